What follows belongs to an exercise in optimizing a design on an open flow for small area, a short achievable clock period and few clock cycles; a production flow would make more cautious choices.
Function was checked by simulation only, so behaviour that the tests miss may differ from the original.
The runs stand in the order in which they began. Some may have run side by side, so a run need not build on the results above it, and the first need not be the original design.
The series may have gaps, and a smaller design here may also do less where the tests do not look.
No activity file was given, so power comes from the tool's default toggle rates.

[flow/run.sh]
#!/bin/bash
# synth_recipe.tcl (not shown) runs the flow's synth.tcl, then flattens the netlist and writes it again
# the make line also repeats each setting of config.mk as NAME=value (left out here)
make -C /OpenROAD-flow-scripts/flow DESIGN_CONFIG=/design/flow/config.mk WORK_HOME=/design/flow/orfs CLKGATE_MAP_FILE= SYNTH_SCRIPT=/design/flow/synth_recipe.tcl finish
[flow/config.mk]
export PLATFORM = sky130hd
export DESIGN_NAME = lc4_core
export DESIGN_NICKNAME = lc4_core
export VERILOG_FILES = /design/flow/design.v
export SDC_FILE = /design/flow/constraint.sdc
export NUM_CORES = 4
export LEC_CHECK = 0
export CAP_MARGIN = 20
export CORE_MARGIN = 2
export CORE_UTILIZATION = 40
export SLEW_MARGIN = 20
[flow/constraint.sdc]
create_clock -name core_clock -period 60.0 [get_ports {clk}]
set_input_delay 12.0000 -clock core_clock [delete_from_list [all_inputs] [get_ports {clk}]]
set_output_delay 12.0000 -clock core_clock [all_outputs]
set_load 0.01 [all_outputs]
[flow/design.v]
`timescale 1ns / 1ps
`default_nettype none
module Nbit_reg #(parameter n=1, r=0)
   (input  wire [n-1:0] in,
    output wire [n-1:0] out,
    input  wire         clk,
    input  wire         we,
    input  wire         gwe,
    input  wire         rst
    );
   reg [n-1:0] state;
   assign out = state;
   always @(posedge clk) 
     begin 
       if (gwe & rst) 
         state <= r;
       else if (gwe & we) 
         state <= in; 
     end
endmodule
module gp1(input wire a, b,
           output wire g, p);
   assign g = a & b;
   assign p = a | b;
endmodule
module gp4(input wire [3:0] gin, pin,
           input wire cin,
           output wire gout, pout,
           output wire [2:0] cout);
  assign pout = (&  pin [3:0]);
  assign gout = (gin[0] & pin[1] & pin[2] & pin[3]) |(gin[1] & pin[2] & pin[3])| (gin[2] & pin[3]) | gin[3];
  assign cout[0] = (gin[0] | pin[0] & cin); 
  assign cout[1] = (gin[1] | pin[1] & cout[0]);
  assign cout[2] = (gin[2] | pin[2] & cout[1]);
endmodule
module cla16
  (input wire [15:0]  a, b,
   input wire         cin,
   output wire [15:0] sum);
  wire [15:0] gin, pin;
  genvar i;
  for(i = 0; i < 16; i=i+1) begin
    gp1 g(.a(a[i]), .b(b[i]), .g(gin[i]), .p(pin[i]));
  end
  wire [15:0] cout;
  wire g30_1, p30_1;
  gpn #(4) gf1(.gin(gin[3:0]), .pin(pin[3:0]), .cin(cin), .gout(g30_1), .pout(p30_1), .cout(cout[2:0]));
  assign cout[3] = (cin & p30_1) | g30_1;
  wire g30_2, p30_2;
  gp4 gf2(.gin(gin[7:4]), .pin(pin[7:4]), .cin(cout[3]), .gout(g30_2), .pout(p30_2), .cout(cout[6:4]));
  assign cout[7] = (cout[3] & p30_2) | g30_2;
  wire g30_3, p30_3;
  gp4 gf3(.gin(gin[11:8]), .pin(pin[11:8]), .cin(cout[7]), .gout(g30_3), .pout(p30_3), .cout(cout[10:8]));
  assign cout[11] = (cout[7] & p30_3) | g30_3;
  wire g30_4, p30_4;
  gp4 gf4(.gin(gin[15:12]), .pin(pin[15:12]), .cin(cout[11]), .gout(g30_4), .pout(p30_4), .cout(cout[14:12]));
  assign cout[15] = (cout[11] & p30_4) | g30_4;
  assign sum[0] = a[0] ^ b[0] ^ cin;
  for(i = 1; i < 16; i = i + 1) begin
    assign sum[i] = a[i] ^ b[i] ^ cout[i - 1];
  end
endmodule
module gpn
  #(parameter N = 4)
  (input wire [N-1:0] gin, pin,
   input wire  cin,
   output wire gout, pout,
   output wire [N-2:0] cout);
  assign pout = (&  pin [N - 1:0]);
  wire [N-2: 0] temp;
  genvar i;
  for (i = 0; i < N-1; i = i + 1) begin
    assign temp[i] = gin[i] & (& pin[N-1:i+1]);
  end
  assign gout = (| temp [N-2:0]) | gin[N-1];
  assign cout[0] = (gin[0] | pin[0] & cin); 
  for(i = 0; i < N - 2; i = i + 1) begin
    assign cout[i + 1] = (gin[i + 1] | pin[i + 1] & cout[i]);
  end
endmodule
`timescale 1ns / 1ps
`default_nettype none
module lc4_divider(input  wire [15:0] i_dividend,
                   input  wire [15:0] i_divisor,
                   output wire [15:0] o_remainder,
                   output wire [15:0] o_quotient);
      wire [15:0] temp_rem [16:0];
      wire [15:0] temp_quot [16:0];
      wire [15:0] temp_div [16:0];
      assign temp_rem[0] = 16'b0;
      assign temp_quot[0] = 16'b0;
      assign temp_div[0] = i_dividend;
      genvar i;
      for (i = 0; i < 16; i = i + 1) begin
            lc4_divider_one_iter div_one_iter(.i_dividend(temp_div[i]),
                              .i_divisor(i_divisor),
                              .i_remainder(temp_rem[i]),
                              .i_quotient(temp_quot[i]),
                              .o_dividend(temp_div[i + 1]),
                              .o_remainder(temp_rem[i + 1]),
                              .o_quotient(temp_quot[i + 1]));
      end
      wire divisor_zero_check = (i_divisor == 16'b0);
      assign o_quotient = divisor_zero_check ? 16'b0 : temp_quot[16];
      assign o_remainder = divisor_zero_check ? 16'b0 : temp_rem[16];
endmodule  
module lc4_divider_one_iter(input  wire [15:0] i_dividend,
                            input  wire [15:0] i_divisor,
                            input  wire [15:0] i_remainder,
                            input  wire [15:0] i_quotient,
                            output wire [15:0] o_dividend,
                            output wire [15:0] o_remainder,
                            output wire [15:0] o_quotient);
       wire zerocheck = 0 == i_divisor;
      assign o_dividend = i_dividend << 1;
      wire [15:0] div_shift_t, a_comp_t, prequot, preremainder, tempquot, remshift;
      assign remshift = i_remainder << 1;
      assign div_shift_t = (i_dividend >> 15) & 1'b1;
      assign a_comp_t =  div_shift_t | remshift;
      wire select_t = a_comp_t < i_divisor;
      assign preremainder = (select_t ? a_comp_t : (a_comp_t - i_divisor));
      assign o_remainder = zerocheck ? 16'b0 : preremainder;
      assign tempquot = i_quotient << 1;
      assign prequot = (select_t ? tempquot : tempquot | 1'b1);
      assign o_quotient = zerocheck ? 16'b0 : prequot;
endmodule
`timescale 1ns / 1ps
`default_nettype none
module cla_input_rs (  
      input wire [15:0] insn,
      input wire [15:0] pc,
      input wire [15:0] r1,
      output wire [15:0] rs
);
      assign rs = (insn[15:12] == 4'd1) | (insn[15:12] == 4'd6) | (insn[15:12] == 4'd7) ? r1 : pc;
endmodule
module cla_input_rt (  
      input wire [15:0] insn,
      input wire [15:0] r2,
      input wire [15:0] imm11,
      input wire [15:0] imm5,
      input wire [15:0] uimm7,
      input wire [15:0] imm9,
      input wire [15:0] imm6,
      output wire [15:0] rt
);
      wire [15:0] mux1, mux2;
      assign mux1 = (insn[5:4] == 2'b00) ? r2 : ((insn[5:4] == 2'b01) ? ~r2 : imm5);
      assign mux2 = imm9;
      assign rt = (insn[15:12] == 4'b1100) ? imm11 : 
                  ((insn[15:12] == 4'b0001) ? mux1 : 
                   (insn[15:12] == 4'b0010) ? uimm7 :
                   (insn[15:12] == 4'b0000) ? mux2 :
                   (insn[15:12] == 4'b0110 | insn[15:12] == 4'b0111) ? imm6:
                   16'b0
                  );
endmodule
module cla_input_ci (
      input wire [15:0] insn,
      output wire cin
);
      wire mux_top = (insn[5:3] == 3'b010) ? ((insn[15:12] == 4'b0001) ? 1 : 0) : 0;
      wire mux_bot = (insn[15:12] == 4'b0000 | insn[15:12] == 4'b0100 | insn[15:12] == 4'b1100 | insn[15:12] == 4'b1111) ? 1 : 0;
      assign cin = mux_top | mux_bot;
endmodule
module comparators (
      input wire [15:0] insn,
      input wire [15:0] r1,
      input wire [15:0] r2,
      input wire [15:0] imm7,
      input wire [15:0] uimm7,
      output wire [15:0] comp_out
);
      wire [15:0] mux_rs = (insn[8:7] == 2'b00 | insn[8:7] == 2'b10) ? $signed(r1) : r1; 
      wire [15:0] mux_rt = (insn[8:7] == 2'b00) ? $signed(r2) : 
                        (insn[8:7] == 2'b01) ? r2 :
                        (insn[8:7] == 2'b10) ? imm7 :
                        uimm7;
      wire signed [15:0] signed_comp_out = ($signed(mux_rs) > $signed(mux_rt)) ? 16'b1 : ($signed(mux_rs) == $signed(mux_rt)) ? 16'b0 : 16'hFFFF;
      wire [15:0] unsigned_comp_out = (mux_rs > mux_rt) ? 16'b1 : (mux_rs == mux_rt) ? 16'b0 : 16'hFFFF;
      assign comp_out = (insn[8:7] == 2'b00 | insn[8:7] == 2'b10) ? signed_comp_out : unsigned_comp_out;
endmodule
module lc4_alu(input  wire [15:0] i_insn,
               input wire [15:0]  i_pc,
               input wire [15:0]  i_r1data,
               input wire [15:0]  i_r2data,
               output wire [15:0] o_result);
      wire [15:0] imm5, imm6, imm7, imm9, imm11, uimm4, uimm7, uimm8;
      assign uimm4 = {12'b0, i_insn[3:0]};
      assign uimm7 = {9'b0, i_insn[6:0]};
      assign uimm8 = {8'b0, i_insn[7:0]};
      assign imm5 = {{12{i_insn[4]}}, i_insn[3:0]};
      assign imm6 = {{11{i_insn[5]}}, i_insn[4:0]};
      assign imm7 = {{10{i_insn[6]}}, i_insn[5:0]};
      assign imm9 = {{8{i_insn[8]}}, i_insn[7:0]};
      assign imm11 = {{6{i_insn[10]}}, i_insn[9:0]};
      wire cla_cin;
      wire [15:0] cla_rt, cla_rs;
      cla_input_ci get_cin(.insn(i_insn), .cin(cla_cin));
      cla_input_rs get_rs(.insn(i_insn), .pc(i_pc), .r1(i_r1data), .rs(cla_rs));
      cla_input_rt get_rt(.insn(i_insn), .r2(i_r2data), .imm11(imm11), .imm5(imm5), .uimm7(uimm7), .imm9(imm9), .imm6(imm6), .rt(cla_rt));
      wire [15:0] cla_output;
      cla16 get_cla_out(.a(cla_rs), .b(cla_rt), .cin(cla_cin), .sum(cla_output));
      wire [15:0] mult_out = i_r1data * i_r2data;
      wire [15:0] div_out, mod_out;
      lc4_divider div(.i_dividend(i_r1data), .i_divisor(i_r2data), .o_remainder(mod_out), .o_quotient(div_out));
      wire [15:0] math_mux = (i_insn[5:3] == 3'b011) ? div_out : (i_insn[5:3] == 3'b001) ? mult_out : cla_output;
      wire [15:0] comp_result;
      comparators get_comp(.insn(i_insn), .r1(i_r1data), .r2(i_r2data), .imm7(imm7), .uimm7(uimm7), .comp_out(comp_result));
      wire signed [15:0] sra_temp = $signed(i_r1data) >>> uimm4;
      wire [15:0] shift_result = (i_insn[5:4] == 2'b00) ? (i_r1data << uimm4) : 
                              (i_insn[5:4] == 2'b01) ? sra_temp : 
                              (i_insn[5:4] == 2'b10) ? (i_r1data >> uimm4) : 
                              mod_out;
      wire [15:0] hiconst = (i_r1data & 8'hFF) | (uimm8 << 8);
      wire [15:0] trap = 16'h8000 | uimm8;
      wire [15:0] basic_log = (i_insn[5:3] == 3'b000) ? i_r1data & i_r2data :
                              (i_insn[5:3] == 3'b001) ? ~i_r1data :
                              (i_insn[5:3] == 3'b010) ? i_r1data | i_r2data :
                              (i_insn[5:3] == 3'b011) ? i_r1data ^ i_r2data :
                              i_r1data & imm5;
      wire [15:0] jsr_out =  (i_insn[11] == 1) ? ((i_pc & 16'h8000) | (i_insn[10:0] << 4)) : i_r1data;
      wire [15:0] jmp_out = (i_insn[11] == 1) ? cla_output : i_r1data;
      assign o_result =  (i_insn[15:12] == 4'b0100) ? jsr_out : 
                        (i_insn[15:12] == 4'b0101) ? basic_log : 
                        (i_insn[15:12] == 4'b1101) ? hiconst : 
                        (i_insn[15:12] == 4'b1111) ? trap :  
                        (i_insn[15:12] == 4'b1001) ? imm9 : 
                        (i_insn[15:12] == 4'b1010) ? shift_result : 
                        (i_insn[15:12] == 4'b0010) ? comp_result : 
                        (i_insn[15:12] == 4'b0001) ? math_mux : 
                        (i_insn[15:12] == 4'b1100) ? jmp_out : 
                        (i_insn[15:12] == 4'b0000) ? cla_output : 
                        (i_insn[15:12] == 4'b0110) ? cla_output : 
                        (i_insn[15:12] == 4'b0111) ? cla_output :
                        (i_insn[15:12] == 4'b1000) ? i_r1data : 
                        16'b0;
endmodule
`timescale 1ns / 1ps
`default_nettype none
module lc4_decoder(input  wire [15:0] insn,                
                   output wire [ 2:0] r1sel,               
                   output wire        r1re,                
                   output wire [ 2:0] r2sel,               
                   output wire        r2re,                
                   output wire [ 2:0] wsel,                
                   output wire        regfile_we,          
                   output wire        nzp_we,              
                   output wire        select_pc_plus_one,  
                   output wire        is_load,             
                   output wire        is_store,            
                   output wire        is_branch,           
                   output wire        is_control_insn      
                   );
   wire [3:0] opcode = insn[15:12];
   assign     is_branch = (opcode == 4'b0000 & insn != 0);
   wire       is_arith = (opcode == 4'b0001);
   wire       is_add = (is_arith & (insn[5:3] == 3'b000));
   wire       is_mul = (is_arith & (insn[5:3] == 3'b001));
   wire       is_sub = (is_arith & (insn[5:3] == 3'b010));
   wire       is_div = (is_arith & (insn[5:3] == 3'b011));
   wire       is_addi = (is_arith & insn[5]);
   wire       is_compare = (opcode == 4'b0010);
   wire       is_cmp = (is_compare & (insn[8:7] == 2'b00));
   wire       is_cmpu = (is_compare & (insn[8:7] == 2'b01));
   wire       is_cmpi = (is_compare & (insn[8:7] == 2'b10));
   wire       is_cmpiu = (is_compare & (insn[8:7] == 2'b11));
   wire       is_jsr = (insn[15:11] == 5'b01001);
   wire       is_jsrr = (insn[15:11] == 5'b01000);
   wire       is_logic = (opcode == 4'b0101);
   wire       is_and = (is_logic & (insn[5:3] == 3'b000));
   wire       is_not = (is_logic & (insn[5:3] == 3'b001));
   wire       is_or = (is_logic & (insn[5:3] == 3'b010));
   wire       is_xor = (is_logic & (insn[5:3] == 3'b011));
   wire       is_andi = (is_logic & insn[5]);
   wire       is_ldr = (opcode == 4'b0110);
   wire       is_str = (opcode == 4'b0111);
   wire       is_rti = (opcode == 4'b1000);
   wire       is_const = (opcode == 4'b1001);
   wire       is_shift = (opcode == 4'b1010);
   wire       is_sll = (is_shift & (insn[5:4] == 2'b00));
   wire       is_sra = (is_shift & (insn[5:4] == 2'b01));
   wire       is_srl = (is_shift & (insn[5:4] == 2'b10));
   wire       is_mod = (is_shift & (insn[5:4] == 2'b11));
   wire       is_jmpr = (insn[15:11] == 5'b11000);
   wire       is_jmp = (insn[15:11] == 5'b11001);
   wire       is_hiconst = (opcode == 4'b1101);
   wire       is_trap = (opcode == 4'b1111);
   assign r1sel = (is_compare | is_hiconst) ? insn[11:9] :   
                  (is_rti) ? 3'd7 : insn[8:6];
   assign r1re = is_arith | 
                 is_compare | 
                 is_jsrr | 
                 is_logic | 
                 is_ldr | 
                 is_str | 
                 is_rti | 
                 is_shift | 
                 is_jmpr |
                 is_hiconst
                 ;
   assign r2sel = (is_str) ? insn[11:9] : insn[2:0];  
   assign r2re = is_add | is_mul |  is_sub | is_div |
                 is_cmp | is_cmpu |
                 is_and | is_or | is_xor |
                 is_str |
                 is_mod;
   assign wsel = (is_jsr | is_jsrr | is_trap) ? 3'd7 : insn[11:9];   
   assign regfile_we = is_arith | is_jsr | is_jsrr | is_logic | is_ldr | is_const | is_shift | is_hiconst | is_trap;
   assign nzp_we = regfile_we | is_compare;
   assign select_pc_plus_one = is_trap | is_jsrr | is_jsr;
   assign is_load = is_ldr;
   assign is_store = is_str;
   assign is_control_insn =  is_jsr | is_jsrr | is_rti | is_jmpr | is_jmp | is_trap;
endmodule
`timescale 1ns / 1ps
`default_nettype none
module lc4_regfile #(parameter n = 16)
   (input  wire         clk,
    input  wire         gwe,
    input  wire         rst,
    input  wire [  2:0] i_rs,       
    output wire [n-1:0] o_rs_data,  
    input  wire [  2:0] i_rt,       
    output wire [n-1:0] o_rt_data,  
    input  wire [  2:0] i_rd,       
    input  wire [n-1:0] i_wdata,    
    input  wire         i_rd_we     
    );
    wire [8:0] registers_write_q;
    wire [16:0] o_data_temp [8:0];
    genvar i;
    for (i = 0; i < 8; i=i+1) begin
        assign registers_write_q[i] = (i_rd == i) & i_rd_we;
        Nbit_reg #(16, 0) thing_register(.in(i_wdata), .out(o_data_temp[i]), .clk(clk), .we(registers_write_q[i]), .gwe(gwe), .rst(rst));
    end
    assign o_rs_data = i_rs == 0 ? o_data_temp[0] :
                       i_rs == 1 ? o_data_temp[1] :
                       i_rs == 2 ? o_data_temp[2] :
                       i_rs == 3 ? o_data_temp[3] :
                       i_rs == 4 ? o_data_temp[4] :
                       i_rs == 5 ? o_data_temp[5] :
                       i_rs == 6 ? o_data_temp[6] :
                       o_data_temp[7];
    assign o_rt_data = i_rt == 0 ? o_data_temp[0] :
                       i_rt == 1 ? o_data_temp[1] :
                       i_rt == 2 ? o_data_temp[2] :
                       i_rt == 3 ? o_data_temp[3] :
                       i_rt == 4 ? o_data_temp[4] :
                       i_rt == 5 ? o_data_temp[5] :
                       i_rt == 6 ? o_data_temp[6] :
                       o_data_temp[7];
endmodule
`timescale 1ns / 1ps
`default_nettype none
module lc4_processor
   (input  wire        clk,                 
    input  wire        rst,                 
    input  wire        gwe,                 
    output wire [15:0] o_cur_pc,            
    input  wire [15:0] i_cur_insn,          
    output wire [15:0] o_dmem_addr,         
    input  wire [15:0] i_cur_dmem_data,     
    output wire        o_dmem_we,           
    output wire [15:0] o_dmem_towrite,      
    output wire [1:0]  test_stall,          
    output wire [15:0] test_cur_pc,         
    output wire [15:0] test_cur_insn,       
    output wire        test_regfile_we,     
    output wire [2:0]  test_regfile_wsel,   
    output wire [15:0] test_regfile_data,   
    output wire        test_nzp_we,         
    output wire [2:0]  test_nzp_new_bits,   
    output wire        test_dmem_we,        
    output wire [15:0] test_dmem_addr,      
    output wire [15:0] test_dmem_data,      
    input  wire [7:0]  switch_data,         
    output wire [7:0]  led_data             
    );
   assign led_data = switch_data;
   assign test_stall = 2'b0; 
   wire [15:0]   pc;       
   wire [15:0]   next_pc;  
   Nbit_reg #(16, 16'h8200) pc_reg (.in(next_pc), .out(pc), .clk(clk), .we(1'b1), .gwe(gwe), .rst(rst));
   wire [2:0] r1sel,r2sel, wsel;
   wire r1re, r2re, regfile_we, nzp_we, select_pc_plus_one, is_load, is_store, is_branch, is_control_insn;
   lc4_decoder decodermain(.insn(i_cur_insn),  .r1sel(r1sel), .r1re(r1re), .r2sel(r2sel), .r2re(r2re), .wsel(wsel), .regfile_we(regfile_we), .nzp_we(nzp_we), .select_pc_plus_one(select_pc_plus_one), .is_load(is_load), .is_store(is_store), .is_branch(is_branch), .is_control_insn(is_control_insn));
   wire [15:0] o_rs_data, o_rt_data;
   lc4_regfile #(16) theregisterfile(.clk(clk), .gwe(gwe), .rst(rst),
    .i_rs(r1sel),       
    .o_rs_data(o_rs_data),  
    .i_rt(r2sel),       
    .o_rt_data(o_rt_data),  
    .i_rd(wsel),       
    .i_wdata(i_wdata),    
    .i_rd_we(regfile_we)     
    );
   wire [15:0] alu_result;
   lc4_alu alu_main(.i_insn(i_cur_insn), .i_pc(pc), .i_r1data(o_rs_data), .i_r2data(o_rt_data),
               .o_result(alu_result));
   wire [15:0] alu_datamem_output;
   assign o_dmem_addr = (is_load == 1 | is_store == 1) ? alu_result : 16'b0;
   assign o_dmem_towrite = is_store == 1 ? o_rt_data : 16'b0;
   assign o_dmem_we = is_store;
   assign alu_datamem_output = is_load ? i_cur_dmem_data : alu_result;
   wire [15:0] pc_plus_1;
   cla16 cla_one(.a(pc), .b(0), .cin(1), .sum(pc_plus_1));
   wire [2:0] nzp_new_bits = ($signed(i_wdata) == 0) ? 3'b010 : 
                        ($signed(i_wdata) > 0) ? 3'b001 :
                        3'b100;
   wire [2:0] nzp_old_bits;
   Nbit_reg #(3, 0) nzp_reg (.in(nzp_new_bits), .out(nzp_old_bits), .clk(clk), .we(nzp_we), .gwe(gwe), .rst(rst));
   wire nzp_correct = i_cur_insn[11] == 1 & nzp_old_bits == 3'b100 | i_cur_insn[10] == 1 & nzp_old_bits == 3'b010 | i_cur_insn[9] == 1 & nzp_old_bits == 3'b001;
   assign next_pc = (is_control_insn == 1) | (is_branch == 1 & nzp_correct) ?
      alu_datamem_output : pc_plus_1;
   wire  [15:0] i_wdata = select_pc_plus_one == 1 ? pc_plus_1 : alu_datamem_output;
   assign test_cur_pc = pc;
   assign test_cur_insn = i_cur_insn;
   assign test_regfile_wsel = wsel;
   assign test_regfile_data = i_wdata;
   assign test_nzp_we = nzp_we;
   assign test_dmem_we = is_store;
   assign test_nzp_new_bits = nzp_new_bits;
   assign test_dmem_addr = o_dmem_addr;
   assign test_regfile_we = regfile_we;
   assign test_dmem_data = is_store == 1 ? o_dmem_towrite :
                           is_load == 1 ? i_cur_dmem_data:
                           0;
   assign o_cur_pc = pc;
endmodule
`timescale 1ns / 1ps
`default_nettype none
module lc4_core
   (input  wire        clk,
    input  wire        rst,
    output wire [15:0] o_cur_pc,
    input  wire [15:0] i_cur_insn,
    output wire [15:0] o_dmem_addr,
    input  wire [15:0] i_cur_dmem_data,
    output wire        o_dmem_we,
    output wire [15:0] o_dmem_towrite,
    output wire [1:0]  test_stall,
    output wire [15:0] test_cur_pc,
    output wire [15:0] test_cur_insn,
    output wire        test_regfile_we,
    output wire [2:0]  test_regfile_wsel,
    output wire [15:0] test_regfile_data,
    output wire        test_nzp_we,
    output wire [2:0]  test_nzp_new_bits,
    output wire        test_dmem_we,
    output wire [15:0] test_dmem_addr,
    output wire [15:0] test_dmem_data
    );
   wire [7:0] led_unused;
   lc4_processor proc (.clk(clk), .rst(rst), .gwe(1'b1),
                       .o_cur_pc(o_cur_pc), .i_cur_insn(i_cur_insn),
                       .o_dmem_addr(o_dmem_addr), .i_cur_dmem_data(i_cur_dmem_data),
                       .o_dmem_we(o_dmem_we), .o_dmem_towrite(o_dmem_towrite),
                       .test_stall(test_stall), .test_cur_pc(test_cur_pc),
                       .test_cur_insn(test_cur_insn), .test_regfile_we(test_regfile_we),
                       .test_regfile_wsel(test_regfile_wsel), .test_regfile_data(test_regfile_data),
                       .test_nzp_we(test_nzp_we), .test_nzp_new_bits(test_nzp_new_bits),
                       .test_dmem_we(test_dmem_we), .test_dmem_addr(test_dmem_addr),
                       .test_dmem_data(test_dmem_data),
                       .switch_data(8'd0), .led_data(led_unused));
endmodule
==> results.sh, run 1 <==
export IMPL_h_tree_depth=4
export IMPL_cp_common_cell="buf_4"
export IMPL_crit_slowest_cell="or4_4"
export IMPL_antenna_found_initial=11
export IMPL_insertion_delay_ps=460
export IMPL_drive_above_1_share_pct=26.3
export IMPL_finalClockSkew_ps=17.7
export IMPL_chipWidth_um=300
export IMPL_fill_cells=8473
export IMPL_crit_path_start="i_cur_insn[13]"
export IMPL_cts_inserted_buffers=17
export IMPL_stdcell_area_sq_mm=0.0477
export IMPL_synth_largest_area_cell="ha_1"
export IMPL_maxCapViolCount=0
export IMPL_initial_core_util_pct=40.4
export IMPL_cpPeakStageDelay_ps=540
export IMPL_finalWeightedCongestion=1.05
export IMPL_port_buffers=171
export IMPL_post_route_drc_count=0
export IMPL_cts_tree="built"
export IMPL_slew_viol_final=0
export IMPL_synth_edf_count=0
export IMPL_dp_hpwl_um=143000
export IMPL_cts_root_buf="clkbuf_16"
export IMPL_critPathKind="in -> out"
export IMPL_vias=45200
export IMPL_r2r_slack_ps=25380
export IMPL_syn_avg_cell_area_sq_um=6.93
export IMPL_synth_flop_cell="dfxtp_1"
export IMPL_slew_headroom_pct=16.0
export IMPL_drt_wl_total_um=188000
export IMPL_register_area_sq_mm=0.00294
export IMPL_crit_arrival_ps=46690
export IMPL_hold_path_class="reg -> reg"
export IMPL_outcome="complete, no violations"
export IMPL_finalCriticalPeriod_ps=58690
export IMPL_overflow=0
export IMPL_core_sq_mm=0.0868
export IMPL_yosysWarnings=7
export IMPL_grt_max_degree=137
export IMPL_via_per_inst=6.19
export IMPL_rows=108
export IMPL_synth_area_leaders="ha_1 (14%), dfxtp_1 (8.4%), nor2_1 (6.8%)"
export IMPL_finalHoldViolCount=0
export IMPL_grtUsageTotal_pct=40.3
export IMPL_yosysSeqAreaShare_pct=8.40
export IMPL_postRouteAntennaNets=0
export IMPL_grt_pass1_wl_um=276000
export IMPL_cp_required_ps=48000
export IMPL_grt_pass1_vias=42900
export IMPL_critPathCaptureType="output port"
export IMPL_post_dp_cell_area_sq_mm=0.0455
export IMPL_syn_instance_count=5053
export IMPL_drtIter0Drc=5497
export IMPL_r2r_end="proc.nzp_reg.state[1]$_SDFFE_PP0P_"
export IMPL_period_share_pct=97.8
export IMPL_yosysUniqueCellTypes=123
export IMPL_drtPass1Iterations=7
export IMPL_setup_viol=0
export IMPL_wl_per_cell_um=25.8
export IMPL_clockBufferDepth=2
export IMPL_async_flop_share_pct=0
export IMPL_cts_sinks=147
export IMPL_cts_clk_slew_worst_paths_ps=70
export IMPL_worst_slew_pin_slew_ps=1260
export IMPL_io_pins=174
export IMPL_nNetsFinal=6659
export IMPL_die_area_sq_mm=0.0900
export IMPL_synth_seq_cells=147
export IMPL_syn_area_sq_mm=0.0350
export IMPL_multi_input_area_sq_mm=0.0303
export IMPL_crit_fanout=8
export IMPL_hold_depth=2
export IMPL_cp_start_kind="primary input"
export IMPL_synth_top_area_share_pct=13.9
export IMPL_reg2regPathDepth=185
export IMPL_die_y_um=300
export IMPL_syn_to_final_growth_pct=36.1
export IMPL_fmax_ghz=0.0170
## worst max-delay path, delay by kind of cell
| kind | cells | cell delay, ps |
|---|---|---|
| mux | 4 | 710 |
| xor+xnor | 1 | 90 |
| compound gates | 84 | 16490 |
| buf+inv | 33 | 4830 |
| fa+ha+maj | 17 | 4690 |
| simple gates | 50 | 7770 |
## metrics by stage
| step | utilization [%] | hold slack (ps) | TNS, ps | setup WS [ps] | std cells |
|---|---|---|---|---|---|
| finish | 55.0 | 476 | 0 | 1310 | 7302 |
| CTS | 53.4 | 473 | 0 | 21.2 | 7233 |
| floorplan | - | 442 | 0 | 23.8 | 5061 |
| detailed placement | 52.4 | 463 | -49600 | -1900 | 7185 |
| global route | 55.0 | 491 | -2410 | -323 | 7298 |
| global placement | 52.4 | 464 | -12220 | -968 | 7185 |
## sequential cells by signal, indices dropped and copies added, names as in the netlist
name and flops:
proc.theregisterfile.genblk1.thing_register.state 128, proc.pc_reg.state 16, proc.nzp_reg.state 3
## synth_stat cells (60+ instances only)
cell type	number
o211ai_1	60
nor2_1	631
inv_1	281
a211oi_1	139
a21oi_1	444
nand2_1	546
fa_1	107
and2_1	69
ha_1	389
dfxtp_1	147
clkbuf_1	215
xnor2_1	126
nor3_1	121
o21ai_0	359
a31oi_1	64
o21a_1	81
buf_4	76
a21o_1	86
mux2i_1	61
nand3_1	92
## per-layer routing
metal  wire length [um]  share of wire (%)  track usage (%)  vias to the layer above
li1                   -                  -                -                    20400
met1              75900                 40             52.3                    21500
met2              78500                 42             60.7                     2667
met3              20800                 11             9.72                      713
met4              13100                7.0             23.0                        8
met5                 48              0.025                0                        -
## worst max-delay path by stage
stage	end	slack, ps	cells past startpoint
6_report	test_nzp_new_bits[0]	1310	189
5_1_grt	test_nzp_new_bits[0]	-320	192
4_1_cts	test_nzp_new_bits[1]	20	188
3_5_place_dp	test_nzp_new_bits[1]	-1900	187
3_3_place_gp	test_nzp_new_bits[1]	-970	184
2_1_floorplan	test_nzp_new_bits[1]	20	191
## layout by cell type (no fill, tap or decap), types with 34 or more instances in the layout
| master | netlist | routed |
|---|---|---|
| o21ai_1 | 12 | 63 |
| nand2_1 | 546 | 539 |
| a21oi_2 | 3 | 34 |
| xnor2_1 | 126 | 125 |
| ha_1 | 389 | 381 |
| a211oi_1 | 139 | 117 |
| a21oi_1 | 444 | 412 |
| o21a_1 | 81 | 77 |
| a31oi_1 | 64 | 57 |
| nand2b_1 | 48 | 47 |
| nor2_1 | 631 | 619 |
| inv_1 | 281 | 281 |
| clkdlybuf4s50_1 | 0 | 152 |
| mux2i_1 | 61 | 55 |
| o21ai_0 | 359 | 281 |
| xor2_1 | 52 | 52 |
| buf_4 | 76 | 1221 |
| dfxtp_1 | 147 | 147 |
| nor3_1 | 121 | 110 |
| fa_1 | 107 | 104 |
| a21o_1 | 86 | 86 |
| nand3_1 | 92 | 91 |
| and2_1 | 69 | 67 |
| o22ai_1 | 47 | 44 |
| o211ai_1 | 60 | 60 |
## area by class of cell
class	instances	share of cell area (%)
tap	1155	3.03
timing repair buffer	1423	23.7
clock inverter	14	0.252
inverter	299	2.35
multi-input combinational	4241	63.5
sequential	147	6.17
antenna	5	0.0262
clock buffer	18	0.921
## what timing repair did
action	4_1_cts	5_1_grt
pin swaps	14	108
hold buffers	0	0
resized for setup	67	265
setup buffers	16	64
cloned	0	1
endpoints found under the setup margin	47	47
## kinds of logic after synthesis
logic type	Yosys count	share of synthesized area [%]
AOI/OAI and AO/OA	1722	32.5
xor gates and xnor gates	184	4.83
adders and majority gates	496	20.0
buffers and inverters	673	8.45
DFF	147	8.40
muxes	99	3.41
other	1	0.0107
and+or+nand+nor	1731	22.4
Testbench counts, summed over its fixed seeds: cycles 48,000.
Power of run 1 is left out: the tool's default activity adds up to more than one toggle a clock period on the data nets, which glitch-free logic cannot reach.
==> run 2, diff against run 1 <==
==> flow/design.v (replaced) <==
`timescale 1ns / 1ps
`default_nettype none
module lc4_divider
   (input  wire        clk,
    input  wire        rst,
    input  wire        i_go,         
    input  wire [15:0] i_dividend,
    input  wire [15:0] i_divisor,
    output wire        o_done,       
    output wire [15:0] o_quotient,
    output wire [15:0] o_remainder);
   reg        busy;
   reg [1:0]  k;
   reg [15:0] rr;
   reg [11:0] qq;
   wire [15:0] a = i_dividend;
   wire [15:0] b = i_divisor;
   wire bz = (b == 16'd0);
   wire c1 = ({4'd0,  a[15:4]}  < b);
   wire c2 = ({8'd0,  a[15:8]}  < b);
   wire c3 = ({12'd0, a[15:12]} < b);
   wire [1:0]  j  = (c1 | bz) ? 2'd0 : c2 ? 2'd1 : c3 ? 2'd2 : 2'd3;
   wire [15:0] r0 = c1 ? {4'd0, a[15:4]} : c2 ? {8'd0, a[15:8]} :
                    c3 ? {12'd0, a[15:12]} : 16'd0;
   wire [1:0]  kk  = busy ? k : j;
   wire [15:0] rin = busy ? rr : r0;
   wire [11:0] qin = busy ? qq : 12'd0;
   wire [3:0]  bits = (kk == 2'd0) ? a[3:0] : (kk == 2'd1) ? a[7:4] :
                      (kk == 2'd2) ? a[11:8] : a[15:12];
   wire [15:0] rs0, rs1, rs2, rs3;
   wire [3:0]  qc;
   lc4_div_row row3 (.i_r(rin), .i_bit(bits[3]), .i_b(b), .o_q(qc[3]), .o_r(rs3));
   lc4_div_row row2 (.i_r(rs3), .i_bit(bits[2]), .i_b(b), .o_q(qc[2]), .o_r(rs2));
   lc4_div_row row1 (.i_r(rs2), .i_bit(bits[1]), .i_b(b), .o_q(qc[1]), .o_r(rs1));
   lc4_div_row row0 (.i_r(rs1), .i_bit(bits[0]), .i_b(b), .o_q(qc[0]), .o_r(rs0));
   assign o_done      = (kk == 2'd0);
   assign o_quotient  = bz ? 16'd0 : {qin, qc};
   assign o_remainder = bz ? 16'd0 : rs0;
   always @(posedge clk) begin
      if (rst)
        busy <= 1'b0;
      else if (i_go)
        busy <= (kk != 2'd0);
      if (i_go) begin
         k  <= kk - 2'd1;
         rr <= rs0;
         qq <= {qin[7:0], qc};
      end
   end
endmodule
module lc4_div_row
   (input  wire [15:0] i_r,
    input  wire        i_bit,
    input  wire [15:0] i_b,
    output wire        o_q,
    output wire [15:0] o_r);
   wire [16:0] t = {i_r, i_bit};
   wire [17:0] d = {1'b0, t} - {2'b0, i_b};
   assign o_q = ~d[17];
   assign o_r = o_q ? d[15:0] : t[15:0];
endmodule
`timescale 1ns / 1ps
`default_nettype none
module lc4_regfile
   (input  wire        clk,
    input  wire        rst,
    input  wire [2:0]  i_rs,
    output wire [15:0] o_rs_data,
    input  wire [2:0]  i_rt,
    output wire [15:0] o_rt_data,
    input  wire [2:0]  i_rd,
    input  wire [15:0] i_wdata,
    input  wire        i_rd_we);
   reg [15:0] r [0:7];
   wire [15:0] wd = rst ? 16'd0 : i_wdata;
   genvar i;
   for (i = 0; i < 8; i = i + 1) begin : g_reg
      always @(posedge clk)
        if (rst | (i_rd_we & (i_rd == i))) r[i] <= wd;
   end
   assign o_rs_data = r[i_rs];
   assign o_rt_data = r[i_rt];
endmodule
`timescale 1ns / 1ps
`default_nettype none
module lc4_core
   (input  wire        clk,
    input  wire        rst,
    output wire [15:0] o_cur_pc,
    input  wire [15:0] i_cur_insn,
    output wire [15:0] o_dmem_addr,
    input  wire [15:0] i_cur_dmem_data,
    output wire        o_dmem_we,
    output wire [15:0] o_dmem_towrite,
    output wire [1:0]  test_stall,
    output wire [15:0] test_cur_pc,
    output wire [15:0] test_cur_insn,
    output wire        test_regfile_we,
    output wire [2:0]  test_regfile_wsel,
    output wire [15:0] test_regfile_data,
    output wire        test_nzp_we,
    output wire [2:0]  test_nzp_new_bits,
    output wire        test_dmem_we,
    output wire [15:0] test_dmem_addr,
    output wire [15:0] test_dmem_data
    );
   reg [15:0] pc;
   reg [2:0]  nzp;
   reg        x_valid;
   reg [15:0] x_insn, x_pc, x_a, x_b;
   reg        w_valid, w_rf_we, w_nzp_we, w_dmem_we;
   reg [15:0] w_pc, w_insn, w_val, w_addr;
   reg [2:0]  w_wsel, w_nzp;
   wire        x_stall;
   wire        x_rf_we, x_nzp_we;
   wire [2:0]  x_wsel, x_nzp;
   wire [15:0] x_res;
   wire [15:0] f_insn = i_cur_insn;
   wire [3:0]  f_op   = f_insn[15:12];
   wire [2:0]  f_asel = (f_op == 4'b0010 || f_op == 4'b1101) ? f_insn[11:9] :
                        (f_op == 4'b1000) ? 3'd7 : f_insn[8:6];
   wire [2:0]  f_bsel = (f_op == 4'b0111) ? f_insn[11:9] : f_insn[2:0];
   wire [15:0] rf_a, rf_b;
   wire        x_wr = x_valid & x_rf_we;
   lc4_regfile rf (.clk(clk), .rst(rst),
                   .i_rs(f_asel), .o_rs_data(rf_a),
                   .i_rt(f_bsel), .o_rt_data(rf_b),
                   .i_rd(x_wsel), .i_wdata(x_res), .i_rd_we(x_wr & ~x_stall));
   wire [15:0] f_a = (x_wr && x_wsel == f_asel) ? x_res : rf_a;
   wire [15:0] f_b = (x_wr && x_wsel == f_bsel) ? x_res : rf_b;
   wire [2:0]  f_nzp = (x_valid & x_nzp_we) ? x_nzp : nzp;
   wire [15:0] pc1 = pc + 16'd1;
   wire        f_is_br = (f_op == 4'b0000);
   wire [15:0] f_off = f_is_br ? {{7{f_insn[8]}}, f_insn[8:0]} : {{5{f_insn[10]}}, f_insn[10:0]};
   wire [15:0] f_tgt = pc1 + f_off;
   wire        f_taken = |(f_insn[11:9] & f_nzp);
   reg [15:0] f_npc;
   always @* begin
      case (f_op)
        4'b0000: f_npc = f_taken ? f_tgt : pc1;                         
        4'b0100: f_npc = f_insn[11] ? {pc[15], f_insn[10:0], 4'b0000}   
                                    : f_a;                              
        4'b1000: f_npc = f_a;                                           
        4'b1100: f_npc = f_insn[11] ? f_tgt : f_a;                      
        4'b1111: f_npc = {8'h80, f_insn[7:0]};                          
        default: f_npc = pc1;
      endcase
   end
   always @(posedge clk) begin
      if (rst) begin
         pc      <= 16'h8200;
         x_valid <= 1'b0;
      end else if (!x_stall) begin
         pc      <= f_npc;
         x_valid <= 1'b1;
      end
      if (!x_stall) begin
         x_insn <= f_insn;
         x_pc   <= pc;
         x_a    <= f_a;
         x_b    <= f_b;
      end
   end
   assign o_cur_pc = pc;
   wire [3:0] x_op = x_insn[15:12];
   wire x_arith = (x_op == 4'b0001);
   wire x_cmp   = (x_op == 4'b0010);
   wire x_jsr   = (x_op == 4'b0100);
   wire x_logic = (x_op == 4'b0101);
   wire x_ldr   = (x_op == 4'b0110);
   wire x_str   = (x_op == 4'b0111);
   wire x_const = (x_op == 4'b1001);
   wire x_shift = (x_op == 4'b1010);
   wire x_hic   = (x_op == 4'b1101);
   wire x_trap  = (x_op == 4'b1111);
   wire x_ari_r = x_arith & ~x_insn[5];
   wire x_mul   = x_ari_r & (x_insn[4:3] == 2'b01);
   wire x_sub   = x_ari_r & (x_insn[4:3] == 2'b10);
   wire x_div   = x_ari_r & (x_insn[4:3] == 2'b11);
   wire x_mod   = x_shift & (x_insn[5:4] == 2'b11);
   wire x_addr  = x_ldr | x_str;
   assign x_rf_we  = x_arith | x_jsr | x_logic | x_ldr | x_const | x_shift | x_hic | x_trap;
   assign x_nzp_we = x_rf_we | x_cmp;
   assign x_wsel   = (x_jsr | x_trap) ? 3'd7 : x_insn[11:9];
   wire [15:0] sx5 = {{11{x_insn[4]}}, x_insn[4:0]};
   wire [15:0] sx6 = {{10{x_insn[5]}}, x_insn[5:0]};
   wire [15:0] sx7 = {{9{x_insn[6]}}, x_insn[6:0]};
   wire [15:0] ux7 = {9'd0, x_insn[6:0]};
   wire [15:0] op2 = x_addr ? sx6 :
                     x_arith ? (x_insn[5] ? sx5 : x_b) :
                     (x_insn[8:7] == 2'b10) ? sx7 :
                     (x_insn[8:7] == 2'b11) ? ux7 : x_b;
   wire        x_neg = x_sub | x_cmp;
   wire        x_sgn = x_cmp & ~x_insn[7];
   wire [16:0] sum = {x_sgn & x_a[15], x_a} + ({x_sgn & op2[15], op2} ^ {17{x_neg}}) + {16'd0, x_neg};
   wire        c_lt = sum[16];
   wire        c_eq = (x_a == op2);
   wire [15:0] prod = x_a * x_b;
   wire        d_done;
   wire [15:0] quo, rem;
   lc4_divider div (.clk(clk), .rst(rst), .i_go(x_valid & (x_div | x_mod)),
                    .i_dividend(x_a), .i_divisor(x_b),
                    .o_done(d_done), .o_quotient(quo), .o_remainder(rem));
   assign x_stall = x_valid & (x_div | x_mod) & ~d_done;
   reg [15:0] lg;
   always @* begin
      if (x_insn[5]) lg = x_a & sx5;
      else case (x_insn[4:3])
             2'b00: lg = x_a & x_b;
             2'b01: lg = ~x_a;
             2'b10: lg = x_a | x_b;
             default: lg = x_a ^ x_b;
           endcase
   end
   wire [3:0]  sh  = x_insn[3:0];
   wire [15:0] sll = x_a << sh;
   wire [15:0] srl = x_a >> sh;
   wire [15:0] sra = $signed(x_a) >>> sh;
   wire [15:0] shr = (x_insn[5:4] == 2'b00) ? sll : (x_insn[5:4] == 2'b01) ? sra :
                     (x_insn[5:4] == 2'b10) ? srl : rem;
   wire [15:0] x_pc1 = x_pc + 16'd1;
   reg [15:0] res;
   always @* begin
      case (x_op)
        4'b0001: res = x_mul ? prod : x_div ? quo : sum[15:0];
        4'b0101: res = lg;
        4'b0110: res = i_cur_dmem_data;
        4'b1001: res = {{7{x_insn[8]}}, x_insn[8:0]};
        4'b1010: res = shr;
        4'b1101: res = {x_insn[7:0], x_a[7:0]};
        default: res = x_pc1;                         
      endcase
   end
   assign x_res = res;
   assign x_nzp = x_cmp ? {c_lt, c_eq, ~c_lt & ~c_eq}
                        : {res[15], res == 16'd0, ~res[15] & (res != 16'd0)};
   always @(posedge clk) begin
      if (rst)
        nzp <= 3'b000;
      else if (x_valid & x_nzp_we & ~x_stall)
        nzp <= x_nzp;
   end
   assign o_dmem_addr    = sum[15:0];
   assign o_dmem_we      = x_valid & x_str;
   assign o_dmem_towrite = x_b;
   always @(posedge clk) begin
      if (rst)
        w_valid <= 1'b0;
      else
        w_valid <= x_valid & ~x_stall;
      w_pc      <= x_pc;
      w_insn    <= x_insn;
      w_rf_we   <= x_rf_we;
      w_wsel    <= x_wsel;
      w_nzp_we  <= x_nzp_we;
      w_nzp     <= x_nzp;
      w_dmem_we <= x_str;
      w_addr    <= sum[15:0];
      w_val     <= x_str ? x_b : res;
   end
   assign test_stall        = {1'b0, ~w_valid};
   assign test_cur_pc       = w_pc;
   assign test_cur_insn     = w_insn;
   assign test_regfile_we   = w_rf_we;
   assign test_regfile_wsel = w_wsel;
   assign test_regfile_data = w_val;
   assign test_nzp_we       = w_nzp_we;
   assign test_nzp_new_bits = w_nzp;
   assign test_dmem_we      = w_dmem_we;
   assign test_dmem_addr    = w_addr;
   assign test_dmem_data    = w_val;
endmodule
==> run 2 against run 1 <==
Core utilization is 8.9 points lower. Worst hold slack worse by 47 ps. Sequential share of layout area is 20 points higher. Critical path depth is 132 lower. Maximum frequency grew to 3.2 times the previous value. Clock skew is 12 ps higher. Register-to-register slack better by 16000 ps.
==> results.sh, run 2 <==
export IMPL_core_sq_mm=0.0715
export IMPL_cpPeakStageDelay_ps=760
export IMPL_synth_most_common_cell="nand2_1"
export IMPL_hold_path_startpoint="x_pc[9]$_DFFE_PN_"
export IMPL_grtUsageTotal_pct=30.5
export IMPL_syn_area_sq_mm=0.0289
export IMPL_hold_path_class="reg -> reg"
export IMPL_chipWidth_um=273
export IMPL_synth_flop_cell="edfxtp_1"
export IMPL_dpl_cell_count=4387
export IMPL_critPathKind="reg -> reg"
export IMPL_crit_arrival_ps=18840
export IMPL_slew_viol_final=0
export IMPL_cts_inserted_buffers=39
export IMPL_nNetsFinal=3808
export IMPL_final_cell_mix="nand2_1 (371), nor2_1 (313), a21oi_1 (279)"
export IMPL_drtPass1Iterations=6
export IMPL_synth_area_leaders="edfxtp_1 (23%), ha_1 (9.1%), dfxtp_1 (6.6%)"
export IMPL_initial_core_util_pct=40.4
export IMPL_wl_per_cell_um=26.1
export IMPL_drt_wl_total_um=117000
export IMPL_drive_above_1_share_pct=7.70
export IMPL_final_common_cell="nand2_1"
export IMPL_cts_sinks=317
export IMPL_cp_start_kind="flip-flop"
export IMPL_io_pins=174
export IMPL_die_area_sq_mm=0.0744
export IMPL_drtIter0Drc=3169
export IMPL_largest_reg_flops=128
export IMPL_syn_avg_cell_area_sq_um=8.56
export IMPL_syn_to_final_growth_pct=13.9
export IMPL_rsz0062_at_grt="false"
export IMPL_critPathCaptureType="flip-flop"
export IMPL_die_y_um=273
export IMPL_cts_clk_slew_worst_paths_ps=60
export IMPL_h_tree_depth=2
export IMPL_cp_common_cell="ha_1"
export IMPL_period_share_pct=30.7
export IMPL_regMostFlops="rf.r"
export IMPL_r2r_start="x_b[2]$_DFFE_PN_"
export IMPL_finalClockSkew_ps=30.0
export IMPL_cp_num_buf_inv=4
export IMPL_clockBufferDepth=3
export IMPL_critPathTopFamily="compound AO/OA/AOI/OAI gates"
export IMPL_insertion_delay_ps=590
export IMPL_min_to="w_pc[9]$_DFF_P_"
export IMPL_r2r_end="pc[0]$_SDFFE_PP0N_"
export IMPL_finalNonFillerCells=4458
export IMPL_port_buffers=172
export IMPL_yosysUniqueCellTypes=110
export IMPL_outcome="complete, no violations"
export IMPL_n_antenna_cell=0
export IMPL_finalCriticalPeriod_ps=18410
export IMPL_crit_fanout=17
export IMPL_reg2regPathDepth=57
export IMPL_postCtsHoldBufs=0
export IMPL_grt_pass1_vias=26100
export IMPL_cts_post_setup_buffers_inserted=0
export IMPL_cts_root_buf="clkbuf_16"
export IMPL_postRouteAntennaNets=0
export IMPL_r2r_slack_ps=41590
export IMPL_cp_required_ps=60430
export IMPL_setup_viol=0
export IMPL_slew_headroom_pct=28.3
export IMPL_dp_hpwl_um=85500
export IMPL_yosysSeqAreaShare_pct=29.6
export IMPL_synth_top_area_share_pct=23.1
export IMPL_pre_cts_ws_ps=42030
export IMPL_grt_pass1_wl_um=171000
export IMPL_finalWeightedCongestion=1.04
export IMPL_vias=27400
export IMPL_synth_largest_area_cell="edfxtp_1"
export IMPL_finalHoldViolCount=0
export IMPL_grt_max_degree=66
export IMPL_post_route_drc_count=0
export IMPL_async_flop_share_pct=0
export IMPL_maxCapViolCount=0
export IMPL_rows=98
export IMPL_hold_depth=0
export IMPL_cts_resized=0
export IMPL_cts_tree="built"
export IMPL_overflow=0
export IMPL_synth_commonest_cells="nand2_1 (371), nor2_1 (313), a21oi_1 (280), inv_1 (233), o21ai_0 (227)"
export IMPL_tns_ps=0
export IMPL_via_per_inst=6.15
export IMPL_yosysWarnings=4
export IMPL_worst_slew_pin_slew_ps=1070
export IMPL_syn_instance_count=3378
export IMPL_synth_seq_cells=317
export IMPL_fmax_ghz=0.0543
export IMPL_setup_ws_ps=41590
export IMPL_synth_edf_count=222
export IMPL_crit_slowest_cell="clkinv_1"
export IMPL_antenna_found_initial=3
run 2: layout make-up:
cell class,count,area [sq um]
tap,950,1190
timing repair buffer,253,2330
fill,6921,38600
clock buffer,54,1090
multi-input combinational,2620,18600
clock inverter,17,174
sequential,317,8570
inverter,247,930
run 2: kinds of logic (layout without fill, tap and decap cells):
logic type	Yosys count	after routing	synth area share [%]
other cells	1	1	0.0130
mux	132	132	5.32
fa+ha+maj	296	296	15.0
simple gates	1018	1018	16.0
compound gates	1007	1007	22.8
flops	317	317	29.6
buf+inv	441	571	6.15
xor+xnor	166	166	5.03
run 2: per-layer routing:
metal / share of wire, % / wire length, um / track usage (%) / vias to the layer above
met2: 45 / 52300 / 48.5 / 1488
met5: 0.0094 / 11 / 0 / -
met4: 6.3 / 7360 / 16.8 / 2
met1: 40 / 46200 / 40.0 / 13200
met3: 9.1 / 10700 / 4.53 / 324
li1: - / - / - / 12400
run 2: worst reg2reg max path: cells and delay by family (launching register included):
kind                     cells  cell delay (ps)
AO/OA/AOI/OAI               31             9240
adder cells (fa/ha/maj)      6             2110
buffers and inverters        4             1450
flip-flops                   1              640
multiplexers                 3             1220
AND/OR/NAND/NOR             13             3580
run 2: metrics by stage:
step	instance area [sq um]	hold slack, ps	utilization, %
finish	32900	429	46.1
CTS	32900	429	46.1
global placement	31700	398	44.3
detailed placement	31700	410	44.3
floorplan	28900	346	-
global route	32900	446	46.1
run 2: worst max-delay path by stage:
stage	from	to	slack [ps]	cells past startpoint
global route	x_b[2]$_DFFE_PN_	pc[0]$_SDFFE_PP0N_	40370	60
global placement	x_b[2]$_DFFE_PN_	pc[9]$_SDFFE_PP1N_	42400	57
CTS	x_b[2]$_DFFE_PN_	pc[0]$_SDFFE_PP0N_	41900	57
floorplan	x_insn[2]$_DFFE_PN_	o_dmem_addr[14]	43940	15
finish	x_b[2]$_DFFE_PN_	pc[0]$_SDFFE_PP0N_	41590	57
detailed placement	x_b[2]$_DFFE_PN_	pc[0]$_SDFFE_PP0N_	42030	57
Testbench counts for the RTL of run 2, summed over its fixed seeds: cycles 48,366.
Power of run 2 is not shown: the default activity estimate is doubtful for this run.
==> run 3, diff against run 2 <==
==> flow/design.v (replaced) <==
`timescale 1ns / 1ps
`default_nettype none
module lc4_divider
   (input  wire        clk,
    input  wire        rst,
    input  wire        i_go,         
    input  wire [15:0] i_dividend,   
    input  wire [15:0] i_divisor,
    output wire        o_done,       
    output wire [15:0] o_shifted,    
    output wire [15:0] o_quotient,
    output wire [15:0] o_remainder);
   reg        busy;
   reg [2:0]  k;
   reg [15:0] rr;
   wire [15:0] a = i_dividend;
   wire [15:0] b = i_divisor;
   wire bz   = (b == 16'd0);
   wire fast = ~busy & ({2'd0, a[15:2]} < b);
   wire [15:0] rin  = fast ? {2'd0, a[15:2]} : busy ? rr : 16'd0;
   wire [1:0]  bits = fast ? a[1:0] : a[15:14];
   wire [15:0] rs1, rs0;
   wire [1:0]  qc;
   lc4_div_row row1 (.i_r(rin), .i_bit(bits[1]), .i_b(b), .o_q(qc[1]), .o_r(rs1));
   lc4_div_row row0 (.i_r(rs1), .i_bit(bits[0]), .i_b(b), .o_q(qc[0]), .o_r(rs0));
   assign o_done      = bz | fast | (busy & (k == 3'd0));
   assign o_shifted   = {a[13:0], qc};
   assign o_quotient  = bz ? 16'd0 : {busy ? a[13:0] : 14'd0, qc};
   assign o_remainder = bz ? 16'd0 : rs0;
   always @(posedge clk) begin
      if (rst)
        busy <= 1'b0;
      else if (i_go)
        busy <= ~o_done;
      k  <= busy ? k - 3'd1 : 3'd6;
      rr <= rs0;
   end
endmodule
module lc4_div_row
   (input  wire [15:0] i_r,
    input  wire        i_bit,
    input  wire [15:0] i_b,
    output wire        o_q,
    output wire [15:0] o_r);
   wire [16:0] t = {i_r, i_bit};
   wire [17:0] d = {1'b0, t} - {2'b0, i_b};
   assign o_q = ~d[17];
   assign o_r = o_q ? d[15:0] : t[15:0];
endmodule
`timescale 1ns / 1ps
`default_nettype none
module lc4_mul16
   (input  wire [15:0] i_a,
    input  wire [15:0] i_b,
    output wire [15:0] o_p);
   wire pp0_0 = i_a[0] & i_b[0];
   wire pp0_1 = i_a[0] & i_b[1];
   wire pp0_2 = i_a[0] & i_b[2];
   wire pp0_3 = i_a[0] & i_b[3];
   wire pp0_4 = i_a[0] & i_b[4];
   wire pp0_5 = i_a[0] & i_b[5];
   wire pp0_6 = i_a[0] & i_b[6];
   wire pp0_7 = i_a[0] & i_b[7];
   wire pp0_8 = i_a[0] & i_b[8];
   wire pp0_9 = i_a[0] & i_b[9];
   wire pp0_10 = i_a[0] & i_b[10];
   wire pp0_11 = i_a[0] & i_b[11];
   wire pp0_12 = i_a[0] & i_b[12];
   wire pp0_13 = i_a[0] & i_b[13];
   wire pp0_14 = i_a[0] & i_b[14];
   wire pp0_15 = i_a[0] & i_b[15];
   wire pp1_0 = i_a[1] & i_b[0];
   wire pp1_1 = i_a[1] & i_b[1];
   wire pp1_2 = i_a[1] & i_b[2];
   wire pp1_3 = i_a[1] & i_b[3];
   wire pp1_4 = i_a[1] & i_b[4];
   wire pp1_5 = i_a[1] & i_b[5];
   wire pp1_6 = i_a[1] & i_b[6];
   wire pp1_7 = i_a[1] & i_b[7];
   wire pp1_8 = i_a[1] & i_b[8];
   wire pp1_9 = i_a[1] & i_b[9];
   wire pp1_10 = i_a[1] & i_b[10];
   wire pp1_11 = i_a[1] & i_b[11];
   wire pp1_12 = i_a[1] & i_b[12];
   wire pp1_13 = i_a[1] & i_b[13];
   wire pp1_14 = i_a[1] & i_b[14];
   wire pp2_0 = i_a[2] & i_b[0];
   wire pp2_1 = i_a[2] & i_b[1];
   wire pp2_2 = i_a[2] & i_b[2];
   wire pp2_3 = i_a[2] & i_b[3];
   wire pp2_4 = i_a[2] & i_b[4];
   wire pp2_5 = i_a[2] & i_b[5];
   wire pp2_6 = i_a[2] & i_b[6];
   wire pp2_7 = i_a[2] & i_b[7];
   wire pp2_8 = i_a[2] & i_b[8];
   wire pp2_9 = i_a[2] & i_b[9];
   wire pp2_10 = i_a[2] & i_b[10];
   wire pp2_11 = i_a[2] & i_b[11];
   wire pp2_12 = i_a[2] & i_b[12];
   wire pp2_13 = i_a[2] & i_b[13];
   wire pp3_0 = i_a[3] & i_b[0];
   wire pp3_1 = i_a[3] & i_b[1];
   wire pp3_2 = i_a[3] & i_b[2];
   wire pp3_3 = i_a[3] & i_b[3];
   wire pp3_4 = i_a[3] & i_b[4];
   wire pp3_5 = i_a[3] & i_b[5];
   wire pp3_6 = i_a[3] & i_b[6];
   wire pp3_7 = i_a[3] & i_b[7];
   wire pp3_8 = i_a[3] & i_b[8];
   wire pp3_9 = i_a[3] & i_b[9];
   wire pp3_10 = i_a[3] & i_b[10];
   wire pp3_11 = i_a[3] & i_b[11];
   wire pp3_12 = i_a[3] & i_b[12];
   wire pp4_0 = i_a[4] & i_b[0];
   wire pp4_1 = i_a[4] & i_b[1];
   wire pp4_2 = i_a[4] & i_b[2];
   wire pp4_3 = i_a[4] & i_b[3];
   wire pp4_4 = i_a[4] & i_b[4];
   wire pp4_5 = i_a[4] & i_b[5];
   wire pp4_6 = i_a[4] & i_b[6];
   wire pp4_7 = i_a[4] & i_b[7];
   wire pp4_8 = i_a[4] & i_b[8];
   wire pp4_9 = i_a[4] & i_b[9];
   wire pp4_10 = i_a[4] & i_b[10];
   wire pp4_11 = i_a[4] & i_b[11];
   wire pp5_0 = i_a[5] & i_b[0];
   wire pp5_1 = i_a[5] & i_b[1];
   wire pp5_2 = i_a[5] & i_b[2];
   wire pp5_3 = i_a[5] & i_b[3];
   wire pp5_4 = i_a[5] & i_b[4];
   wire pp5_5 = i_a[5] & i_b[5];
   wire pp5_6 = i_a[5] & i_b[6];
   wire pp5_7 = i_a[5] & i_b[7];
   wire pp5_8 = i_a[5] & i_b[8];
   wire pp5_9 = i_a[5] & i_b[9];
   wire pp5_10 = i_a[5] & i_b[10];
   wire pp6_0 = i_a[6] & i_b[0];
   wire pp6_1 = i_a[6] & i_b[1];
   wire pp6_2 = i_a[6] & i_b[2];
   wire pp6_3 = i_a[6] & i_b[3];
   wire pp6_4 = i_a[6] & i_b[4];
   wire pp6_5 = i_a[6] & i_b[5];
   wire pp6_6 = i_a[6] & i_b[6];
   wire pp6_7 = i_a[6] & i_b[7];
   wire pp6_8 = i_a[6] & i_b[8];
   wire pp6_9 = i_a[6] & i_b[9];
   wire pp7_0 = i_a[7] & i_b[0];
   wire pp7_1 = i_a[7] & i_b[1];
   wire pp7_2 = i_a[7] & i_b[2];
   wire pp7_3 = i_a[7] & i_b[3];
   wire pp7_4 = i_a[7] & i_b[4];
   wire pp7_5 = i_a[7] & i_b[5];
   wire pp7_6 = i_a[7] & i_b[6];
   wire pp7_7 = i_a[7] & i_b[7];
   wire pp7_8 = i_a[7] & i_b[8];
   wire pp8_0 = i_a[8] & i_b[0];
   wire pp8_1 = i_a[8] & i_b[1];
   wire pp8_2 = i_a[8] & i_b[2];
   wire pp8_3 = i_a[8] & i_b[3];
   wire pp8_4 = i_a[8] & i_b[4];
   wire pp8_5 = i_a[8] & i_b[5];
   wire pp8_6 = i_a[8] & i_b[6];
   wire pp8_7 = i_a[8] & i_b[7];
   wire pp9_0 = i_a[9] & i_b[0];
   wire pp9_1 = i_a[9] & i_b[1];
   wire pp9_2 = i_a[9] & i_b[2];
   wire pp9_3 = i_a[9] & i_b[3];
   wire pp9_4 = i_a[9] & i_b[4];
   wire pp9_5 = i_a[9] & i_b[5];
   wire pp9_6 = i_a[9] & i_b[6];
   wire pp10_0 = i_a[10] & i_b[0];
   wire pp10_1 = i_a[10] & i_b[1];
   wire pp10_2 = i_a[10] & i_b[2];
   wire pp10_3 = i_a[10] & i_b[3];
   wire pp10_4 = i_a[10] & i_b[4];
   wire pp10_5 = i_a[10] & i_b[5];
   wire pp11_0 = i_a[11] & i_b[0];
   wire pp11_1 = i_a[11] & i_b[1];
   wire pp11_2 = i_a[11] & i_b[2];
   wire pp11_3 = i_a[11] & i_b[3];
   wire pp11_4 = i_a[11] & i_b[4];
   wire pp12_0 = i_a[12] & i_b[0];
   wire pp12_1 = i_a[12] & i_b[1];
   wire pp12_2 = i_a[12] & i_b[2];
   wire pp12_3 = i_a[12] & i_b[3];
   wire pp13_0 = i_a[13] & i_b[0];
   wire pp13_1 = i_a[13] & i_b[1];
   wire pp13_2 = i_a[13] & i_b[2];
   wire pp14_0 = i_a[14] & i_b[0];
   wire pp14_1 = i_a[14] & i_b[1];
   wire pp15_0 = i_a[15] & i_b[0];
   wire s0, c0;
   lc4_fa fa0 (.a(pp0_2), .b(pp1_1), .c(pp2_0), .s(s0), .co(c0));
   wire s1, c1;
   lc4_fa fa1 (.a(pp0_3), .b(pp1_2), .c(pp2_1), .s(s1), .co(c1));
   wire s2, c2;
   lc4_fa fa2 (.a(pp0_4), .b(pp1_3), .c(pp2_2), .s(s2), .co(c2));
   wire s3 = pp3_1 ^ pp4_0;
   wire c3 = pp3_1 & pp4_0;
   wire s4, c4;
   lc4_fa fa4 (.a(pp0_5), .b(pp1_4), .c(pp2_3), .s(s4), .co(c4));
   wire s5, c5;
   lc4_fa fa5 (.a(pp3_2), .b(pp4_1), .c(pp5_0), .s(s5), .co(c5));
   wire s6, c6;
   lc4_fa fa6 (.a(pp0_6), .b(pp1_5), .c(pp2_4), .s(s6), .co(c6));
   wire s7, c7;
   lc4_fa fa7 (.a(pp3_3), .b(pp4_2), .c(pp5_1), .s(s7), .co(c7));
   wire s8, c8;
   lc4_fa fa8 (.a(pp0_7), .b(pp1_6), .c(pp2_5), .s(s8), .co(c8));
   wire s9, c9;
   lc4_fa fa9 (.a(pp3_4), .b(pp4_3), .c(pp5_2), .s(s9), .co(c9));
   wire s10 = pp6_1 ^ pp7_0;
   wire c10 = pp6_1 & pp7_0;
   wire s11, c11;
   lc4_fa fa11 (.a(pp0_8), .b(pp1_7), .c(pp2_6), .s(s11), .co(c11));
   wire s12, c12;
   lc4_fa fa12 (.a(pp3_5), .b(pp4_4), .c(pp5_3), .s(s12), .co(c12));
   wire s13, c13;
   lc4_fa fa13 (.a(pp6_2), .b(pp7_1), .c(pp8_0), .s(s13), .co(c13));
   wire s14, c14;
   lc4_fa fa14 (.a(pp0_9), .b(pp1_8), .c(pp2_7), .s(s14), .co(c14));
   wire s15, c15;
   lc4_fa fa15 (.a(pp3_6), .b(pp4_5), .c(pp5_4), .s(s15), .co(c15));
   wire s16, c16;
   lc4_fa fa16 (.a(pp6_3), .b(pp7_2), .c(pp8_1), .s(s16), .co(c16));
   wire s17, c17;
   lc4_fa fa17 (.a(pp0_10), .b(pp1_9), .c(pp2_8), .s(s17), .co(c17));
   wire s18, c18;
   lc4_fa fa18 (.a(pp3_7), .b(pp4_6), .c(pp5_5), .s(s18), .co(c18));
   wire s19, c19;
   lc4_fa fa19 (.a(pp6_4), .b(pp7_3), .c(pp8_2), .s(s19), .co(c19));
   wire s20 = pp9_1 ^ pp10_0;
   wire c20 = pp9_1 & pp10_0;
   wire s21, c21;
   lc4_fa fa21 (.a(pp0_11), .b(pp1_10), .c(pp2_9), .s(s21), .co(c21));
   wire s22, c22;
   lc4_fa fa22 (.a(pp3_8), .b(pp4_7), .c(pp5_6), .s(s22), .co(c22));
   wire s23, c23;
   lc4_fa fa23 (.a(pp6_5), .b(pp7_4), .c(pp8_3), .s(s23), .co(c23));
   wire s24, c24;
   lc4_fa fa24 (.a(pp9_2), .b(pp10_1), .c(pp11_0), .s(s24), .co(c24));
   wire s25, c25;
   lc4_fa fa25 (.a(pp0_12), .b(pp1_11), .c(pp2_10), .s(s25), .co(c25));
   wire s26, c26;
   lc4_fa fa26 (.a(pp3_9), .b(pp4_8), .c(pp5_7), .s(s26), .co(c26));
   wire s27, c27;
   lc4_fa fa27 (.a(pp6_6), .b(pp7_5), .c(pp8_4), .s(s27), .co(c27));
   wire s28, c28;
   lc4_fa fa28 (.a(pp9_3), .b(pp10_2), .c(pp11_1), .s(s28), .co(c28));
   wire s29, c29;
   lc4_fa fa29 (.a(pp0_13), .b(pp1_12), .c(pp2_11), .s(s29), .co(c29));
   wire s30, c30;
   lc4_fa fa30 (.a(pp3_10), .b(pp4_9), .c(pp5_8), .s(s30), .co(c30));
   wire s31, c31;
   lc4_fa fa31 (.a(pp6_7), .b(pp7_6), .c(pp8_5), .s(s31), .co(c31));
   wire s32, c32;
   lc4_fa fa32 (.a(pp9_4), .b(pp10_3), .c(pp11_2), .s(s32), .co(c32));
   wire s33 = pp12_1 ^ pp13_0;
   wire c33 = pp12_1 & pp13_0;
   wire s34, c34;
   lc4_fa fa34 (.a(pp0_14), .b(pp1_13), .c(pp2_12), .s(s34), .co(c34));
   wire s35, c35;
   lc4_fa fa35 (.a(pp3_11), .b(pp4_10), .c(pp5_9), .s(s35), .co(c35));
   wire s36, c36;
   lc4_fa fa36 (.a(pp6_8), .b(pp7_7), .c(pp8_6), .s(s36), .co(c36));
   wire s37, c37;
   lc4_fa fa37 (.a(pp9_5), .b(pp10_4), .c(pp11_3), .s(s37), .co(c37));
   wire s38, c38;
   lc4_fa fa38 (.a(pp12_2), .b(pp13_1), .c(pp14_0), .s(s38), .co(c38));
   wire s39, c39;
   lc4_fa fa39 (.a(pp0_15), .b(pp1_14), .c(pp2_13), .s(s39), .co(c39));
   wire s40, c40;
   lc4_fa fa40 (.a(pp3_12), .b(pp4_11), .c(pp5_10), .s(s40), .co(c40));
   wire s41, c41;
   lc4_fa fa41 (.a(pp6_9), .b(pp7_8), .c(pp8_7), .s(s41), .co(c41));
   wire s42, c42;
   lc4_fa fa42 (.a(pp9_6), .b(pp10_5), .c(pp11_4), .s(s42), .co(c42));
   wire s43, c43;
   lc4_fa fa43 (.a(pp12_3), .b(pp13_2), .c(pp14_1), .s(s43), .co(c43));
   wire s44, c44;
   lc4_fa fa44 (.a(c0), .b(s1), .c(pp3_0), .s(s44), .co(c44));
   wire s45, c45;
   lc4_fa fa45 (.a(c1), .b(s2), .c(s3), .s(s45), .co(c45));
   wire s46, c46;
   lc4_fa fa46 (.a(c2), .b(c3), .c(s4), .s(s46), .co(c46));
   wire s47, c47;
   lc4_fa fa47 (.a(c4), .b(c5), .c(s6), .s(s47), .co(c47));
   wire s48 = s7 ^ pp6_0;
   wire c48 = s7 & pp6_0;
   wire s49, c49;
   lc4_fa fa49 (.a(c6), .b(c7), .c(s8), .s(s49), .co(c49));
   wire s50 = s9 ^ s10;
   wire c50 = s9 & s10;
   wire s51, c51;
   lc4_fa fa51 (.a(c8), .b(c9), .c(c10), .s(s51), .co(c51));
   wire s52, c52;
   lc4_fa fa52 (.a(s11), .b(s12), .c(s13), .s(s52), .co(c52));
   wire s53, c53;
   lc4_fa fa53 (.a(c11), .b(c12), .c(c13), .s(s53), .co(c53));
   wire s54, c54;
   lc4_fa fa54 (.a(s14), .b(s15), .c(s16), .s(s54), .co(c54));
   wire s55, c55;
   lc4_fa fa55 (.a(c14), .b(c15), .c(c16), .s(s55), .co(c55));
   wire s56, c56;
   lc4_fa fa56 (.a(s17), .b(s18), .c(s19), .s(s56), .co(c56));
   wire s57, c57;
   lc4_fa fa57 (.a(c17), .b(c18), .c(c19), .s(s57), .co(c57));
   wire s58, c58;
   lc4_fa fa58 (.a(c20), .b(s21), .c(s22), .s(s58), .co(c58));
   wire s59 = s23 ^ s24;
   wire c59 = s23 & s24;
   wire s60, c60;
   lc4_fa fa60 (.a(c21), .b(c22), .c(c23), .s(s60), .co(c60));
   wire s61, c61;
   lc4_fa fa61 (.a(c24), .b(s25), .c(s26), .s(s61), .co(c61));
   wire s62, c62;
   lc4_fa fa62 (.a(s27), .b(s28), .c(pp12_0), .s(s62), .co(c62));
   wire s63, c63;
   lc4_fa fa63 (.a(c25), .b(c26), .c(c27), .s(s63), .co(c63));
   wire s64, c64;
   lc4_fa fa64 (.a(c28), .b(s29), .c(s30), .s(s64), .co(c64));
   wire s65, c65;
   lc4_fa fa65 (.a(s31), .b(s32), .c(s33), .s(s65), .co(c65));
   wire s66, c66;
   lc4_fa fa66 (.a(c29), .b(c30), .c(c31), .s(s66), .co(c66));
   wire s67, c67;
   lc4_fa fa67 (.a(c32), .b(c33), .c(s34), .s(s67), .co(c67));
   wire s68, c68;
   lc4_fa fa68 (.a(s35), .b(s36), .c(s37), .s(s68), .co(c68));
   wire s69, c69;
   lc4_fa fa69 (.a(c34), .b(c35), .c(c36), .s(s69), .co(c69));
   wire s70, c70;
   lc4_fa fa70 (.a(c37), .b(c38), .c(s39), .s(s70), .co(c70));
   wire s71, c71;
   lc4_fa fa71 (.a(s40), .b(s41), .c(s42), .s(s71), .co(c71));
   wire s72 = s43 ^ pp15_0;
   wire c72 = s43 & pp15_0;
   wire s73, c73;
   lc4_fa fa73 (.a(c45), .b(s46), .c(s5), .s(s73), .co(c73));
   wire s74, c74;
   lc4_fa fa74 (.a(c46), .b(s47), .c(s48), .s(s74), .co(c74));
   wire s75, c75;
   lc4_fa fa75 (.a(c47), .b(c48), .c(s49), .s(s75), .co(c75));
   wire s76, c76;
   lc4_fa fa76 (.a(c49), .b(c50), .c(s51), .s(s76), .co(c76));
   wire s77, c77;
   lc4_fa fa77 (.a(c51), .b(c52), .c(s53), .s(s77), .co(c77));
   wire s78 = s54 ^ pp9_0;
   wire c78 = s54 & pp9_0;
   wire s79, c79;
   lc4_fa fa79 (.a(c53), .b(c54), .c(s55), .s(s79), .co(c79));
   wire s80 = s56 ^ s20;
   wire c80 = s56 & s20;
   wire s81, c81;
   lc4_fa fa81 (.a(c55), .b(c56), .c(s57), .s(s81), .co(c81));
   wire s82 = s58 ^ s59;
   wire c82 = s58 & s59;
   wire s83, c83;
   lc4_fa fa83 (.a(c57), .b(c58), .c(c59), .s(s83), .co(c83));
   wire s84, c84;
   lc4_fa fa84 (.a(s60), .b(s61), .c(s62), .s(s84), .co(c84));
   wire s85, c85;
   lc4_fa fa85 (.a(c60), .b(c61), .c(c62), .s(s85), .co(c85));
   wire s86, c86;
   lc4_fa fa86 (.a(s63), .b(s64), .c(s65), .s(s86), .co(c86));
   wire s87, c87;
   lc4_fa fa87 (.a(c63), .b(c64), .c(c65), .s(s87), .co(c87));
   wire s88, c88;
   lc4_fa fa88 (.a(s66), .b(s67), .c(s68), .s(s88), .co(c88));
   wire s89, c89;
   lc4_fa fa89 (.a(c66), .b(c67), .c(c68), .s(s89), .co(c89));
   wire s90, c90;
   lc4_fa fa90 (.a(s69), .b(s70), .c(s71), .s(s90), .co(c90));
   wire s91, c91;
   lc4_fa fa91 (.a(c74), .b(s75), .c(s50), .s(s91), .co(c91));
   wire s92, c92;
   lc4_fa fa92 (.a(c75), .b(s76), .c(s52), .s(s92), .co(c92));
   wire s93, c93;
   lc4_fa fa93 (.a(c76), .b(s77), .c(s78), .s(s93), .co(c93));
   wire s94, c94;
   lc4_fa fa94 (.a(c77), .b(c78), .c(s79), .s(s94), .co(c94));
   wire s95, c95;
   lc4_fa fa95 (.a(c79), .b(c80), .c(s81), .s(s95), .co(c95));
   wire s96, c96;
   lc4_fa fa96 (.a(c81), .b(c82), .c(s83), .s(s96), .co(c96));
   wire s97, c97;
   lc4_fa fa97 (.a(c83), .b(c84), .c(s85), .s(s97), .co(c97));
   wire s98, c98;
   lc4_fa fa98 (.a(c85), .b(c86), .c(s87), .s(s98), .co(c98));
   wire s99 = s88 ^ s38;
   wire c99 = s88 & s38;
   wire s100, c100;
   lc4_fa fa100 (.a(c87), .b(c88), .c(s89), .s(s100), .co(c100));
   wire s101 = s90 ^ s72;
   wire c101 = s90 & s72;
   wire s102, c102;
   lc4_fa fa102 (.a(c93), .b(s94), .c(s80), .s(s102), .co(c102));
   wire s103, c103;
   lc4_fa fa103 (.a(c94), .b(s95), .c(s82), .s(s103), .co(c103));
   wire s104, c104;
   lc4_fa fa104 (.a(c95), .b(s96), .c(s84), .s(s104), .co(c104));
   wire s105, c105;
   lc4_fa fa105 (.a(c96), .b(s97), .c(s86), .s(s105), .co(c105));
   wire s106, c106;
   lc4_fa fa106 (.a(c97), .b(s98), .c(s99), .s(s106), .co(c106));
   wire s107, c107;
   lc4_fa fa107 (.a(c98), .b(c99), .c(s100), .s(s107), .co(c107));
   wire s108, c108;
   lc4_fa fa108 (.a(c106), .b(s107), .c(s101), .s(s108), .co(c108));
   wire [15:0] xx = {s108, c105, c104, c103, c102, s102, c92, c91, s91, c73, s73, c44, s44, s0, pp0_1, pp0_0};
   wire [15:0] yy = {1'b0, s106, s105, s104, s103, 1'b0, s93, s92, 1'b0, s74, 1'b0, s45, 1'b0, 1'b0, pp1_0, 1'b0};
   assign o_p = xx + yy;
endmodule
module lc4_fa(input wire a, b, c, output wire s, co);
   assign s  = a ^ b ^ c;
   assign co = (a & b) | (a & c) | (b & c);
endmodule
`timescale 1ns / 1ps
`default_nettype none
module lc4_regfile
   (input  wire        clk,
    input  wire        rst,
    input  wire [2:0]  i_rs,
    output wire [15:0] o_rs_data,
    input  wire [2:0]  i_rt,
    output wire [15:0] o_rt_data,
    input  wire [2:0]  i_rd,
    input  wire [15:0] i_wdata,
    input  wire        i_rd_we);
   reg [15:0] r [0:7];
   wire [15:0] wd = rst ? 16'd0 : i_wdata;
   genvar i;
   for (i = 0; i < 8; i = i + 1) begin : g_reg
      always @(posedge clk)
        if (rst | (i_rd_we & (i_rd == i))) r[i] <= wd;
   end
   assign o_rs_data = r[i_rs];
   assign o_rt_data = r[i_rt];
endmodule
`timescale 1ns / 1ps
`default_nettype none
module lc4_core
   (input  wire        clk,
    input  wire        rst,
    output wire [15:0] o_cur_pc,
    input  wire [15:0] i_cur_insn,
    output wire [15:0] o_dmem_addr,
    input  wire [15:0] i_cur_dmem_data,
    output wire        o_dmem_we,
    output wire [15:0] o_dmem_towrite,
    output wire [1:0]  test_stall,
    output wire [15:0] test_cur_pc,
    output wire [15:0] test_cur_insn,
    output wire        test_regfile_we,
    output wire [2:0]  test_regfile_wsel,
    output wire [15:0] test_regfile_data,
    output wire        test_nzp_we,
    output wire [2:0]  test_nzp_new_bits,
    output wire        test_dmem_we,
    output wire [15:0] test_dmem_addr,
    output wire [15:0] test_dmem_data
    );
   reg [15:0] pc;
   reg [2:0]  nzp;
   reg        x_valid;
   reg [15:0] x_insn, x_pc, x_a, x_b;
   reg        w_valid, w_rf_we, w_nzp_we, w_dmem_we;
   reg [15:0] w_pc, w_insn, w_val, w_addr;
   reg [2:0]  w_wsel, w_nzp;
   wire        x_stall;
   wire        x_rf_we, x_nzp_we, x_ldr;
   wire [2:0]  x_wsel, x_nzp_alu, ld_nzp;
   wire [15:0] x_res;
   wire [15:0] f_insn = i_cur_insn;
   wire [3:0]  f_op   = f_insn[15:12];
   wire [2:0]  f_asel = (f_op == 4'b0010 || f_op == 4'b1101) ? f_insn[11:9] :
                        (f_op == 4'b1000) ? 3'd7 : f_insn[8:6];
   wire [2:0]  f_bsel = (f_op == 4'b0111) ? f_insn[11:9] : f_insn[2:0];
   wire [15:0] rf_a, rf_b;
   wire        x_wr = x_valid & x_rf_we;
   lc4_regfile rf (.clk(clk), .rst(rst),
                   .i_rs(f_asel), .o_rs_data(rf_a),
                   .i_rt(f_bsel), .o_rt_data(rf_b),
                   .i_rd(x_wsel), .i_wdata(x_res), .i_rd_we(x_wr & ~x_stall));
   wire [15:0] f_a = (x_wr && x_wsel == f_asel) ? x_res : rf_a;
   wire [15:0] f_b = (x_wr && x_wsel == f_bsel) ? x_res : rf_b;
   wire [2:0]  f_nzp = ~(x_valid & x_nzp_we) ? nzp : x_ldr ? ld_nzp : x_nzp_alu;
   wire        f_taken = |(f_insn[11:9] & f_nzp);
   wire [15:0] pc1 = pc + 16'd1;
   wire [9:0]  t9_lo = {1'b0, pc1[8:0]} + {1'b0, f_insn[8:0]};
   wire [6:0]  t9_hi = (t9_lo[9] & ~f_insn[8]) ? pc1[15:9] + 7'd1 :
                       (~t9_lo[9] & f_insn[8]) ? pc1[15:9] - 7'd1 : pc1[15:9];
   wire [15:0] t9 = {t9_hi, t9_lo[8:0]};
   wire [11:0] t11_lo = {1'b0, pc1[10:0]} + {1'b0, f_insn[10:0]};
   wire [4:0]  t11_hi = (t11_lo[11] & ~f_insn[10]) ? pc1[15:11] + 5'd1 :
                        (~t11_lo[11] & f_insn[10]) ? pc1[15:11] - 5'd1 : pc1[15:11];
   wire [15:0] t11 = {t11_hi, t11_lo[10:0]};
   wire f_br    = (f_op == 4'b0000);
   wire f_jmp   = (f_insn[15:11] == 5'b11001);
   wire f_jsr   = (f_insn[15:11] == 5'b01001);
   wire f_trap  = (f_op == 4'b1111);
   wire f_ind   = (f_insn[15:11] == 5'b11000) | (f_insn[15:11] == 5'b01000) |
                  (f_op == 4'b1000);                         
   wire f_seq   = ~(f_br | f_jmp | f_jsr | f_trap | f_ind);
   wire [15:0] f_npc =
      ({16{f_br & f_taken}}  & t9) |
      ({16{f_br & ~f_taken}} & pc1) |
      ({16{f_seq}}           & pc1) |
      ({16{f_jmp}}           & t11) |
      ({16{f_jsr}}           & {pc[15], f_insn[10:0], 4'b0000}) |
      ({16{f_trap}}          & {8'h80, f_insn[7:0]}) |
      ({16{f_ind}}           & f_a);
   wire [15:0] d_shifted;
   always @(posedge clk) begin
      if (rst) begin
         pc      <= 16'h8200;
         x_valid <= 1'b0;
      end else if (!x_stall) begin
         pc      <= f_npc;
         x_valid <= 1'b1;
      end
      if (!x_stall) begin
         x_insn <= f_insn;
         x_pc   <= pc;
         x_b    <= f_b;
      end
      x_a <= x_stall ? d_shifted : f_a;
   end
   assign o_cur_pc = pc;
   wire [3:0] x_op = x_insn[15:12];
   wire x_arith = (x_op == 4'b0001);
   wire x_cmp   = (x_op == 4'b0010);
   wire x_jsrx  = (x_op == 4'b0100);
   wire x_logic = (x_op == 4'b0101);
   wire x_str   = (x_op == 4'b0111);
   wire x_const = (x_op == 4'b1001);
   wire x_shift = (x_op == 4'b1010);
   wire x_hic   = (x_op == 4'b1101);
   wire x_trap  = (x_op == 4'b1111);
   assign x_ldr = (x_op == 4'b0110);
   wire x_ari_r = x_arith & ~x_insn[5];
   wire x_mul   = x_ari_r & (x_insn[4:3] == 2'b01);
   wire x_sub   = x_ari_r & (x_insn[4:3] == 2'b10);
   wire x_div   = x_ari_r & (x_insn[4:3] == 2'b11);
   wire x_mod   = x_shift & (x_insn[5:4] == 2'b11);
   wire x_shr   = x_shift & (x_insn[5] ^ x_insn[4]);    
   wire x_sh    = x_shift & ~(x_insn[5] & x_insn[4]);   
   assign x_rf_we  = x_arith | x_jsrx | x_logic | x_ldr | x_const | x_shift | x_hic | x_trap;
   assign x_nzp_we = x_rf_we | x_cmp;
   assign x_wsel   = (x_jsrx | x_trap) ? 3'd7 : x_insn[11:9];
   wire [15:0] addr = x_a + {{10{x_insn[5]}}, x_insn[5:0]};
   wire [15:0] sx5 = {{11{x_insn[4]}}, x_insn[4:0]};
   wire [15:0] op2 = x_arith ? (x_insn[5] ? sx5 : x_b) :
                     (x_insn[8:7] == 2'b10) ? {{9{x_insn[6]}}, x_insn[6:0]} :
                     (x_insn[8:7] == 2'b11) ? {9'd0, x_insn[6:0]} : x_b;
   wire        x_neg = x_sub | x_cmp;
   wire        x_sgn = x_cmp & ~x_insn[7];
   wire [16:0] sum = {x_sgn & x_a[15], x_a} + ({x_sgn & op2[15], op2} ^ {17{x_neg}}) + {16'd0, x_neg};
   wire        c_lt = sum[16];
   wire        c_eq = (x_a == op2);
   wire [15:0] x_a_rev, onehot;
   genvar i;
   for (i = 0; i < 16; i = i + 1) begin : g_rev
      assign x_a_rev[i] = x_a[15-i];
      assign onehot[i]  = (x_insn[3:0] == i);
   end
   wire [15:0] m_a = x_shr ? x_a_rev : x_a;
   wire [15:0] m_b = x_sh ? onehot : x_b;
   wire [15:0] prod, prod_rev;
   lc4_mul16 mul (.i_a(m_a), .i_b(m_b), .o_p(prod));
   for (i = 0; i < 16; i = i + 1) begin : g_prev
      assign prod_rev[i] = prod[15-i];
   end
   wire [15:0] sra_fill = {16{x_a[15] & ~x_insn[5] & x_insn[4]}} & ~(16'hFFFF >> x_insn[3:0]);
   wire        d_done;
   wire [15:0] quo, rem;
   lc4_divider div (.clk(clk), .rst(rst), .i_go(x_valid & (x_div | x_mod)),
                    .i_dividend(x_a), .i_divisor(x_b),
                    .o_done(d_done), .o_shifted(d_shifted),
                    .o_quotient(quo), .o_remainder(rem));
   assign x_stall = x_valid & (x_div | x_mod) & ~d_done;
   reg [15:0] lg;
   always @* begin
      if (x_insn[5]) lg = x_a & sx5;
      else case (x_insn[4:3])
             2'b00: lg = x_a & x_b;
             2'b01: lg = ~x_a;
             2'b10: lg = x_a | x_b;
             default: lg = x_a ^ x_b;
           endcase
   end
   wire [15:0] x_pc1 = x_pc + 16'd1;
   reg [15:0] res;
   always @* begin
      case (x_op)
        4'b0001: res = x_mul ? prod : x_div ? quo : sum[15:0];
        4'b0101: res = lg;
        4'b0110: res = i_cur_dmem_data;
        4'b1001: res = {{7{x_insn[8]}}, x_insn[8:0]};
        4'b1010: res = x_mod ? rem : x_shr ? (prod_rev | sra_fill) : prod;
        4'b1101: res = {x_insn[7:0], x_a[7:0]};
        default: res = x_pc1;                         
      endcase
   end
   assign x_res = res;
   wire [2:0] res_nzp = {res[15], res == 16'd0, ~res[15] & (res != 16'd0)};
   assign x_nzp_alu = x_cmp ? {c_lt, c_eq, ~c_lt & ~c_eq} : res_nzp;
   wire   ld_zero = (i_cur_dmem_data == 16'd0);
   assign ld_nzp  = {i_cur_dmem_data[15], ld_zero, ~i_cur_dmem_data[15] & ~ld_zero};
   always @(posedge clk) begin
      if (rst)
        nzp <= 3'b000;
      else if (x_valid & x_nzp_we & ~x_stall)
        nzp <= x_nzp_alu;
   end
   assign o_dmem_addr    = addr;
   assign o_dmem_we      = x_valid & x_str;
   assign o_dmem_towrite = x_b;
   always @(posedge clk) begin
      if (rst)
        w_valid <= 1'b0;
      else
        w_valid <= x_valid & ~x_stall;
      w_pc      <= x_pc;
      w_insn    <= x_insn;
      w_rf_we   <= x_rf_we;
      w_wsel    <= x_wsel;
      w_nzp_we  <= x_nzp_we;
      w_nzp     <= x_nzp_alu;
      w_dmem_we <= x_str;
      w_addr    <= addr;
      w_val     <= x_str ? x_b : res;
   end
   assign test_stall        = {1'b0, ~w_valid};
   assign test_cur_pc       = w_pc;
   assign test_cur_insn     = w_insn;
   assign test_regfile_we   = w_rf_we;
   assign test_regfile_wsel = w_wsel;
   assign test_regfile_data = w_val;
   assign test_nzp_we       = w_nzp_we;
   assign test_nzp_new_bits = w_nzp;
   assign test_dmem_we      = w_dmem_we;
   assign test_dmem_addr    = w_addr;
   assign test_dmem_data    = w_val;
endmodule
==> run 3 against run 2 <==
Worst hold slack lost 15 ps. Via count decreased by 13%. Non-clock buffer count rose by 6. Global-route usage grew 2.3 points. Wire length shrank 7.3%. Flip-flop and latch count decreased by 11. Core utilization up 1.1 points. Critical path depth down 39. First-iteration DRC count decreased by 23%. Maximum frequency increased by 8.3%. Die area decreased by 13%. Clock skew fell by 9.2 ps. Critical path type is now reg -> out. Highest routed layer unchanged.
==> results.sh, run 3 <==
export IMPL_crit_arrival_ps=4990
export IMPL_period_share_pct=28.3
export IMPL_syn_area_sq_mm=0.0251
export IMPL_cts_sinks=306
export IMPL_synth_area_leaders="edfxtp_1 (21%), dfxtp_1 (10%), ha_1 (7.4%)"
export IMPL_syn_instance_count=2862
export IMPL_antenna_found_initial=2
export IMPL_yosysUniqueCellTypes=90
export IMPL_synth_flop_cell="edfxtp_1"
export IMPL_yosysWarnings=4
export IMPL_worstSetupPathDepth=18
export IMPL_finalClockSkew_ps=20.8
export IMPL_drt_wl_total_um=108000
export IMPL_io_pins=174
export IMPL_critPathTopFamily="compound AO/OA/AOI/OAI gates"
export IMPL_critPathCaptureType="output port"
export IMPL_hold_path_class="reg -> reg"
export IMPL_cts_resized=0
export IMPL_insertion_delay_ps=570
export IMPL_core_sq_mm=0.0619
export IMPL_synth_seq_cells=306
export IMPL_grt_max_degree=69
export IMPL_outcome="complete, no violations"
export IMPL_nNetsFinal=3255
export IMPL_synth_edf_count=176
export IMPL_reg2regPathDepth=31
export IMPL_drtIter0Drc=2437
export IMPL_synth_most_common_cell="nor2_1"
export IMPL_h_tree_depth=2
export IMPL_slew_viol_final=0
export IMPL_cts_root_buf="clkbuf_16"
export IMPL_crit_fanout=13
export IMPL_clockBufferDepth=3
export IMPL_slew_headroom_pct=24.8
export IMPL_path_cells="ha_1 > a21o_1 > a21oi_1 > o21ai_0 > a21oi_1 > o21ai_0 > a21oi_1 > o21bai_1 > a21oi_1 > o21bai_1 > a21oi_1 > nor2b_1 > o21a_1 > o21ai_0 > nand2b_1 > a21oi_1 > xor2_1 > clkdlybuf4s50_1"
export IMPL_postCtsHoldBufs=0
export IMPL_cp_num_buf_inv=1
export IMPL_r2r_end="pc[13]$_SDFFE_PP0N_"
export IMPL_cts_clk_slew_worst_paths_ps=60
export IMPL_fmax_ghz=0.0589
export IMPL_finalWeightedCongestion=1.01
export IMPL_cts_tree="built"
export IMPL_async_flop_share_pct=0
export IMPL_synth_largest_area_cell="edfxtp_1"
export IMPL_cts_post_setup_buffers_inserted=0
export IMPL_cp_required_ps=48000
export IMPL_r2r_slack_ps=48130
export IMPL_rows=91
export IMPL_cpPeakStageDelay_ps=880
export IMPL_cp_start_kind="flip-flop"
export IMPL_critPathKind="reg -> out"
export IMPL_syn_avg_cell_area_sq_um=8.79
export IMPL_via_per_inst=6.23
export IMPL_largest_reg_flops=128
export IMPL_post_route_drc_count=0
export IMPL_port_buffers=172
export IMPL_r2r_start="x_insn[5]$_DFFE_PN_"
export IMPL_worst_slew_pin_slew_ps=1100
export IMPL_finalHoldViolCount=0
export IMPL_final_cell_mix="nor2_1 (304), nand2_1 (264), a21oi_1 (220)"
export IMPL_final_common_cell="nor2_1"
export IMPL_syn_to_final_growth_pct=16.1
export IMPL_yosysSeqAreaShare_pct=31.4
export IMPL_rsz0062_at_grt="false"
export IMPL_grt_pass1_wl_um=157000
export IMPL_crit_path_start="x_a[1]$_DFF_P_"
export IMPL_finalCriticalPeriod_ps=16990
export IMPL_crit_slowest_cell="dfxtp_1"
export IMPL_grtUsageTotal_pct=32.9
export IMPL_drtPass1Iterations=5
export IMPL_chipWidth_um=255
export IMPL_vias=24000
export IMPL_overflow=0
export IMPL_maxCapViolCount=0
export IMPL_cp_common_cell="a21oi_1"
export IMPL_endpoint="o_dmem_addr[15]"
export IMPL_die_y_um=255
export IMPL_regMostFlops="rf.r"
export IMPL_postRouteAntennaNets=0
export IMPL_wl_per_cell_um=28.1
export IMPL_initial_core_util_pct=40.6
export IMPL_die_area_sq_mm=0.0649
export IMPL_dp_hpwl_um=80300
export IMPL_drive_above_1_share_pct=8.10
export IMPL_tns_ps=0
export IMPL_cts_inserted_buffers=37
export IMPL_grt_pass1_vias=23400
export IMPL_setup_viol=0
export IMPL_synth_top_area_share_pct=21.0
export IMPL_synth_commonest_cells="nor2_1 (304), nand2_1 (264), a21oi_1 (220), inv_1 (212), edfxtp_1 (176)"
run 3: layout make-up:
type / count / area [sq um]
Fill cell: 5995 / 32700
Multi-Input combinational cell: 2165 / 15800
Tap cell: 837 / 1050
Sequential cell: 306 / 7890
Inverter: 215 / 808
Timing Repair Buffer: 259 / 2370
Antenna cell: 1 / 2.50
Clock inverter: 21 / 287
Clock buffer: 47 / 1000
run 3: cell families (layout without fill, tap and decap cells):
| logic type | Yosys count | count (layout) | synth area share (%) |
|---|---|---|---|
| compound gates | 778 | 778 | 20.0 |
| flops | 306 | 306 | 31.4 |
| buf+inv | 391 | 542 | 6.22 |
| other cells | 1 | 2 | 0.0149 |
| xor+xnor | 149 | 149 | 5.46 |
| fa+ha+maj | 240 | 240 | 14.5 |
| mux | 108 | 108 | 5.94 |
| simple gates | 889 | 889 | 16.4 |
run 3: worst register-to-register path, delay by kind of cell, from the launching register on:
family / cells / cell delay (ps)
compound gates: 8 / 2990
fa+ha+maj: 7 / 3350
buf+inv: 5 / 730
flops: 1 / 890
mux: 1 / 200
simple gates: 10 / 3540
run 3: through the flow:
| step | utilization, % | area, sq um | setup WS (ps) | hold WS, ps | cells |
|---|---|---|---|---|---|
| 5_1_grt | 47.1 | 29200 | 42780 | 426 | 3850 |
| 3_5_place_dp | 45.0 | 27900 | 43250 | 401 | 3782 |
| 2_1_floorplan | - | 25100 | 44830 | 349 | 2862 |
| 3_3_place_gp | 45.0 | 27900 | 43360 | 405 | 3781 |
| 6_report | 47.1 | 29200 | 43010 | 414 | 3851 |
| 4_1_cts | 47.1 | 29200 | 43010 | 415 | 3850 |
run 3: layer usage:
layer  GRT usage, %  part of all wire (%)
met4           19.6                   6.6
met2           51.8                    45
met1           41.5                    39
met3           6.86                   9.5
met5              0                 0.010
run 3: how the worst min path moves through the flow:
| stage | start | end | cells after the start |
|---|---|---|---|
| 6_report | x_pc[15]$_DFFE_PN_ | w_pc[15]$_DFF_P_ | 0 |
| 2_1_floorplan | x_insn[15]$_DFFE_PN_ | w_insn[15]$_DFF_P_ | 0 |
| 5_1_grt | x_pc[15]$_DFFE_PN_ | w_pc[15]$_DFF_P_ | 0 |
| 3_5_place_dp | x_pc[15]$_DFFE_PN_ | w_pc[15]$_DFF_P_ | 0 |
| 4_1_cts | x_pc[15]$_DFFE_PN_ | w_pc[15]$_DFF_P_ | 0 |
| 3_3_place_gp | div.k[0]$_SDFF_PN0_ | div.k[0]$_SDFF_PN0_ | 1 |
Testbench counts for the RTL of run 3, summed over its fixed seeds: cycles 49,549.
Power of run 3 is not shown: the default activity estimate is doubtful for this run.
==> run 4, diff against run 3 <==
--- a/flow/design.v
+++ b/flow/design.v
@@ -1,11 +1,165 @@
 `timescale 1ns / 1ps
 `default_nettype none
+module lc4_add16(input wire [15:0] a, input wire [15:0] b, input wire ci, output wire [15:0] s, output wire co);
+   wire [15:0] p = a ^ b;
+   wire [15:0] g0 = a & b;
+   wire gc0 = g0[0] | (p[0] & ci);
+   wire G0 = g0[1] | (p[1] & gc0);
+   wire P0 = p[1] & p[0];
+   wire G1 = g0[3] | (p[3] & g0[2]);
+   wire P1 = p[3] & p[2];
+   wire G2 = g0[5] | (p[5] & g0[4]);
+   wire P2 = p[5] & p[4];
+   wire G3 = g0[7] | (p[7] & g0[6]);
+   wire P3 = p[7] & p[6];
+   wire G4 = g0[9] | (p[9] & g0[8]);
+   wire P4 = p[9] & p[8];
+   wire G5 = g0[11] | (p[11] & g0[10]);
+   wire P5 = p[11] & p[10];
+   wire G6 = g0[13] | (p[13] & g0[12]);
+   wire P6 = p[13] & p[12];
+   wire G7 = g0[15] | (p[15] & g0[14]);
+   wire P7 = p[15] & p[14];
+   wire G8 = G1 | (P1 & G0);
+   wire P8 = P1 & P0;
+   wire G9 = G3 | (P3 & G2);
+   wire P9 = P3 & P2;
+   wire G10 = G5 | (P5 & G4);
+   wire P10 = P5 & P4;
+   wire G11 = G7 | (P7 & G6);
+   wire P11 = P7 & P6;
+   wire G12 = G9 | (P9 & G8);
+   wire P12 = P9 & P8;
+   wire G13 = G11 | (P11 & G10);
+   wire P13 = P11 & P10;
+   wire G14 = G13 | (P13 & G12);
+   wire P14 = P13 & P12;
+   wire G15 = G10 | (P10 & G12);
+   wire P15 = P10 & P12;
+   wire G16 = G2 | (P2 & G8);
+   wire P16 = P2 & P8;
+   wire G17 = G4 | (P4 & G12);
+   wire P17 = P4 & P12;
+   wire G18 = G6 | (P6 & G15);
+   wire P18 = P6 & P15;
+   wire G19 = g0[2] | (p[2] & G0);
+   wire P19 = p[2] & P0;
+   wire G20 = g0[4] | (p[4] & G8);
+   wire P20 = p[4] & P8;
+   wire G21 = g0[6] | (p[6] & G16);
+   wire P21 = p[6] & P16;
+   wire G22 = g0[8] | (p[8] & G12);
+   wire P22 = p[8] & P12;
+   wire G23 = g0[10] | (p[10] & G17);
+   wire P23 = p[10] & P17;
+   wire G24 = g0[12] | (p[12] & G15);
+   wire P24 = p[12] & P15;
+   wire G25 = g0[14] | (p[14] & G18);
+   wire P25 = p[14] & P18;
+   assign s[0] = p[0] ^ ci;
+   assign s[1] = p[1] ^ gc0;
+   assign s[2] = p[2] ^ G0;
+   assign s[3] = p[3] ^ G19;
+   assign s[4] = p[4] ^ G8;
+   assign s[5] = p[5] ^ G20;
+   assign s[6] = p[6] ^ G16;
+   assign s[7] = p[7] ^ G21;
+   assign s[8] = p[8] ^ G12;
+   assign s[9] = p[9] ^ G22;
+   assign s[10] = p[10] ^ G17;
+   assign s[11] = p[11] ^ G23;
+   assign s[12] = p[12] ^ G15;
+   assign s[13] = p[13] ^ G24;
+   assign s[14] = p[14] ^ G18;
+   assign s[15] = p[15] ^ G25;
+   assign co = G14;
+endmodule
+module lc4_add17(input wire [16:0] a, input wire [16:0] b, input wire ci, output wire [16:0] s, output wire co);
+   wire [16:0] p = a ^ b;
+   wire [16:0] g0 = a & b;
+   wire gc0 = g0[0] | (p[0] & ci);
+   wire G0 = g0[1] | (p[1] & gc0);
+   wire P0 = p[1] & p[0];
+   wire G1 = g0[3] | (p[3] & g0[2]);
+   wire P1 = p[3] & p[2];
+   wire G2 = g0[5] | (p[5] & g0[4]);
+   wire P2 = p[5] & p[4];
+   wire G3 = g0[7] | (p[7] & g0[6]);
+   wire P3 = p[7] & p[6];
+   wire G4 = g0[9] | (p[9] & g0[8]);
+   wire P4 = p[9] & p[8];
+   wire G5 = g0[11] | (p[11] & g0[10]);
+   wire P5 = p[11] & p[10];
+   wire G6 = g0[13] | (p[13] & g0[12]);
+   wire P6 = p[13] & p[12];
+   wire G7 = g0[15] | (p[15] & g0[14]);
+   wire P7 = p[15] & p[14];
+   wire G8 = G1 | (P1 & G0);
+   wire P8 = P1 & P0;
+   wire G9 = G3 | (P3 & G2);
+   wire P9 = P3 & P2;
+   wire G10 = G5 | (P5 & G4);
+   wire P10 = P5 & P4;
+   wire G11 = G7 | (P7 & G6);
+   wire P11 = P7 & P6;
+   wire G12 = G9 | (P9 & G8);
+   wire P12 = P9 & P8;
+   wire G13 = G11 | (P11 & G10);
+   wire P13 = P11 & P10;
+   wire G14 = G13 | (P13 & G12);
+   wire P14 = P13 & P12;
+   wire G15 = G10 | (P10 & G12);
+   wire P15 = P10 & P12;
+   wire G16 = G2 | (P2 & G8);
+   wire P16 = P2 & P8;
+   wire G17 = G4 | (P4 & G12);
+   wire P17 = P4 & P12;
+   wire G18 = G6 | (P6 & G15);
+   wire P18 = P6 & P15;
+   wire G19 = g0[2] | (p[2] & G0);
+   wire P19 = p[2] & P0;
+   wire G20 = g0[4] | (p[4] & G8);
+   wire P20 = p[4] & P8;
+   wire G21 = g0[6] | (p[6] & G16);
+   wire P21 = p[6] & P16;
+   wire G22 = g0[8] | (p[8] & G12);
+   wire P22 = p[8] & P12;
+   wire G23 = g0[10] | (p[10] & G17);
+   wire P23 = p[10] & P17;
+   wire G24 = g0[12] | (p[12] & G15);
+   wire P24 = p[12] & P15;
+   wire G25 = g0[14] | (p[14] & G18);
+   wire P25 = p[14] & P18;
+   wire G26 = g0[16] | (p[16] & G14);
+   wire P26 = p[16] & P14;
+   assign s[0] = p[0] ^ ci;
+   assign s[1] = p[1] ^ gc0;
+   assign s[2] = p[2] ^ G0;
+   assign s[3] = p[3] ^ G19;
+   assign s[4] = p[4] ^ G8;
+   assign s[5] = p[5] ^ G20;
+   assign s[6] = p[6] ^ G16;
+   assign s[7] = p[7] ^ G21;
+   assign s[8] = p[8] ^ G12;
+   assign s[9] = p[9] ^ G22;
+   assign s[10] = p[10] ^ G17;
+   assign s[11] = p[11] ^ G23;
+   assign s[12] = p[12] ^ G15;
+   assign s[13] = p[13] ^ G24;
+   assign s[14] = p[14] ^ G18;
+   assign s[15] = p[15] ^ G25;
+   assign s[16] = p[16] ^ G14;
+   assign co = G26;
+endmodule
+`timescale 1ns / 1ps
+`default_nettype none
 module lc4_divider
    (input  wire        clk,
     input  wire        rst,
     input  wire        i_go,         
     input  wire [15:0] i_dividend,   
     input  wire [15:0] i_divisor,
+    input  wire        i_div0,       
     output wire        o_done,       
     output wire [15:0] o_shifted,    
     output wire [15:0] o_quotient,
@@ -15,18 +169,20 @@
    reg [15:0] rr;
    wire [15:0] a = i_dividend;
    wire [15:0] b = i_divisor;
-   wire bz   = (b == 16'd0);
-   wire fast = ~busy & ({2'd0, a[15:2]} < b);
+   wire [16:0] cmp_s;
+   wire        cmp_c;
+   lc4_add17 cmp (.a({3'd0, a[15:2]}), .b(~{1'b0, b}), .ci(1'b1), .s(cmp_s), .co(cmp_c));
+   wire fast = ~busy & ~cmp_c;
    wire [15:0] rin  = fast ? {2'd0, a[15:2]} : busy ? rr : 16'd0;
    wire [1:0]  bits = fast ? a[1:0] : a[15:14];
    wire [15:0] rs1, rs0;
    wire [1:0]  qc;
    lc4_div_row row1 (.i_r(rin), .i_bit(bits[1]), .i_b(b), .o_q(qc[1]), .o_r(rs1));
    lc4_div_row row0 (.i_r(rs1), .i_bit(bits[0]), .i_b(b), .o_q(qc[0]), .o_r(rs0));
-   assign o_done      = bz | fast | (busy & (k == 3'd0));
+   assign o_done      = i_div0 | fast | (busy & (k == 3'd0));
    assign o_shifted   = {a[13:0], qc};
-   assign o_quotient  = bz ? 16'd0 : {busy ? a[13:0] : 14'd0, qc};
-   assign o_remainder = bz ? 16'd0 : rs0;
+   assign o_quotient  = {busy ? a[13:0] : 14'd0, qc};
+   assign o_remainder = rs0;
    always @(posedge clk) begin
       if (rst)
         busy <= 1'b0;
@@ -43,8 +199,8 @@
     output wire        o_q,
     output wire [15:0] o_r);
    wire [16:0] t = {i_r, i_bit};
-   wire [17:0] d = {1'b0, t} - {2'b0, i_b};
-   assign o_q = ~d[17];
+   wire [16:0] d;
+   lc4_add17 sub (.a(t), .b(~{1'b0, i_b}), .ci(1'b1), .s(d), .co(o_q));
    assign o_r = o_q ? d[15:0] : t[15:0];
 endmodule
 `timescale 1ns / 1ps
@@ -409,7 +565,8 @@
    lc4_fa fa108 (.a(c106), .b(s107), .c(s101), .s(s108), .co(c108));
    wire [15:0] xx = {s108, c105, c104, c103, c102, s102, c92, c91, s91, c73, s73, c44, s44, s0, pp0_1, pp0_0};
    wire [15:0] yy = {1'b0, s106, s105, s104, s103, 1'b0, s93, s92, 1'b0, s74, 1'b0, s45, 1'b0, 1'b0, pp1_0, 1'b0};
-   assign o_p = xx + yy;
+   wire        co_unused;
+   lc4_add16 fin (.a(xx), .b(yy), .ci(1'b0), .s(o_p), .co(co_unused));
 endmodule
 module lc4_fa(input wire a, b, c, output wire s, co);
    assign s  = a ^ b ^ c;
@@ -463,39 +620,44 @@
    reg [15:0] pc;
    reg [2:0]  nzp;
    reg        x_valid;
-   reg [15:0] x_insn, x_pc, x_a, x_b;
-   reg        w_valid, w_rf_we, w_nzp_we, w_dmem_we;
+   reg [15:0] x_insn, x_pc, x_a;
+   reg [2:0]  x_bsel;
+   reg        w_valid;
    reg [15:0] w_pc, w_insn, w_val, w_addr;
-   reg [2:0]  w_wsel, w_nzp;
+   reg [2:0]  w_nzp;
    wire        x_stall;
    wire        x_rf_we, x_nzp_we, x_ldr;
    wire [2:0]  x_wsel, x_nzp_alu, ld_nzp;
-   wire [15:0] x_res;
+   wire [15:0] x_res, x_b;
    wire [15:0] f_insn = i_cur_insn;
    wire [3:0]  f_op   = f_insn[15:12];
    wire [2:0]  f_asel = (f_op == 4'b0010 || f_op == 4'b1101) ? f_insn[11:9] :
                         (f_op == 4'b1000) ? 3'd7 : f_insn[8:6];
    wire [2:0]  f_bsel = (f_op == 4'b0111) ? f_insn[11:9] : f_insn[2:0];
-   wire [15:0] rf_a, rf_b;
+   wire [15:0] rf_a;
    wire        x_wr = x_valid & x_rf_we;
    lc4_regfile rf (.clk(clk), .rst(rst),
                    .i_rs(f_asel), .o_rs_data(rf_a),
-                   .i_rt(f_bsel), .o_rt_data(rf_b),
+                   .i_rt(x_bsel), .o_rt_data(x_b),
                    .i_rd(x_wsel), .i_wdata(x_res), .i_rd_we(x_wr & ~x_stall));
    wire [15:0] f_a = (x_wr && x_wsel == f_asel) ? x_res : rf_a;
-   wire [15:0] f_b = (x_wr && x_wsel == f_bsel) ? x_res : rf_b;
    wire [2:0]  f_nzp = ~(x_valid & x_nzp_we) ? nzp : x_ldr ? ld_nzp : x_nzp_alu;
    wire        f_taken = |(f_insn[11:9] & f_nzp);
-   wire [15:0] pc1 = pc + 16'd1;
-   wire [9:0]  t9_lo = {1'b0, pc1[8:0]} + {1'b0, f_insn[8:0]};
-   wire [6:0]  t9_hi = (t9_lo[9] & ~f_insn[8]) ? pc1[15:9] + 7'd1 :
-                       (~t9_lo[9] & f_insn[8]) ? pc1[15:9] - 7'd1 : pc1[15:9];
-   wire [15:0] t9 = {t9_hi, t9_lo[8:0]};
-   wire [11:0] t11_lo = {1'b0, pc1[10:0]} + {1'b0, f_insn[10:0]};
-   wire [4:0]  t11_hi = (t11_lo[11] & ~f_insn[10]) ? pc1[15:11] + 5'd1 :
-                        (~t11_lo[11] & f_insn[10]) ? pc1[15:11] - 5'd1 : pc1[15:11];
-   wire [15:0] t11 = {t11_hi, t11_lo[10:0]};
-   wire f_br    = (f_op == 4'b0000);
+   wire [15:0] pc1;
+   wire [16:0] pc_c;
+   assign pc_c[0] = 1'b1;
+   genvar i;
+   for (i = 0; i < 16; i = i + 1) begin : g_pc1
+      assign pc1[i]    = pc[i] ^ pc_c[i];
+      assign pc_c[i+1] = pc[i] & pc_c[i];
+   end
+   wire        f_br   = (f_op == 4'b0000);
+   wire        f_sign = f_br ? f_insn[8] : f_insn[10];
+   wire [10:0] f_off  = {f_br ? {2{f_insn[8]}} : f_insn[10:9], f_insn[8:0]};
+   wire [11:0] t_lo   = {1'b0, pc1[10:0]} + {1'b0, f_off};
+   wire [4:0]  t_hi   = (t_lo[11] & ~f_sign) ? pc1[15:11] + 5'd1 :
+                        (~t_lo[11] & f_sign) ? pc1[15:11] - 5'd1 : pc1[15:11];
+   wire [15:0] f_tgt  = {t_hi, t_lo[10:0]};
    wire f_jmp   = (f_insn[15:11] == 5'b11001);
    wire f_jsr   = (f_insn[15:11] == 5'b01001);
    wire f_trap  = (f_op == 4'b1111);
@@ -503,13 +665,11 @@
                   (f_op == 4'b1000);                         
    wire f_seq   = ~(f_br | f_jmp | f_jsr | f_trap | f_ind);
    wire [15:0] f_npc =
-      ({16{f_br & f_taken}}  & t9) |
-      ({16{f_br & ~f_taken}} & pc1) |
-      ({16{f_seq}}           & pc1) |
-      ({16{f_jmp}}           & t11) |
-      ({16{f_jsr}}           & {pc[15], f_insn[10:0], 4'b0000}) |
-      ({16{f_trap}}          & {8'h80, f_insn[7:0]}) |
-      ({16{f_ind}}           & f_a);
+      ({16{(f_br & f_taken) | f_jmp}} & f_tgt) |
+      ({16{(f_br & ~f_taken) | f_seq}} & pc1) |
+      ({16{f_jsr}}  & {pc[15], f_insn[10:0], 4'b0000}) |
+      ({16{f_trap}} & {8'h80, f_insn[7:0]}) |
+      ({16{f_ind}}  & f_a);
    wire [15:0] d_shifted;
    always @(posedge clk) begin
       if (rst) begin
@@ -522,7 +682,7 @@
       if (!x_stall) begin
          x_insn <= f_insn;
          x_pc   <= pc;
-         x_b    <= f_b;
+         x_bsel <= f_bsel;
       end
       x_a <= x_stall ? d_shifted : f_a;
    end
@@ -544,7 +704,7 @@
    wire x_div   = x_ari_r & (x_insn[4:3] == 2'b11);
    wire x_mod   = x_shift & (x_insn[5:4] == 2'b11);
    wire x_shr   = x_shift & (x_insn[5] ^ x_insn[4]);    
-   wire x_sh    = x_shift & ~(x_insn[5] & x_insn[4]);   
+   wire x_sll   = x_shift & (x_insn[5:4] == 2'b00);
    assign x_rf_we  = x_arith | x_jsrx | x_logic | x_ldr | x_const | x_shift | x_hic | x_trap;
    assign x_nzp_we = x_rf_we | x_cmp;
    assign x_wsel   = (x_jsrx | x_trap) ? 3'd7 : x_insn[11:9];
@@ -555,27 +715,31 @@
                      (x_insn[8:7] == 2'b11) ? {9'd0, x_insn[6:0]} : x_b;
    wire        x_neg = x_sub | x_cmp;
    wire        x_sgn = x_cmp & ~x_insn[7];
-   wire [16:0] sum = {x_sgn & x_a[15], x_a} + ({x_sgn & op2[15], op2} ^ {17{x_neg}}) + {16'd0, x_neg};
+   wire [16:0] sum;
+   wire        sum_co;
+   lc4_add17 alu_add (.a({x_sgn & x_a[15], x_a}),
+                      .b({x_sgn & op2[15], op2} ^ {17{x_neg}}),
+                      .ci(x_neg), .s(sum), .co(sum_co));
    wire        c_lt = sum[16];
-   wire        c_eq = (x_a == op2);
+   wire        c_eq = (sum[15:0] == 16'd0);
    wire [15:0] x_a_rev, onehot;
-   genvar i;
    for (i = 0; i < 16; i = i + 1) begin : g_rev
       assign x_a_rev[i] = x_a[15-i];
       assign onehot[i]  = (x_insn[3:0] == i);
    end
    wire [15:0] m_a = x_shr ? x_a_rev : x_a;
-   wire [15:0] m_b = x_sh ? onehot : x_b;
+   wire [15:0] m_b = x_shift ? onehot : x_b;
    wire [15:0] prod, prod_rev;
    lc4_mul16 mul (.i_a(m_a), .i_b(m_b), .o_p(prod));
    for (i = 0; i < 16; i = i + 1) begin : g_prev
       assign prod_rev[i] = prod[15-i];
    end
-   wire [15:0] sra_fill = {16{x_a[15] & ~x_insn[5] & x_insn[4]}} & ~(16'hFFFF >> x_insn[3:0]);
+   wire [15:0] sra_fill = {16{x_a[15] & ~x_insn[5]}} & ~(16'hFFFF >> x_insn[3:0]);
+   wire        div0 = (x_b == 16'd0);
    wire        d_done;
    wire [15:0] quo, rem;
    lc4_divider div (.clk(clk), .rst(rst), .i_go(x_valid & (x_div | x_mod)),
-                    .i_dividend(x_a), .i_divisor(x_b),
+                    .i_dividend(x_a), .i_divisor(x_b), .i_div0(div0),
                     .o_done(d_done), .o_shifted(d_shifted),
                     .o_quotient(quo), .o_remainder(rem));
    assign x_stall = x_valid & (x_div | x_mod) & ~d_done;
@@ -589,19 +753,29 @@
              default: lg = x_a ^ x_b;
            endcase
    end
-   wire [15:0] x_pc1 = x_pc + 16'd1;
-   reg [15:0] res;
-   always @* begin
-      case (x_op)
-        4'b0001: res = x_mul ? prod : x_div ? quo : sum[15:0];
-        4'b0101: res = lg;
-        4'b0110: res = i_cur_dmem_data;
-        4'b1001: res = {{7{x_insn[8]}}, x_insn[8:0]};
-        4'b1010: res = x_mod ? rem : x_shr ? (prod_rev | sra_fill) : prod;
-        4'b1101: res = {x_insn[7:0], x_a[7:0]};
-        default: res = x_pc1;                         
-      endcase
+   wire [15:0] x_pc1;
+   wire [16:0] xpc_c;
+   assign xpc_c[0] = 1'b1;
+   for (i = 0; i < 16; i = i + 1) begin : g_xpc1
+      assign x_pc1[i]    = x_pc[i] ^ xpc_c[i];
+      assign xpc_c[i+1]  = x_pc[i] & xpc_c[i];
    end
+   wire s_sum  = x_arith & ~x_mul & ~x_div;
+   wire s_prod = (x_arith & x_mul) | x_sll;
+   wire s_rsh  = x_shr;
+   wire s_quo  = x_div & ~div0;
+   wire s_rem  = x_mod & ~div0;
+   wire [15:0] res =
+      ({16{s_sum}}   & sum[15:0]) |
+      ({16{s_prod}}  & prod) |
+      ({16{s_rsh}}   & (prod_rev | sra_fill)) |
+      ({16{s_quo}}   & quo) |
+      ({16{s_rem}}   & rem) |
+      ({16{x_logic}} & lg) |
+      ({16{x_ldr}}   & i_cur_dmem_data) |
+      ({16{x_const}} & {{7{x_insn[8]}}, x_insn[8:0]}) |
+      ({16{x_hic}}   & {x_insn[7:0], x_a[7:0]}) |
+      ({16{x_jsrx | x_trap}} & x_pc1);
    assign x_res = res;
    wire [2:0] res_nzp = {res[15], res == 16'd0, ~res[15] & (res != 16'd0)};
    assign x_nzp_alu = x_cmp ? {c_lt, c_eq, ~c_lt & ~c_eq} : res_nzp;
@@ -621,25 +795,26 @@
         w_valid <= 1'b0;
       else
         w_valid <= x_valid & ~x_stall;
-      w_pc      <= x_pc;
-      w_insn    <= x_insn;
-      w_rf_we   <= x_rf_we;
-      w_wsel    <= x_wsel;
-      w_nzp_we  <= x_nzp_we;
-      w_nzp     <= x_nzp_alu;
-      w_dmem_we <= x_str;
-      w_addr    <= addr;
-      w_val     <= x_str ? x_b : res;
+      w_pc   <= x_pc;
+      w_insn <= x_insn;
+      w_nzp  <= x_nzp_alu;
+      w_addr <= addr;
+      w_val  <= x_str ? x_b : res;
    end
+   wire [3:0] w_op = w_insn[15:12];
+   wire w_jsrx = (w_op == 4'b0100) | (w_op == 4'b1111);
+   wire w_rf   = (w_op == 4'b0001) | (w_op == 4'b0100) | (w_op == 4'b0101) |
+                 (w_op == 4'b0110) | (w_op == 4'b1001) | (w_op == 4'b1010) |
+                 (w_op == 4'b1101) | (w_op == 4'b1111);
    assign test_stall        = {1'b0, ~w_valid};
    assign test_cur_pc       = w_pc;
    assign test_cur_insn     = w_insn;
-   assign test_regfile_we   = w_rf_we;
-   assign test_regfile_wsel = w_wsel;
+   assign test_regfile_we   = w_rf;
+   assign test_regfile_wsel = w_jsrx ? 3'd7 : w_insn[11:9];
    assign test_regfile_data = w_val;
-   assign test_nzp_we       = w_nzp_we;
+   assign test_nzp_we       = w_rf | (w_op == 4'b0010);
    assign test_nzp_new_bits = w_nzp;
-   assign test_dmem_we      = w_dmem_we;
+   assign test_dmem_we      = (w_op == 4'b0111);
    assign test_dmem_addr    = w_addr;
    assign test_dmem_data    = w_val;
 endmodule
==> run 4 against run 3 <==
Still clean on timing, DRC and antenna. Core utilization hardly changed. Flip-flop and latch count down 19. Register-to-register slack got worse by 1300 ps. Synthesized area is 7.2% lower. Maximum frequency barely moved. Largest cell class unchanged. Wire length fell by 14%. Die area is 7.1% lower.
==> results.sh, run 4 <==
export IMPL_outcome="complete, no violations"
export IMPL_finalClockSkew_ps=23.1
export IMPL_syn_area_sq_mm=0.0233
export IMPL_grt_max_degree=65
export IMPL_setup_viol=0
export IMPL_crit_fanout=19
export IMPL_drive_above_1_share_pct=8.65
export IMPL_syn_avg_cell_area_sq_um=9.18
export IMPL_critPathKind="reg -> out"
export IMPL_final_common_cell="nand2_1"
export IMPL_synth_most_common_cell="nand2_1"
export IMPL_cts_root_buf="clkbuf_16"
export IMPL_port_buffers=172
export IMPL_use_met1_pct=38.9
export IMPL_busiest_layer="met2"
export IMPL_crit_slowest_cell="edfxtp_1"
export IMPL_grt_pass1_vias=21100
export IMPL_tns_ps=0
export IMPL_syn_instance_count=2543
export IMPL_post_route_drc_count=0
export IMPL_dp_hpwl_um=69200
export IMPL_path_cells="ha_1 > a21o_1 > a21oi_1 > o21ai_0 > a21oi_1 > o21bai_1 > a21oi_1 > nor2b_1 > o21a_1 > o21ai_0 > nand2b_1 > a21oi_1 > nor2b_1 > o21a_1 > o21ai_0 > nand2b_1 > a21oi_1 > xor2_1 > clkdlybuf4s50_1"
export IMPL_synth_flop_cell="edfxtp_1"
export IMPL_synth_top_area_share_pct=21.0
export IMPL_setup_ws_ps=43000
export IMPL_yosysWarnings=4
export IMPL_syn_to_final_growth_pct=16.5
export IMPL_finalCriticalPeriod_ps=17000
export IMPL_wl_per_cell_um=26.9
export IMPL_n_antenna_cell=0
export IMPL_chipWidth_um=246
export IMPL_core_sq_mm=0.0577
export IMPL_async_flop_share_pct=0
export IMPL_critPathCaptureType="output port"
export IMPL_worst_slew_pin_slew_ps=1210
export IMPL_cts_resized=0
export IMPL_synth_largest_area_cell="edfxtp_1"
export IMPL_drtIter0Drc=2501
export IMPL_slew_headroom_pct=19.4
export IMPL_cts_post_setup_buffers_inserted=0
export IMPL_grt_pass1_wl_um=137000
export IMPL_synth_seq_cells=287
export IMPL_cp_common_cell="a21oi_1"
export IMPL_cts_clk_slew_worst_paths_ps=60
export IMPL_insertion_delay_ps=570
export IMPL_fmax_ghz=0.0588
export IMPL_postCtsHoldBufs=0
export IMPL_via_per_inst=6.12
export IMPL_drtPass1Iterations=9
export IMPL_yosysSeqAreaShare_pct=31.6
export IMPL_maxCapViolCount=0
export IMPL_grtUsageTotal_pct=30.5
export IMPL_slew_viol_final=0
export IMPL_drt_wl_total_um=93400
export IMPL_die_area_sq_mm=0.0603
export IMPL_grtUsageMet2_pct=48.5
export IMPL_cp_start_kind="flip-flop"
export IMPL_rows=88
export IMPL_die_y_um=246
export IMPL_postRouteAntennaNets=0
export IMPL_finalHoldViolCount=0
export IMPL_pre_cts_ws_ps=43600
export IMPL_gr_usage_met3_pct=5.53
export IMPL_yosysUniqueCellTypes=102
export IMPL_cpPeakStageDelay_ps=780
export IMPL_cts_tree="built"
export IMPL_finalWeightedCongestion=1.03
export IMPL_initial_core_util_pct=40.5
export IMPL_cp_required_ps=48000
export IMPL_synth_edf_count=163
export IMPL_leakage_nw=11.5
export IMPL_cts_sinks=287
export IMPL_crit_arrival_ps=5000
export IMPL_h_tree_depth=2
export IMPL_cts_inserted_buffers=35
export IMPL_nNetsFinal=2999
export IMPL_period_share_pct=28.3
export IMPL_antenna_found_initial=2
export IMPL_ir_drop_mv=0.112
export IMPL_hold_path_class="reg -> reg"
export IMPL_clockBufferDepth=3
export IMPL_rsz0062_at_grt="false"
export IMPL_regMostFlops="rf.r"
export IMPL_synth_area_leaders="edfxtp_1 (21%), dfxtp_1 (11%), fa_1 (9.8%)"
export IMPL_overflow=0
export IMPL_reg2regPathDepth=40
export IMPL_vias=21200
export IMPL_pwr_density_cell_mw_per_mm2=58.6
export IMPL_largest_reg_flops=128
export IMPL_final_cell_mix="nand2_1 (237), nor2_1 (235), inv_1 (211)"
export IMPL_io_pins=174
export IMPL_hold_depth=0
export IMPL_synth_commonest_cells="nand2_1 (237), nor2_1 (235), inv_1 (212), a21oi_1 (178), ha_1 (171)"
## run 4: cell count changes in the layout (fill, tap and decap cells not counted), sizes merged, moves of 18 or more
cell,delta
o21ai,-37
fa,+26
nor4,-20
ha,+22
xor2,-20
mux2i,+22
xnor2,-26
nor2,-68
mux4,-22
nand2,-26
a21oi,-40
and3,-18
## run 4: final timing paths
kind | to | slack [ps] | from
max | o_dmem_addr[15] | 43000 | x_insn[1]$_DFFE_PN_
min reg2reg | w_pc[5]$_DFF_P_ | 380 | x_pc[5]$_DFFE_PN_
min | w_pc[5]$_DFF_P_ | 380 | x_pc[5]$_DFFE_PN_
max reg2reg | pc[14]$_SDFFE_PP0N_ | 46840 | x_bsel[0]$_DFFE_PN_
## run 4: area by class of cell
class                      instances  area (sq um)
timing repair buffer             254          2340
clock inverter                    18           254
fill                            5565         30500
multi-input combinational       1890         14500
inverter                         212           796
sequential                       287          7380
tap                              765           957
clock buffer                      44           982
## run 4: power by group
group | internal, W | switching [W]
Combinational | 0.000407 | 0.000673
Sequential | 0.000257 | 0.0000231
Clock | 0.000142 | 0.0000906
## run 4: cells by family (layout without fill, tap and decap cells)
kind of cell    Yosys count  in the layout  synth area share [%]
xor+xnor                 99             99                  3.78
buf+inv                 366            528                  6.58
other cells               1              1                0.0161
flops                   287            287                  31.6
mux                     103            103                  4.97
compound gates          678            678                  19.8
fa+ha+maj               285            285                  18.9
simple gates            724            724                  14.3
## run 4: through the flow
stage | area [sq um] | cells | utilization, % | hold slack [ps] | power, W
floorplan | 23300 | 2543 | - | 346 | 0.000928
detailed placement | 25900 | 3407 | 45.0 | 368 | 0.00133
global placement | 25900 | 3407 | 45.0 | 369 | 0.00132
global route | 27200 | 3470 | 47.1 | 395 | 0.00168
CTS | 27200 | 3469 | 47.1 | 381 | 0.00157
finish | 27200 | 3470 | 47.1 | 381 | 0.00159
## run 4: critical path, delay by kind of cell (launching register included)
kind	cells	cell delay, ps
xor+xnor	1	240
buf+inv	1	580
fa+ha+maj	1	350
flops	1	780
simple gates	4	300
compound gates	12	2200
## run 4: metal layers
metal,part of all wire (%),wire [um]
met5,0,0
met4,6.4,5960
met3,9.2,8610
met2,45,42300
met1,39,36600
Testbench counts for the RTL of run 4, summed over its fixed seeds: cycles 49,549.
==> run 5, diff against run 4 <==
--- a/flow/config.mk
+++ b/flow/config.mk
@@ -8,4 +8,6 @@
 export CAP_MARGIN = 20
 export CORE_MARGIN = 2
 export CORE_UTILIZATION = 40
+export CTS_CLUSTER_DIAMETER = 100
+export CTS_CLUSTER_SIZE = 20
 export SLEW_MARGIN = 20
==> run 5 against run 4 <==
Still clean. Synthesized area is the same. Clock skew grew 1.7 ps. Worst setup slack lost 66 ps. Flip-flop and latch count is the same. Combinational power is essentially flat. Sequential power is essentially flat. Clock-buffer cell count shrank 14. Sequential share of layout area grew 0.59 points. Power shrank 5.1%. Critical path type unchanged.
==> results.sh, run 5 <==
export IMPL_finalNonFillerCells=3446
export IMPL_synth_area_leaders="edfxtp_1 (21%), dfxtp_1 (11%), fa_1 (9.8%)"
export IMPL_drtIter0Drc=2312
export IMPL_largest_reg_flops=128
export IMPL_die_area_sq_mm=0.0603
export IMPL_cts_root_buf="clkbuf_16"
export IMPL_r2r_start="x_bsel[0]$_DFFE_PN_"
export IMPL_rsz0062_at_grt="false"
export IMPL_grt_max_degree=65
export IMPL_overflow=0
export IMPL_grtUsageTotal_pct=30.3
export IMPL_drtPass1Iterations=9
export IMPL_grt_pass1_vias=21100
export IMPL_hold_path_startpoint="x_pc[5]$_DFFE_PN_"
export IMPL_intPower_w=0.000732
export IMPL_syn_area_sq_mm=0.0233
export IMPL_synth_largest_area_cell="edfxtp_1"
export IMPL_period_share_pct=28.4
export IMPL_wl_per_cell_um=27.1
export IMPL_cts_clk_slew_worst_paths_ps=80
export IMPL_grt_pass1_wl_um=137000
export IMPL_synth_most_common_cell="nand2_1"
export IMPL_slew_viol_final=0
export IMPL_ir_drop_mv=0.113
export IMPL_final_cell_mix="nand2_1 (237), nor2_1 (235), inv_1 (211)"
export IMPL_tns_ps=0
export IMPL_crit_arrival_ps=5060
export IMPL_io_pins=174
export IMPL_yosysSeqAreaShare_pct=31.6
export IMPL_syn_instance_count=2543
export IMPL_syn_avg_cell_area_sq_um=9.18
export IMPL_async_flop_share_pct=0
export IMPL_dp_hpwl_um=69200
export IMPL_drive_above_1_share_pct=7.68
export IMPL_maxCapViolCount=0
export IMPL_crit_fanout=19
export IMPL_finalCriticalPeriod_ps=17060
export IMPL_dpl_cell_count=3407
export IMPL_critPathCaptureType="output port"
export IMPL_cts_post_setup_buffers_inserted=0
export IMPL_nNetsFinal=2985
export IMPL_finalWeightedCongestion=1.03
export IMPL_min_to="w_pc[5]$_DFF_P_"
export IMPL_final_common_cell="nand2_1"
export IMPL_power_frac_seq_pct=18.5
export IMPL_chipWidth_um=246
export IMPL_switching_share_pct=51.6
export IMPL_critPathKind="reg -> out"
export IMPL_synth_commonest_cells="nand2_1 (237), nor2_1 (235), inv_1 (212), a21oi_1 (178), ha_1 (171)"
export IMPL_regMostFlops="rf.r"
export IMPL_slew_headroom_pct=22.6
export IMPL_die_y_um=246
export IMPL_n_antenna_cell=0
export IMPL_yosysUniqueCellTypes=102
export IMPL_fmax_ghz=0.0586
export IMPL_holdWs_ps=385
export IMPL_insertion_delay_ps=590
export IMPL_synth_top_area_share_pct=21.0
export IMPL_clock_power_share_pct=9.9
export IMPL_drt_wl_total_um=93300
export IMPL_synth_edf_count=163
export IMPL_clockBufferDepth=3
export IMPL_switching_power_w=0.000781
export IMPL_combPwrFrac_pct=71.6
export IMPL_finalPower_w=0.00151
export IMPL_postCtsHoldBufs=0
export IMPL_yosysWarnings=4
export IMPL_worst_slew_pin_slew_ps=1160
export IMPL_syn_to_final_growth_pct=14.0
export IMPL_cts_tree="built"
export IMPL_antenna_found_initial=2
export IMPL_outcome="complete, no violations"
export IMPL_cts_inserted_buffers=21
export IMPL_core_sq_mm=0.0577
export IMPL_hold_depth=0
export IMPL_synth_flop_cell="edfxtp_1"
export IMPL_cp_start_kind="flip-flop"
export IMPL_hold_path_class="reg -> reg"
export IMPL_synth_seq_cells=287
export IMPL_vias=21300
export IMPL_r2r_end="pc[14]$_SDFFE_PP0N_"
export IMPL_via_per_inst=6.17
export IMPL_finalHoldViolCount=0
export IMPL_reg2regPathDepth=40
export IMPL_cts_sinks=287
export IMPL_port_buffers=172
export IMPL_initial_core_util_pct=40.5
export IMPL_cts_resized=0
export IMPL_leakage_nw=11.2
export IMPL_h_tree_depth=1
export IMPL_rows=88
export IMPL_r2r_slack_ps=46800
export IMPL_post_route_drc_count=0
export IMPL_cp_required_ps=48000
export IMPL_pwr_density_cell_mw_per_mm2=56.9
export IMPL_postRouteAntennaNets=0
export IMPL_finalClockSkew_ps=24.8
export IMPL_setup_viol=0
==> run 5: cell counts after synthesis <==
Identical to the previous run, type by type.
==> run 5: cell families after synthesis <==
| logic type | count (synthesis) | share of synthesized area [%] |
|---|---|---|
| AOI/OAI and AO/OA | 678 | 19.8 |
| xor gates and xnor gates | 99 | 3.78 |
| adders and majority gates | 285 | 18.9 |
| buffers and inverters | 366 | 6.58 |
| DFF | 287 | 31.6 |
| muxes | 103 | 4.97 |
| other | 1 | 0.0161 |
| and+or+nand+nor | 724 | 14.3 |
==> run 5: how the worst max path moves through the flow <==
| stage | to | from |
|---|---|---|
| 6_report | o_dmem_addr[15] | x_insn[1]$_DFFE_PN_ |
| 3_5_place_dp | o_dmem_addr[15] | x_insn[1]$_DFFE_PN_ |
| 4_1_cts | o_dmem_addr[15] | x_insn[1]$_DFFE_PN_ |
| 2_1_floorplan | o_dmem_addr[14] | x_insn[1]$_DFFE_PN_ |
| 5_1_grt | o_dmem_addr[15] | x_insn[1]$_DFFE_PN_ |
| 3_3_place_gp | o_dmem_addr[15] | x_insn[1]$_DFFE_PN_ |
==> run 5: final cells by class <==
cell class | count | area [sq um]
Tap cell | 765 | 957
Fill cell | 5647 | 31100
Inverter | 212 | 796
Clock buffer | 30 | 559
Clock inverter | 8 | 93.8
Timing Repair Buffer | 254 | 2340
Multi-Input combinational cell | 1890 | 14500
Sequential cell | 287 | 7380
==> run 5: layer usage <==
metal / GRT usage [%] / vias up / part of all wire (%)
li1: - / 9299 / -
met1: 38.9 / 10500 / 39
met2: 48.6 / 1176 / 45
met3: 5.39 / 312 / 8.8
met4: 16.3 / 0 / 6.5
met5: 0 / - / 0
==> run 5: metrics by stage <==
stage,instance area [sq um],util (%),setup slack (ps)
after global placement,25900,45.0,43710
after global routing,26600,46.1,42490
final,26600,46.1,42940
after CTS,26600,46.1,42950
after floorplan,23300,-,44700
after detailed placement,25900,45.0,43600
==> run 5: power groups by stage <==
stage / registers (W) / logic [W] / clock network, W
6_report: 0.000280 / 0.00108 / 0.000150
3_3_place_gp: 0.000283 / 0.00103 / 0
2_1_floorplan: 0.000286 / 0.000642 / 0
5_1_grt: 0.000284 / 0.00116 / 0.000158
3_5_place_dp: 0.000284 / 0.00104 / 0
4_1_cts: 0.000280 / 0.00105 / 0.000152
==> run 5: worst max-delay path, cell delays in order (launching register included) <==
cell and delay (ps):
edfxtp_1 810, ha_1 360, a21o_1 170, a21oi_1 260
o21ai_0 110, a21oi_1 250, o21bai_1 100, a21oi_1 230
nor2b_1 80, o21a_1 180, o21ai_0 150, nand2b_1 70
a21oi_1 220, nor2b_1 70, o21a_1 180, o21ai_0 150
nand2b_1 80, a21oi_1 190, xor2_1 250, clkdlybuf4s50_1 580
==> run 6, diff against run 5 <==
--- a/flow/design.v
+++ b/flow/design.v
@@ -151,6 +151,143 @@
    assign s[16] = p[16] ^ G14;
    assign co = G26;
 endmodule
+module lc4_add16f(input wire [15:0] a, input wire [15:0] b, input wire ci, output wire [15:0] s, output wire co);
+   wire [15:0] p = a ^ b;
+   wire [15:0] g0 = a & b;
+   wire gc0 = g0[0] | (p[0] & ci);
+   wire G0 = g0[1] | (p[1] & gc0);
+   wire P0 = p[1] & p[0];
+   wire G1 = g0[3] | (p[3] & g0[2]);
+   wire P1 = p[3] & p[2];
+   wire G2 = g0[5] | (p[5] & g0[4]);
+   wire P2 = p[5] & p[4];
+   wire G3 = g0[7] | (p[7] & g0[6]);
+   wire P3 = p[7] & p[6];
+   wire G4 = g0[9] | (p[9] & g0[8]);
+   wire P4 = p[9] & p[8];
+   wire G5 = g0[11] | (p[11] & g0[10]);
+   wire P5 = p[11] & p[10];
+   wire G6 = g0[13] | (p[13] & g0[12]);
+   wire P6 = p[13] & p[12];
+   wire G7 = g0[15] | (p[15] & g0[14]);
+   wire P7 = p[15] & p[14];
+   wire G8 = g0[2] | (p[2] & G0);
+   wire P8 = p[2] & P0;
+   wire G9 = G1 | (P1 & G0);
+   wire P9 = P1 & P0;
+   wire G10 = g0[6] | (p[6] & G2);
+   wire P10 = p[6] & P2;
+   wire G11 = G3 | (P3 & G2);
+   wire P11 = P3 & P2;
+   wire G12 = g0[10] | (p[10] & G4);
+   wire P12 = p[10] & P4;
+   wire G13 = G5 | (P5 & G4);
+   wire P13 = P5 & P4;
+   wire G14 = g0[14] | (p[14] & G6);
+   wire P14 = p[14] & P6;
+   wire G15 = G7 | (P7 & G6);
+   wire P15 = P7 & P6;
+   wire G16 = g0[4] | (p[4] & G9);
+   wire P16 = p[4] & P9;
+   wire G17 = G2 | (P2 & G9);
+   wire P17 = P2 & P9;
+   wire G18 = G10 | (P10 & G9);
+   wire P18 = P10 & P9;
+   wire G19 = G11 | (P11 & G9);
+   wire P19 = P11 & P9;
+   wire G20 = g0[12] | (p[12] & G13);
+   wire P20 = p[12] & P13;
+   wire G21 = G6 | (P6 & G13);
+   wire P21 = P6 & P13;
+   wire G22 = G14 | (P14 & G13);
+   wire P22 = P14 & P13;
+   wire G23 = G15 | (P15 & G13);
+   wire P23 = P15 & P13;
+   wire G24 = g0[8] | (p[8] & G19);
+   wire P24 = p[8] & P19;
+   wire G25 = G4 | (P4 & G19);
+   wire P25 = P4 & P19;
+   wire G26 = G12 | (P12 & G19);
+   wire P26 = P12 & P19;
+   wire G27 = G13 | (P13 & G19);
+   wire P27 = P13 & P19;
+   wire G28 = G20 | (P20 & G19);
+   wire P28 = P20 & P19;
+   wire G29 = G21 | (P21 & G19);
+   wire P29 = P21 & P19;
+   wire G30 = G22 | (P22 & G19);
+   wire P30 = P22 & P19;
+   wire G31 = G23 | (P23 & G19);
+   wire P31 = P23 & P19;
+   assign s[0] = p[0] ^ ci;
+   assign s[1] = p[1] ^ gc0;
+   assign s[2] = p[2] ^ G0;
+   assign s[3] = p[3] ^ G8;
+   assign s[4] = p[4] ^ G9;
+   assign s[5] = p[5] ^ G16;
+   assign s[6] = p[6] ^ G17;
+   assign s[7] = p[7] ^ G18;
+   assign s[8] = p[8] ^ G19;
+   assign s[9] = p[9] ^ G24;
+   assign s[10] = p[10] ^ G25;
+   assign s[11] = p[11] ^ G26;
+   assign s[12] = p[12] ^ G27;
+   assign s[13] = p[13] ^ G28;
+   assign s[14] = p[14] ^ G29;
+   assign s[15] = p[15] ^ G30;
+   assign co = G31;
+endmodule
+module lc4_add11f(input wire [10:0] a, input wire [10:0] b, input wire ci, output wire [10:0] s, output wire co);
+   wire [10:0] p = a ^ b;
+   wire [10:0] g0 = a & b;
+   wire gc0 = g0[0] | (p[0] & ci);
+   wire G0 = g0[1] | (p[1] & gc0);
+   wire P0 = p[1] & p[0];
+   wire G1 = g0[3] | (p[3] & g0[2]);
+   wire P1 = p[3] & p[2];
+   wire G2 = g0[5] | (p[5] & g0[4]);
+   wire P2 = p[5] & p[4];
+   wire G3 = g0[7] | (p[7] & g0[6]);
+   wire P3 = p[7] & p[6];
+   wire G4 = g0[9] | (p[9] & g0[8]);
+   wire P4 = p[9] & p[8];
+   wire G5 = g0[2] | (p[2] & G0);
+   wire P5 = p[2] & P0;
+   wire G6 = G1 | (P1 & G0);
+   wire P6 = P1 & P0;
+   wire G7 = g0[6] | (p[6] & G2);
+   wire P7 = p[6] & P2;
+   wire G8 = G3 | (P3 & G2);
+   wire P8 = P3 & P2;
+   wire G9 = g0[10] | (p[10] & G4);
+   wire P9 = p[10] & P4;
+   wire G10 = g0[4] | (p[4] & G6);
+   wire P10 = p[4] & P6;
+   wire G11 = G2 | (P2 & G6);
+   wire P11 = P2 & P6;
+   wire G12 = G7 | (P7 & G6);
+   wire P12 = P7 & P6;
+   wire G13 = G8 | (P8 & G6);
+   wire P13 = P8 & P6;
+   wire G14 = g0[8] | (p[8] & G13);
+   wire P14 = p[8] & P13;
+   wire G15 = G4 | (P4 & G13);
+   wire P15 = P4 & P13;
+   wire G16 = G9 | (P9 & G13);
+   wire P16 = P9 & P13;
+   assign s[0] = p[0] ^ ci;
+   assign s[1] = p[1] ^ gc0;
+   assign s[2] = p[2] ^ G0;
+   assign s[3] = p[3] ^ G5;
+   assign s[4] = p[4] ^ G6;
+   assign s[5] = p[5] ^ G10;
+   assign s[6] = p[6] ^ G11;
+   assign s[7] = p[7] ^ G12;
+   assign s[8] = p[8] ^ G13;
+   assign s[9] = p[9] ^ G14;
+   assign s[10] = p[10] ^ G15;
+   assign co = G16;
+endmodule
 `timescale 1ns / 1ps
 `default_nettype none
 module lc4_divider
@@ -642,34 +779,9 @@
                    .i_rd(x_wsel), .i_wdata(x_res), .i_rd_we(x_wr & ~x_stall));
    wire [15:0] f_a = (x_wr && x_wsel == f_asel) ? x_res : rf_a;
    wire [2:0]  f_nzp = ~(x_valid & x_nzp_we) ? nzp : x_ldr ? ld_nzp : x_nzp_alu;
-   wire        f_taken = |(f_insn[11:9] & f_nzp);
-   wire [15:0] pc1;
-   wire [16:0] pc_c;
-   assign pc_c[0] = 1'b1;
+   wire [15:0] f_npc;
+   lc4_nextpc npc (.i_pc(pc), .i_insn(f_insn), .i_nzp(f_nzp), .i_reg(f_a), .o_npc(f_npc));
    genvar i;
-   for (i = 0; i < 16; i = i + 1) begin : g_pc1
-      assign pc1[i]    = pc[i] ^ pc_c[i];
-      assign pc_c[i+1] = pc[i] & pc_c[i];
-   end
-   wire        f_br   = (f_op == 4'b0000);
-   wire        f_sign = f_br ? f_insn[8] : f_insn[10];
-   wire [10:0] f_off  = {f_br ? {2{f_insn[8]}} : f_insn[10:9], f_insn[8:0]};
-   wire [11:0] t_lo   = {1'b0, pc1[10:0]} + {1'b0, f_off};
-   wire [4:0]  t_hi   = (t_lo[11] & ~f_sign) ? pc1[15:11] + 5'd1 :
-                        (~t_lo[11] & f_sign) ? pc1[15:11] - 5'd1 : pc1[15:11];
-   wire [15:0] f_tgt  = {t_hi, t_lo[10:0]};
-   wire f_jmp   = (f_insn[15:11] == 5'b11001);
-   wire f_jsr   = (f_insn[15:11] == 5'b01001);
-   wire f_trap  = (f_op == 4'b1111);
-   wire f_ind   = (f_insn[15:11] == 5'b11000) | (f_insn[15:11] == 5'b01000) |
-                  (f_op == 4'b1000);                         
-   wire f_seq   = ~(f_br | f_jmp | f_jsr | f_trap | f_ind);
-   wire [15:0] f_npc =
-      ({16{(f_br & f_taken) | f_jmp}} & f_tgt) |
-      ({16{(f_br & ~f_taken) | f_seq}} & pc1) |
-      ({16{f_jsr}}  & {pc[15], f_insn[10:0], 4'b0000}) |
-      ({16{f_trap}} & {8'h80, f_insn[7:0]}) |
-      ({16{f_ind}}  & f_a);
    wire [15:0] d_shifted;
    always @(posedge clk) begin
       if (rst) begin
@@ -708,7 +820,8 @@
    assign x_rf_we  = x_arith | x_jsrx | x_logic | x_ldr | x_const | x_shift | x_hic | x_trap;
    assign x_nzp_we = x_rf_we | x_cmp;
    assign x_wsel   = (x_jsrx | x_trap) ? 3'd7 : x_insn[11:9];
-   wire [15:0] addr = x_a + {{10{x_insn[5]}}, x_insn[5:0]};
+   wire [15:0] addr;
+   lc4_agen agen (.i_base(x_a), .i_off(x_insn[5:0]), .o_addr(addr));
    wire [15:0] sx5 = {{11{x_insn[4]}}, x_insn[4:0]};
    wire [15:0] op2 = x_arith ? (x_insn[5] ? sx5 : x_b) :
                      (x_insn[8:7] == 2'b10) ? {{9{x_insn[6]}}, x_insn[6:0]} :
@@ -818,3 +931,64 @@
    assign test_dmem_addr    = w_addr;
    assign test_dmem_data    = w_val;
 endmodule
+module lc4_agen
+   (input  wire [15:0] i_base,
+    input  wire [5:0]  i_off,
+    output wire [15:0] o_addr);
+   genvar i;
+   wire [6:0]  a_lo = {1'b0, i_base[5:0]} + {1'b0, i_off};
+   wire [9:0]  a_hi = i_base[15:6];
+   wire [9:0]  a_inc, a_dec;
+   for (i = 0; i < 10; i = i + 1) begin : g_incdec
+      if (i == 0) begin : g0
+         assign a_inc[i] = ~a_hi[i];
+         assign a_dec[i] = ~a_hi[i];
+      end else begin : gn
+         assign a_inc[i] = a_hi[i] ^ (&a_hi[i-1:0]);
+         assign a_dec[i] = a_hi[i] ^ ~(|a_hi[i-1:0]);
+      end
+   end
+   wire        a_up = a_lo[6] & ~i_off[5];
+   wire        a_dn = ~a_lo[6] & i_off[5];
+   assign o_addr = {a_up ? a_inc : a_dn ? a_dec : a_hi, a_lo[5:0]};
+endmodule
+module lc4_nextpc
+   (input  wire [15:0] i_pc,
+    input  wire [15:0] i_insn,
+    input  wire [2:0]  i_nzp,
+    input  wire [15:0] i_reg,
+    output wire [15:0] o_npc);
+   genvar i;
+   wire f_taken = |(i_insn[11:9] & i_nzp);
+   wire [15:0] pc1;
+   wire [16:0] pc_c;
+   assign pc_c[0] = 1'b1;
+   for (i = 0; i < 16; i = i + 1) begin : g_pc1
+      assign pc1[i]    = i_pc[i] ^ pc_c[i];
+      assign pc_c[i+1] = i_pc[i] & pc_c[i];
+   end
+   wire [9:0]  lo9  = {1'b0, pc1[8:0]} + {1'b0, i_insn[8:0]};
+   wire [6:0]  h7   = pc1[15:9];
+   wire [6:0]  h7_p = h7 + 7'd1;
+   wire [6:0]  h7_m = h7 - 7'd1;
+   wire [6:0]  t9_hi = (lo9[9] & ~i_insn[8]) ? h7_p : (~lo9[9] & i_insn[8]) ? h7_m : h7;
+   wire [2:0]  mid  = {1'b0, pc1[10:9]} + {1'b0, i_insn[10:9]} + {2'd0, lo9[9]};
+   wire [4:0]  h5   = pc1[15:11];
+   wire [4:0]  h5_p = h5 + 5'd1;
+   wire [4:0]  h5_m = h5 - 5'd1;
+   wire [4:0]  t11_hi = (mid[2] & ~i_insn[10]) ? h5_p : (~mid[2] & i_insn[10]) ? h5_m : h5;
+   wire        f_br  = (i_insn[15:12] == 4'b0000);
+   wire [15:0] f_tgt = f_br ? {t9_hi, lo9[8:0]} : {t11_hi, mid[1:0], lo9[8:0]};
+   wire f_jmp   = (i_insn[15:11] == 5'b11001);
+   wire f_jsr   = (i_insn[15:11] == 5'b01001);
+   wire f_trap  = (i_insn[15:12] == 4'b1111);
+   wire f_ind   = (i_insn[15:11] == 5'b11000) | (i_insn[15:11] == 5'b01000) |
+                  (i_insn[15:12] == 4'b1000);                         
+   wire f_seq   = ~(f_br | f_jmp | f_jsr | f_trap | f_ind);
+   assign o_npc =
+      ({16{(f_br & f_taken) | f_jmp}} & f_tgt) |
+      ({16{(f_br & ~f_taken) | f_seq}} & pc1) |
+      ({16{f_jsr}}  & {i_pc[15], i_insn[10:0], 4'b0000}) |
+      ({16{f_trap}} & {8'h80, i_insn[7:0]}) |
+      ({16{f_ind}}  & i_reg);
+endmodule
==> run 6 against run 5 <==
Core utilization down 0.62 points. Final area up 0.53%. Worst hold slack better by 4.8 ps. Wire length up 5.1%. Combinational power about the same. Critical path depth down 6. Power up 1.4%. Cell count up 1.2%. Register-to-register slack worse by 690 ps. Via count up 2.1%. First-iteration DRC count up 5.2%. Clock power down 5%.
==> results.sh, run 6 <==
export IMPL_worst_slew_pin_slew_ps=1140
export IMPL_holdWs_ps=390
export IMPL_slew_headroom_pct=23.8
export IMPL_vias=21700
export IMPL_h_tree_depth=1
export IMPL_drt_wl_total_um=98000
export IMPL_initial_core_util_pct=40.2
export IMPL_maxCapViolCount=0
export IMPL_n_antenna_cell=0
export IMPL_largest_reg_flops=128
export IMPL_cts_sinks=287
export IMPL_cp_required_ps=48000
export IMPL_chipWidth_um=247
export IMPL_cts_tree="built"
export IMPL_syn_to_final_growth_pct=13.1
export IMPL_wl_per_cell_um=28.1
export IMPL_io_pins=174
export IMPL_grt_pass1_vias=21500
export IMPL_final_common_cell="nand2_1"
export IMPL_synth_area_leaders="edfxtp_1 (21%), dfxtp_1 (10%), fa_1 (9.8%)"
export IMPL_final_cell_mix="nand2_1 (254), nor2_1 (233), inv_1 (199)"
export IMPL_async_flop_share_pct=0
export IMPL_dp_hpwl_um=73900
export IMPL_grtUsageTotal_pct=31.6
export IMPL_postCtsHoldBufs=0
export IMPL_critPathKind="reg -> out"
export IMPL_finalClockSkew_ps=27.4
export IMPL_syn_avg_cell_area_sq_um=9.07
export IMPL_crit_arrival_ps=4380
export IMPL_cts_inserted_buffers=20
export IMPL_cts_clk_slew_worst_paths_ps=90
export IMPL_rsz0062_at_grt="false"
export IMPL_via_per_inst=6.22
export IMPL_hold_path_class="reg -> reg"
export IMPL_syn_area_sq_mm=0.0237
export IMPL_clockBufferDepth=3
export IMPL_fill_cells=5689
export IMPL_min_to="w_pc[12]$_DFF_P_"
export IMPL_r2r_start="x_bsel[2]$_DFFE_PN_"
export IMPL_period_share_pct=27.3
export IMPL_hold_depth=0
export IMPL_antenna_found_initial=4
export IMPL_synth_top_area_share_pct=20.7
export IMPL_leakage_nw=10.9
export IMPL_cts_root_buf="clkbuf_16"
export IMPL_dpl_cell_count=3453
export IMPL_outcome="complete, no violations"
export IMPL_synth_seq_cells=287
export IMPL_regMostFlops="rf.r"
export IMPL_grt_pass1_wl_um=142000
export IMPL_rows=89
export IMPL_r2r_end="pc[0]$_SDFFE_PP0N_"
export IMPL_core_sq_mm=0.0588
export IMPL_post_route_drc_count=0
export IMPL_finalWeightedCongestion=1.03
export IMPL_yosysWarnings=4
export IMPL_overflow=0
export IMPL_syn_instance_count=2607
export IMPL_reg2regPathDepth=41
export IMPL_synth_commonest_cells="nand2_1 (254), nor2_1 (233), inv_1 (199), a21oi_1 (180), ha_1 (169)"
export IMPL_slew_viol_final=0
export IMPL_multi_input_area_sq_mm=0.0148
export IMPL_synth_flop_cell="edfxtp_1"
export IMPL_hold_path_startpoint="x_pc[12]$_DFFE_PN_"
export IMPL_drtIter0Drc=2433
export IMPL_postRouteAntennaNets=0
export IMPL_synth_most_common_cell="nand2_1"
export IMPL_setup_viol=0
export IMPL_crit_fanout=17
export IMPL_drtPass1Iterations=8
export IMPL_tns_ps=0
export IMPL_synth_largest_area_cell="edfxtp_1"
export IMPL_cp_start_kind="flip-flop"
export IMPL_ir_drop_mv=0.180
export IMPL_fmax_ghz=0.0610
export IMPL_yosysUniqueCellTypes=110
export IMPL_drive_above_1_share_pct=7.40
export IMPL_r2r_slack_ps=46110
export IMPL_register_area_sq_mm=0.00738
export IMPL_insertion_delay_ps=560
export IMPL_finalNonFillerCells=3489
export IMPL_cts_resized=0
export IMPL_die_area_sq_mm=0.0611
export IMPL_pwr_density_cell_mw_per_mm2=57.4
export IMPL_nNetsFinal=3021
export IMPL_port_buffers=172
export IMPL_finalCriticalPeriod_ps=16380
export IMPL_grt_max_degree=55
export IMPL_synth_edf_count=163
export IMPL_critPathCaptureType="output port"
export IMPL_yosysSeqAreaShare_pct=31.2
export IMPL_finalPower_w=0.00153
export IMPL_die_y_um=247
export IMPL_cts_post_setup_buffers_inserted=0
export IMPL_finalHoldViolCount=0
run 6: changes by cell type after synthesis, sizes merged, moves of 13 or more:
cell,delta
a21o,-17
o22ai,-14
and2,+15
nor3,+14
nand3,+22
nand4,+15
a31oi,+13
o31ai,-16
nand2,+16
mux2i,-31
a221o,+13
o211a,-14
or3,-13
run 6: worst max-delay path, cell delays in order, from the launching register on:
cell and delay [ps]:
edfxtp_1 900, ha_1 350, inv_1 80, fa_1 400
inv_1 70, a21oi_1 50, o21bai_1 210, a21o_1 160
a21oi_1 70, buf_4 200, xnor2_1 330, nor2_1 80
a211oi_1 290, clkdlybuf4s50_1 610
run 6: worst max-delay path by stage:
stage | start | to | depth (start not counted) | slack (ps)
detailed placement | i_cur_insn[15] | pc[3]$_SDFFE_PP0N_ | 11 | 43170
global route | i_cur_insn[15] | pc[6]$_SDFFE_PP0N_ | 11 | 43290
finish | x_insn[0]$_DFFE_PN_ | o_dmem_addr[8] | 13 | 43620
global placement | i_cur_insn[15] | pc[6]$_SDFFE_PP0N_ | 11 | 43380
floorplan | i_cur_insn[1] | pc[15]$_SDFFE_PP1N_ | 20 | 44470
CTS | x_insn[0]$_DFFE_PN_ | o_dmem_addr[8] | 13 | 43610
run 6: logic make-up (layout without fill, tap and decap cells):
| family | count (synthesis) | count (layout) | share of synthesized area, % |
|---|---|---|---|
| compound gates | 657 | 657 | 19.0 |
| xor+xnor | 97 | 97 | 3.71 |
| fa+ha+maj | 285 | 285 | 18.8 |
| buf+inv | 371 | 480 | 6.67 |
| flops | 287 | 287 | 31.2 |
| mux | 82 | 82 | 4.01 |
| other cells | 1 | 1 | 0.0159 |
| simple gates | 827 | 827 | 16.7 |
run 6: layer usage:
metal | vias up | wire (um) | track usage [%]
li1 | 9490 | - | -
met1 | 10600 | 37400 | 38.8
met2 | 1263 | 44900 | 51.4
met3 | 359 | 8670 | 5.87
met4 | 6 | 7090 | 19.4
met5 | - | 34 | 0
run 6: cell type report:
type	count	area share (%)
Multi-Input combinational cell	1949	55.2
Sequential cell	287	27.6
Timing Repair Buffer	239	8.32
Tap cell	773	3.62
Inverter	205	2.90
Clock buffer	31	2.11
Clock inverter	5	0.257
run 6: power breakdown:
part / switching, W / leakage (nW) / internal, W / total (W)
registers: 0.0000264 / 2.75 / 0.000258 / 0.000284
logic: 0.000670 / 7.85 / 0.000437 / 0.00111
clock network: 0.0000759 / 0.302 / 0.0000675 / 0.000143
total: 0.000773 / 10.9 / 0.000762 / 0.00153
run 6: stage by stage:
stage | setup WS, ps | area (sq um) | util (%)
after floorplan | 44470 | 23700 | -
after global placement | 43380 | 26100 | 44.4
after detailed placement | 43170 | 26100 | 44.4
after CTS | 43610 | 26700 | 45.5
after global routing | 43290 | 26700 | 45.5
final | 43620 | 26700 | 45.5
Testbench counts for the RTL of run 6, summed over its fixed seeds: cycles 49,549.
==> run 7, diff against run 6 <==
--- a/flow/design.v
+++ b/flow/design.v
@@ -300,7 +300,10 @@
     output wire        o_done,       
     output wire [15:0] o_shifted,    
     output wire [15:0] o_quotient,
-    output wire [15:0] o_remainder);
+    output wire [15:0] o_remainder,
+    output wire [16:0] o_t1,         
+    input  wire [15:0] i_d1,         
+    input  wire        i_q1);        
    reg        busy;
    reg [2:0]  k;
    reg [15:0] rr;
@@ -314,7 +317,9 @@
    wire [1:0]  bits = fast ? a[1:0] : a[15:14];
    wire [15:0] rs1, rs0;
    wire [1:0]  qc;
-   lc4_div_row row1 (.i_r(rin), .i_bit(bits[1]), .i_b(b), .o_q(qc[1]), .o_r(rs1));
+   assign o_t1  = {rin, bits[1]};
+   assign qc[1] = i_q1;
+   assign rs1   = i_q1 ? i_d1 : o_t1[15:0];
    lc4_div_row row0 (.i_r(rs1), .i_bit(bits[0]), .i_b(b), .o_q(qc[0]), .o_r(rs0));
    assign o_done      = i_div0 | fast | (busy & (k == 3'd0));
    assign o_shifted   = {a[13:0], qc};
@@ -345,7 +350,8 @@
 module lc4_mul16
    (input  wire [15:0] i_a,
     input  wire [15:0] i_b,
-    output wire [15:0] o_p);
+    output wire [15:0] o_x,
+    output wire [15:0] o_y);
    wire pp0_0 = i_a[0] & i_b[0];
    wire pp0_1 = i_a[0] & i_b[1];
    wire pp0_2 = i_a[0] & i_b[2];
@@ -702,8 +708,8 @@
    lc4_fa fa108 (.a(c106), .b(s107), .c(s101), .s(s108), .co(c108));
    wire [15:0] xx = {s108, c105, c104, c103, c102, s102, c92, c91, s91, c73, s73, c44, s44, s0, pp0_1, pp0_0};
    wire [15:0] yy = {1'b0, s106, s105, s104, s103, 1'b0, s93, s92, 1'b0, s74, 1'b0, s45, 1'b0, 1'b0, pp1_0, 1'b0};
-   wire        co_unused;
-   lc4_add16 fin (.a(xx), .b(yy), .ci(1'b0), .s(o_p), .co(co_unused));
+   assign o_x = xx;
+   assign o_y = yy;
 endmodule
 module lc4_fa(input wire a, b, c, output wire s, co);
    assign s  = a ^ b ^ c;
@@ -823,14 +829,19 @@
    wire [15:0] addr;
    lc4_agen agen (.i_base(x_a), .i_off(x_insn[5:0]), .o_addr(addr));
    wire [15:0] sx5 = {{11{x_insn[4]}}, x_insn[4:0]};
-   wire [15:0] op2 = x_arith ? (x_insn[5] ? sx5 : x_b) :
+   wire        x_dm  = x_div | x_mod;
+   wire        x_mm  = x_mul | (x_shift & ~x_mod);    
+   wire [16:0] d_t1;
+   wire [15:0] op2 = x_mm ? mul_y :
+                     (x_ari_r | x_mod) ? x_b :
+                     x_arith ? sx5 :
                      (x_insn[8:7] == 2'b10) ? {{9{x_insn[6]}}, x_insn[6:0]} :
                      (x_insn[8:7] == 2'b11) ? {9'd0, x_insn[6:0]} : x_b;
-   wire        x_neg = x_sub | x_cmp;
+   wire        x_neg = x_sub | x_cmp | x_dm;
    wire        x_sgn = x_cmp & ~x_insn[7];
    wire [16:0] sum;
    wire        sum_co;
-   lc4_add17 alu_add (.a({x_sgn & x_a[15], x_a}),
+   lc4_add17 alu_add (.a(x_dm ? d_t1 : x_mm ? {1'b0, mul_x} : {x_sgn & x_a[15], x_a}),
                       .b({x_sgn & op2[15], op2} ^ {17{x_neg}}),
                       .ci(x_neg), .s(sum), .co(sum_co));
    wire        c_lt = sum[16];
@@ -842,8 +853,9 @@
    end
    wire [15:0] m_a = x_shr ? x_a_rev : x_a;
    wire [15:0] m_b = x_shift ? onehot : x_b;
-   wire [15:0] prod, prod_rev;
-   lc4_mul16 mul (.i_a(m_a), .i_b(m_b), .o_p(prod));
+   wire [15:0] prod, prod_rev, mul_x, mul_y;
+   lc4_mul16 mul (.i_a(m_a), .i_b(m_b), .o_x(mul_x), .o_y(mul_y));
+   assign prod = sum[15:0];                      
    for (i = 0; i < 16; i = i + 1) begin : g_prev
       assign prod_rev[i] = prod[15-i];
    end
@@ -854,7 +866,8 @@
    lc4_divider div (.clk(clk), .rst(rst), .i_go(x_valid & (x_div | x_mod)),
                     .i_dividend(x_a), .i_divisor(x_b), .i_div0(div0),
                     .o_done(d_done), .o_shifted(d_shifted),
-                    .o_quotient(quo), .o_remainder(rem));
+                    .o_quotient(quo), .o_remainder(rem),
+                    .o_t1(d_t1), .i_d1(sum[15:0]), .i_q1(sum_co));
    assign x_stall = x_valid & (x_div | x_mod) & ~d_done;
    reg [15:0] lg;
    always @* begin
==> flow/flow/run.sh (new file) <==
#!/bin/bash
# Layout flow: the standard synthesis unchanged, then the standard ORFS
# layout steps, with two changes to how the layout is optimised (the clock,
# the SDC and every constraint stay the design's):
#  - the resizer's setup repair aims for extra slack (SETUP_SLACK_MARGIN), so
#    it sizes and buffers the critical paths instead of stopping at 60 ns;
#  - the port buffers are buf_2 cells instead of the default choice.
# Each run's full output goes to its own log here; ORFS's step logs are kept
# under orfs/logs/.
set -euo pipefail
bash standard.sh synth > synth.log 2>&1
bash standard.sh SETUP_SLACK_MARGIN=45 \
  "BUFFER_PORTS_ARGS=-buffer_cell sky130_fd_sc_hd__buf_2" finish > layout.log 2>&1
==> flow/standard.sh (new file) <==
#!/bin/bash
# synth_recipe.tcl (not shown) runs the flow's synth.tcl, then flattens the netlist and writes it again
# the make line also repeats each setting of config.mk as NAME=value (left out here)
make -C /OpenROAD-flow-scripts/flow DESIGN_CONFIG=/design/flow/config.mk WORK_HOME=/design/flow/orfs CLKGATE_MAP_FILE= SYNTH_SCRIPT=/design/flow/synth_recipe.tcl "${@:-finish}"
--- a/flow/config.mk
+++ b/flow/config.mk
@@ -7,7 +7,7 @@
 export LEC_CHECK = 0
 export CAP_MARGIN = 20
 export CORE_MARGIN = 2
-export CORE_UTILIZATION = 40
+export CORE_UTILIZATION = 50
 export CTS_CLUSTER_DIAMETER = 100
 export CTS_CLUSTER_SIZE = 20
 export SLEW_MARGIN = 20
removed: flow/run.sh
==> run 7 against run 6 <==
Synthesized area decreased by 4.1%. Largest cell class unchanged. Largest power group unchanged. Critical endpoint is now o_dmem_addr[7]. Sequential power fell by 8.5%. Combinational power is 38% lower. Power is 28% lower. Clock-buffer cell count down 1. Still clean on timing, DRC and antenna.
==> results.sh, run 7 <==
export IMPL_insertion_delay_ps=580
export IMPL_die_area_sq_mm=0.0471
export IMPL_overflow=0
export IMPL_syn_to_final_growth_pct=12.7
export IMPL_synth_seq_cells=287
export IMPL_nNetsFinal=3001
export IMPL_cts_sinks=287
export IMPL_synth_commonest_cells="nand2_1 (310), nor2_1 (286), a21oi_1 (193), inv_1 (186), edfxtp_1 (163)"
export IMPL_die_y_um=217
export IMPL_pwr_density_cell_mw_per_mm2=43.0
export IMPL_power_frac_seq_pct=23.6
export IMPL_synth_top_area_share_pct=21.6
export IMPL_grtUsageTotal_pct=40.1
export IMPL_chipWidth_um=217
export IMPL_critPathKind="reg -> out"
export IMPL_hold_path_startpoint="x_pc[5]$_DFFE_PN_"
export IMPL_drt_wl_total_um=96900
export IMPL_postRouteAntennaNets=0
export IMPL_post_route_drc_count=0
export IMPL_cts_root_buf="clkbuf_16"
export IMPL_r2r_start="x_bsel[1]$_DFFE_PN_"
export IMPL_antenna_found_initial=7
export IMPL_dpl_cell_count=3261
export IMPL_finish_utilization_pct=56.7
export IMPL_rows=78
export IMPL_reg2regPathDepth=53
export IMPL_worst_slew_pin_slew_ps=1150
export IMPL_fmax_ghz=0.0666
export IMPL_cp_required_ps=48000
export IMPL_cts_clk_slew_worst_paths_ps=100
export IMPL_grt_pass1_wl_um=138000
export IMPL_setup_viol=0
export IMPL_combPwrFrac_pct=62.9
export IMPL_yosysSeqAreaShare_pct=32.5
export IMPL_finalWeightedCongestion=1.05
export IMPL_syn_instance_count=2588
export IMPL_critPathCaptureType="output port"
export IMPL_syn_avg_cell_area_sq_um=8.77
export IMPL_outcome="complete, no violations"
export IMPL_yosysWarnings=4
export IMPL_grt_pass1_vias=20500
export IMPL_r2r_end="pc[7]$_SDFFE_PP0N_"
export IMPL_h_tree_depth=1
export IMPL_finalHoldViolCount=0
export IMPL_finalClockSkew_ps=43.5
export IMPL_rsz0062_at_grt="true"
export IMPL_via_per_inst=6.54
export IMPL_slew_headroom_pct=23.2
export IMPL_finalNonFillerCells=3338
export IMPL_wl_per_cell_um=29.0
export IMPL_async_flop_share_pct=0
export IMPL_hold_path_class="reg -> reg"
export IMPL_synth_most_common_cell="nand2_1"
export IMPL_maxCapViolCount=0
export IMPL_clockBufferDepth=3
export IMPL_clock_power_share_pct=13.4
export IMPL_initial_core_util_pct=50.3
export IMPL_r2r_slack_ps=45670
export IMPL_switching_share_pct=49.2
export IMPL_intPower_w=0.000558
export IMPL_regMostFlops="rf.r"
export IMPL_final_common_cell="nand2_1"
export IMPL_synth_area_leaders="edfxtp_1 (22%), dfxtp_1 (11%), fa_1 (9.2%)"
export IMPL_drive_above_1_share_pct=16.5
export IMPL_finalCriticalPeriod_ps=15020
export IMPL_crit_arrival_ps=3020
export IMPL_core_sq_mm=0.0451
export IMPL_final_cell_mix="nand2_1 (310), nor2_1 (281), a21oi_1 (178)"
export IMPL_period_share_pct=25.0
export IMPL_slew_viol_final=0
export IMPL_tns_ps=0
export IMPL_port_buffers=172
export IMPL_crit_fanout=8
export IMPL_min_to="w_pc[5]$_DFF_P_"
export IMPL_io_pins=174
export IMPL_vias=21800
export IMPL_synth_flop_cell="edfxtp_1"
export IMPL_dp_hpwl_um=69500
export IMPL_synth_edf_count=163
export IMPL_cts_tree="built"
export IMPL_ir_drop_mv=0.0450
export IMPL_switching_power_w=0.000541
export IMPL_cts_inserted_buffers=20
export IMPL_grt_max_degree=81
export IMPL_largest_reg_flops=128
export IMPL_synth_largest_area_cell="edfxtp_1"
export IMPL_cp_start_kind="flip-flop"
export IMPL_drtIter0Drc=3051
export IMPL_yosysUniqueCellTypes=89
export IMPL_hold_depth=0
export IMPL_leakage_nw=10.9
export IMPL_drtPass1Iterations=8
export IMPL_syn_area_sq_mm=0.0227
-- run 7: power groups by stage --
stage          logic, W  clock network (W)  registers (W)
2_1_floorplan  0.000394                  0       0.000265
3_3_place_gp   0.000648                  0       0.000262
3_5_place_dp   0.000654                  0       0.000263
4_1_cts        0.000666           0.000147       0.000259
5_1_grt        0.000734           0.000154       0.000262
6_report       0.000692           0.000148       0.000260
-- run 7: layer usage --
layer / vias up / wire [um] / global-route usage [%]
met5: - / 61 / 0.313
met4: 6 / 5870 / 20.7
met3: 337 / 10300 / 7.62
met2: 1423 / 42200 / 61.0
met1: 10600 / 38500 / 54.4
li1: 9440 / - / -
-- run 7: logic make-up after synthesis --
logic type	Yosys count	synth area share, %
xor gates and xnor gates	87	3.36
and+or+nand+nor	847	16.8
muxes	71	3.70
DFF	287	32.5
AOI/OAI and AO/OA	677	19.7
buffers and inverters	367	6.63
other	1	0.0165
adders and majority gates	251	17.2
-- run 7: final cells by class --
class | count | area [sq um]
Antenna cell | 5 | 12.5
Clock buffer | 30 | 559
Clock inverter | 6 | 85.1
Fill cell | 4153 | 19500
Inverter | 188 | 731
Multi-Input combinational cell | 1936 | 14200
Sequential cell | 287 | 7380
Tap cell | 600 | 751
Timing Repair Buffer | 286 | 1830
-- run 7: how the worst max path moves through the flow --
| stage | start | end | slack (ps) | depth (start not counted) |
|---|---|---|---|---|
| after floorplan | i_cur_insn[1] | pc[15]$_SDFFE_PP1N_ | 44750 | 20 |
| after global placement | i_cur_insn[15] | pc[15]$_SDFFE_PP1N_ | 44190 | 13 |
| after detailed placement | i_cur_insn[15] | pc[8]$_SDFFE_PP0N_ | 44160 | 12 |
| after CTS | x_insn[0]$_DFFE_PN_ | o_dmem_addr[14] | 44930 | 13 |
| after global routing | i_cur_insn[1] | pc[15]$_SDFFE_PP1N_ | 44890 | 20 |
| final | x_insn[0]$_DFFE_PN_ | o_dmem_addr[7] | 44980 | 14 |
-- run 7: metrics by stage --
| step | cell area (sq um) | total power, W | setup WS [ps] | hold slack [ps] |
|---|---|---|---|---|
| floorplan | 22800 | 0.000658 | 44750 | 346 |
| global placement | 24300 | 0.000911 | 44190 | 371 |
| detailed placement | 24300 | 0.000917 | 44160 | 369 |
| CTS | 25100 | 0.00107 | 44930 | 368 |
| global route | 25600 | 0.00115 | 44890 | 372 |
| finish | 25600 | 0.00110 | 44980 | 372 |
-- run 7: timing repair --
item / in CTS / in global routing
hold buffers: 0 / 0
resized for setup: 34 / 52
endpoints found under the setup margin: 30 / 28
cloned: 1 / 1
pin swaps: 12 / 12
buffers inserted: 13 / 21
-- run 7: worst max-delay path: stages, from the launching register on --
cell and delay [ps]:
edfxtp_1 420, buf_12 160, ha_4 160, inv_4 50, fa_2 210, inv_2 40, a21oi_2 110, o21bai_1 90
a21o_1 220, buf_6 130, a21o_4 240, buf_8 150, a211oi_2 240, a21oi_2 50, buf_2 160
Testbench counts for the RTL of run 7, summed over its fixed seeds: cycles 49,549.
==> run 8, diff against run 7 <==
--- a/flow/design.v
+++ b/flow/design.v
@@ -770,7 +770,7 @@
    reg [2:0]  w_nzp;
    wire        x_stall;
    wire        x_rf_we, x_nzp_we, x_ldr;
-   wire [2:0]  x_wsel, x_nzp_alu, ld_nzp;
+   wire [2:0]  x_wsel, x_nzp_alu;
    wire [15:0] x_res, x_b;
    wire [15:0] f_insn = i_cur_insn;
    wire [3:0]  f_op   = f_insn[15:12];
@@ -784,9 +784,10 @@
                    .i_rt(x_bsel), .o_rt_data(x_b),
                    .i_rd(x_wsel), .i_wdata(x_res), .i_rd_we(x_wr & ~x_stall));
    wire [15:0] f_a = (x_wr && x_wsel == f_asel) ? x_res : rf_a;
-   wire [2:0]  f_nzp = ~(x_valid & x_nzp_we) ? nzp : x_ldr ? ld_nzp : x_nzp_alu;
+   wire [2:0]  f_nzp = ~(x_valid & x_nzp_we) ? nzp : x_nzp_alu;
    wire [15:0] f_npc;
-   lc4_nextpc npc (.i_pc(pc), .i_insn(f_insn), .i_nzp(f_nzp), .i_reg(f_a), .o_npc(f_npc));
+   lc4_nextpc npc (.i_pc(pc), .i_insn(f_insn), .i_nzp(f_nzp), .i_ld(x_valid & x_ldr),
+                   .i_ld_data(i_cur_dmem_data), .i_reg(f_a), .o_npc(f_npc));
    genvar i;
    wire [15:0] d_shifted;
    always @(posedge clk) begin
@@ -891,27 +892,28 @@
    wire s_rsh  = x_shr;
    wire s_quo  = x_div & ~div0;
    wire s_rem  = x_mod & ~div0;
-   wire [15:0] res =
+   wire [15:0] res_nl =
       ({16{s_sum}}   & sum[15:0]) |
       ({16{s_prod}}  & prod) |
       ({16{s_rsh}}   & (prod_rev | sra_fill)) |
       ({16{s_quo}}   & quo) |
       ({16{s_rem}}   & rem) |
       ({16{x_logic}} & lg) |
-      ({16{x_ldr}}   & i_cur_dmem_data) |
       ({16{x_const}} & {{7{x_insn[8]}}, x_insn[8:0]}) |
       ({16{x_hic}}   & {x_insn[7:0], x_a[7:0]}) |
       ({16{x_jsrx | x_trap}} & x_pc1);
+   wire [15:0] res = x_ldr ? i_cur_dmem_data : res_nl;
    assign x_res = res;
-   wire [2:0] res_nzp = {res[15], res == 16'd0, ~res[15] & (res != 16'd0)};
+   wire [2:0] res_nzp = {res_nl[15], res_nl == 16'd0, ~res_nl[15] & (res_nl != 16'd0)};
    assign x_nzp_alu = x_cmp ? {c_lt, c_eq, ~c_lt & ~c_eq} : res_nzp;
-   wire   ld_zero = (i_cur_dmem_data == 16'd0);
-   assign ld_nzp  = {i_cur_dmem_data[15], ld_zero, ~i_cur_dmem_data[15] & ~ld_zero};
+   wire       ld_zero = (i_cur_dmem_data == 16'd0);
+   wire [2:0] x_nzp   = x_ldr ? {i_cur_dmem_data[15], ld_zero, ~i_cur_dmem_data[15] & ~ld_zero}
+                              : x_nzp_alu;
    always @(posedge clk) begin
       if (rst)
         nzp <= 3'b000;
       else if (x_valid & x_nzp_we & ~x_stall)
-        nzp <= x_nzp_alu;
+        nzp <= x_nzp;
    end
    assign o_dmem_addr    = addr;
    assign o_dmem_we      = x_valid & x_str;
@@ -923,7 +925,7 @@
         w_valid <= x_valid & ~x_stall;
       w_pc   <= x_pc;
       w_insn <= x_insn;
-      w_nzp  <= x_nzp_alu;
+      w_nzp  <= x_nzp;
       w_addr <= addr;
       w_val  <= x_str ? x_b : res;
    end
@@ -968,11 +970,15 @@
 module lc4_nextpc
    (input  wire [15:0] i_pc,
     input  wire [15:0] i_insn,
-    input  wire [2:0]  i_nzp,
+    input  wire [2:0]  i_nzp,       
+    input  wire        i_ld,        
+    input  wire [15:0] i_ld_data,
     input  wire [15:0] i_reg,
     output wire [15:0] o_npc);
    genvar i;
-   wire f_taken = |(i_insn[11:9] & i_nzp);
+   wire       ld_zero = (i_ld_data == 16'd0);
+   wire [2:0] ld_nzp  = {i_ld_data[15], ld_zero, ~i_ld_data[15] & ~ld_zero};
+   wire f_taken = |(i_insn[11:9] & (i_ld ? ld_nzp : i_nzp));
    wire [15:0] pc1;
    wire [16:0] pc_c;
    assign pc_c[0] = 1'b1;
@@ -985,7 +991,9 @@
    wire [6:0]  h7_p = h7 + 7'd1;
    wire [6:0]  h7_m = h7 - 7'd1;
    wire [6:0]  t9_hi = (lo9[9] & ~i_insn[8]) ? h7_p : (~lo9[9] & i_insn[8]) ? h7_m : h7;
-   wire [2:0]  mid  = {1'b0, pc1[10:9]} + {1'b0, i_insn[10:9]} + {2'd0, lo9[9]};
+   wire [2:0]  mid0 = {1'b0, pc1[10:9]} + {1'b0, i_insn[10:9]};
+   wire [2:0]  mid1 = {1'b0, pc1[10:9]} + {1'b0, i_insn[10:9]} + 3'd1;
+   wire [2:0]  mid  = lo9[9] ? mid1 : mid0;
    wire [4:0]  h5   = pc1[15:11];
    wire [4:0]  h5_p = h5 + 5'd1;
    wire [4:0]  h5_m = h5 - 5'd1;
==> run 8 against run 7 <==
Still clean on timing, DRC and antenna. Wire length decreased by 1.7%. Synthesized cell count about the same. Critical path depth is 2 lower. Die area rose by 0.39%. Global-route usage shrank 0.54 points. Non-clock buffer count shrank 6. Critical endpoint is now o_dmem_addr[8]. Largest cell class unchanged. Largest power group unchanged. Highest routed layer is now met4.
==> results.sh, run 8 <==
export IMPL_outcome="complete, no violations"
export IMPL_cts_sinks=287
export IMPL_n_antenna_cell=0
export IMPL_regMostFlops="rf.r"
export IMPL_post_route_drc_count=0
export IMPL_largest_reg_flops=128
export IMPL_crit_fanout=6
export IMPL_slew_headroom_pct=30.9
export IMPL_synth_flop_cell="edfxtp_1"
export IMPL_tns_ps=0
export IMPL_io_pins=174
export IMPL_crit_arrival_ps=3090
export IMPL_cp_start_kind="flip-flop"
export IMPL_yosysUniqueCellTypes=97
export IMPL_syn_area_sq_mm=0.0228
export IMPL_pwr_density_cell_mw_per_mm2=38.7
export IMPL_drtIter0Drc=2732
export IMPL_slew_viol_final=0
export IMPL_synth_top_area_share_pct=21.5
export IMPL_vias=21900
export IMPL_final_common_cell="nor2_1"
export IMPL_drive_above_1_share_pct=16.3
export IMPL_postCtsHoldBufs=0
export IMPL_drtPass1Iterations=7
export IMPL_synth_seq_cells=287
export IMPL_period_share_pct=25.2
export IMPL_synth_area_leaders="edfxtp_1 (21%), dfxtp_1 (11%), fa_1 (9.1%)"
export IMPL_rows=78
export IMPL_overflow=0
export IMPL_die_area_sq_mm=0.0473
export IMPL_finish_utilization_pct=56.6
export IMPL_grt_pass1_wl_um=138000
export IMPL_finalPower_w=0.000989
export IMPL_cts_clk_slew_worst_paths_ps=90
export IMPL_finalWeightedCongestion=1.04
export IMPL_async_flop_share_pct=0
export IMPL_cts_tree="built"
export IMPL_worst_slew_pin_slew_ps=1040
export IMPL_finalHoldViolCount=0
export IMPL_port_buffers=172
export IMPL_cts_root_buf="clkbuf_16"
export IMPL_nNetsFinal=3002
export IMPL_critPathKind="reg -> out"
export IMPL_yosysSeqAreaShare_pct=32.4
export IMPL_die_y_um=217
export IMPL_syn_to_final_growth_pct=12.2
export IMPL_fmax_ghz=0.0663
export IMPL_critPathCaptureType="output port"
export IMPL_dp_hpwl_um=69600
export IMPL_synth_most_common_cell="nor2_1"
export IMPL_finalClockSkew_ps=23.7
export IMPL_synth_commonest_cells="nor2_1 (281), nand2_1 (261), inv_1 (190), a21oi_1 (180), edfxtp_1 (163)"
export IMPL_yosysWarnings=4
export IMPL_antenna_found_initial=1
export IMPL_postRouteAntennaNets=0
export IMPL_finalCriticalPeriod_ps=15090
export IMPL_core_sq_mm=0.0452
export IMPL_final_cell_mix="nor2_1 (280), nand2_1 (258), inv_1 (184)"
export IMPL_via_per_inst=6.56
export IMPL_ir_drop_mv=0.0387
export IMPL_syn_instance_count=2586
export IMPL_insertion_delay_ps=550
export IMPL_grt_pass1_vias=20700
export IMPL_chipWidth_um=217
export IMPL_cp_required_ps=48000
export IMPL_synth_largest_area_cell="edfxtp_1"
export IMPL_clockBufferDepth=3
export IMPL_h_tree_depth=1
export IMPL_wl_per_cell_um=28.6
export IMPL_leakage_nw=10.9
export IMPL_hold_path_class="reg -> reg"
export IMPL_holdWs_ps=399
export IMPL_drt_wl_total_um=95200
export IMPL_stdcell_area_sq_mm=0.0256
export IMPL_rsz0062_at_grt="true"
export IMPL_grtUsageTotal_pct=39.5
export IMPL_setup_viol=0
export IMPL_cts_inserted_buffers=19
export IMPL_initial_core_util_pct=50.4
export IMPL_synth_edf_count=163
export IMPL_syn_avg_cell_area_sq_um=8.81
export IMPL_grt_max_degree=68
export IMPL_post_dp_cell_area_sq_mm=0.0242
export IMPL_maxCapViolCount=0
run 8: cell count changes in the layout (fill, tap and decap cells not counted), sizes merged, moves of 10 or more:
cell | before | now
a21oi | 196 | 181
inv | 183 | 196
o21ai | 136 | 174
mux2i | 49 | 59
a211oi | 44 | 54
nand2 | 310 | 262
o22ai | 24 | 36
run 8: stage by stage:
stage | worst slack [ps] | instances
after floorplan | 45010 | 2586
after global placement | 43920 | 3259
after detailed placement | 43850 | 3259
after CTS | 44990 | 3307
after global routing | 44810 | 3331
final | 44910 | 3331
run 8: repair_timing:
item | CTS | global route
cloned | 2 | 1
pin swaps | 10 | 19
gates resized for setup | 38 | 62
setup endpoints to repair | 52 | 32
setup buffers | 13 | 23
run 8: metal layers:
metal | vias up | global-route usage, % | wire length (um)
met5 | - | 0 | 0
met2 | 1408 | 60.2 | 41500
li1 | 9446 | - | -
met4 | 0 | 23.1 | 6700
met1 | 10700 | 52.9 | 37600
met3 | 327 | 7.03 | 9490
run 8: cells by family (layout without fill, tap and decap cells):
logic type               Yosys count  in the layout  share of synthesized area, %
AND/OR/NAND/NOR                  786            787                          15.6
AO/OA/AOI/OAI                    734            736                          21.5
buffers and inverters            369            511                          6.66
flip-flops                       287            287                          32.4
adder cells (fa/ha/maj)          251            251                          17.2
XOR/XNOR                          87             87                          3.34
multiplexers                      71             71                          3.33
other                              1              1                        0.0165
run 8: report_power, final:
part / internal, W / switching (W)
registers: 0.000242 / 0.0000198
clock network: 0.0000621 / 0.0000728
logic: 0.000213 / 0.000379
run 8: path summary, 6_finish.rpt:
kind	from	end	slack (ps)	cells past startpoint
max	x_insn[0]$_DFFE_PN_	o_dmem_addr[8]	44910	12
min	x_pc[1]$_DFFE_PN_	w_pc[1]$_DFF_P_	400	0
max reg2reg	x_bsel[0]$_DFFE_PN_	pc[4]$_SDFFE_PP0N_	45710	57
min reg2reg	x_pc[1]$_DFFE_PN_	w_pc[1]$_DFF_P_	400	0
run 8: layout make-up:
type / count / area, sq um
inverters: 198 / 758
well taps: 600 / 751
clock buffers: 29 / 523
fillers: 4156 / 19600
multi-input cells: 1933 / 14300
clock inverters: 4 / 45.0
flip-flops and latches: 287 / 7380
repair buffers: 280 / 1770
run 8: critical path, stage by stage, from the launching register on:
cell and delay (ps):
edfxtp_1 480, ha_2 230, inv_2 50, fa_2 400, inv_2 60, a21oi_2 40
o21bai_1 180, a21o_1 260, a21o_2 260, nor3_1 60, a31oi_1 170, o21ai_1 150
buf_2 170
Testbench counts for the RTL of run 8, summed over its fixed seeds: cycles 49,549.
==> run 9, diff against run 8 <==
--- a/flow/design.v
+++ b/flow/design.v
@@ -842,9 +842,11 @@
    wire        x_sgn = x_cmp & ~x_insn[7];
    wire [16:0] sum;
    wire        sum_co;
-   lc4_add17 alu_add (.a(x_dm ? d_t1 : x_mm ? {1'b0, mul_x} : {x_sgn & x_a[15], x_a}),
-                      .b({x_sgn & op2[15], op2} ^ {17{x_neg}}),
-                      .ci(x_neg), .s(sum), .co(sum_co));
+   wire        x_link = x_jsrx | x_trap;              
+   lc4_add17 alu_add (.a(x_dm ? d_t1 : x_mm ? {1'b0, mul_x} : x_link ? {1'b0, x_pc} :
+                         {x_sgn & x_a[15], x_a}),
+                      .b(x_link ? 17'd0 : {x_sgn & op2[15], op2} ^ {17{x_neg}}),
+                      .ci(x_neg | x_link), .s(sum), .co(sum_co));
    wire        c_lt = sum[16];
    wire        c_eq = (sum[15:0] == 16'd0);
    wire [15:0] x_a_rev, onehot;
@@ -880,13 +882,6 @@
              default: lg = x_a ^ x_b;
            endcase
    end
-   wire [15:0] x_pc1;
-   wire [16:0] xpc_c;
-   assign xpc_c[0] = 1'b1;
-   for (i = 0; i < 16; i = i + 1) begin : g_xpc1
-      assign x_pc1[i]    = x_pc[i] ^ xpc_c[i];
-      assign xpc_c[i+1]  = x_pc[i] & xpc_c[i];
-   end
    wire s_sum  = x_arith & ~x_mul & ~x_div;
    wire s_prod = (x_arith & x_mul) | x_sll;
    wire s_rsh  = x_shr;
@@ -901,7 +896,8 @@
       ({16{x_logic}} & lg) |
       ({16{x_const}} & {{7{x_insn[8]}}, x_insn[8:0]}) |
       ({16{x_hic}}   & {x_insn[7:0], x_a[7:0]}) |
-      ({16{x_jsrx | x_trap}} & x_pc1);
+      ({16{x_link}}  & sum[15:0]) |
+      ({16{x_str}}   & x_b);              
    wire [15:0] res = x_ldr ? i_cur_dmem_data : res_nl;
    assign x_res = res;
    wire [2:0] res_nzp = {res_nl[15], res_nl == 16'd0, ~res_nl[15] & (res_nl != 16'd0)};
@@ -927,7 +923,7 @@
       w_insn <= x_insn;
       w_nzp  <= x_nzp;
       w_addr <= addr;
-      w_val  <= x_str ? x_b : res;
+      w_val  <= res;
    end
    wire [3:0] w_op = w_insn[15:12];
    wire w_jsrx = (w_op == 4'b0100) | (w_op == 4'b1111);
==> flow/flow/run.sh (replaced) <==
#!/bin/bash
# Layout flow: the standard synthesis unchanged, then the standard ORFS
# layout steps, with two changes to how the layout is optimised (the clock,
# the SDC and every constraint stay the design's):
#  - the resizer's setup repair aims for extra slack (SETUP_SLACK_MARGIN), so
#    it sizes and buffers the critical paths instead of stopping at 60 ns;
#  - the port buffers are buf_1 cells instead of the default choice.
# Each run's full output goes to its own log here; ORFS's step logs are kept
# under orfs/logs/.
set -euo pipefail
bash standard.sh synth > synth.log 2>&1
bash standard.sh SETUP_SLACK_MARGIN=45 \
  "BUFFER_PORTS_ARGS=-buffer_cell sky130_fd_sc_hd__buf_1" finish > layout.log 2>&1
==> run 9 against run 8 <==
Still clean on timing, DRC and antenna. Clock power is 6% higher. Worst hold slack worse by 22 ps. Core utilization is 0.82 points lower. Final area is 1.7% lower. Global-route usage is 0.94 points higher. Cell count is 1.4% lower. Wire length is 2.3% higher. Synthesized cell count is 1.5% lower. Synthesized area is 0.35% lower. Largest cell class unchanged.
==> results.sh, run 9 <==
export IMPL_regMostFlops="rf.r"
export IMPL_finalHoldViolCount=0
export IMPL_period_share_pct=25.1
export IMPL_yosysWarnings=4
export IMPL_synth_flop_cell="edfxtp_1"
export IMPL_worst_slew_pin_slew_ps=1120
export IMPL_finish_utilization_pct=55.7
export IMPL_synth_most_common_cell="nor2_1"
export IMPL_synth_edf_count=163
export IMPL_core_sq_mm=0.0451
export IMPL_rows=78
export IMPL_setup_ws_ps=44940
export IMPL_syn_avg_cell_area_sq_um=8.92
export IMPL_cts_sinks=287
export IMPL_hold_path_class="reg -> reg"
export IMPL_final_common_cell="nor2_1"
export IMPL_cp_start_kind="flip-flop"
export IMPL_cts_inserted_buffers=20
export IMPL_syn_to_final_growth_pct=10.7
export IMPL_pwr_density_cell_mw_per_mm2=42.0
export IMPL_syn_area_sq_mm=0.0227
export IMPL_die_y_um=217
export IMPL_drive_above_1_share_pct=10.4
export IMPL_finalWeightedCongestion=1.04
export IMPL_insertion_delay_ps=570
export IMPL_slew_viol_final=0
export IMPL_via_per_inst=6.58
export IMPL_pre_cts_ws_ps=44030
export IMPL_post_dp_cell_area_sq_mm=0.0240
export IMPL_synth_top_area_share_pct=21.6
export IMPL_finalCriticalPeriod_ps=15060
export IMPL_port_buffers=172
export IMPL_die_area_sq_mm=0.0471
export IMPL_hold_depth=0
export IMPL_cts_clk_slew_worst_paths_ps=80
export IMPL_vias=21600
export IMPL_post_route_drc_count=0
export IMPL_antenna_found_initial=4
export IMPL_cts_root_buf="clkbuf_16"
export IMPL_synth_largest_area_cell="edfxtp_1"
export IMPL_synth_seq_cells=287
export IMPL_overflow=0
export IMPL_async_flop_share_pct=0
export IMPL_crit_fanout=46
export IMPL_yosysSeqAreaShare_pct=32.5
export IMPL_grtUsageTotal_pct=40.5
export IMPL_ir_drop_mv=0.0304
export IMPL_tns_ps=0
export IMPL_leakage_nw=10.2
export IMPL_yosysUniqueCellTypes=108
export IMPL_drtIter0Drc=2840
export IMPL_holdWs_ps=378
export IMPL_synth_area_leaders="edfxtp_1 (22%), dfxtp_1 (11%), fa_1 (9.2%)"
export IMPL_io_pins=174
export IMPL_wl_met1_um=37800
export IMPL_drtPass1Iterations=6
export IMPL_wl_met2_um=43700
export IMPL_nNetsFinal=2939
export IMPL_stdcell_area_sq_mm=0.0251
export IMPL_critPathKind="reg -> out"
export IMPL_rsz0062_at_grt="true"
export IMPL_clockBufferDepth=3
export IMPL_largest_reg_flops=128
export IMPL_wl_met3_um=9500
export IMPL_critPathCaptureType="output port"
export IMPL_cpPeakStageDelay_ps=690
export IMPL_crit_slowest_cell="nor2_1"
export IMPL_cp_required_ps=48000
export IMPL_dp_hpwl_um=70900
export IMPL_chipWidth_um=217
export IMPL_syn_instance_count=2546
export IMPL_drt_wl_total_um=97400
export IMPL_wl_per_cell_um=29.7
export IMPL_initial_core_util_pct=50.3
export IMPL_slew_headroom_pct=24.7
export IMPL_postRouteAntennaNets=0
export IMPL_finalClockSkew_ps=28.6
export IMPL_cts_tree="built"
export IMPL_routed_top_layer="met5"
export IMPL_path_cells="clkbuf_8 > nor2_1 > a22o_1 > o32ai_4 > buf_4 > inv_1 > buf_1"
export IMPL_crit_arrival_ps=3060
export IMPL_grt_pass1_vias=20400
export IMPL_final_cell_mix="nor2_1 (294), nand2_1 (245), a21oi_1 (187)"
export IMPL_setup_viol=0
export IMPL_postCtsHoldBufs=0
export IMPL_reg2regPathDepth=54
export IMPL_maxCapViolCount=0
export IMPL_grt_max_degree=59
export IMPL_h_tree_depth=1
export IMPL_outcome="complete, no violations"
export IMPL_grt_pass1_wl_um=139000
export IMPL_synth_commonest_cells="nor2_1 (295), nand2_1 (246), a21oi_1 (197), inv_1 (173), edfxtp_1 (163)"
export IMPL_fmax_ghz=0.0664
## run 9: power breakdown
group	total [W]	switching (W)	internal, W
Clock	0.000143	0.0000781	0.0000653
Sequential	0.000270	0.0000227	0.000248
Combinational	0.000641	0.000409	0.000232
Total	0.00105	0.000509	0.000545
## run 9: through the flow
stage | std cells | total power (W)
6_report | 3285 | 0.00105
5_1_grt | 3283 | 0.00111
4_1_cts | 3262 | 0.00103
3_5_place_dp | 3220 | 0.000881
3_3_place_gp | 3220 | 0.000875
2_1_floorplan | 2546 | 0.000665
## run 9: cell type report
type                            count  area [sq um]
Tap cell                          600           751
Inverter                          179           687
Sequential cell                   287          7380
Clock buffer                       30           538
Clock inverter                      6          80.1
Timing Repair Buffer              273          1460
Fill cell                        4191         20000
Antenna cell                        2          5.00
Multi-Input combinational cell   1908         14200
## run 9: worst paths after layout
check / start / endpoint / slack, ps
worst min-delay path: x_pc[5]$_DFFE_PN_ / w_pc[5]$_DFF_P_ / 380
worst max register to register: x_bsel[1]$_DFFE_PN_ / pc[12]$_SDFFE_PP0N_ / 45720
worst max-delay path: x_bsel[1]$_DFFE_PN_ / o_dmem_towrite[10] / 44940
worst min register to register: x_pc[5]$_DFFE_PN_ / w_pc[5]$_DFF_P_ / 380
## run 9: what timing repair did
item,CTS,global route
cloned,2,2
pin swaps,4,16
resized for setup,25,52
buffers inserted,4,19
endpoints found under the setup margin,32,39
## run 9: critical path, delay by kind of cell (launching register included)
kind            cells  cell delay [ps]
compound gates      2              400
buf+inv             4              960
flops               1              370
simple gates        1              690
## run 9: logic make-up (layout without fill, tap and decap cells)
kind of cell,after synthesis,count (layout),share of synthesized area (%)
and+or+nand+nor,813,814,16.6
AOI/OAI and AO/OA,700,703,21.1
buffers and inverters,355,488,6.67
DFF,287,287,32.5
adders and majority gates,236,236,16.4
xor gates and xnor gates,79,79,3.05
muxes,75,75,3.61
other,1,3,0.0165
## run 9: metal layers
metal / vias to the layer above / GRT usage [%]
met4: 2 / 22.1
li1: 9341 / -
met2: 1384 / 63.2
met1: 10500 / 53.4
met3: 330 / 7.31
met5: - / 0
Testbench counts for the RTL of run 9, summed over its fixed seeds: cycles 49,549.

static timing again, ports no longer ideal:
No port has a modelled driver above. Below, the same layouts with a new extraction and two added sets of constraints.
Step 1 sets driving cells, clkbuf_16 on the clock port and buf_2 on the other inputs (assumed; they add their load-dependent delay and slew).
Step 2 times the ports against the registers' clock, not the clock port: input delays grow and output delays shrink by t, the midpoint of the rising clock arrivals with the driver on.
Three values: ideal ports, drivers, drivers and shift; two values: the first two.
run	shift t [ns]	setup slack, ns	hold slack, ns
run 1	0.500	1.315 / 1.286 / 1.286	0.476 / 0.476 / 0.476
run 2	0.639	41.594 / 41.594 / 41.594	0.429 / 0.429 / 0.429
run 3	0.621	43.011 / 42.948 / 42.987	0.414 / 0.414 / 0.414
run 4	0.621	43.002 / 42.940 / 43.557	0.381 / 0.381 / 0.381
run 5	0.645	42.936 / 42.869 / 43.513	0.385 / 0.385 / 0.385
run 6	0.605	43.619 / 43.559 / 43.069	0.390 / 0.390 / 0.390
run 7	0.621	44.976 / 44.914 / 44.526	0.372 / 0.372 / 0.372
run 8	0.603	44.907 / 44.844 / 44.595	0.399 / 0.399 / 0.399
run 9	0.611	44.938 / 44.879 / 44.643	0.378 / 0.378 / 0.378
After both steps setup and hold are still met in every run listed. For run 6, which loses most, drivers alone change the setup slack by -0.060 ns; drivers and shift together by -0.550 ns.
